This design comes from an exercise in tuning for small area and a short achievable clock period on the open sky130 flow, not from production work. In this exercise RTL edits were held to simulation tests only and were not proved equivalent to the original. Order is by start time. A run may have started before the one above it ended, and the first run may already hold edits. Some runs may be left out. An edit can pass the tests and still lose a function that they never use.

--- flow/config.mk ---
export PLATFORM = sky130hd
export DESIGN_NAME = top_module
export DESIGN_NICKNAME = top_module
export VERILOG_FILES = /design/flow/design.v
export SDC_FILE = /design/flow/constraint.sdc
export NUM_CORES = 4
export LEC_CHECK = 0
export CAP_MARGIN = 20
export CORE_MARGIN = 2
export CORE_UTILIZATION = 40
export SLEW_MARGIN = 20
--- flow/constraint.sdc ---
create_clock -name core_clock -period 110.0 [get_ports {clk}]
set_input_delay 22.0000 -clock core_clock [delete_from_list [all_inputs] [get_ports {clk}]]
set_output_delay 22.0000 -clock core_clock [all_outputs]
set_load 0.01 [all_outputs]
--- flow/design.v ---
module fpadder3(a, b, sub, agtb, altb, r);
  input  [31:0] a, b;
  input  sub;           
  input  agtb, altb;    
  output [31:0] r;
  wire [30:0] big = altb ? b[30:0] : a[30:0];
  wire [30:0] sml = altb ? a[30:0] : b[30:0];
  wire [7:0] eb = big[30:23];
  wire [7:0] d = eb - sml[30:23];
  wire [23:0] s5 = {1'b1, big[22:0]};
  wire [23:0] s3 = {1'b1, sml[22:0]} - {23'b0, sub};
  wire [23:0] sh = (d > 8'd23) ? 24'b0 : (s3 >> d[4:0]);
  wire [24:0] sum = {1'b0, s5} + {1'b0, sh ^ {24{sub}}};
  wire [7:0] ea_add = eb + {7'b0, sum[24]};
  wire [22:0] ma_add = sum[24] ? sum[23:1] : sum[22:0];
  wire eqe = (a[30:23] == b[30:23]);
  wire dec = ~sum[23] & ~(eqe & altb);
  wire [7:0] es = eb - {7'b0, dec};
  wire [22:0] ms = sum[23] ? sum[22:0] : {sum[21:0], 1'b0};
  wire ss = agtb ? a[31] : b[31];
  assign r = sub ? {ss, es, ms} : {a[31], ea_add, ma_add};
endmodule
module fpmultiplier(a, b, mul_out);
  input  [31:0] a, b;
  output [31:0] mul_out;
  wire [47:0] f = {1'b1, a[22:0]} * {1'b1, b[22:0]};
  wire [7:0] e = a[30:23] + b[30:23] - 8'd127;
  wire [7:0] e1 = f[47] ? e + 8'd1 : e;
  wire [22:0] m = f[47] ? f[46:24] : f[45:23];
  assign mul_out = {a[31] ^ b[31], e1, m};
endmodule
module srt_row(ws, wc, d, ws_o, wc_o, qp, qn);
  input  [25:0] ws, wc;
  input  [23:0] d;
  output [25:0] ws_o, wc_o;
  output qp, qn;
  wire [3:0] v = ws[25:22] + wc[25:22];
  assign qp = ~v[3];
  assign qn = v[3] & ~(&v[2:0]);
  wire [25:0] a = {ws[24:0], 1'b0};
  wire [25:0] b = {wc[24:0], 1'b0};
  wire [25:0] dd = {2'b00, d};
  wire [25:0] c = ({26{qp}} & ~dd) | ({26{qn}} & dd);
  assign ws_o = a ^ b ^ c;
  assign wc_o = {((a[24:0] & b[24:0]) | (a[24:0] & c[24:0]) | (b[24:0] & c[24:0])), qp};
endmodule
module srt_front #(parameter K = 1) (xm, bm, ws, wc, qp, qn);
  input  [22:0] xm, bm;
  output [25:0] ws, wc;
  output [K-1:0] qp, qn;    
  wire [23:0] d = {1'b1, bm};
  wire [25:0] x = {3'b001, xm};
  wire [25:0] dn = ~{2'b00, d};
  wire [25:0] s1 = x ^ dn;
  wire [25:0] c1 = {x[24:0] & dn[24:0], 1'b1};
  wire [25:0] ws_r [0:K];
  wire [25:0] wc_r [0:K];
  assign ws_r[0] = s1;
  assign wc_r[0] = c1;
  genvar i;
  generate for (i = 0; i < K; i = i + 1) begin : row
    srt_row r(ws_r[i], wc_r[i], d, ws_r[i+1], wc_r[i+1], qp[K-1-i], qn[K-1-i]);
  end endgenerate
  assign ws = ws_r[K];
  assign wc = wc_r[K];
endmodule
module srt_mid #(parameter K = 1) (ws_i, wc_i, bm, ws, wc, qp, qn);
  input  [25:0] ws_i, wc_i;
  input  [22:0] bm;
  output [25:0] ws, wc;
  output [K-1:0] qp, qn;
  wire [23:0] d = {1'b1, bm};
  wire [25:0] ws_r [0:K];
  wire [25:0] wc_r [0:K];
  assign ws_r[0] = ws_i;
  assign wc_r[0] = wc_i;
  genvar i;
  generate for (i = 0; i < K; i = i + 1) begin : row
    srt_row r(ws_r[i], wc_r[i], d, ws_r[i+1], wc_r[i+1], qp[K-1-i], qn[K-1-i]);
  end endgenerate
  assign ws = ws_r[K];
  assign wc = wc_r[K];
endmodule
module srt_final #(parameter K = 1) (ws_i, wc_i, bm, qp_i, qn_i, e, s, z);
  input  [25:0] ws_i, wc_i;
  input  [22:0] bm;
  input  [24-K:0] qp_i, qn_i;
  input  [7:0] e;       
  input  s;
  output [31:0] z;
  wire [25:0] ws, wc;
  wire [K-1:0] qp3, qn3;
  srt_mid #(K) u_rows(ws_i, wc_i, bm, ws, wc, qp3, qn3);
  wire [24:0] qp = {qp_i, qp3};
  wire [24:0] qn = {qn_i, qn3};
  wire [25:0] w = ws + wc;
  wire neg = w[25];
  wire [25:0] q = {1'b1, qp} + {1'b1, ~qn} + {25'b0, ~neg};
  wire [22:0] m;
  genvar i;
  generate for (i = 0; i < 23; i = i + 1) begin : mb
    assign m[i] = q[0] ? q[23-i] : q[24-i];
  end endgenerate
  assign z = {s, e - {7'b0, q[0]}, m};
endmodule
module top_module(final_out,clk,reset,load,select,qnan,snan,negzero,poszero,neginfinity,posinfinity,overflow,underflow,a,b);
  input [31:0] a,b;
  output [31:0] final_out;
  input clk,reset,load;
  input [1:0] select;
  output qnan,snan,negzero,poszero,neginfinity,posinfinity,overflow,underflow;
  localparam K1 = 6;            
  localparam K3 = 3;            
  localparam K2 = 25 - K1 - K3;  
  wire [25:0] ws1, wc1, ws1z, wc1z;
  wire [K1-1:0] qp1, qn1, qp1z, qn1z;
  srt_front #(K1) f1(a[22:0], b[22:0], ws1, wc1, qp1, qn1);
  srt_front #(K1) f0(23'b0, 23'b0, ws1z, wc1z, qp1z, qn1z);    
  reg [31:0] ra, rb;
  reg [1:0] rsel;
  reg [25:0] rws, rwc;
  reg [K1-1:0] rqp, rqn;
  always @(posedge clk)
    if (reset) begin
      ra <= 0; rb <= 0; rsel <= 0;
      rws <= ws1z; rwc <= wc1z; rqp <= qp1z; rqn <= qn1z;
    end else if (load) begin
      ra <= a; rb <= b; rsel <= select;
      rws <= ws1; rwc <= wc1; rqp <= qp1; rqn <= qn1;
    end
  wire agtb = ra[30:0] > rb[30:0];
  wire altb = ra[30:0] < rb[30:0];
  wire [31:0] addsub, mul_out;
  fpadder3 u_as(ra, rb, rsel[0], agtb, altb, addsub);
  fpmultiplier u_mul(ra, rb, mul_out);
  wire [31:0] other = rsel[1] ? (rsel[0] ? {9'b0, rb[22:0]} : mul_out) : addsub;
  wire [25:0] ws2, wc2;
  wire [K2-1:0] qp2, qn2;
  srt_mid #(K2) m2(rws, rwc, rb[22:0], ws2, wc2, qp2, qn2);
  wire [7:0] ed = ra[30:23] - rb[30:23] + 8'd127;
  wire za = ra[22:0] == 23'b0, zb = rb[22:0] == 23'b0;
  wire e0a = ra[30:23] == 8'd0, e0b = rb[30:23] == 8'd0;
  wire e1a = ra[30:23] == 8'd1, e1b = rb[30:23] == 8'd1;
  wire o_pz = (za & ~ra[31]) | (zb & ~rb[31]);
  wire o_sn = (e1a & ~ra[22]) | (e1b & ~rb[22]);
  wire o_qn = (e1a & ra[22]) | (e1b & rb[22]);
  wire o_nz = (za & e0a & ra[31]) | (zb & e0b & rb[31]);
  wire o_ni = (ra[31] & e1a & za) | (rb[31] & e1b & zb);
  reg [31:0] r_other;
  reg r_div, r_v;
  reg [25:0] r_ws, r_wc;
  reg [24-K3:0] r_qp, r_qn;
  reg [7:0] r_ed;
  reg r_sd;
  reg [4:0] r_of;
  always @(posedge clk)
    if (reset) begin
      r_other <= 0; r_div <= 0; r_v <= 0; r_ws <= 0; r_wc <= 0; r_qp <= 0; r_qn <= 0;
      r_ed <= 0; r_sd <= 0; r_of <= 0;
    end else begin
      r_other <= other; r_div <= &rsel; r_v <= 1'b1; r_ws <= ws2; r_wc <= wc2;
      r_qp <= {rqp, qp2}; r_qn <= {rqn, qn2};
      r_ed <= ed; r_sd <= ra[31] ^ rb[31];
      r_of <= {o_pz, o_sn, o_qn, o_nz, o_ni};
    end
  wire [31:0] z;
  srt_final #(K3) u_fin(r_ws, r_wc, r_other[22:0], r_qp, r_qn, r_ed, r_sd, z);
  wire [31:0] result = r_div ? z : r_other;
  wire [22:0] fm = result[22:0];
  wire [7:0] fe = result[30:23];
  wire fs = result[31];
  wire mz = fm == 23'b0;
  wire e0 = fe == 8'd0, e1 = fe == 8'd1;
  assign final_out = result;
  assign poszero     = r_v & (r_of[4] | (mz & e0 & ~fs));
  assign posinfinity = r_v & (~fs & e1 & mz);
  assign snan        = r_v & (r_of[3] | (e1 & mz));
  assign qnan        = r_v & (r_of[2] | (e1 & (fm == 23'd1)));
  assign negzero     = r_v & (r_of[1] | (mz & e0 & fs));
  assign neginfinity = r_v & r_of[0];
  assign overflow    = r_v & (fe == 8'h80);
  assign underflow   = r_v & (fe == 8'h82);
endmodule
--- flow/run.sh ---
#!/bin/bash
# synth_recipe.tcl (not shown) runs the flow's synth.tcl, then flattens the netlist and writes it again
# the make line also repeats each setting of config.mk as NAME=value (left out here)
make -C /OpenROAD-flow-scripts/flow DESIGN_CONFIG=/design/flow/config.mk WORK_HOME=/design/flow/orfs CLKGATE_MAP_FILE= SYNTH_SCRIPT=/design/flow/synth_recipe.tcl finish
==> impl_metrics.csv, run 1 <==
group,metric,value,unit
worst_setup_path,critPathKind,"reg2reg",
floorplanning,die_y,386,µm
logic_synthesis,synth_edf_count,0,
worst_setup_path,endpoint_kind,"flop",
worst_setup_path,critPathMaxFanout,28,
floorplanning,die_area,149000,µm²
sta,fin_tns_setup,0,ns
logic_synthesis,avgSynthCellArea,8.27,µm²
sta,fin_skew,0.0596,ns
logic_synthesis,yosys-top-cells-area,"fa_1 (36%), ha_1 (9.5%), dfxtp_1 (9.3%)",
global_route,antenna_found_initial,8,
worst_setup_path,critPathMaxStageDelay,0.91,ns
clocking,cts_tree,"yes",
worst_setup_path,worst-r2r-setup-slack,63.53,ns
logic_synthesis,yosys_register_bits,270,
clocking,clkLatencyLatePin,0.60,ns
logic_synthesis,postSynthCellCount,7056,
global_route,grt-ovfl-total,0,
worst_setup_path,cpMostUsedCell,"inv_1",
clocking,cts_buffers,34,
place,place_congestion,0.930,
clocking,clockBufferDepth,3,
clocking,clkTransAtPathRegs,0.07,ns
route,drtAntennaViolNets,0,
floorplanning,ios,109,
floorplanning,dieWidth,386,µm
worst_setup_path,crit_cells,159,
sta,period_needed,46.47,ns
clocking,clock-sinks,270,
clocking,postCtsSetupBuffers,0,
sta,max_freq,21.5,MHz
clocking,cts-root-buf,"clkbuf_16",
final_layout,n_fill_cell,14400,
sta,finalCritPeriodShare,42.2,%
hold_path,hp-class,"reg2reg",
hold_path,holdPathStages,1,
logic_synthesis,syn-num-nets,8621,
logic_synthesis,synthArstFlopShare,0,%
sta,relSlewSlack,29.6,%
logic_synthesis,yosys_warnings,4,
logic_synthesis,syn_area,58400,µm²
logic_synthesis,synth_cell_types,87,
final_layout,drive_gt1_share,3.94,%
floorplanning,initial_core_util,40.2,%
clocking,ctsHoldBuffers,0,
floorplanning,design.core.area,145000,µm²
route,via_per_inst,5.40,
sta,setup_viol,0,
sta,tightest_slew,1.05,ns
sta,finalMaxSlewViolations,0,
hold_path,whs_endpoint,"r_qp[17]$_SDFF_PP0_",
route,drtIter0Drc,4624,
worst_setup_path,path_buf_inv,30,
worst_setup_path,crit-reg2reg-launch,"rws[24]$_SDFFE_PP1P_",
logic_synthesis,synth_commonest_cells,"inv_1 (1109), fa_1 (1051), nand2_1 (883)",
worst_setup_path,r2r_cells,159,
place,dp_hpwl,145,mm
worst_setup_path,worstPathArrival,46.87,ns
final_layout,syn_to_final_growth,6.60,%
worst_setup_path,critPathRequiredTime,110.41,ns
place,numPortBuffers,108,
route,routedWlPerCell,21.7,µm
worst_setup_path,cp-start-kind,"flop",
logic_synthesis,synth_ff_type,"dfxtp_1",
worst_setup_path,crit_path_top_delay_cell,"and2_0",
logic_synthesis,ys_seq_area_share,9.26,%
sta,holdWs,0.464,ns
clocking,htree_levels,2,
run,max-cap-violations,0,
hold_path,hold_path.startpoint,"rqp[1]$_SDFFE_PP0P_",
sta,rsz0062_at_grt,"no",
final_layout,final_nets,8418,
logic_synthesis,yosysTopAreaCell,"fa_1",
floorplanning,rows,140,
clocking,post_cts_resized,0,
route,drc,0,
logic_synthesis,synth_top_area_share,36.0,%
sta,hold_violations,0,
global_route,grt_max_degree,89,
run_status,outcome,"timing/DRC/antenna clean",
logic_synthesis,post-synth-top-count-cell,"inv_1",
route,drtPass1Iterations,8,
worst_setup_path,reg2reg_to,"r_ws[4]$_SDFF_PP0_",
global_route,grt_pass1_vias,48400,
worst_setup_path,critical_path.top_delay_family,"simple AND/OR/NAND/NOR gates",
route,num_vias,47500,
global_route,grtUsageTotal,25.8,%
global_route,grt_pass1_wl,294,mm
route,drt_wl_total,191,mm
-- kinds of logic after synthesis --
group	count (synthesis)	share of synthesized area (%)
AND/OR/NAND/NOR	2030	15.6
buffers and inverters	1590	10.3
adder cells (fa/ha/maj)	1496	45.6
AO/OA/AOI/OAI	1202	11.7
flip-flops	270	9.26
XOR/XNOR	259	3.92
multiplexers	209	3.62
-- worst max path at each step --
stage / end / from / slack (ns)
after detailed placement: r_ws[4]$_SDFF_PP0_ / rws[24]$_SDFFE_PP1P_ / 63.97
final: r_ws[4]$_SDFF_PP0_ / rws[24]$_SDFFE_PP1P_ / 63.53
after CTS: r_ws[4]$_SDFF_PP0_ / rws[24]$_SDFFE_PP1P_ / 63.81
after floorplan: r_ws[13]$_SDFF_PP0_ / rws[24]$_SDFFE_PP1P_ / 71.42
after global placement: r_ws[4]$_SDFF_PP0_ / rws[24]$_SDFFE_PP1P_ / 65.12
after global routing: r_ws[4]$_SDFF_PP0_ / rws[24]$_SDFFE_PP1P_ / 59.42
-- area by class of cell --
class / count / area [µm²] / share of cell area [%]
inverters: 1128 / 4230 / 6.80
clock buffers: 43 / 966 / 1.55
flip-flops and latches: 270 / 5440 / 8.74
clock inverters: 18 / 150 / 0.241
multi-input cells: 5196 / 47100 / 75.7
repair buffers: 223 / 1950 / 3.13
diodes: 2 / 5.00 / 0.00804
well taps: 1917 / 2400 / 3.85
-- cells in the final DEF, fill, tap and decap left out, types with 21 or more instances in the layout --
cell type / Yosys / final
or3_1: 21 / 21
nand2_1: 883 / 882
buf_4: 3 / 115
nand3_1: 60 / 60
nor4_1: 25 / 24
nand2b_1: 32 / 32
ha_1: 445 / 444
mux2i_1: 194 / 194
xor2_1: 90 / 84
nand4_1: 24 / 24
a211oi_1: 21 / 21
nor2_1: 544 / 544
fa_1: 1051 / 1051
nor3_1: 56 / 56
a21o_1: 73 / 73
o21a_1: 25 / 25
o21ai_1: 23 / 23
a21oi_1: 385 / 385
clkbuf_16: 0 / 35
and2_1: 200 / 200
dfxtp_2: 0 / 25
dfxtp_1: 270 / 245
xnor2_1: 167 / 159
clkdlybuf4s50_1: 0 / 106
nor2b_1: 84 / 84
and3_1: 25 / 25
inv_1: 1109 / 1109
o21ai_0: 503 / 503
a31oi_1: 24 / 24
-- routing by layer --
| layer | share of wire, % | track usage [%] | routed length, µm | up-vias |
|---|---|---|---|---|
| met5 | 0.016 | 0 | 30 | - |
| li1 | - | - | - | 21700 |
| met1 | 43 | 35.3 | 81400 | 23500 |
| met3 | 8.1 | 3.68 | 15500 | 347 |
| met4 | 3.7 | 8.25 | 7160 | 4 |
| met2 | 46 | 42.2 | 87000 | 2004 |
-- sequential cells by signal, summed over array words and instances (netlist names), 6 cells and up --
signal,cells
r_ed,8
r_other,32
r_qn,22
r_qp,22
r_wc,24
r_ws,26
ra,32
rb,32
rqn,6
rqp,6
rwc,24
rws,26
-- metrics by stage --
step | utilization, % | cell area (µm²) | worst slack (ns) | cells
final | 42.8 | 62200 | 63.53 | 8797
after global routing | 42.8 | 62200 | 59.42 | 8797
after CTS | 42.8 | 62200 | 63.81 | 8795
after detailed placement | 42.1 | 61100 | 63.97 | 8734
after global placement | 42.1 | 61100 | 65.12 | 8734
after floorplan | - | 58400 | 71.42 | 7056
Power of run 1 is left out: the tool's default activity adds up to more than one toggle a clock period on the data nets, which glitch-free logic cannot reach.
==> run 2, diff against run 1 <==
==> flow/design.v (replaced) <==
module fpadder3(a, b, sub, agtb, altb, r);
  input  [31:0] a, b;
  input  sub;           
  input  agtb, altb;    
  output [31:0] r;
  wire [30:0] big = altb ? b[30:0] : a[30:0];
  wire [30:0] sml = altb ? a[30:0] : b[30:0];
  wire [7:0] eb = big[30:23];
  wire [7:0] d = eb - sml[30:23];
  wire [23:0] s5 = {1'b1, big[22:0]};
  wire [23:0] s3 = {1'b1, sml[22:0]} - {23'b0, sub};
  wire [23:0] sh = (d > 8'd23) ? 24'b0 : (s3 >> d[4:0]);
  wire [24:0] sum = {1'b0, s5} + {1'b0, sh ^ {24{sub}}};
  wire [7:0] ea_add = eb + {7'b0, sum[24]};
  wire [22:0] ma_add = sum[24] ? sum[23:1] : sum[22:0];
  wire eqe = (a[30:23] == b[30:23]);
  wire dec = ~sum[23] & ~(eqe & altb);
  wire [7:0] es = eb - {7'b0, dec};
  wire [22:0] ms = sum[23] ? sum[22:0] : {sum[21:0], 1'b0};
  wire ss = agtb ? a[31] : b[31];
  assign r = sub ? {ss, es, ms} : {a[31], ea_add, ma_add};
endmodule
module fpmultiplier(a, b, mul_out);
  input  [31:0] a, b;
  output [31:0] mul_out;
  wire [23:0] x = {1'b1, a[22:0]};
  wire [23:0] y = {1'b1, b[22:0]};
  wire [23:0] s [0:23];
  wire [23:0] c [0:23];
  assign s[0] = x & {24{y[0]}};
  assign c[0] = 24'b0;
  genvar i, j;
  generate for (i = 1; i < 24; i = i + 1) begin : row
    wire [23:0] pp = x & {24{y[i]}};
    wire [23:0] sin = {1'b0, s[i-1][23:1]};
    assign s[i] = pp ^ sin ^ c[i-1];
    assign c[i] = (pp & sin) | (pp & c[i-1]) | (sin & c[i-1]);
  end endgenerate
  wire [23:0] hs = {1'b0, s[23][23:1]};
  wire [24:0] hc;
  wire [23:0] hi;
  assign hc[0] = 1'b0;
  generate for (j = 0; j < 24; j = j + 1) begin : cpa
    assign hi[j] = hs[j] ^ c[23][j] ^ hc[j];
    assign hc[j+1] = (hs[j] & c[23][j]) | (hs[j] & hc[j]) | (c[23][j] & hc[j]);
  end endgenerate
  wire [47:0] f;
  assign f[47:24] = hi[23:0];
  assign f[23] = s[23][0];
  assign f[22:0] = 23'b0;    
  wire [7:0] e = a[30:23] + b[30:23] - 8'd127;
  wire [7:0] e1 = f[47] ? e + 8'd1 : e;
  wire [22:0] m = f[47] ? f[46:24] : f[45:23];
  assign mul_out = {a[31] ^ b[31], e1, m};
endmodule
module srt4_sel(y, k, p2, p1, n2, n1);
  input  [6:0] y;
  input  [2:0] k;
  output p2, p1, n2, n1;
  reg [5:0] m2, m1;
  always @* case (k)
    3'd0: begin m2 = 6'd12; m1 = 6'd4; end
    3'd1: begin m2 = 6'd14; m1 = 6'd4; end
    3'd2: begin m2 = 6'd15; m1 = 6'd5; end
    3'd3: begin m2 = 6'd17; m1 = 6'd5; end
    3'd4: begin m2 = 6'd18; m1 = 6'd6; end
    3'd5: begin m2 = 6'd20; m1 = 6'd6; end
    3'd6: begin m2 = 6'd21; m1 = 6'd7; end
    default: begin m2 = 6'd23; m1 = 6'd7; end
  endcase
  wire s = y[6];
  wire [5:0] m = y[5:0] ^ {6{s}};
  wire ge2 = s ? (m > m2) : (m >= m2);
  wire ge1 = s ? (m > m1) : (m >= m1);
  assign p2 = ~s & ge2;
  assign p1 = ~s & ge1 & ~ge2;
  assign n2 = s & ge2;
  assign n1 = s & ge1 & ~ge2;
endmodule
module srt4_row(ws, wc, d, ws_o, wc_o, p2, p1, n2, n1);
  input  [24:0] ws, wc;
  input  [23:0] d;
  output [24:0] ws_o, wc_o;
  output p2, p1, n2, n1;
  wire [6:0] y = ws[24:18] + wc[24:18];
  srt4_sel sel(y, d[22:20], p2, p1, n2, n1);
  wire [24:0] a = {ws[22:0], 2'b00};
  wire [24:0] b = {wc[22:0], 2'b00};
  wire [24:0] d1 = {1'b0, d};
  wire [24:0] d2 = {d, 1'b0};
  wire [24:0] c = ({25{p1}} & ~d1) | ({25{p2}} & ~d2) | ({25{n1}} & d1) | ({25{n2}} & d2);
  assign ws_o = a ^ b ^ c;
  assign wc_o = {((a[23:0] & b[23:0]) | (a[23:0] & c[23:0]) | (b[23:0] & c[23:0])), p1 | p2};
endmodule
module srt4_front #(parameter K = 1) (xm, bm, ws, wc, p, n);
  input  [22:0] xm, bm;
  output [24:0] ws, wc;
  output [2*K-1:0] p, n;
  wire [23:0] d = {1'b1, bm};
  wire [24:0] x = {2'b01, xm};
  wire p2, p1, n2, n1;
  srt4_sel sel({3'b000, x[23:20]}, d[22:20], p2, p1, n2, n1);
  wire [24:0] d1 = {1'b0, d};
  wire [24:0] d2 = {d, 1'b0};
  wire [24:0] c = ({25{p1}} & ~d1) | ({25{p2}} & ~d2) | ({25{n1}} & d1) | ({25{n2}} & d2);
  wire [24:0] ws_r [0:K];
  wire [24:0] wc_r [0:K];
  wire [2*K+1:0] pp, nn;
  assign ws_r[1] = x ^ c;
  assign wc_r[1] = {x[23:0] & c[23:0], p1 | p2};
  assign pp[2*K+1:2*K] = {p2, p1};
  assign nn[2*K+1:2*K] = {n2, n1};
  genvar i;
  generate for (i = 1; i < K; i = i + 1) begin : row
    srt4_row r(ws_r[i], wc_r[i], d, ws_r[i+1], wc_r[i+1],
               pp[2*K+1-2*i], pp[2*K-2*i], nn[2*K+1-2*i], nn[2*K-2*i]);
  end endgenerate
  assign ws = ws_r[K];
  assign wc = wc_r[K];
  assign p = pp[2*K+1:2];
  assign n = nn[2*K+1:2];
endmodule
module srt4_mid #(parameter K = 1) (ws_i, wc_i, bm, ws, wc, p, n);
  input  [24:0] ws_i, wc_i;
  input  [22:0] bm;
  output [24:0] ws, wc;
  output [2*K-1:0] p, n;
  wire [23:0] d = {1'b1, bm};
  wire [24:0] ws_r [0:K];
  wire [24:0] wc_r [0:K];
  assign ws_r[0] = ws_i;
  assign wc_r[0] = wc_i;
  genvar i;
  generate for (i = 0; i < K; i = i + 1) begin : row
    srt4_row r(ws_r[i], wc_r[i], d, ws_r[i+1], wc_r[i+1],
               p[2*K-1-2*i], p[2*K-2-2*i], n[2*K-1-2*i], n[2*K-2-2*i]);
  end endgenerate
  assign ws = ws_r[K];
  assign wc = wc_r[K];
endmodule
module srt4_final #(parameter K = 1) (ws_i, wc_i, bm, p_i, n_i, e, s, z);
  input  [24:0] ws_i, wc_i;
  input  [22:0] bm;
  input  [25-2*K:0] p_i, n_i;
  input  [7:0] e;       
  input  s;
  output [31:0] z;
  wire [23:0] d = {1'b1, bm};
  wire [24:0] ws, wc;
  wire [2*K-1:0] p3, n3;
  srt4_mid #(K) u_rows(ws_i, wc_i, bm, ws, wc, p3, n3);
  wire [3:0] v = ws[24:21] + wc[24:21];
  wire qp = ~v[3];
  wire qn = v[3] & (v[2:0] <= 3'd5);
  wire [24:0] a = {ws[23:0], 1'b0};
  wire [24:0] b = {wc[23:0], 1'b0};
  wire [24:0] d1 = {1'b0, d};
  wire [24:0] c = ({25{qp}} & ~d1) | ({25{qn}} & d1);
  wire [24:0] ws2 = a ^ b ^ c;
  wire [24:0] wc2 = {((a[23:0] & b[23:0]) | (a[23:0] & c[23:0]) | (b[23:0] & c[23:0])), qp};
  wire [24:0] w = ws2 + wc2;
  wire neg = w[24];
  wire [26:0] P = {p_i, p3, qp};
  wire [26:0] N = {n_i, n3, qn};
  wire [25:0] q = P[25:0] + ~N[25:0] + {25'b0, ~neg};
  wire [22:0] m;
  genvar i;
  generate for (i = 0; i < 23; i = i + 1) begin : mb
    assign m[i] = q[0] ? q[23-i] : q[24-i];
  end endgenerate
  assign z = {s, e - {7'b0, q[0]}, m};
endmodule
module top_module(final_out,clk,reset,load,select,qnan,snan,negzero,poszero,neginfinity,posinfinity,overflow,underflow,a,b);
  input [31:0] a,b;
  output [31:0] final_out;
  input clk,reset,load;
  input [1:0] select;
  output qnan,snan,negzero,poszero,neginfinity,posinfinity,overflow,underflow;
  localparam K1 = 4;             
  localparam K3 = 1;             
  localparam K2 = 13 - K1 - K3;  
  wire [24:0] ws1, wc1, ws1z, wc1z;
  wire [2*K1-1:0] qp1, qn1, qp1z, qn1z;
  srt4_front #(K1) f1(a[22:0], b[22:0], ws1, wc1, qp1, qn1);
  srt4_front #(K1) f0(23'b0, 23'b0, ws1z, wc1z, qp1z, qn1z);    
  reg [31:0] ra, rb;
  reg [1:0] rsel;
  reg [24:0] rws, rwc;
  reg [2*K1-1:0] rqp, rqn;
  always @(posedge clk)
    if (reset) begin
      ra <= 0; rb <= 0; rsel <= 0;
      rws <= ws1z; rwc <= wc1z; rqp <= qp1z; rqn <= qn1z;
    end else if (load) begin
      ra <= a; rb <= b; rsel <= select;
      rws <= ws1; rwc <= wc1; rqp <= qp1; rqn <= qn1;
    end
  wire agtb = ra[30:0] > rb[30:0];
  wire altb = ra[30:0] < rb[30:0];
  wire [31:0] addsub, mul_out;
  fpadder3 u_as(ra, rb, rsel[0], agtb, altb, addsub);
  fpmultiplier u_mul(ra, rb, mul_out);
  wire [31:0] other = rsel[1] ? (rsel[0] ? {9'b0, rb[22:0]} : mul_out) : addsub;
  wire [24:0] ws2, wc2;
  wire [2*K2-1:0] qp2, qn2;
  srt4_mid #(K2) m2(rws, rwc, rb[22:0], ws2, wc2, qp2, qn2);
  wire [7:0] ed = ra[30:23] - rb[30:23] + 8'd127;
  wire za = ra[22:0] == 23'b0, zb = rb[22:0] == 23'b0;
  wire e0a = ra[30:23] == 8'd0, e0b = rb[30:23] == 8'd0;
  wire e1a = ra[30:23] == 8'd1, e1b = rb[30:23] == 8'd1;
  wire o_pz = (za & ~ra[31]) | (zb & ~rb[31]);
  wire o_sn = (e1a & ~ra[22]) | (e1b & ~rb[22]);
  wire o_qn = (e1a & ra[22]) | (e1b & rb[22]);
  wire o_nz = (za & e0a & ra[31]) | (zb & e0b & rb[31]);
  wire o_ni = (ra[31] & e1a & za) | (rb[31] & e1b & zb);
  reg [31:0] r_other;
  reg r_div, r_v;
  reg [24:0] r_ws, r_wc;
  reg [25-2*K3:0] r_qp, r_qn;
  reg [7:0] r_ed;
  reg r_sd;
  reg [4:0] r_of;
  always @(posedge clk)
    if (reset) begin
      r_other <= 0; r_div <= 0; r_v <= 0; r_ws <= 0; r_wc <= 0; r_qp <= 0; r_qn <= 0;
      r_ed <= 0; r_sd <= 0; r_of <= 0;
    end else begin
      r_other <= other; r_div <= &rsel; r_v <= 1'b1; r_ws <= ws2; r_wc <= wc2;
      r_qp <= {rqp, qp2}; r_qn <= {rqn, qn2};
      r_ed <= ed; r_sd <= ra[31] ^ rb[31];
      r_of <= {o_pz, o_sn, o_qn, o_nz, o_ni};
    end
  wire [31:0] z;
  srt4_final #(K3) u_fin(r_ws, r_wc, r_other[22:0], r_qp, r_qn, r_ed, r_sd, z);
  wire [31:0] result = r_div ? z : r_other;
  wire [22:0] fm = result[22:0];
  wire [7:0] fe = result[30:23];
  wire fs = result[31];
  wire mz = fm == 23'b0;
  wire e0 = fe == 8'd0, e1 = fe == 8'd1;
  assign final_out = result;
  assign poszero     = r_v & (r_of[4] | (mz & e0 & ~fs));
  assign posinfinity = r_v & (~fs & e1 & mz);
  assign snan        = r_v & (r_of[3] | (e1 & mz));
  assign qnan        = r_v & (r_of[2] | (e1 & (fm == 23'd1)));
  assign negzero     = r_v & (r_of[1] | (mz & e0 & fs));
  assign neginfinity = r_v & r_of[0];
  assign overflow    = r_v & (fe == 8'h80);
  assign underflow   = r_v & (fe == 8'h82);
endmodule
--- a/flow/config.mk
+++ b/flow/config.mk
@@ -5,6 +5,7 @@
 export SDC_FILE = /design/flow/constraint.sdc
 export NUM_CORES = 4
 export LEC_CHECK = 0
+export ABC_AREA = 1
 export CAP_MARGIN = 20
 export CORE_MARGIN = 2
 export CORE_UTILIZATION = 40
==> run 2 against run 1 <==
Effect of this change:
- design area down 9.4%
- sequential share of layout area rose by 0.77 points
- critical endpoint is now rws[18]$_SDFFE_PP1P_
- still clean on timing, DRC and antenna
- first-iteration DRC count is 5.1% lower
- largest cell class unchanged
- synthesized cell count up 0.41%
- via count down 1.6%
- routed wire length fell by 7.6%
==> impl_metrics.csv, run 2 <==
group,metric,value,unit
worst_setup_path,r2r_cells,192,
hold_path,hold_path.startpoint,"rqp[0]$_SDFFE_PP0P_",
global_route,grt_pass1_vias,46700,
place,place_inst,8610,
floorplanning,rows,134,
clocking,cts-root-buf,"clkbuf_16",
logic_synthesis,yosysTopAreaCell,"fa_1",
worst_setup_path,critPathRequiredTime,110.41,ns
route,num_vias,46800,
final_layout,final_util,42.4,%
final_layout,layout_commonest_cell,"inv_1",
logic_synthesis,postSynthCellCount,7085,
hold_path,whs_endpoint,"r_qp[16]$_SDFF_PP0_",
worst_setup_path,critPathMaxFanout,44,
worst_setup_path,endpoint_kind,"flop",
clocking,htree_levels,2,
clocking,clkLatencyLatePin,0.57,ns
sta,rsz0062_at_grt,"no",
sta,relSlewSlack,23.0,%
route,via_per_inst,5.40,
clocking,clkTransAtPathRegs,0.06,ns
sta,fin_tns_setup,0,ns
worst_setup_path,worst-r2r-setup-slack,71.74,ns
logic_synthesis,syn-num-nets,8315,
final_layout,final_nets,8108,
sta,hold_violations,0,
floorplanning,initial_core_util,40.2,%
logic_synthesis,synth_edf_count,0,
hold_path,hp-class,"reg2reg",
sta,fin_skew,0.0339,ns
place,place_congestion,0.956,
clocking,ctsHoldBuffers,0,
final_layout,most-common-layout-cells,"inv_1 (1377), nand2_1 (1247), fa_1 (790), o21ai_0 (462), a21oi_1 (426)",
route,drtPass1Iterations,6,
clocking,post_cts_resized,0,
global_route,antenna_found_initial,8,
clocking,cts_buffers,34,
logic_synthesis,yosys-top-cells-area,"fa_1 (30%), dfxtp_1 (10%), inv_1 (9.7%)",
place,dp_hpwl,138,mm
logic_synthesis,avgSynthCellArea,7.54,µm²
logic_synthesis,post-synth-top-count-cell,"inv_1",
logic_synthesis,synth_commonest_cells,"inv_1 (1379), nand2_1 (1248), fa_1 (790)",
floorplanning,dieWidth,370,µm
floorplanning,ios,109,
global_route,grt-ovfl-total,0,
sta,tightest_slew,1.15,ns
run,max-cap-violations,0,
floorplanning,die_area,137000,µm²
logic_synthesis,ys_seq_area_share,9.97,%
worst_setup_path,crit-reg2reg-launch,"rb[21]$_SDFFE_PP0P_",
global_route,grt_pass1_wl,276,mm
sta,setup_viol,0,
run_status,outcome,"timing/DRC/antenna clean",
sta,finalCritPeriodShare,36.8,%
worst_setup_path,critPathKind,"in2reg",
final_layout,syn_to_final_growth,5.50,%
sta,period_needed,40.53,ns
global_route,grt_max_degree,78,
floorplanning,die_y,370,µm
logic_synthesis,yosys_register_bits,266,
route,routedWlPerCell,20.4,µm
sta,max_freq,24.7,MHz
worst_setup_path,cp-start-kind,"input pin",
logic_synthesis,yosys_warnings,6,
worst_setup_path,crit_start,"b[21]",
sta,final.setup.worst_slack,69.47,ns
final_layout,drive_gt1_share,5.72,%
final_layout,layout_top_registers,"r_other: 32 flops, ra: 32 flops, rb: 32 flops",
worst_setup_path,cpMostUsedCell,"nand2_1",
worst_setup_path,crit_path_top_delay_cell,"a21oi_1",
worst_setup_path,reg2reg_to,"r_ws[6]$_SDFF_PP0_",
final_layout,final_cells,8672,
logic_synthesis,syn_area,53400,µm²
floorplanning,design.core.area,133000,µm²
clocking,cts_tree,"yes",
sta,finalMaxSlewViolations,0,
clocking,clock-sinks,266,
clocking,clockBufferDepth,3,
hold_path,holdPathStages,2,
logic_synthesis,synthArstFlopShare,0,%
global_route,grtUsageTotal,25.9,%
logic_synthesis,synth_ff_type,"dfxtp_1",
logic_synthesis,synth_cell_types,73,
route,drtIter0Drc,4390,
clocking,postCtsSetupBuffers,0,
logic_synthesis,synth_top_area_share,29.6,%
worst_setup_path,worstPathArrival,40.94,ns
route,drt_wl_total,177,mm
route,drc,0,
place,dp_slack,68.89,ns
place,numPortBuffers,108,
route,drtAntennaViolNets,0,
worst_setup_path,critPathMaxStageDelay,0.73,ns
## run 2: changes by cell type in the layout (fill, tap and decap cells not counted), moves of 73 or more
cell	change
a221oi_1	+89
and2_1	-187
fa_1	-261
ha_1	-73
inv_1	+268
mux2i_1	-174
nand2_1	+365
nand2_2	+74
nand3_1	+144
nor2_1	-133
nor2b_1	-84
o22ai_1	+113
xnor2_1	-88
## run 2: cell families after synthesis
family / share of synthesized area [%]
DFF: 9.97
buffers and inverters: 14.4
and+or+nand+nor: 17.6
AOI/OAI and AO/OA: 15.7
adders and majority gates: 38.3
muxes: 0.375
xor gates and xnor gates: 3.74
## run 2: area by class of cell
class / count / area [µm²]
Tap cell: 1768 / 2210
Clock buffer: 46 / 967
Multi-Input combinational cell: 4949 / 40400
Clock inverter: 14 / 220
Sequential cell: 266 / 5360
Antenna cell: 2 / 5.00
Inverter: 1416 / 5330
Timing Repair Buffer: 211 / 1850
Fill cell: 13600 / 76600
## run 2: critical path, delay by kind of cell
family / cells / cell delay, ns
adders and majority gates: 14 / 4.88
and+or+nand+nor: 20 / 3.75
AOI/OAI and AO/OA: 31 / 5.71
xor gates and xnor gates: 5 / 1.09
buffers and inverters: 16 / 3.45
## run 2: routing by layer
metal / wire length (µm) / global-route usage, % / up-vias
met5: 77 / 0 / -
met4: 6840 / 8.74 / 10
met3: 13600 / 4.12 / 316
met2: 78100 / 41.3 / 1711
met1: 77800 / 35.7 / 22800
li1: - / - / 21900
## run 2: how the worst max path moves through the flow
stage | endpoint | slack [ns] | cells past startpoint
2_1_floorplan | rws[21]$_SDFFE_PP1P_ | 72.93 | 88
3_3_place_gp | rws[21]$_SDFFE_PP1P_ | 69.05 | 84
3_5_place_dp | rws[18]$_SDFFE_PP1P_ | 68.89 | 86
4_1_cts | rws[18]$_SDFFE_PP1P_ | 69.40 | 86
5_1_grt | rws[17]$_SDFFE_PP1P_ | 67.78 | 85
6_report | rws[18]$_SDFFE_PP1P_ | 69.47 | 86
## run 2: per-stage QoR
stage          instance area (µm²)  hold WS, ns
2_1_floorplan                53400        0.399
6_report                     56400        0.429
3_3_place_gp                 55200        0.416
3_5_place_dp                 55200        0.419
4_1_cts                      56400        0.428
5_1_grt                      56400        0.448
Power of run 2 is left out for the same reason.
==> run 3, diff against run 2 <==
==> flow/design.v (replaced) <==
module fpadder3(a, b, sub, agtb, altb, r);
  input  [31:0] a, b;
  input  sub;           
  input  agtb, altb;    
  output [31:0] r;
  wire [30:0] big = altb ? b[30:0] : a[30:0];
  wire [30:0] sml = altb ? a[30:0] : b[30:0];
  wire [7:0] eb = big[30:23];
  wire [7:0] d = eb - sml[30:23];
  wire [23:0] s5 = {1'b1, big[22:0]};
  wire [23:0] s3 = {1'b1, sml[22:0]} - {23'b0, sub};
  wire [23:0] sh = (d > 8'd23) ? 24'b0 : (s3 >> d[4:0]);
  wire [24:0] sum = {1'b0, s5} + {1'b0, sh ^ {24{sub}}};
  wire [7:0] ea_add = eb + {7'b0, sum[24]};
  wire [22:0] ma_add = sum[24] ? sum[23:1] : sum[22:0];
  wire eqe = (a[30:23] == b[30:23]);
  wire dec = ~sum[23] & ~(eqe & altb);
  wire [7:0] es = eb - {7'b0, dec};
  wire [22:0] ms = sum[23] ? sum[22:0] : {sum[21:0], 1'b0};
  wire ss = agtb ? a[31] : b[31];
  assign r = sub ? {ss, es, ms} : {a[31], ea_add, ma_add};
endmodule
module fpmultiplier(a, b, mul_out);
  input  [31:0] a, b;
  output [31:0] mul_out;
  wire [23:0] x = {1'b1, a[22:0]};
  wire [23:0] y = {1'b1, b[22:0]};
  wire neg0 = y[1];
  wire one0 = y[0] ^ 1'b0;
  wire two0 = (y[1] & ~y[0] & ~1'b0) | (~y[1] & y[0] & 1'b0);
  wire pp0_0 = ((one0 & x[0]) | (two0 & 1'b0)) ^ neg0;
  wire pp0_1 = ((one0 & x[1]) | (two0 & x[0])) ^ neg0;
  wire pp0_2 = ((one0 & x[2]) | (two0 & x[1])) ^ neg0;
  wire pp0_3 = ((one0 & x[3]) | (two0 & x[2])) ^ neg0;
  wire pp0_4 = ((one0 & x[4]) | (two0 & x[3])) ^ neg0;
  wire pp0_5 = ((one0 & x[5]) | (two0 & x[4])) ^ neg0;
  wire pp0_6 = ((one0 & x[6]) | (two0 & x[5])) ^ neg0;
  wire pp0_7 = ((one0 & x[7]) | (two0 & x[6])) ^ neg0;
  wire pp0_8 = ((one0 & x[8]) | (two0 & x[7])) ^ neg0;
  wire pp0_9 = ((one0 & x[9]) | (two0 & x[8])) ^ neg0;
  wire pp0_10 = ((one0 & x[10]) | (two0 & x[9])) ^ neg0;
  wire pp0_11 = ((one0 & x[11]) | (two0 & x[10])) ^ neg0;
  wire pp0_12 = ((one0 & x[12]) | (two0 & x[11])) ^ neg0;
  wire pp0_13 = ((one0 & x[13]) | (two0 & x[12])) ^ neg0;
  wire pp0_14 = ((one0 & x[14]) | (two0 & x[13])) ^ neg0;
  wire pp0_15 = ((one0 & x[15]) | (two0 & x[14])) ^ neg0;
  wire pp0_16 = ((one0 & x[16]) | (two0 & x[15])) ^ neg0;
  wire pp0_17 = ((one0 & x[17]) | (two0 & x[16])) ^ neg0;
  wire pp0_18 = ((one0 & x[18]) | (two0 & x[17])) ^ neg0;
  wire pp0_19 = ((one0 & x[19]) | (two0 & x[18])) ^ neg0;
  wire pp0_20 = ((one0 & x[20]) | (two0 & x[19])) ^ neg0;
  wire pp0_21 = ((one0 & x[21]) | (two0 & x[20])) ^ neg0;
  wire pp0_22 = ((one0 & x[22]) | (two0 & x[21])) ^ neg0;
  wire pp0_23 = ((one0 & x[23]) | (two0 & x[22])) ^ neg0;
  wire pp0_24 = ((one0 & 1'b0) | (two0 & x[23])) ^ neg0;
  wire nneg0 = ~neg0;
  wire neg1 = y[3];
  wire one1 = y[2] ^ y[1];
  wire two1 = (y[3] & ~y[2] & ~y[1]) | (~y[3] & y[2] & y[1]);
  wire pp1_0 = ((one1 & x[0]) | (two1 & 1'b0)) ^ neg1;
  wire pp1_1 = ((one1 & x[1]) | (two1 & x[0])) ^ neg1;
  wire pp1_2 = ((one1 & x[2]) | (two1 & x[1])) ^ neg1;
  wire pp1_3 = ((one1 & x[3]) | (two1 & x[2])) ^ neg1;
  wire pp1_4 = ((one1 & x[4]) | (two1 & x[3])) ^ neg1;
  wire pp1_5 = ((one1 & x[5]) | (two1 & x[4])) ^ neg1;
  wire pp1_6 = ((one1 & x[6]) | (two1 & x[5])) ^ neg1;
  wire pp1_7 = ((one1 & x[7]) | (two1 & x[6])) ^ neg1;
  wire pp1_8 = ((one1 & x[8]) | (two1 & x[7])) ^ neg1;
  wire pp1_9 = ((one1 & x[9]) | (two1 & x[8])) ^ neg1;
  wire pp1_10 = ((one1 & x[10]) | (two1 & x[9])) ^ neg1;
  wire pp1_11 = ((one1 & x[11]) | (two1 & x[10])) ^ neg1;
  wire pp1_12 = ((one1 & x[12]) | (two1 & x[11])) ^ neg1;
  wire pp1_13 = ((one1 & x[13]) | (two1 & x[12])) ^ neg1;
  wire pp1_14 = ((one1 & x[14]) | (two1 & x[13])) ^ neg1;
  wire pp1_15 = ((one1 & x[15]) | (two1 & x[14])) ^ neg1;
  wire pp1_16 = ((one1 & x[16]) | (two1 & x[15])) ^ neg1;
  wire pp1_17 = ((one1 & x[17]) | (two1 & x[16])) ^ neg1;
  wire pp1_18 = ((one1 & x[18]) | (two1 & x[17])) ^ neg1;
  wire pp1_19 = ((one1 & x[19]) | (two1 & x[18])) ^ neg1;
  wire pp1_20 = ((one1 & x[20]) | (two1 & x[19])) ^ neg1;
  wire pp1_21 = ((one1 & x[21]) | (two1 & x[20])) ^ neg1;
  wire pp1_22 = ((one1 & x[22]) | (two1 & x[21])) ^ neg1;
  wire pp1_23 = ((one1 & x[23]) | (two1 & x[22])) ^ neg1;
  wire pp1_24 = ((one1 & 1'b0) | (two1 & x[23])) ^ neg1;
  wire nneg1 = ~neg1;
  wire neg2 = y[5];
  wire one2 = y[4] ^ y[3];
  wire two2 = (y[5] & ~y[4] & ~y[3]) | (~y[5] & y[4] & y[3]);
  wire pp2_0 = ((one2 & x[0]) | (two2 & 1'b0)) ^ neg2;
  wire pp2_1 = ((one2 & x[1]) | (two2 & x[0])) ^ neg2;
  wire pp2_2 = ((one2 & x[2]) | (two2 & x[1])) ^ neg2;
  wire pp2_3 = ((one2 & x[3]) | (two2 & x[2])) ^ neg2;
  wire pp2_4 = ((one2 & x[4]) | (two2 & x[3])) ^ neg2;
  wire pp2_5 = ((one2 & x[5]) | (two2 & x[4])) ^ neg2;
  wire pp2_6 = ((one2 & x[6]) | (two2 & x[5])) ^ neg2;
  wire pp2_7 = ((one2 & x[7]) | (two2 & x[6])) ^ neg2;
  wire pp2_8 = ((one2 & x[8]) | (two2 & x[7])) ^ neg2;
  wire pp2_9 = ((one2 & x[9]) | (two2 & x[8])) ^ neg2;
  wire pp2_10 = ((one2 & x[10]) | (two2 & x[9])) ^ neg2;
  wire pp2_11 = ((one2 & x[11]) | (two2 & x[10])) ^ neg2;
  wire pp2_12 = ((one2 & x[12]) | (two2 & x[11])) ^ neg2;
  wire pp2_13 = ((one2 & x[13]) | (two2 & x[12])) ^ neg2;
  wire pp2_14 = ((one2 & x[14]) | (two2 & x[13])) ^ neg2;
  wire pp2_15 = ((one2 & x[15]) | (two2 & x[14])) ^ neg2;
  wire pp2_16 = ((one2 & x[16]) | (two2 & x[15])) ^ neg2;
  wire pp2_17 = ((one2 & x[17]) | (two2 & x[16])) ^ neg2;
  wire pp2_18 = ((one2 & x[18]) | (two2 & x[17])) ^ neg2;
  wire pp2_19 = ((one2 & x[19]) | (two2 & x[18])) ^ neg2;
  wire pp2_20 = ((one2 & x[20]) | (two2 & x[19])) ^ neg2;
  wire pp2_21 = ((one2 & x[21]) | (two2 & x[20])) ^ neg2;
  wire pp2_22 = ((one2 & x[22]) | (two2 & x[21])) ^ neg2;
  wire pp2_23 = ((one2 & x[23]) | (two2 & x[22])) ^ neg2;
  wire pp2_24 = ((one2 & 1'b0) | (two2 & x[23])) ^ neg2;
  wire nneg2 = ~neg2;
  wire neg3 = y[7];
  wire one3 = y[6] ^ y[5];
  wire two3 = (y[7] & ~y[6] & ~y[5]) | (~y[7] & y[6] & y[5]);
  wire pp3_0 = ((one3 & x[0]) | (two3 & 1'b0)) ^ neg3;
  wire pp3_1 = ((one3 & x[1]) | (two3 & x[0])) ^ neg3;
  wire pp3_2 = ((one3 & x[2]) | (two3 & x[1])) ^ neg3;
  wire pp3_3 = ((one3 & x[3]) | (two3 & x[2])) ^ neg3;
  wire pp3_4 = ((one3 & x[4]) | (two3 & x[3])) ^ neg3;
  wire pp3_5 = ((one3 & x[5]) | (two3 & x[4])) ^ neg3;
  wire pp3_6 = ((one3 & x[6]) | (two3 & x[5])) ^ neg3;
  wire pp3_7 = ((one3 & x[7]) | (two3 & x[6])) ^ neg3;
  wire pp3_8 = ((one3 & x[8]) | (two3 & x[7])) ^ neg3;
  wire pp3_9 = ((one3 & x[9]) | (two3 & x[8])) ^ neg3;
  wire pp3_10 = ((one3 & x[10]) | (two3 & x[9])) ^ neg3;
  wire pp3_11 = ((one3 & x[11]) | (two3 & x[10])) ^ neg3;
  wire pp3_12 = ((one3 & x[12]) | (two3 & x[11])) ^ neg3;
  wire pp3_13 = ((one3 & x[13]) | (two3 & x[12])) ^ neg3;
  wire pp3_14 = ((one3 & x[14]) | (two3 & x[13])) ^ neg3;
  wire pp3_15 = ((one3 & x[15]) | (two3 & x[14])) ^ neg3;
  wire pp3_16 = ((one3 & x[16]) | (two3 & x[15])) ^ neg3;
  wire pp3_17 = ((one3 & x[17]) | (two3 & x[16])) ^ neg3;
  wire pp3_18 = ((one3 & x[18]) | (two3 & x[17])) ^ neg3;
  wire pp3_19 = ((one3 & x[19]) | (two3 & x[18])) ^ neg3;
  wire pp3_20 = ((one3 & x[20]) | (two3 & x[19])) ^ neg3;
  wire pp3_21 = ((one3 & x[21]) | (two3 & x[20])) ^ neg3;
  wire pp3_22 = ((one3 & x[22]) | (two3 & x[21])) ^ neg3;
  wire pp3_23 = ((one3 & x[23]) | (two3 & x[22])) ^ neg3;
  wire pp3_24 = ((one3 & 1'b0) | (two3 & x[23])) ^ neg3;
  wire nneg3 = ~neg3;
  wire neg4 = y[9];
  wire one4 = y[8] ^ y[7];
  wire two4 = (y[9] & ~y[8] & ~y[7]) | (~y[9] & y[8] & y[7]);
  wire pp4_0 = ((one4 & x[0]) | (two4 & 1'b0)) ^ neg4;
  wire pp4_1 = ((one4 & x[1]) | (two4 & x[0])) ^ neg4;
  wire pp4_2 = ((one4 & x[2]) | (two4 & x[1])) ^ neg4;
  wire pp4_3 = ((one4 & x[3]) | (two4 & x[2])) ^ neg4;
  wire pp4_4 = ((one4 & x[4]) | (two4 & x[3])) ^ neg4;
  wire pp4_5 = ((one4 & x[5]) | (two4 & x[4])) ^ neg4;
  wire pp4_6 = ((one4 & x[6]) | (two4 & x[5])) ^ neg4;
  wire pp4_7 = ((one4 & x[7]) | (two4 & x[6])) ^ neg4;
  wire pp4_8 = ((one4 & x[8]) | (two4 & x[7])) ^ neg4;
  wire pp4_9 = ((one4 & x[9]) | (two4 & x[8])) ^ neg4;
  wire pp4_10 = ((one4 & x[10]) | (two4 & x[9])) ^ neg4;
  wire pp4_11 = ((one4 & x[11]) | (two4 & x[10])) ^ neg4;
  wire pp4_12 = ((one4 & x[12]) | (two4 & x[11])) ^ neg4;
  wire pp4_13 = ((one4 & x[13]) | (two4 & x[12])) ^ neg4;
  wire pp4_14 = ((one4 & x[14]) | (two4 & x[13])) ^ neg4;
  wire pp4_15 = ((one4 & x[15]) | (two4 & x[14])) ^ neg4;
  wire pp4_16 = ((one4 & x[16]) | (two4 & x[15])) ^ neg4;
  wire pp4_17 = ((one4 & x[17]) | (two4 & x[16])) ^ neg4;
  wire pp4_18 = ((one4 & x[18]) | (two4 & x[17])) ^ neg4;
  wire pp4_19 = ((one4 & x[19]) | (two4 & x[18])) ^ neg4;
  wire pp4_20 = ((one4 & x[20]) | (two4 & x[19])) ^ neg4;
  wire pp4_21 = ((one4 & x[21]) | (two4 & x[20])) ^ neg4;
  wire pp4_22 = ((one4 & x[22]) | (two4 & x[21])) ^ neg4;
  wire pp4_23 = ((one4 & x[23]) | (two4 & x[22])) ^ neg4;
  wire pp4_24 = ((one4 & 1'b0) | (two4 & x[23])) ^ neg4;
  wire nneg4 = ~neg4;
  wire neg5 = y[11];
  wire one5 = y[10] ^ y[9];
  wire two5 = (y[11] & ~y[10] & ~y[9]) | (~y[11] & y[10] & y[9]);
  wire pp5_0 = ((one5 & x[0]) | (two5 & 1'b0)) ^ neg5;
  wire pp5_1 = ((one5 & x[1]) | (two5 & x[0])) ^ neg5;
  wire pp5_2 = ((one5 & x[2]) | (two5 & x[1])) ^ neg5;
  wire pp5_3 = ((one5 & x[3]) | (two5 & x[2])) ^ neg5;
  wire pp5_4 = ((one5 & x[4]) | (two5 & x[3])) ^ neg5;
  wire pp5_5 = ((one5 & x[5]) | (two5 & x[4])) ^ neg5;
  wire pp5_6 = ((one5 & x[6]) | (two5 & x[5])) ^ neg5;
  wire pp5_7 = ((one5 & x[7]) | (two5 & x[6])) ^ neg5;
  wire pp5_8 = ((one5 & x[8]) | (two5 & x[7])) ^ neg5;
  wire pp5_9 = ((one5 & x[9]) | (two5 & x[8])) ^ neg5;
  wire pp5_10 = ((one5 & x[10]) | (two5 & x[9])) ^ neg5;
  wire pp5_11 = ((one5 & x[11]) | (two5 & x[10])) ^ neg5;
  wire pp5_12 = ((one5 & x[12]) | (two5 & x[11])) ^ neg5;
  wire pp5_13 = ((one5 & x[13]) | (two5 & x[12])) ^ neg5;
  wire pp5_14 = ((one5 & x[14]) | (two5 & x[13])) ^ neg5;
  wire pp5_15 = ((one5 & x[15]) | (two5 & x[14])) ^ neg5;
  wire pp5_16 = ((one5 & x[16]) | (two5 & x[15])) ^ neg5;
  wire pp5_17 = ((one5 & x[17]) | (two5 & x[16])) ^ neg5;
  wire pp5_18 = ((one5 & x[18]) | (two5 & x[17])) ^ neg5;
  wire pp5_19 = ((one5 & x[19]) | (two5 & x[18])) ^ neg5;
  wire pp5_20 = ((one5 & x[20]) | (two5 & x[19])) ^ neg5;
  wire pp5_21 = ((one5 & x[21]) | (two5 & x[20])) ^ neg5;
  wire pp5_22 = ((one5 & x[22]) | (two5 & x[21])) ^ neg5;
  wire pp5_23 = ((one5 & x[23]) | (two5 & x[22])) ^ neg5;
  wire pp5_24 = ((one5 & 1'b0) | (two5 & x[23])) ^ neg5;
  wire nneg5 = ~neg5;
  wire neg6 = y[13];
  wire one6 = y[12] ^ y[11];
  wire two6 = (y[13] & ~y[12] & ~y[11]) | (~y[13] & y[12] & y[11]);
  wire pp6_0 = ((one6 & x[0]) | (two6 & 1'b0)) ^ neg6;
  wire pp6_1 = ((one6 & x[1]) | (two6 & x[0])) ^ neg6;
  wire pp6_2 = ((one6 & x[2]) | (two6 & x[1])) ^ neg6;
  wire pp6_3 = ((one6 & x[3]) | (two6 & x[2])) ^ neg6;
  wire pp6_4 = ((one6 & x[4]) | (two6 & x[3])) ^ neg6;
  wire pp6_5 = ((one6 & x[5]) | (two6 & x[4])) ^ neg6;
  wire pp6_6 = ((one6 & x[6]) | (two6 & x[5])) ^ neg6;
  wire pp6_7 = ((one6 & x[7]) | (two6 & x[6])) ^ neg6;
  wire pp6_8 = ((one6 & x[8]) | (two6 & x[7])) ^ neg6;
  wire pp6_9 = ((one6 & x[9]) | (two6 & x[8])) ^ neg6;
  wire pp6_10 = ((one6 & x[10]) | (two6 & x[9])) ^ neg6;
  wire pp6_11 = ((one6 & x[11]) | (two6 & x[10])) ^ neg6;
  wire pp6_12 = ((one6 & x[12]) | (two6 & x[11])) ^ neg6;
  wire pp6_13 = ((one6 & x[13]) | (two6 & x[12])) ^ neg6;
  wire pp6_14 = ((one6 & x[14]) | (two6 & x[13])) ^ neg6;
  wire pp6_15 = ((one6 & x[15]) | (two6 & x[14])) ^ neg6;
  wire pp6_16 = ((one6 & x[16]) | (two6 & x[15])) ^ neg6;
  wire pp6_17 = ((one6 & x[17]) | (two6 & x[16])) ^ neg6;
  wire pp6_18 = ((one6 & x[18]) | (two6 & x[17])) ^ neg6;
  wire pp6_19 = ((one6 & x[19]) | (two6 & x[18])) ^ neg6;
  wire pp6_20 = ((one6 & x[20]) | (two6 & x[19])) ^ neg6;
  wire pp6_21 = ((one6 & x[21]) | (two6 & x[20])) ^ neg6;
  wire pp6_22 = ((one6 & x[22]) | (two6 & x[21])) ^ neg6;
  wire pp6_23 = ((one6 & x[23]) | (two6 & x[22])) ^ neg6;
  wire pp6_24 = ((one6 & 1'b0) | (two6 & x[23])) ^ neg6;
  wire nneg6 = ~neg6;
  wire neg7 = y[15];
  wire one7 = y[14] ^ y[13];
  wire two7 = (y[15] & ~y[14] & ~y[13]) | (~y[15] & y[14] & y[13]);
  wire pp7_0 = ((one7 & x[0]) | (two7 & 1'b0)) ^ neg7;
  wire pp7_1 = ((one7 & x[1]) | (two7 & x[0])) ^ neg7;
  wire pp7_2 = ((one7 & x[2]) | (two7 & x[1])) ^ neg7;
  wire pp7_3 = ((one7 & x[3]) | (two7 & x[2])) ^ neg7;
  wire pp7_4 = ((one7 & x[4]) | (two7 & x[3])) ^ neg7;
  wire pp7_5 = ((one7 & x[5]) | (two7 & x[4])) ^ neg7;
  wire pp7_6 = ((one7 & x[6]) | (two7 & x[5])) ^ neg7;
  wire pp7_7 = ((one7 & x[7]) | (two7 & x[6])) ^ neg7;
  wire pp7_8 = ((one7 & x[8]) | (two7 & x[7])) ^ neg7;
  wire pp7_9 = ((one7 & x[9]) | (two7 & x[8])) ^ neg7;
  wire pp7_10 = ((one7 & x[10]) | (two7 & x[9])) ^ neg7;
  wire pp7_11 = ((one7 & x[11]) | (two7 & x[10])) ^ neg7;
  wire pp7_12 = ((one7 & x[12]) | (two7 & x[11])) ^ neg7;
  wire pp7_13 = ((one7 & x[13]) | (two7 & x[12])) ^ neg7;
  wire pp7_14 = ((one7 & x[14]) | (two7 & x[13])) ^ neg7;
  wire pp7_15 = ((one7 & x[15]) | (two7 & x[14])) ^ neg7;
  wire pp7_16 = ((one7 & x[16]) | (two7 & x[15])) ^ neg7;
  wire pp7_17 = ((one7 & x[17]) | (two7 & x[16])) ^ neg7;
  wire pp7_18 = ((one7 & x[18]) | (two7 & x[17])) ^ neg7;
  wire pp7_19 = ((one7 & x[19]) | (two7 & x[18])) ^ neg7;
  wire pp7_20 = ((one7 & x[20]) | (two7 & x[19])) ^ neg7;
  wire pp7_21 = ((one7 & x[21]) | (two7 & x[20])) ^ neg7;
  wire pp7_22 = ((one7 & x[22]) | (two7 & x[21])) ^ neg7;
  wire pp7_23 = ((one7 & x[23]) | (two7 & x[22])) ^ neg7;
  wire pp7_24 = ((one7 & 1'b0) | (two7 & x[23])) ^ neg7;
  wire nneg7 = ~neg7;
  wire neg8 = y[17];
  wire one8 = y[16] ^ y[15];
  wire two8 = (y[17] & ~y[16] & ~y[15]) | (~y[17] & y[16] & y[15]);
  wire pp8_0 = ((one8 & x[0]) | (two8 & 1'b0)) ^ neg8;
  wire pp8_1 = ((one8 & x[1]) | (two8 & x[0])) ^ neg8;
  wire pp8_2 = ((one8 & x[2]) | (two8 & x[1])) ^ neg8;
  wire pp8_3 = ((one8 & x[3]) | (two8 & x[2])) ^ neg8;
  wire pp8_4 = ((one8 & x[4]) | (two8 & x[3])) ^ neg8;
  wire pp8_5 = ((one8 & x[5]) | (two8 & x[4])) ^ neg8;
  wire pp8_6 = ((one8 & x[6]) | (two8 & x[5])) ^ neg8;
  wire pp8_7 = ((one8 & x[7]) | (two8 & x[6])) ^ neg8;
  wire pp8_8 = ((one8 & x[8]) | (two8 & x[7])) ^ neg8;
  wire pp8_9 = ((one8 & x[9]) | (two8 & x[8])) ^ neg8;
  wire pp8_10 = ((one8 & x[10]) | (two8 & x[9])) ^ neg8;
  wire pp8_11 = ((one8 & x[11]) | (two8 & x[10])) ^ neg8;
  wire pp8_12 = ((one8 & x[12]) | (two8 & x[11])) ^ neg8;
  wire pp8_13 = ((one8 & x[13]) | (two8 & x[12])) ^ neg8;
  wire pp8_14 = ((one8 & x[14]) | (two8 & x[13])) ^ neg8;
  wire pp8_15 = ((one8 & x[15]) | (two8 & x[14])) ^ neg8;
  wire pp8_16 = ((one8 & x[16]) | (two8 & x[15])) ^ neg8;
  wire pp8_17 = ((one8 & x[17]) | (two8 & x[16])) ^ neg8;
  wire pp8_18 = ((one8 & x[18]) | (two8 & x[17])) ^ neg8;
  wire pp8_19 = ((one8 & x[19]) | (two8 & x[18])) ^ neg8;
  wire pp8_20 = ((one8 & x[20]) | (two8 & x[19])) ^ neg8;
  wire pp8_21 = ((one8 & x[21]) | (two8 & x[20])) ^ neg8;
  wire pp8_22 = ((one8 & x[22]) | (two8 & x[21])) ^ neg8;
  wire pp8_23 = ((one8 & x[23]) | (two8 & x[22])) ^ neg8;
  wire pp8_24 = ((one8 & 1'b0) | (two8 & x[23])) ^ neg8;
  wire nneg8 = ~neg8;
  wire neg9 = y[19];
  wire one9 = y[18] ^ y[17];
  wire two9 = (y[19] & ~y[18] & ~y[17]) | (~y[19] & y[18] & y[17]);
  wire pp9_0 = ((one9 & x[0]) | (two9 & 1'b0)) ^ neg9;
  wire pp9_1 = ((one9 & x[1]) | (two9 & x[0])) ^ neg9;
  wire pp9_2 = ((one9 & x[2]) | (two9 & x[1])) ^ neg9;
  wire pp9_3 = ((one9 & x[3]) | (two9 & x[2])) ^ neg9;
  wire pp9_4 = ((one9 & x[4]) | (two9 & x[3])) ^ neg9;
  wire pp9_5 = ((one9 & x[5]) | (two9 & x[4])) ^ neg9;
  wire pp9_6 = ((one9 & x[6]) | (two9 & x[5])) ^ neg9;
  wire pp9_7 = ((one9 & x[7]) | (two9 & x[6])) ^ neg9;
  wire pp9_8 = ((one9 & x[8]) | (two9 & x[7])) ^ neg9;
  wire pp9_9 = ((one9 & x[9]) | (two9 & x[8])) ^ neg9;
  wire pp9_10 = ((one9 & x[10]) | (two9 & x[9])) ^ neg9;
  wire pp9_11 = ((one9 & x[11]) | (two9 & x[10])) ^ neg9;
  wire pp9_12 = ((one9 & x[12]) | (two9 & x[11])) ^ neg9;
  wire pp9_13 = ((one9 & x[13]) | (two9 & x[12])) ^ neg9;
  wire pp9_14 = ((one9 & x[14]) | (two9 & x[13])) ^ neg9;
  wire pp9_15 = ((one9 & x[15]) | (two9 & x[14])) ^ neg9;
  wire pp9_16 = ((one9 & x[16]) | (two9 & x[15])) ^ neg9;
  wire pp9_17 = ((one9 & x[17]) | (two9 & x[16])) ^ neg9;
  wire pp9_18 = ((one9 & x[18]) | (two9 & x[17])) ^ neg9;
  wire pp9_19 = ((one9 & x[19]) | (two9 & x[18])) ^ neg9;
  wire pp9_20 = ((one9 & x[20]) | (two9 & x[19])) ^ neg9;
  wire pp9_21 = ((one9 & x[21]) | (two9 & x[20])) ^ neg9;
  wire pp9_22 = ((one9 & x[22]) | (two9 & x[21])) ^ neg9;
  wire pp9_23 = ((one9 & x[23]) | (two9 & x[22])) ^ neg9;
  wire pp9_24 = ((one9 & 1'b0) | (two9 & x[23])) ^ neg9;
  wire nneg9 = ~neg9;
  wire neg10 = y[21];
  wire one10 = y[20] ^ y[19];
  wire two10 = (y[21] & ~y[20] & ~y[19]) | (~y[21] & y[20] & y[19]);
  wire pp10_0 = ((one10 & x[0]) | (two10 & 1'b0)) ^ neg10;
  wire pp10_1 = ((one10 & x[1]) | (two10 & x[0])) ^ neg10;
  wire pp10_2 = ((one10 & x[2]) | (two10 & x[1])) ^ neg10;
  wire pp10_3 = ((one10 & x[3]) | (two10 & x[2])) ^ neg10;
  wire pp10_4 = ((one10 & x[4]) | (two10 & x[3])) ^ neg10;
  wire pp10_5 = ((one10 & x[5]) | (two10 & x[4])) ^ neg10;
  wire pp10_6 = ((one10 & x[6]) | (two10 & x[5])) ^ neg10;
  wire pp10_7 = ((one10 & x[7]) | (two10 & x[6])) ^ neg10;
  wire pp10_8 = ((one10 & x[8]) | (two10 & x[7])) ^ neg10;
  wire pp10_9 = ((one10 & x[9]) | (two10 & x[8])) ^ neg10;
  wire pp10_10 = ((one10 & x[10]) | (two10 & x[9])) ^ neg10;
  wire pp10_11 = ((one10 & x[11]) | (two10 & x[10])) ^ neg10;
  wire pp10_12 = ((one10 & x[12]) | (two10 & x[11])) ^ neg10;
  wire pp10_13 = ((one10 & x[13]) | (two10 & x[12])) ^ neg10;
  wire pp10_14 = ((one10 & x[14]) | (two10 & x[13])) ^ neg10;
  wire pp10_15 = ((one10 & x[15]) | (two10 & x[14])) ^ neg10;
  wire pp10_16 = ((one10 & x[16]) | (two10 & x[15])) ^ neg10;
  wire pp10_17 = ((one10 & x[17]) | (two10 & x[16])) ^ neg10;
  wire pp10_18 = ((one10 & x[18]) | (two10 & x[17])) ^ neg10;
  wire pp10_19 = ((one10 & x[19]) | (two10 & x[18])) ^ neg10;
  wire pp10_20 = ((one10 & x[20]) | (two10 & x[19])) ^ neg10;
  wire pp10_21 = ((one10 & x[21]) | (two10 & x[20])) ^ neg10;
  wire pp10_22 = ((one10 & x[22]) | (two10 & x[21])) ^ neg10;
  wire pp10_23 = ((one10 & x[23]) | (two10 & x[22])) ^ neg10;
  wire pp10_24 = ((one10 & 1'b0) | (two10 & x[23])) ^ neg10;
  wire nneg10 = ~neg10;
  wire neg11 = y[23];
  wire one11 = y[22] ^ y[21];
  wire two11 = (y[23] & ~y[22] & ~y[21]) | (~y[23] & y[22] & y[21]);
  wire pp11_0 = ((one11 & x[0]) | (two11 & 1'b0)) ^ neg11;
  wire pp11_1 = ((one11 & x[1]) | (two11 & x[0])) ^ neg11;
  wire pp11_2 = ((one11 & x[2]) | (two11 & x[1])) ^ neg11;
  wire pp11_3 = ((one11 & x[3]) | (two11 & x[2])) ^ neg11;
  wire pp11_4 = ((one11 & x[4]) | (two11 & x[3])) ^ neg11;
  wire pp11_5 = ((one11 & x[5]) | (two11 & x[4])) ^ neg11;
  wire pp11_6 = ((one11 & x[6]) | (two11 & x[5])) ^ neg11;
  wire pp11_7 = ((one11 & x[7]) | (two11 & x[6])) ^ neg11;
  wire pp11_8 = ((one11 & x[8]) | (two11 & x[7])) ^ neg11;
  wire pp11_9 = ((one11 & x[9]) | (two11 & x[8])) ^ neg11;
  wire pp11_10 = ((one11 & x[10]) | (two11 & x[9])) ^ neg11;
  wire pp11_11 = ((one11 & x[11]) | (two11 & x[10])) ^ neg11;
  wire pp11_12 = ((one11 & x[12]) | (two11 & x[11])) ^ neg11;
  wire pp11_13 = ((one11 & x[13]) | (two11 & x[12])) ^ neg11;
  wire pp11_14 = ((one11 & x[14]) | (two11 & x[13])) ^ neg11;
  wire pp11_15 = ((one11 & x[15]) | (two11 & x[14])) ^ neg11;
  wire pp11_16 = ((one11 & x[16]) | (two11 & x[15])) ^ neg11;
  wire pp11_17 = ((one11 & x[17]) | (two11 & x[16])) ^ neg11;
  wire pp11_18 = ((one11 & x[18]) | (two11 & x[17])) ^ neg11;
  wire pp11_19 = ((one11 & x[19]) | (two11 & x[18])) ^ neg11;
  wire pp11_20 = ((one11 & x[20]) | (two11 & x[19])) ^ neg11;
  wire pp11_21 = ((one11 & x[21]) | (two11 & x[20])) ^ neg11;
  wire pp11_22 = ((one11 & x[22]) | (two11 & x[21])) ^ neg11;
  wire pp11_23 = ((one11 & x[23]) | (two11 & x[22])) ^ neg11;
  wire pp11_24 = ((one11 & 1'b0) | (two11 & x[23])) ^ neg11;
  wire nneg11 = ~neg11;
  wire s1 = pp0_2 ^ pp1_0 ^ neg1;
  wire c2 = (pp0_2 & pp1_0) | (pp0_2 & neg1) | (pp1_0 & neg1);
  wire s3 = pp0_4 ^ pp1_2 ^ pp2_0;
  wire c4 = (pp0_4 & pp1_2) | (pp0_4 & pp2_0) | (pp1_2 & pp2_0);
  wire s5 = pp0_5 ^ pp1_3 ^ pp2_1;
  wire c6 = (pp0_5 & pp1_3) | (pp0_5 & pp2_1) | (pp1_3 & pp2_1);
  wire s7 = pp0_6 ^ pp1_4 ^ pp2_2;
  wire c8 = (pp0_6 & pp1_4) | (pp0_6 & pp2_2) | (pp1_4 & pp2_2);
  wire s9 = pp0_7 ^ pp1_5 ^ pp2_3;
  wire c10 = (pp0_7 & pp1_5) | (pp0_7 & pp2_3) | (pp1_5 & pp2_3);
  wire s11 = pp0_8 ^ pp1_6 ^ pp2_4;
  wire c12 = (pp0_8 & pp1_6) | (pp0_8 & pp2_4) | (pp1_6 & pp2_4);
  wire s13 = pp3_2 ^ pp4_0 ^ neg4;
  wire c14 = (pp3_2 & pp4_0) | (pp3_2 & neg4) | (pp4_0 & neg4);
  wire s15 = pp0_9 ^ pp1_7 ^ pp2_5;
  wire c16 = (pp0_9 & pp1_7) | (pp0_9 & pp2_5) | (pp1_7 & pp2_5);
  wire s17 = pp0_10 ^ pp1_8 ^ pp2_6;
  wire c18 = (pp0_10 & pp1_8) | (pp0_10 & pp2_6) | (pp1_8 & pp2_6);
  wire s19 = pp3_4 ^ pp4_2 ^ pp5_0;
  wire c20 = (pp3_4 & pp4_2) | (pp3_4 & pp5_0) | (pp4_2 & pp5_0);
  wire s21 = pp0_11 ^ pp1_9 ^ pp2_7;
  wire c22 = (pp0_11 & pp1_9) | (pp0_11 & pp2_7) | (pp1_9 & pp2_7);
  wire s23 = pp3_5 ^ pp4_3 ^ pp5_1;
  wire c24 = (pp3_5 & pp4_3) | (pp3_5 & pp5_1) | (pp4_3 & pp5_1);
  wire s25 = pp0_12 ^ pp1_10 ^ pp2_8;
  wire c26 = (pp0_12 & pp1_10) | (pp0_12 & pp2_8) | (pp1_10 & pp2_8);
  wire s27 = pp3_6 ^ pp4_4 ^ pp5_2;
  wire c28 = (pp3_6 & pp4_4) | (pp3_6 & pp5_2) | (pp4_4 & pp5_2);
  wire s29 = pp0_13 ^ pp1_11 ^ pp2_9;
  wire c30 = (pp0_13 & pp1_11) | (pp0_13 & pp2_9) | (pp1_11 & pp2_9);
  wire s31 = pp3_7 ^ pp4_5 ^ pp5_3;
  wire c32 = (pp3_7 & pp4_5) | (pp3_7 & pp5_3) | (pp4_5 & pp5_3);
  wire s33 = pp0_14 ^ pp1_12 ^ pp2_10;
  wire c34 = (pp0_14 & pp1_12) | (pp0_14 & pp2_10) | (pp1_12 & pp2_10);
  wire s35 = pp3_8 ^ pp4_6 ^ pp5_4;
  wire c36 = (pp3_8 & pp4_6) | (pp3_8 & pp5_4) | (pp4_6 & pp5_4);
  wire s37 = pp6_2 ^ pp7_0 ^ neg7;
  wire c38 = (pp6_2 & pp7_0) | (pp6_2 & neg7) | (pp7_0 & neg7);
  wire s39 = pp0_15 ^ pp1_13 ^ pp2_11;
  wire c40 = (pp0_15 & pp1_13) | (pp0_15 & pp2_11) | (pp1_13 & pp2_11);
  wire s41 = pp3_9 ^ pp4_7 ^ pp5_5;
  wire c42 = (pp3_9 & pp4_7) | (pp3_9 & pp5_5) | (pp4_7 & pp5_5);
  wire s43 = pp0_16 ^ pp1_14 ^ pp2_12;
  wire c44 = (pp0_16 & pp1_14) | (pp0_16 & pp2_12) | (pp1_14 & pp2_12);
  wire s45 = pp3_10 ^ pp4_8 ^ pp5_6;
  wire c46 = (pp3_10 & pp4_8) | (pp3_10 & pp5_6) | (pp4_8 & pp5_6);
  wire s47 = pp6_4 ^ pp7_2 ^ pp8_0;
  wire c48 = (pp6_4 & pp7_2) | (pp6_4 & pp8_0) | (pp7_2 & pp8_0);
  wire s49 = pp0_17 ^ pp1_15 ^ pp2_13;
  wire c50 = (pp0_17 & pp1_15) | (pp0_17 & pp2_13) | (pp1_15 & pp2_13);
  wire s51 = pp3_11 ^ pp4_9 ^ pp5_7;
  wire c52 = (pp3_11 & pp4_9) | (pp3_11 & pp5_7) | (pp4_9 & pp5_7);
  wire s53 = pp6_5 ^ pp7_3 ^ pp8_1;
  wire c54 = (pp6_5 & pp7_3) | (pp6_5 & pp8_1) | (pp7_3 & pp8_1);
  wire s55 = pp0_18 ^ pp1_16 ^ pp2_14;
  wire c56 = (pp0_18 & pp1_16) | (pp0_18 & pp2_14) | (pp1_16 & pp2_14);
  wire s57 = pp3_12 ^ pp4_10 ^ pp5_8;
  wire c58 = (pp3_12 & pp4_10) | (pp3_12 & pp5_8) | (pp4_10 & pp5_8);
  wire s59 = pp6_6 ^ pp7_4 ^ pp8_2;
  wire c60 = (pp6_6 & pp7_4) | (pp6_6 & pp8_2) | (pp7_4 & pp8_2);
  wire s61 = pp0_19 ^ pp1_17 ^ pp2_15;
  wire c62 = (pp0_19 & pp1_17) | (pp0_19 & pp2_15) | (pp1_17 & pp2_15);
  wire s63 = pp3_13 ^ pp4_11 ^ pp5_9;
  wire c64 = (pp3_13 & pp4_11) | (pp3_13 & pp5_9) | (pp4_11 & pp5_9);
  wire s65 = pp6_7 ^ pp7_5 ^ pp8_3;
  wire c66 = (pp6_7 & pp7_5) | (pp6_7 & pp8_3) | (pp7_5 & pp8_3);
  wire s67 = pp0_20 ^ pp1_18 ^ pp2_16;
  wire c68 = (pp0_20 & pp1_18) | (pp0_20 & pp2_16) | (pp1_18 & pp2_16);
  wire s69 = pp3_14 ^ pp4_12 ^ pp5_10;
  wire c70 = (pp3_14 & pp4_12) | (pp3_14 & pp5_10) | (pp4_12 & pp5_10);
  wire s71 = pp6_8 ^ pp7_6 ^ pp8_4;
  wire c72 = (pp6_8 & pp7_6) | (pp6_8 & pp8_4) | (pp7_6 & pp8_4);
  wire s73 = pp9_2 ^ pp10_0 ^ neg10;
  wire c74 = (pp9_2 & pp10_0) | (pp9_2 & neg10) | (pp10_0 & neg10);
  wire s75 = pp0_21 ^ pp1_19 ^ pp2_17;
  wire c76 = (pp0_21 & pp1_19) | (pp0_21 & pp2_17) | (pp1_19 & pp2_17);
  wire s77 = pp3_15 ^ pp4_13 ^ pp5_11;
  wire c78 = (pp3_15 & pp4_13) | (pp3_15 & pp5_11) | (pp4_13 & pp5_11);
  wire s79 = pp6_9 ^ pp7_7 ^ pp8_5;
  wire c80 = (pp6_9 & pp7_7) | (pp6_9 & pp8_5) | (pp7_7 & pp8_5);
  wire s81 = pp0_22 ^ pp1_20 ^ pp2_18;
  wire c82 = (pp0_22 & pp1_20) | (pp0_22 & pp2_18) | (pp1_20 & pp2_18);
  wire s83 = pp3_16 ^ pp4_14 ^ pp5_12;
  wire c84 = (pp3_16 & pp4_14) | (pp3_16 & pp5_12) | (pp4_14 & pp5_12);
  wire s85 = pp6_10 ^ pp7_8 ^ pp8_6;
  wire c86 = (pp6_10 & pp7_8) | (pp6_10 & pp8_6) | (pp7_8 & pp8_6);
  wire s87 = pp9_4 ^ pp10_2 ^ pp11_0;
  wire c88 = (pp9_4 & pp10_2) | (pp9_4 & pp11_0) | (pp10_2 & pp11_0);
  wire s89 = pp0_23 ^ pp1_21 ^ pp2_19;
  wire c90 = (pp0_23 & pp1_21) | (pp0_23 & pp2_19) | (pp1_21 & pp2_19);
  wire s91 = pp3_17 ^ pp4_15 ^ pp5_13;
  wire c92 = (pp3_17 & pp4_15) | (pp3_17 & pp5_13) | (pp4_15 & pp5_13);
  wire s93 = pp6_11 ^ pp7_9 ^ pp8_7;
  wire c94 = (pp6_11 & pp7_9) | (pp6_11 & pp8_7) | (pp7_9 & pp8_7);
  wire s95 = pp9_5 ^ pp10_3 ^ pp11_1;
  wire c96 = (pp9_5 & pp10_3) | (pp9_5 & pp11_1) | (pp10_3 & pp11_1);
  wire s97 = pp0_24 ^ pp1_22 ^ pp2_20;
  wire c98 = (pp0_24 & pp1_22) | (pp0_24 & pp2_20) | (pp1_22 & pp2_20);
  wire s99 = pp3_18 ^ pp4_16 ^ pp5_14;
  wire c100 = (pp3_18 & pp4_16) | (pp3_18 & pp5_14) | (pp4_16 & pp5_14);
  wire s101 = pp6_12 ^ pp7_10 ^ pp8_8;
  wire c102 = (pp6_12 & pp7_10) | (pp6_12 & pp8_8) | (pp7_10 & pp8_8);
  wire s103 = pp9_6 ^ pp10_4 ^ pp11_2;
  wire c104 = (pp9_6 & pp10_4) | (pp9_6 & pp11_2) | (pp10_4 & pp11_2);
  wire s105 = nneg0 ^ pp1_23 ^ pp2_21;
  wire c106 = (nneg0 & pp1_23) | (nneg0 & pp2_21) | (pp1_23 & pp2_21);
  wire s107 = pp3_19 ^ pp4_17 ^ pp5_15;
  wire c108 = (pp3_19 & pp4_17) | (pp3_19 & pp5_15) | (pp4_17 & pp5_15);
  wire s109 = pp6_13 ^ pp7_11 ^ pp8_9;
  wire c110 = (pp6_13 & pp7_11) | (pp6_13 & pp8_9) | (pp7_11 & pp8_9);
  wire s111 = pp9_7 ^ pp10_5 ^ pp11_3;
  wire c112 = (pp9_7 & pp10_5) | (pp9_7 & pp11_3) | (pp10_5 & pp11_3);
  wire s113 = pp1_24 ^ pp2_22 ^ pp3_20;
  wire c114 = (pp1_24 & pp2_22) | (pp1_24 & pp3_20) | (pp2_22 & pp3_20);
  wire s115 = pp4_18 ^ pp5_16 ^ pp6_14;
  wire c116 = (pp4_18 & pp5_16) | (pp4_18 & pp6_14) | (pp5_16 & pp6_14);
  wire s117 = pp7_12 ^ pp8_10 ^ pp9_8;
  wire c118 = (pp7_12 & pp8_10) | (pp7_12 & pp9_8) | (pp8_10 & pp9_8);
  wire s119 = pp10_6 ^ pp11_4 ^ x[2];
  wire c120 = (pp10_6 & pp11_4) | (pp10_6 & x[2]) | (pp11_4 & x[2]);
  wire s121 = nneg1 ^ pp2_23 ^ pp3_21;
  wire c122 = (nneg1 & pp2_23) | (nneg1 & pp3_21) | (pp2_23 & pp3_21);
  wire s123 = pp4_19 ^ pp5_17 ^ pp6_15;
  wire c124 = (pp4_19 & pp5_17) | (pp4_19 & pp6_15) | (pp5_17 & pp6_15);
  wire s125 = pp7_13 ^ pp8_11 ^ pp9_9;
  wire c126 = (pp7_13 & pp8_11) | (pp7_13 & pp9_9) | (pp8_11 & pp9_9);
  wire s127 = pp10_7 ^ pp11_5 ^ x[3];
  wire c128 = (pp10_7 & pp11_5) | (pp10_7 & x[3]) | (pp11_5 & x[3]);
  wire s129 = pp2_24 ^ pp3_22 ^ pp4_20;
  wire c130 = (pp2_24 & pp3_22) | (pp2_24 & pp4_20) | (pp3_22 & pp4_20);
  wire s131 = pp5_18 ^ pp6_16 ^ pp7_14;
  wire c132 = (pp5_18 & pp6_16) | (pp5_18 & pp7_14) | (pp6_16 & pp7_14);
  wire s133 = pp8_12 ^ pp9_10 ^ pp10_8;
  wire c134 = (pp8_12 & pp9_10) | (pp8_12 & pp10_8) | (pp9_10 & pp10_8);
  wire s135 = pp11_6 ^ x[4] ^ 1'b1;
  wire c136 = (pp11_6 & x[4]) | (pp11_6 & 1'b1) | (x[4] & 1'b1);
  wire s137 = nneg2 ^ pp3_23 ^ pp4_21;
  wire c138 = (nneg2 & pp3_23) | (nneg2 & pp4_21) | (pp3_23 & pp4_21);
  wire s139 = pp5_19 ^ pp6_17 ^ pp7_15;
  wire c140 = (pp5_19 & pp6_17) | (pp5_19 & pp7_15) | (pp6_17 & pp7_15);
  wire s141 = pp8_13 ^ pp9_11 ^ pp10_9;
  wire c142 = (pp8_13 & pp9_11) | (pp8_13 & pp10_9) | (pp9_11 & pp10_9);
  wire s143 = pp3_24 ^ pp4_22 ^ pp5_20;
  wire c144 = (pp3_24 & pp4_22) | (pp3_24 & pp5_20) | (pp4_22 & pp5_20);
  wire s145 = pp6_18 ^ pp7_16 ^ pp8_14;
  wire c146 = (pp6_18 & pp7_16) | (pp6_18 & pp8_14) | (pp7_16 & pp8_14);
  wire s147 = pp9_12 ^ pp10_10 ^ pp11_8;
  wire c148 = (pp9_12 & pp10_10) | (pp9_12 & pp11_8) | (pp10_10 & pp11_8);
  wire s149 = nneg3 ^ pp4_23 ^ pp5_21;
  wire c150 = (nneg3 & pp4_23) | (nneg3 & pp5_21) | (pp4_23 & pp5_21);
  wire s151 = pp6_19 ^ pp7_17 ^ pp8_15;
  wire c152 = (pp6_19 & pp7_17) | (pp6_19 & pp8_15) | (pp7_17 & pp8_15);
  wire s153 = pp9_13 ^ pp10_11 ^ pp11_9;
  wire c154 = (pp9_13 & pp10_11) | (pp9_13 & pp11_9) | (pp10_11 & pp11_9);
  wire s155 = pp4_24 ^ pp5_22 ^ pp6_20;
  wire c156 = (pp4_24 & pp5_22) | (pp4_24 & pp6_20) | (pp5_22 & pp6_20);
  wire s157 = pp7_18 ^ pp8_16 ^ pp9_14;
  wire c158 = (pp7_18 & pp8_16) | (pp7_18 & pp9_14) | (pp8_16 & pp9_14);
  wire s159 = pp10_12 ^ pp11_10 ^ x[8];
  wire c160 = (pp10_12 & pp11_10) | (pp10_12 & x[8]) | (pp11_10 & x[8]);
  wire s161 = nneg4 ^ pp5_23 ^ pp6_21;
  wire c162 = (nneg4 & pp5_23) | (nneg4 & pp6_21) | (pp5_23 & pp6_21);
  wire s163 = pp7_19 ^ pp8_17 ^ pp9_15;
  wire c164 = (pp7_19 & pp8_17) | (pp7_19 & pp9_15) | (pp8_17 & pp9_15);
  wire s165 = pp10_13 ^ pp11_11 ^ x[9];
  wire c166 = (pp10_13 & pp11_11) | (pp10_13 & x[9]) | (pp11_11 & x[9]);
  wire s167 = pp5_24 ^ pp6_22 ^ pp7_20;
  wire c168 = (pp5_24 & pp6_22) | (pp5_24 & pp7_20) | (pp6_22 & pp7_20);
  wire s169 = pp8_18 ^ pp9_16 ^ pp10_14;
  wire c170 = (pp8_18 & pp9_16) | (pp8_18 & pp10_14) | (pp9_16 & pp10_14);
  wire s171 = pp11_12 ^ x[10] ^ 1'b1;
  wire c172 = (pp11_12 & x[10]) | (pp11_12 & 1'b1) | (x[10] & 1'b1);
  wire s173 = nneg5 ^ pp6_23 ^ pp7_21;
  wire c174 = (nneg5 & pp6_23) | (nneg5 & pp7_21) | (pp6_23 & pp7_21);
  wire s175 = pp8_19 ^ pp9_17 ^ pp10_15;
  wire c176 = (pp8_19 & pp9_17) | (pp8_19 & pp10_15) | (pp9_17 & pp10_15);
  wire s177 = pp6_24 ^ pp7_22 ^ pp8_20;
  wire c178 = (pp6_24 & pp7_22) | (pp6_24 & pp8_20) | (pp7_22 & pp8_20);
  wire s179 = pp9_18 ^ pp10_16 ^ pp11_14;
  wire c180 = (pp9_18 & pp10_16) | (pp9_18 & pp11_14) | (pp10_16 & pp11_14);
  wire s181 = nneg6 ^ pp7_23 ^ pp8_21;
  wire c182 = (nneg6 & pp7_23) | (nneg6 & pp8_21) | (pp7_23 & pp8_21);
  wire s183 = pp9_19 ^ pp10_17 ^ pp11_15;
  wire c184 = (pp9_19 & pp10_17) | (pp9_19 & pp11_15) | (pp10_17 & pp11_15);
  wire s185 = pp7_24 ^ pp8_22 ^ pp9_20;
  wire c186 = (pp7_24 & pp8_22) | (pp7_24 & pp9_20) | (pp8_22 & pp9_20);
  wire s187 = pp10_18 ^ pp11_16 ^ x[14];
  wire c188 = (pp10_18 & pp11_16) | (pp10_18 & x[14]) | (pp11_16 & x[14]);
  wire s189 = nneg7 ^ pp8_23 ^ pp9_21;
  wire c190 = (nneg7 & pp8_23) | (nneg7 & pp9_21) | (pp8_23 & pp9_21);
  wire s191 = pp10_19 ^ pp11_17 ^ x[15];
  wire c192 = (pp10_19 & pp11_17) | (pp10_19 & x[15]) | (pp11_17 & x[15]);
  wire s193 = pp8_24 ^ pp9_22 ^ pp10_20;
  wire c194 = (pp8_24 & pp9_22) | (pp8_24 & pp10_20) | (pp9_22 & pp10_20);
  wire s195 = pp11_18 ^ x[16] ^ 1'b1;
  wire c196 = (pp11_18 & x[16]) | (pp11_18 & 1'b1) | (x[16] & 1'b1);
  wire s197 = nneg8 ^ pp9_23 ^ pp10_21;
  wire c198 = (nneg8 & pp9_23) | (nneg8 & pp10_21) | (pp9_23 & pp10_21);
  wire s199 = pp9_24 ^ pp10_22 ^ pp11_20;
  wire c200 = (pp9_24 & pp10_22) | (pp9_24 & pp11_20) | (pp10_22 & pp11_20);
  wire s201 = nneg9 ^ pp10_23 ^ pp11_21;
  wire c202 = (nneg9 & pp10_23) | (nneg9 & pp11_21) | (pp10_23 & pp11_21);
  wire s203 = pp10_24 ^ pp11_22 ^ x[20];
  wire c204 = (pp10_24 & pp11_22) | (pp10_24 & x[20]) | (pp11_22 & x[20]);
  wire s205 = nneg10 ^ pp11_23 ^ x[21];
  wire c206 = (nneg10 & pp11_23) | (nneg10 & x[21]) | (pp11_23 & x[21]);
  wire s207 = pp11_24 ^ x[22] ^ 1'b1;
  wire c208 = (pp11_24 & x[22]) | (pp11_24 & 1'b1) | (x[22] & 1'b1);
  wire s209 = c2 ^ pp0_3 ^ pp1_1;
  wire c210 = (c2 & pp0_3) | (c2 & pp1_1) | (pp0_3 & pp1_1);
  wire s211 = c6 ^ s7 ^ pp3_0;
  wire c212 = (c6 & s7) | (c6 & pp3_0) | (s7 & pp3_0);
  wire s213 = c8 ^ s9 ^ pp3_1;
  wire c214 = (c8 & s9) | (c8 & pp3_1) | (s9 & pp3_1);
  wire s215 = c10 ^ s11 ^ s13;
  wire c216 = (c10 & s11) | (c10 & s13) | (s11 & s13);
  wire s217 = c12 ^ c14 ^ s15;
  wire c218 = (c12 & c14) | (c12 & s15) | (c14 & s15);
  wire s219 = c16 ^ s17 ^ s19;
  wire c220 = (c16 & s17) | (c16 & s19) | (s17 & s19);
  wire s221 = c18 ^ c20 ^ s21;
  wire c222 = (c18 & c20) | (c18 & s21) | (c20 & s21);
  wire s223 = c22 ^ c24 ^ s25;
  wire c224 = (c22 & c24) | (c22 & s25) | (c24 & s25);
  wire s225 = s27 ^ pp6_0 ^ neg6;
  wire c226 = (s27 & pp6_0) | (s27 & neg6) | (pp6_0 & neg6);
  wire s227 = c26 ^ c28 ^ s29;
  wire c228 = (c26 & c28) | (c26 & s29) | (c28 & s29);
  wire s229 = c30 ^ c32 ^ s33;
  wire c230 = (c30 & c32) | (c30 & s33) | (c32 & s33);
  wire s231 = c34 ^ c36 ^ c38;
  wire c232 = (c34 & c36) | (c34 & c38) | (c36 & c38);
  wire s233 = s39 ^ s41 ^ pp6_3;
  wire c234 = (s39 & s41) | (s39 & pp6_3) | (s41 & pp6_3);
  wire s235 = c40 ^ c42 ^ s43;
  wire c236 = (c40 & c42) | (c40 & s43) | (c42 & s43);
  wire s237 = s45 ^ s47 ^ neg8;
  wire c238 = (s45 & s47) | (s45 & neg8) | (s47 & neg8);
  wire s239 = c44 ^ c46 ^ c48;
  wire c240 = (c44 & c46) | (c44 & c48) | (c46 & c48);
  wire s241 = s49 ^ s51 ^ s53;
  wire c242 = (s49 & s51) | (s49 & s53) | (s51 & s53);
  wire s243 = c50 ^ c52 ^ c54;
  wire c244 = (c50 & c52) | (c50 & c54) | (c52 & c54);
  wire s245 = s55 ^ s57 ^ s59;
  wire c246 = (s55 & s57) | (s55 & s59) | (s57 & s59);
  wire s247 = c56 ^ c58 ^ c60;
  wire c248 = (c56 & c58) | (c56 & c60) | (c58 & c60);
  wire s249 = s61 ^ s63 ^ s65;
  wire c250 = (s61 & s63) | (s61 & s65) | (s63 & s65);
  wire s251 = c62 ^ c64 ^ c66;
  wire c252 = (c62 & c64) | (c62 & c66) | (c64 & c66);
  wire s253 = s67 ^ s69 ^ s71;
  wire c254 = (s67 & s69) | (s67 & s71) | (s69 & s71);
  wire s255 = c68 ^ c70 ^ c72;
  wire c256 = (c68 & c70) | (c68 & c72) | (c70 & c72);
  wire s257 = c74 ^ s75 ^ s77;
  wire c258 = (c74 & s75) | (c74 & s77) | (s75 & s77);
  wire s259 = s79 ^ pp9_3 ^ pp10_1;
  wire c260 = (s79 & pp9_3) | (s79 & pp10_1) | (pp9_3 & pp10_1);
  wire s261 = c76 ^ c78 ^ c80;
  wire c262 = (c76 & c78) | (c76 & c80) | (c78 & c80);
  wire s263 = s81 ^ s83 ^ s85;
  wire c264 = (s81 & s83) | (s81 & s85) | (s83 & s85);
  wire s265 = c82 ^ c84 ^ c86;
  wire c266 = (c82 & c84) | (c82 & c86) | (c84 & c86);
  wire s267 = c88 ^ s89 ^ s91;
  wire c268 = (c88 & s89) | (c88 & s91) | (s89 & s91);
  wire s269 = c90 ^ c92 ^ c94;
  wire c270 = (c90 & c92) | (c90 & c94) | (c92 & c94);
  wire s271 = c96 ^ s97 ^ s99;
  wire c272 = (c96 & s97) | (c96 & s99) | (s97 & s99);
  wire s273 = s101 ^ s103 ^ x[0];
  wire c274 = (s101 & s103) | (s101 & x[0]) | (s103 & x[0]);
  wire s275 = c98 ^ c100 ^ c102;
  wire c276 = (c98 & c100) | (c98 & c102) | (c100 & c102);
  wire s277 = c104 ^ s105 ^ s107;
  wire c278 = (c104 & s105) | (c104 & s107) | (s105 & s107);
  wire s279 = s109 ^ s111 ^ x[1];
  wire c280 = (s109 & s111) | (s109 & x[1]) | (s111 & x[1]);
  wire s281 = c106 ^ c108 ^ c110;
  wire c282 = (c106 & c108) | (c106 & c110) | (c108 & c110);
  wire s283 = c112 ^ s113 ^ s115;
  wire c284 = (c112 & s113) | (c112 & s115) | (s113 & s115);
  wire s285 = s117 ^ s119 ^ 1'b1;
  wire c286 = (s117 & s119) | (s117 & 1'b1) | (s119 & 1'b1);
  wire s287 = c114 ^ c116 ^ c118;
  wire c288 = (c114 & c116) | (c114 & c118) | (c116 & c118);
  wire s289 = c120 ^ s121 ^ s123;
  wire c290 = (c120 & s121) | (c120 & s123) | (s121 & s123);
  wire s291 = c122 ^ c124 ^ c126;
  wire c292 = (c122 & c124) | (c122 & c126) | (c124 & c126);
  wire s293 = c128 ^ s129 ^ s131;
  wire c294 = (c128 & s129) | (c128 & s131) | (s129 & s131);
  wire s295 = c130 ^ c132 ^ c134;
  wire c296 = (c130 & c132) | (c130 & c134) | (c132 & c134);
  wire s297 = c136 ^ s137 ^ s139;
  wire c298 = (c136 & s137) | (c136 & s139) | (s137 & s139);
  wire s299 = s141 ^ pp11_7 ^ x[5];
  wire c300 = (s141 & pp11_7) | (s141 & x[5]) | (pp11_7 & x[5]);
  wire s301 = c138 ^ c140 ^ c142;
  wire c302 = (c138 & c140) | (c138 & c142) | (c140 & c142);
  wire s303 = s143 ^ s145 ^ s147;
  wire c304 = (s143 & s145) | (s143 & s147) | (s145 & s147);
  wire s305 = c144 ^ c146 ^ c148;
  wire c306 = (c144 & c146) | (c144 & c148) | (c146 & c148);
  wire s307 = s149 ^ s151 ^ s153;
  wire c308 = (s149 & s151) | (s149 & s153) | (s151 & s153);
  wire s309 = c150 ^ c152 ^ c154;
  wire c310 = (c150 & c152) | (c150 & c154) | (c152 & c154);
  wire s311 = s155 ^ s157 ^ s159;
  wire c312 = (s155 & s157) | (s155 & s159) | (s157 & s159);
  wire s313 = c156 ^ c158 ^ c160;
  wire c314 = (c156 & c158) | (c156 & c160) | (c158 & c160);
  wire s315 = s161 ^ s163 ^ s165;
  wire c316 = (s161 & s163) | (s161 & s165) | (s163 & s165);
  wire s317 = c162 ^ c164 ^ c166;
  wire c318 = (c162 & c164) | (c162 & c166) | (c164 & c166);
  wire s319 = s167 ^ s169 ^ s171;
  wire c320 = (s167 & s169) | (s167 & s171) | (s169 & s171);
  wire s321 = c168 ^ c170 ^ c172;
  wire c322 = (c168 & c170) | (c168 & c172) | (c170 & c172);
  wire s323 = s173 ^ s175 ^ pp11_13;
  wire c324 = (s173 & s175) | (s173 & pp11_13) | (s175 & pp11_13);
  wire s325 = c174 ^ c176 ^ s177;
  wire c326 = (c174 & c176) | (c174 & s177) | (c176 & s177);
  wire s327 = s179 ^ x[12] ^ 1'b1;
  wire c328 = (s179 & x[12]) | (s179 & 1'b1) | (x[12] & 1'b1);
  wire s329 = c178 ^ c180 ^ s181;
  wire c330 = (c178 & c180) | (c178 & s181) | (c180 & s181);
  wire s331 = c182 ^ c184 ^ s185;
  wire c332 = (c182 & c184) | (c182 & s185) | (c184 & s185);
  wire s333 = c186 ^ c188 ^ s189;
  wire c334 = (c186 & c188) | (c186 & s189) | (c188 & s189);
  wire s335 = c190 ^ c192 ^ s193;
  wire c336 = (c190 & c192) | (c190 & s193) | (c192 & s193);
  wire s337 = c194 ^ c196 ^ s197;
  wire c338 = (c194 & c196) | (c194 & s197) | (c196 & s197);
  wire s339 = c198 ^ s199 ^ x[18];
  wire c340 = (c198 & s199) | (c198 & x[18]) | (s199 & x[18]);
  wire s341 = c200 ^ s201 ^ x[19];
  wire c342 = (c200 & s201) | (c200 & x[19]) | (s201 & x[19]);
  wire s343 = c202 ^ s203 ^ 1'b1;
  wire c344 = (c202 & s203) | (c202 & 1'b1) | (s203 & 1'b1);
  wire s345 = c208 ^ nneg11 ^ x[23];
  wire c346 = (c208 & nneg11) | (c208 & x[23]) | (nneg11 & x[23]);
  wire s347 = c210 ^ s3 ^ neg2;
  wire c348 = (c210 & s3) | (c210 & neg2) | (s3 & neg2);
  wire s349 = c216 ^ s217 ^ pp3_3;
  wire c350 = (c216 & s217) | (c216 & pp3_3) | (s217 & pp3_3);
  wire s351 = c218 ^ s219 ^ neg5;
  wire c352 = (c218 & s219) | (c218 & neg5) | (s219 & neg5);
  wire s353 = c220 ^ s221 ^ s23;
  wire c354 = (c220 & s221) | (c220 & s23) | (s221 & s23);
  wire s355 = c222 ^ s223 ^ s225;
  wire c356 = (c222 & s223) | (c222 & s225) | (s223 & s225);
  wire s357 = c224 ^ c226 ^ s227;
  wire c358 = (c224 & c226) | (c224 & s227) | (c226 & s227);
  wire s359 = c228 ^ s229 ^ s35;
  wire c360 = (c228 & s229) | (c228 & s35) | (s229 & s35);
  wire s361 = c230 ^ s231 ^ s233;
  wire c362 = (c230 & s231) | (c230 & s233) | (s231 & s233);
  wire s363 = c232 ^ c234 ^ s235;
  wire c364 = (c232 & c234) | (c232 & s235) | (c234 & s235);
  wire s365 = c236 ^ c238 ^ s239;
  wire c366 = (c236 & c238) | (c236 & s239) | (c238 & s239);
  wire s367 = c240 ^ c242 ^ s243;
  wire c368 = (c240 & c242) | (c240 & s243) | (c242 & s243);
  wire s369 = s245 ^ pp9_0 ^ neg9;
  wire c370 = (s245 & pp9_0) | (s245 & neg9) | (pp9_0 & neg9);
  wire s371 = c244 ^ c246 ^ s247;
  wire c372 = (c244 & c246) | (c244 & s247) | (c246 & s247);
  wire s373 = c248 ^ c250 ^ s251;
  wire c374 = (c248 & c250) | (c248 & s251) | (c250 & s251);
  wire s375 = c252 ^ c254 ^ s255;
  wire c376 = (c252 & c254) | (c252 & s255) | (c254 & s255);
  wire s377 = c256 ^ c258 ^ c260;
  wire c378 = (c256 & c258) | (c256 & c260) | (c258 & c260);
  wire s379 = s261 ^ s263 ^ s87;
  wire c380 = (s261 & s263) | (s261 & s87) | (s263 & s87);
  wire s381 = c262 ^ c264 ^ s265;
  wire c382 = (c262 & c264) | (c262 & s265) | (c264 & s265);
  wire s383 = s267 ^ s93 ^ s95;
  wire c384 = (s267 & s93) | (s267 & s95) | (s93 & s95);
  wire s385 = c266 ^ c268 ^ s269;
  wire c386 = (c266 & c268) | (c266 & s269) | (c268 & s269);
  wire s387 = c270 ^ c272 ^ c274;
  wire c388 = (c270 & c272) | (c270 & c274) | (c272 & c274);
  wire s389 = s275 ^ s277 ^ s279;
  wire c390 = (s275 & s277) | (s275 & s279) | (s277 & s279);
  wire s391 = c276 ^ c278 ^ c280;
  wire c392 = (c276 & c278) | (c276 & c280) | (c278 & c280);
  wire s393 = s281 ^ s283 ^ s285;
  wire c394 = (s281 & s283) | (s281 & s285) | (s283 & s285);
  wire s395 = c282 ^ c284 ^ c286;
  wire c396 = (c282 & c284) | (c282 & c286) | (c284 & c286);
  wire s397 = s287 ^ s289 ^ s125;
  wire c398 = (s287 & s289) | (s287 & s125) | (s289 & s125);
  wire s399 = c288 ^ c290 ^ s291;
  wire c400 = (c288 & c290) | (c288 & s291) | (c290 & s291);
  wire s401 = s293 ^ s133 ^ s135;
  wire c402 = (s293 & s133) | (s293 & s135) | (s133 & s135);
  wire s403 = c292 ^ c294 ^ s295;
  wire c404 = (c292 & c294) | (c292 & s295) | (c294 & s295);
  wire s405 = c296 ^ c298 ^ c300;
  wire c406 = (c296 & c298) | (c296 & c300) | (c298 & c300);
  wire s407 = s301 ^ s303 ^ x[6];
  wire c408 = (s301 & s303) | (s301 & x[6]) | (s303 & x[6]);
  wire s409 = c302 ^ c304 ^ s305;
  wire c410 = (c302 & c304) | (c302 & s305) | (c304 & s305);
  wire s411 = c306 ^ c308 ^ s309;
  wire c412 = (c306 & c308) | (c306 & s309) | (c308 & s309);
  wire s413 = c310 ^ c312 ^ s313;
  wire c414 = (c310 & c312) | (c310 & s313) | (c312 & s313);
  wire s415 = c314 ^ c316 ^ s317;
  wire c416 = (c314 & c316) | (c314 & s317) | (c316 & s317);
  wire s417 = c318 ^ c320 ^ s321;
  wire c418 = (c318 & c320) | (c318 & s321) | (c320 & s321);
  wire s419 = c322 ^ c324 ^ s325;
  wire c420 = (c322 & c324) | (c322 & s325) | (c324 & s325);
  wire s421 = c326 ^ c328 ^ s329;
  wire c422 = (c326 & c328) | (c326 & s329) | (c328 & s329);
  wire s423 = c330 ^ s331 ^ s187;
  wire c424 = (c330 & s331) | (c330 & s187) | (s331 & s187);
  wire s425 = c332 ^ s333 ^ s191;
  wire c426 = (c332 & s333) | (c332 & s191) | (s333 & s191);
  wire s427 = c334 ^ s335 ^ s195;
  wire c428 = (c334 & s335) | (c334 & s195) | (s335 & s195);
  wire s429 = c336 ^ s337 ^ pp11_19;
  wire c430 = (c336 & s337) | (c336 & pp11_19) | (s337 & pp11_19);
  wire s431 = c338 ^ s339 ^ 1'b1;
  wire c432 = (c338 & s339) | (c338 & 1'b1) | (s339 & 1'b1);
  wire s433 = c344 ^ c204 ^ s205;
  wire c434 = (c344 & c204) | (c344 & s205) | (c204 & s205);
  wire s435 = c348 ^ c4 ^ s5;
  wire c436 = (c348 & c4) | (c348 & s5) | (c4 & s5);
  wire s437 = c356 ^ s357 ^ s31;
  wire c438 = (c356 & s357) | (c356 & s31) | (s357 & s31);
  wire s439 = c358 ^ s359 ^ s37;
  wire c440 = (c358 & s359) | (c358 & s37) | (s359 & s37);
  wire s441 = c360 ^ s361 ^ pp7_1;
  wire c442 = (c360 & s361) | (c360 & pp7_1) | (s361 & pp7_1);
  wire s443 = c362 ^ s363 ^ s237;
  wire c444 = (c362 & s363) | (c362 & s237) | (s363 & s237);
  wire s445 = c364 ^ s365 ^ s241;
  wire c446 = (c364 & s365) | (c364 & s241) | (s365 & s241);
  wire s447 = c366 ^ s367 ^ s369;
  wire c448 = (c366 & s367) | (c366 & s369) | (s367 & s369);
  wire s449 = c368 ^ c370 ^ s371;
  wire c450 = (c368 & c370) | (c368 & s371) | (c370 & s371);
  wire s451 = c372 ^ s373 ^ s253;
  wire c452 = (c372 & s373) | (c372 & s253) | (s373 & s253);
  wire s453 = c374 ^ s375 ^ s257;
  wire c454 = (c374 & s375) | (c374 & s257) | (s375 & s257);
  wire s455 = c376 ^ s377 ^ s379;
  wire c456 = (c376 & s377) | (c376 & s379) | (s377 & s379);
  wire s457 = c378 ^ c380 ^ s381;
  wire c458 = (c378 & c380) | (c378 & s381) | (c380 & s381);
  wire s459 = c382 ^ c384 ^ s385;
  wire c460 = (c382 & c384) | (c382 & s385) | (c384 & s385);
  wire s461 = c386 ^ s387 ^ s389;
  wire c462 = (c386 & s387) | (c386 & s389) | (s387 & s389);
  wire s463 = c388 ^ c390 ^ s391;
  wire c464 = (c388 & c390) | (c388 & s391) | (c390 & s391);
  wire s465 = c392 ^ c394 ^ s395;
  wire c466 = (c392 & c394) | (c392 & s395) | (c394 & s395);
  wire s467 = c396 ^ c398 ^ s399;
  wire c468 = (c396 & c398) | (c396 & s399) | (c398 & s399);
  wire s469 = c400 ^ c402 ^ s403;
  wire c470 = (c400 & c402) | (c400 & s403) | (c402 & s403);
  wire s471 = c404 ^ s405 ^ s407;
  wire c472 = (c404 & s405) | (c404 & s407) | (s405 & s407);
  wire s473 = c406 ^ c408 ^ s409;
  wire c474 = (c406 & c408) | (c406 & s409) | (c408 & s409);
  wire s475 = c410 ^ s411 ^ s311;
  wire c476 = (c410 & s411) | (c410 & s311) | (s411 & s311);
  wire s477 = c412 ^ s413 ^ s315;
  wire c478 = (c412 & s413) | (c412 & s315) | (s413 & s315);
  wire s479 = c414 ^ s415 ^ s319;
  wire c480 = (c414 & s415) | (c414 & s319) | (s415 & s319);
  wire s481 = c416 ^ s417 ^ s323;
  wire c482 = (c416 & s417) | (c416 & s323) | (s417 & s323);
  wire s483 = c418 ^ s419 ^ s327;
  wire c484 = (c418 & s419) | (c418 & s327) | (s419 & s327);
  wire s485 = c420 ^ s421 ^ s183;
  wire c486 = (c420 & s421) | (c420 & s183) | (s421 & s183);
  wire s487 = c422 ^ s423 ^ 1'b1;
  wire c488 = (c422 & s423) | (c422 & 1'b1) | (s423 & 1'b1);
  wire s489 = c428 ^ s429 ^ x[17];
  wire c490 = (c428 & s429) | (c428 & x[17]) | (s429 & x[17]);
  wire s491 = c432 ^ c340 ^ s341;
  wire c492 = (c432 & c340) | (c432 & s341) | (c340 & s341);
  wire s493 = c434 ^ c206 ^ s207;
  wire c494 = (c434 & c206) | (c434 & s207) | (c206 & s207);
  wire s495 = c436 ^ s211 ^ neg3;
  wire c496 = (c436 & s211) | (c436 & neg3) | (s211 & neg3);
  wire s497 = c448 ^ s449 ^ s249;
  wire c498 = (c448 & s449) | (c448 & s249) | (s449 & s249);
  wire s499 = c450 ^ s451 ^ s73;
  wire c500 = (c450 & s451) | (c450 & s73) | (s451 & s73);
  wire s501 = c452 ^ s453 ^ s259;
  wire c502 = (c452 & s453) | (c452 & s259) | (s453 & s259);
  wire s503 = c454 ^ s455 ^ neg11;
  wire c504 = (c454 & s455) | (c454 & neg11) | (s455 & neg11);
  wire s505 = c456 ^ s457 ^ s383;
  wire c506 = (c456 & s457) | (c456 & s383) | (s457 & s383);
  wire s507 = c458 ^ s459 ^ s271;
  wire c508 = (c458 & s459) | (c458 & s271) | (s459 & s271);
  wire s509 = c460 ^ s461 ^ 1'b1;
  wire c510 = (c460 & s461) | (c460 & 1'b1) | (s461 & 1'b1);
  wire s511 = c462 ^ s463 ^ s393;
  wire c512 = (c462 & s463) | (c462 & s393) | (s463 & s393);
  wire s513 = c464 ^ s465 ^ s397;
  wire c514 = (c464 & s465) | (c464 & s397) | (s465 & s397);
  wire s515 = c466 ^ s467 ^ s401;
  wire c516 = (c466 & s467) | (c466 & s401) | (s467 & s401);
  wire s517 = c468 ^ s469 ^ s297;
  wire c518 = (c468 & s469) | (c468 & s297) | (s469 & s297);
  wire s519 = c470 ^ s471 ^ 1'b1;
  wire c520 = (c470 & s471) | (c470 & 1'b1) | (s471 & 1'b1);
  wire s521 = c472 ^ s473 ^ s307;
  wire c522 = (c472 & s473) | (c472 & s307) | (s473 & s307);
  wire s523 = c474 ^ s475 ^ 1'b1;
  wire c524 = (c474 & s475) | (c474 & 1'b1) | (s475 & 1'b1);
  wire s525 = c480 ^ s481 ^ x[11];
  wire c526 = (c480 & s481) | (c480 & x[11]) | (s481 & x[11]);
  wire s527 = c484 ^ s485 ^ x[13];
  wire c528 = (c484 & s485) | (c484 & x[13]) | (s485 & x[13]);
  wire s529 = c488 ^ c424 ^ s425;
  wire c530 = (c488 & c424) | (c488 & s425) | (c424 & s425);
  wire s531 = c490 ^ c430 ^ s431;
  wire c532 = (c490 & c430) | (c490 & s431) | (c430 & s431);
  wire s533 = c492 ^ c342 ^ s343;
  wire c534 = (c492 & c342) | (c492 & s343) | (c342 & s343);
  wire s535 = c496 ^ c212 ^ s213;
  wire c536 = (c496 & c212) | (c496 & s213) | (c212 & s213);
  wire s537 = c506 ^ s507 ^ s273;
  wire c538 = (c506 & s507) | (c506 & s273) | (s507 & s273);
  wire s539 = c512 ^ s513 ^ s127;
  wire c540 = (c512 & s513) | (c512 & s127) | (s513 & s127);
  wire s541 = c516 ^ s517 ^ s299;
  wire c542 = (c516 & s517) | (c516 & s299) | (s517 & s299);
  wire s543 = c520 ^ s521 ^ x[7];
  wire c544 = (c520 & s521) | (c520 & x[7]) | (s521 & x[7]);
  wire s545 = c524 ^ c476 ^ s477;
  wire c546 = (c524 & c476) | (c524 & s477) | (c476 & s477);
  wire s547 = c526 ^ c482 ^ s483;
  wire c548 = (c526 & c482) | (c526 & s483) | (c482 & s483);
  wire s549 = c528 ^ c486 ^ s487;
  wire c550 = (c528 & c486) | (c528 & s487) | (c486 & s487);
  wire s551 = c530 ^ c426 ^ s427;
  wire c552 = (c530 & c426) | (c530 & s427) | (c426 & s427);
  wire s553 = c536 ^ c214 ^ s215;
  wire c554 = (c536 & c214) | (c536 & s215) | (c214 & s215);
  wire s555 = c538 ^ c508 ^ s509;
  wire c556 = (c538 & c508) | (c538 & s509) | (c508 & s509);
  wire s557 = c540 ^ c514 ^ s515;
  wire c558 = (c540 & c514) | (c540 & s515) | (c514 & s515);
  wire s559 = c542 ^ c518 ^ s519;
  wire c560 = (c542 & c518) | (c542 & s519) | (c518 & s519);
  wire s561 = c544 ^ c522 ^ s523;
  wire c562 = (c544 & c522) | (c544 & s523) | (c522 & s523);
  wire s563 = c546 ^ c478 ^ s479;
  wire c564 = (c546 & c478) | (c546 & s479) | (c478 & s479);
  wire s565 = c554 ^ s349 ^ pp4_1;
  wire c566 = (c554 & s349) | (c554 & pp4_1) | (s349 & pp4_1);
  wire s567 = c556 ^ c510 ^ s511;
  wire c568 = (c556 & c510) | (c556 & s511) | (c510 & s511);
  wire s569 = c566 ^ c350 ^ s351;
  wire c570 = (c566 & c350) | (c566 & s351) | (c350 & s351);
  wire s571 = c570 ^ c352 ^ s353;
  wire c572 = (c570 & c352) | (c570 & s353) | (c352 & s353);
  wire s573 = c572 ^ c354 ^ s355;
  wire c574 = (c572 & c354) | (c572 & s355) | (c354 & s355);
  wire s575 = c574 ^ s437 ^ pp6_1;
  wire c576 = (c574 & s437) | (c574 & pp6_1) | (s437 & pp6_1);
  wire s577 = c576 ^ c438 ^ s439;
  wire c578 = (c576 & c438) | (c576 & s439) | (c438 & s439);
  wire s579 = c578 ^ c440 ^ s441;
  wire c580 = (c578 & c440) | (c578 & s441) | (c440 & s441);
  wire s581 = c580 ^ c442 ^ s443;
  wire c582 = (c580 & c442) | (c580 & s443) | (c442 & s443);
  wire s583 = c582 ^ c444 ^ s445;
  wire c584 = (c582 & c444) | (c582 & s445) | (c444 & s445);
  wire s585 = c584 ^ c446 ^ s447;
  wire c586 = (c584 & c446) | (c584 & s447) | (c446 & s447);
  wire s587 = c586 ^ s497 ^ pp9_1;
  wire c588 = (c586 & s497) | (c586 & pp9_1) | (s497 & pp9_1);
  wire s589 = c588 ^ c498 ^ s499;
  wire c590 = (c588 & c498) | (c588 & s499) | (c498 & s499);
  wire s591 = c590 ^ c500 ^ s501;
  wire c592 = (c590 & c500) | (c590 & s501) | (c500 & s501);
  wire s593 = c592 ^ c502 ^ s503;
  wire c594 = (c592 & c502) | (c592 & s503) | (c502 & s503);
  wire s595 = c594 ^ c504 ^ s505;
  wire c596 = (c594 & c504) | (c594 & s505) | (c504 & s505);
  wire [48:0] rc;
  wire [47:0] f;
  assign rc[0] = 1'b0;
  assign f[0] = pp0_0 ^ neg0 ^ rc[0];
  assign rc[1] = (pp0_0 & neg0) | (pp0_0 & rc[0]) | (neg0 & rc[0]);
  assign f[1] = pp0_1 ^ 1'b0 ^ rc[1];
  assign rc[2] = (pp0_1 & 1'b0) | (pp0_1 & rc[1]) | (1'b0 & rc[1]);
  assign f[2] = s1 ^ 1'b0 ^ rc[2];
  assign rc[3] = (s1 & 1'b0) | (s1 & rc[2]) | (1'b0 & rc[2]);
  assign f[3] = s209 ^ 1'b0 ^ rc[3];
  assign rc[4] = (s209 & 1'b0) | (s209 & rc[3]) | (1'b0 & rc[3]);
  assign f[4] = s347 ^ 1'b0 ^ rc[4];
  assign rc[5] = (s347 & 1'b0) | (s347 & rc[4]) | (1'b0 & rc[4]);
  assign f[5] = s435 ^ 1'b0 ^ rc[5];
  assign rc[6] = (s435 & 1'b0) | (s435 & rc[5]) | (1'b0 & rc[5]);
  assign f[6] = s495 ^ 1'b0 ^ rc[6];
  assign rc[7] = (s495 & 1'b0) | (s495 & rc[6]) | (1'b0 & rc[6]);
  assign f[7] = s535 ^ 1'b0 ^ rc[7];
  assign rc[8] = (s535 & 1'b0) | (s535 & rc[7]) | (1'b0 & rc[7]);
  assign f[8] = s553 ^ 1'b0 ^ rc[8];
  assign rc[9] = (s553 & 1'b0) | (s553 & rc[8]) | (1'b0 & rc[8]);
  assign f[9] = s565 ^ 1'b0 ^ rc[9];
  assign rc[10] = (s565 & 1'b0) | (s565 & rc[9]) | (1'b0 & rc[9]);
  assign f[10] = s569 ^ 1'b0 ^ rc[10];
  assign rc[11] = (s569 & 1'b0) | (s569 & rc[10]) | (1'b0 & rc[10]);
  assign f[11] = s571 ^ 1'b0 ^ rc[11];
  assign rc[12] = (s571 & 1'b0) | (s571 & rc[11]) | (1'b0 & rc[11]);
  assign f[12] = s573 ^ 1'b0 ^ rc[12];
  assign rc[13] = (s573 & 1'b0) | (s573 & rc[12]) | (1'b0 & rc[12]);
  assign f[13] = s575 ^ 1'b0 ^ rc[13];
  assign rc[14] = (s575 & 1'b0) | (s575 & rc[13]) | (1'b0 & rc[13]);
  assign f[14] = s577 ^ 1'b0 ^ rc[14];
  assign rc[15] = (s577 & 1'b0) | (s577 & rc[14]) | (1'b0 & rc[14]);
  assign f[15] = s579 ^ 1'b0 ^ rc[15];
  assign rc[16] = (s579 & 1'b0) | (s579 & rc[15]) | (1'b0 & rc[15]);
  assign f[16] = s581 ^ 1'b0 ^ rc[16];
  assign rc[17] = (s581 & 1'b0) | (s581 & rc[16]) | (1'b0 & rc[16]);
  assign f[17] = s583 ^ 1'b0 ^ rc[17];
  assign rc[18] = (s583 & 1'b0) | (s583 & rc[17]) | (1'b0 & rc[17]);
  assign f[18] = s585 ^ 1'b0 ^ rc[18];
  assign rc[19] = (s585 & 1'b0) | (s585 & rc[18]) | (1'b0 & rc[18]);
  assign f[19] = s587 ^ 1'b0 ^ rc[19];
  assign rc[20] = (s587 & 1'b0) | (s587 & rc[19]) | (1'b0 & rc[19]);
  assign f[20] = s589 ^ 1'b0 ^ rc[20];
  assign rc[21] = (s589 & 1'b0) | (s589 & rc[20]) | (1'b0 & rc[20]);
  assign f[21] = s591 ^ 1'b0 ^ rc[21];
  assign rc[22] = (s591 & 1'b0) | (s591 & rc[21]) | (1'b0 & rc[21]);
  assign f[22] = s593 ^ 1'b0 ^ rc[22];
  assign rc[23] = (s593 & 1'b0) | (s593 & rc[22]) | (1'b0 & rc[22]);
  assign f[23] = s595 ^ 1'b0 ^ rc[23];
  assign rc[24] = (s595 & 1'b0) | (s595 & rc[23]) | (1'b0 & rc[23]);
  assign f[24] = c596 ^ s537 ^ rc[24];
  assign rc[25] = (c596 & s537) | (c596 & rc[24]) | (s537 & rc[24]);
  assign f[25] = s555 ^ 1'b0 ^ rc[25];
  assign rc[26] = (s555 & 1'b0) | (s555 & rc[25]) | (1'b0 & rc[25]);
  assign f[26] = s567 ^ 1'b0 ^ rc[26];
  assign rc[27] = (s567 & 1'b0) | (s567 & rc[26]) | (1'b0 & rc[26]);
  assign f[27] = c568 ^ s539 ^ rc[27];
  assign rc[28] = (c568 & s539) | (c568 & rc[27]) | (s539 & rc[27]);
  assign f[28] = s557 ^ 1'b0 ^ rc[28];
  assign rc[29] = (s557 & 1'b0) | (s557 & rc[28]) | (1'b0 & rc[28]);
  assign f[29] = c558 ^ s541 ^ rc[29];
  assign rc[30] = (c558 & s541) | (c558 & rc[29]) | (s541 & rc[29]);
  assign f[30] = s559 ^ 1'b0 ^ rc[30];
  assign rc[31] = (s559 & 1'b0) | (s559 & rc[30]) | (1'b0 & rc[30]);
  assign f[31] = c560 ^ s543 ^ rc[31];
  assign rc[32] = (c560 & s543) | (c560 & rc[31]) | (s543 & rc[31]);
  assign f[32] = s561 ^ 1'b0 ^ rc[32];
  assign rc[33] = (s561 & 1'b0) | (s561 & rc[32]) | (1'b0 & rc[32]);
  assign f[33] = c562 ^ s545 ^ rc[33];
  assign rc[34] = (c562 & s545) | (c562 & rc[33]) | (s545 & rc[33]);
  assign f[34] = s563 ^ 1'b0 ^ rc[34];
  assign rc[35] = (s563 & 1'b0) | (s563 & rc[34]) | (1'b0 & rc[34]);
  assign f[35] = c564 ^ s525 ^ rc[35];
  assign rc[36] = (c564 & s525) | (c564 & rc[35]) | (s525 & rc[35]);
  assign f[36] = s547 ^ 1'b0 ^ rc[36];
  assign rc[37] = (s547 & 1'b0) | (s547 & rc[36]) | (1'b0 & rc[36]);
  assign f[37] = c548 ^ s527 ^ rc[37];
  assign rc[38] = (c548 & s527) | (c548 & rc[37]) | (s527 & rc[37]);
  assign f[38] = s549 ^ 1'b0 ^ rc[38];
  assign rc[39] = (s549 & 1'b0) | (s549 & rc[38]) | (1'b0 & rc[38]);
  assign f[39] = c550 ^ s529 ^ rc[39];
  assign rc[40] = (c550 & s529) | (c550 & rc[39]) | (s529 & rc[39]);
  assign f[40] = s551 ^ 1'b0 ^ rc[40];
  assign rc[41] = (s551 & 1'b0) | (s551 & rc[40]) | (1'b0 & rc[40]);
  assign f[41] = c552 ^ s489 ^ rc[41];
  assign rc[42] = (c552 & s489) | (c552 & rc[41]) | (s489 & rc[41]);
  assign f[42] = s531 ^ 1'b0 ^ rc[42];
  assign rc[43] = (s531 & 1'b0) | (s531 & rc[42]) | (1'b0 & rc[42]);
  assign f[43] = c532 ^ s491 ^ rc[43];
  assign rc[44] = (c532 & s491) | (c532 & rc[43]) | (s491 & rc[43]);
  assign f[44] = s533 ^ 1'b0 ^ rc[44];
  assign rc[45] = (s533 & 1'b0) | (s533 & rc[44]) | (1'b0 & rc[44]);
  assign f[45] = c534 ^ s433 ^ rc[45];
  assign rc[46] = (c534 & s433) | (c534 & rc[45]) | (s433 & rc[45]);
  assign f[46] = s493 ^ 1'b0 ^ rc[46];
  assign rc[47] = (s493 & 1'b0) | (s493 & rc[46]) | (1'b0 & rc[46]);
  assign f[47] = c494 ^ s345 ^ rc[47];
  assign rc[48] = (c494 & s345) | (c494 & rc[47]) | (s345 & rc[47]);
  wire [7:0] e = a[30:23] + b[30:23] - 8'd127;
  wire [7:0] e1 = f[47] ? e + 8'd1 : e;
  wire [22:0] m = f[47] ? f[46:24] : f[45:23];
  assign mul_out = {a[31] ^ b[31], e1, m};
endmodule
module srt4_sel(y, k, p2, p1, n2, n1);
  input  [6:0] y;
  input  [2:0] k;
  output p2, p1, n2, n1;
  reg [5:0] m2, m1;
  always @* case (k)
    3'd0: begin m2 = 6'd12; m1 = 6'd4; end
    3'd1: begin m2 = 6'd14; m1 = 6'd4; end
    3'd2: begin m2 = 6'd15; m1 = 6'd5; end
    3'd3: begin m2 = 6'd17; m1 = 6'd5; end
    3'd4: begin m2 = 6'd18; m1 = 6'd6; end
    3'd5: begin m2 = 6'd20; m1 = 6'd6; end
    3'd6: begin m2 = 6'd21; m1 = 6'd7; end
    default: begin m2 = 6'd23; m1 = 6'd7; end
  endcase
  wire s = y[6];
  wire [5:0] m = y[5:0] ^ {6{s}};
  wire ge2 = s ? (m > m2) : (m >= m2);
  wire ge1 = s ? (m > m1) : (m >= m1);
  assign p2 = ~s & ge2;
  assign p1 = ~s & ge1 & ~ge2;
  assign n2 = s & ge2;
  assign n1 = s & ge1 & ~ge2;
endmodule
module srt4_csa(ws, wc, d, p2, p1, n2, n1, ws_o, wc_o);
  input  [24:0] ws, wc;
  input  [23:0] d;
  input  p2, p1, n2, n1;
  output [24:0] ws_o, wc_o;
  wire [24:0] a = {ws[22:0], 2'b00};
  wire [24:0] b = {wc[22:0], 2'b00};
  wire [24:0] d1 = {1'b0, d};
  wire [24:0] d2 = {d, 1'b0};
  wire [24:0] c = ({25{p1}} & ~d1) | ({25{p2}} & ~d2) | ({25{n1}} & d1) | ({25{n2}} & d2);
  assign ws_o = a ^ b ^ c;
  assign wc_o = {((a[23:0] & b[23:0]) | (a[23:0] & c[23:0]) | (b[23:0] & c[23:0])), p1 | p2};
endmodule
module srt4_next(ws, wc, d, p2, p1, n2, n1);
  input  [24:0] ws, wc;
  input  [23:0] d;
  output p2, p1, n2, n1;
  wire [6:0] y = ws[24:18] + wc[24:18];
  srt4_sel sel(y, d[22:20], p2, p1, n2, n1);
endmodule
module srt4_mid #(parameter K = 1) (ws_i, wc_i, q_i, bm, ws, wc, q_o, p, n);
  input  [24:0] ws_i, wc_i;
  input  [3:0] q_i;             
  input  [22:0] bm;
  output [24:0] ws, wc;
  output [3:0] q_o;
  output [2*K-1:0] p, n;
  wire [23:0] d = {1'b1, bm};
  wire [24:0] ws_r [0:K];
  wire [24:0] wc_r [0:K];
  wire [3:0] q_r [0:K];
  assign ws_r[0] = ws_i;
  assign wc_r[0] = wc_i;
  assign q_r[0] = q_i;
  genvar i;
  generate for (i = 0; i < K; i = i + 1) begin : row
    srt4_csa c(ws_r[i], wc_r[i], d, q_r[i][3], q_r[i][2], q_r[i][1], q_r[i][0], ws_r[i+1], wc_r[i+1]);
    srt4_next s(ws_r[i+1], wc_r[i+1], d, q_r[i+1][3], q_r[i+1][2], q_r[i+1][1], q_r[i+1][0]);
    assign p[2*K-1-2*i] = q_r[i+1][3];
    assign p[2*K-2-2*i] = q_r[i+1][2];
    assign n[2*K-1-2*i] = q_r[i+1][1];
    assign n[2*K-2-2*i] = q_r[i+1][0];
  end endgenerate
  assign ws = ws_r[K];
  assign wc = wc_r[K];
  assign q_o = q_r[K];
endmodule
module srt4_front #(parameter K = 1) (xm, bm, ws, wc, q_o, p, n);
  input  [22:0] xm, bm;
  output [24:0] ws, wc;
  output [3:0] q_o;
  output [2*K+1:0] p, n;
  wire [23:0] d = {1'b1, bm};
  wire [24:0] x = {2'b01, xm};
  wire p2, p1, n2, n1;
  srt4_sel sel({3'b000, x[23:20]}, d[22:20], p2, p1, n2, n1);
  wire [24:0] c = ({25{p1}} & ~{1'b0, d}) | ({25{p2}} & ~{d, 1'b0}) | ({25{n1}} & {1'b0, d}) | ({25{n2}} & {d, 1'b0});
  wire [24:0] ws1 = x ^ c;
  wire [24:0] wc1 = {x[23:0] & c[23:0], p1 | p2};
  wire [3:0] q2;
  srt4_next s2(ws1, wc1, d, q2[3], q2[2], q2[1], q2[0]);
  generate if (K > 1) begin : more
    wire [2*K-3:0] pm, nm;
    srt4_mid #(K-1) m(ws1, wc1, q2, bm, ws, wc, q_o, pm, nm);
    assign p = {p2, p1, q2[3], q2[2], pm};
    assign n = {n2, n1, q2[1], q2[0], nm};
  end else begin : one
    assign ws = ws1;
    assign wc = wc1;
    assign q_o = q2;
    assign p = {p2, p1, q2[3], q2[2]};
    assign n = {n2, n1, q2[1], q2[0]};
  end endgenerate
endmodule
module srt4_final #(parameter K = 1) (ws_i, wc_i, q_i, bm, p_i, n_i, e, s, z);
  input  [24:0] ws_i, wc_i;
  input  [3:0] q_i;
  input  [22:0] bm;
  input  [25-2*K:0] p_i, n_i;
  input  [7:0] e;       
  input  s;
  output [31:0] z;
  wire [23:0] d = {1'b1, bm};
  wire [24:0] ws, wc;
  wire [26:0] P, N;
  assign P[26:2*K-1] = {p_i, q_i[3], q_i[2]};
  assign N[26:2*K-1] = {n_i, q_i[1], q_i[0]};
  generate if (K > 1) begin : more
    wire [24:0] ws_m, wc_m;
    wire [3:0] q_m;
    srt4_mid #(K-1) m(ws_i, wc_i, q_i, bm, ws_m, wc_m, q_m, P[2*K-2:1], N[2*K-2:1]);
    srt4_csa c(ws_m, wc_m, d, q_m[3], q_m[2], q_m[1], q_m[0], ws, wc);
  end else begin : one
    srt4_csa c(ws_i, wc_i, d, q_i[3], q_i[2], q_i[1], q_i[0], ws, wc);
  end endgenerate
  wire [3:0] v = ws[24:21] + wc[24:21];
  wire qp = ~v[3];
  wire qn = v[3] & (v[2:0] <= 3'd5);
  wire [24:0] a = {ws[23:0], 1'b0};
  wire [24:0] b = {wc[23:0], 1'b0};
  wire [24:0] d1 = {1'b0, d};
  wire [24:0] c2 = ({25{qp}} & ~d1) | ({25{qn}} & d1);
  wire [24:0] ws2 = a ^ b ^ c2;
  wire [24:0] wc2 = {((a[23:0] & b[23:0]) | (a[23:0] & c2[23:0]) | (b[23:0] & c2[23:0])), qp};
  wire [24:0] w = ws2 + wc2;
  wire neg = w[24];
  assign P[0] = qp;
  assign N[0] = qn;
  wire [25:0] q = P[25:0] + ~N[25:0] + {25'b0, ~neg};
  wire [22:0] m;
  genvar i;
  generate for (i = 0; i < 23; i = i + 1) begin : mb
    assign m[i] = q[0] ? q[23-i] : q[24-i];
  end endgenerate
  assign z = {s, e - {7'b0, q[0]}, m};
endmodule
module top_module(final_out,clk,reset,load,select,qnan,snan,negzero,poszero,neginfinity,posinfinity,overflow,underflow,a,b);
  input [31:0] a,b;
  output [31:0] final_out;
  input clk,reset,load;
  input [1:0] select;
  output qnan,snan,negzero,poszero,neginfinity,posinfinity,overflow,underflow;
  localparam K1 = 3;             
  localparam K3 = 2;             
  localparam K2 = 13 - K1 - K3;  
  wire [24:0] ws1, wc1, ws1z, wc1z;
  wire [3:0] q1, q1z;
  wire [2*K1+1:0] qp1, qn1, qp1z, qn1z;
  srt4_front #(K1) f1(a[22:0], b[22:0], ws1, wc1, q1, qp1, qn1);
  srt4_front #(K1) f0(23'b0, 23'b0, ws1z, wc1z, q1z, qp1z, qn1z);    
  reg [31:0] ra, rb;
  reg [1:0] rsel;
  reg [24:0] rws, rwc;
  reg [2*K1+1:0] rqp, rqn;
  always @(posedge clk)
    if (reset) begin
      ra <= 0; rb <= 0; rsel <= 0;
      rws <= ws1z; rwc <= wc1z; rqp <= qp1z; rqn <= qn1z;
    end else if (load) begin
      ra <= a; rb <= b; rsel <= select;
      rws <= ws1; rwc <= wc1; rqp <= qp1; rqn <= qn1;
    end
  wire agtb = ra[30:0] > rb[30:0];
  wire altb = ra[30:0] < rb[30:0];
  wire [31:0] addsub, mul_out;
  fpadder3 u_as(ra, rb, rsel[0], agtb, altb, addsub);
  fpmultiplier u_mul(ra, rb, mul_out);
  wire [7:0] ed = ra[30:23] - rb[30:23] + 8'd127;
  wire [31:0] other = rsel[1] ? (rsel[0] ? {ra[31] ^ rb[31], ed, rb[22:0]} : mul_out) : addsub;
  wire [24:0] ws2, wc2;
  wire [3:0] q2;
  wire [2*K2-1:0] qp2, qn2;
  srt4_mid #(K2) m2(rws, rwc, {rqp[1:0], rqn[1:0]}, rb[22:0], ws2, wc2, q2, qp2, qn2);
  wire za = ra[22:0] == 23'b0, zb = rb[22:0] == 23'b0;
  wire e0a = ra[30:23] == 8'd0, e0b = rb[30:23] == 8'd0;
  wire e1a = ra[30:23] == 8'd1, e1b = rb[30:23] == 8'd1;
  wire o_pz = (za & ~ra[31]) | (zb & ~rb[31]);
  wire o_sn = (e1a & ~ra[22]) | (e1b & ~rb[22]);
  wire o_qn = (e1a & ra[22]) | (e1b & rb[22]);
  wire o_nz = (za & e0a & ra[31]) | (zb & e0b & rb[31]);
  wire o_ni = (ra[31] & e1a & za) | (rb[31] & e1b & zb);
  reg [31:0] r_other;
  reg r_div, r_v;
  reg [24:0] r_ws, r_wc;
  reg [27-2*K3:0] r_qp, r_qn;
  reg [4:0] r_of;
  always @(posedge clk)
    if (reset) begin
      r_other <= 0; r_div <= 0; r_v <= 0;
    end else begin
      r_other <= other; r_div <= &rsel; r_v <= 1'b1;
    end
  always @(posedge clk) begin
    r_ws <= ws2; r_wc <= wc2; r_qp <= {rqp, qp2}; r_qn <= {rqn, qn2};
    r_of <= {o_pz, o_sn, o_qn, o_nz, o_ni};
  end
  wire [31:0] z;
  srt4_final #(K3) u_fin(r_ws, r_wc, {r_qp[1:0], r_qn[1:0]}, r_other[22:0], r_qp[27-2*K3:2], r_qn[27-2*K3:2], r_other[30:23], r_other[31], z);
  wire [31:0] result = r_div ? z : r_other;
  wire [22:0] fm = result[22:0];
  wire [7:0] fe = result[30:23];
  wire fs = result[31];
  wire mz = fm == 23'b0;
  wire e0 = fe == 8'd0, e1 = fe == 8'd1;
  assign final_out = result;
  assign poszero     = r_v & (r_of[4] | (mz & e0 & ~fs));
  assign posinfinity = r_v & (~fs & e1 & mz);
  assign snan        = r_v & (r_of[3] | (e1 & mz));
  assign qnan        = r_v & (r_of[2] | (e1 & (fm == 23'd1)));
  assign negzero     = r_v & (r_of[1] | (mz & e0 & fs));
  assign neginfinity = r_v & r_of[0];
  assign overflow    = r_v & (fe == 8'h80);
  assign underflow   = r_v & (fe == 8'h82);
endmodule
==> run 3 against run 2 <==
Effect of this change:
- still clean on timing, DRC and antenna
- non-clock buffer count rose by 16
- first-iteration DRC count rose by 15%
- area after synthesis fell by 9.7%
- critical path depth fell by 1
- utilization rose by 0.56 points
- via count fell by 1.6%
- synthesized cell count fell by 8.3%
- die area fell by 9.6%
- register-to-register slack improved by 0.49 ns
- design area fell by 8.7%
- fmax rose by 3.3%
- flip-flop and latch count fell by 17
==> impl_metrics.csv, run 3 <==
group,metric,value,unit
run_status,outcome,"timing/DRC/antenna clean",
worst_setup_path,crit_path_top_delay_cell,"clkinv_1",
run,max-cap-violations,0,
sta,fin_skew,0.0448,ns
route,num_vias,46100,
sta,period_needed,39.22,ns
logic_synthesis,synthAdderAreaFrac,33.0,%
route,drc,0,
final_layout,drive_gt1_share,4.75,%
logic_synthesis,synth_edf_count,0,
floorplanning,rows,127,
worst_setup_path,critPathKind,"reg2out",
global_route,grtUsageTotal,28.6,%
logic_synthesis,yosysTopAreaCell,"fa_1",
logic_synthesis,post-synth-top-count-cell,"inv_1",
sta,setup_viol,0,
floorplanning,die_y,351,µm
global_route,grt_max_degree,93,
floorplanning,die_area,123000,µm²
worst_setup_path,critPathRequiredTime,88.00,ns
clocking,cts_tree,"yes",
final_layout,layout_commonest_cell,"inv_1",
clocking,clock-sinks,249,
logic_synthesis,synth-xor-area-share,8.75,%
hold_path,hp-class,"reg2reg",
logic_synthesis,synth_ff_type,"dfxtp_1",
worst_setup_path,cpMostUsedCell,"a21oi_1",
logic_synthesis,yosys_register_bits,249,
worst_setup_path,critPathMaxStageDelay,0.63,ns
sta,tightest_slew,1.24,ns
sta,relSlewSlack,17.1,%
worst_setup_path,endpoint_kind,"primary output",
final_layout,layout_top_registers,"r_other: 32 flops, ra: 32 flops, rb: 32 flops",
global_route,grt-ovfl-total,0,
global_route,antenna_found_initial,14,
place,dp_hpwl,136,mm
clocking,cts-root-buf,"clkbuf_16",
clocking,post_cts_resized,0,
clocking,clockBufferDepth,3,
route,drtAntennaViolNets,0,
global_route,grt_pass1_vias,44600,
logic_synthesis,synth-compound-area-share,21.8,%
final_layout,most-common-layout-cells,"inv_1 (1080), nand2_1 (799), fa_1 (572), o21ai_0 (512), o22ai_1 (476)",
final_layout,syn_to_final_growth,6.72,%
clocking,clkLatencyLatePin,0.61,ns
logic_synthesis,syn-num-nets,7494,
sta,fin_tns_setup,0,ns
clocking,postCtsSetupBuffers,0,
route,drtPass1Iterations,8,
floorplanning,ios,109,
place,place_congestion,0.953,
floorplanning,design.core.area,120000,µm²
logic_synthesis,avgSynthCellArea,7.43,µm²
logic_synthesis,yosys-top-cells-area,"fa_1 (24%), dfxtp_1 (10%), ha_1 (9.3%)",
sta,rsz0062_at_grt,"no",
sta,hold_violations,0,
place,numPortBuffers,108,
floorplanning,initial_core_util,40.3,%
logic_synthesis,postSynthCellCount,6496,
route,via_per_inst,5.80,
worst_setup_path,critPathMaxFanout,26,
logic_synthesis,yosys_warnings,5,
logic_synthesis,syn_area,48200,µm²
worst_setup_path,worstPathArrival,17.22,ns
sta,finalMaxSlewViolations,0,
sta,holdWs,0.351,ns
logic_synthesis,synth_top_family_by_area,"adder cells",
logic_synthesis,synth_top_area_share,23.7,%
logic_synthesis,synth_cell_types,62,
sta,max_freq,25.5,MHz
final_layout,n_fill_cell,12400,
route,routedWlPerCell,22.5,µm
floorplanning,dieWidth,351,µm
logic_synthesis,ys_seq_area_share,10.3,%
clocking,htree_levels,1,
logic_synthesis,synthArstFlopShare,0,%
global_route,grt_pass1_wl,271,mm
sta,finalCritPeriodShare,35.7,%
final_layout,final_nets,7299,
logic_synthesis,synth_commonest_cells,"inv_1 (1084), nand2_1 (799), fa_1 (572)",
clocking,cts_buffers,29,
logic_synthesis,synth-simple-area-share,13.3,%
logic_synthesis,synth.area.mux_share,0.213,%
clocking,clkTransAtPathRegs,0.07,ns
route,drt_wl_total,178,mm
clocking,ctsHoldBuffers,0,
worst_setup_path,cp-start-kind,"flop",
route,drtIter0Drc,5054,
==> run 3: changes by cell type after synthesis, moves of 50 or more <==
cell,delta
a221oi_1,+64
clkbuf_1,+56
fa_1,-218
inv_1,-295
nand2_1,-449
nor2_1,-118
o21ai_0,+50
o22ai_1,+343
xor2_1,+288
==> run 3: per-layer routing <==
metal	part of all wire, %	global-route usage [%]	routed length [µm]	vias up
met5	0.0090	0	16	-
met4	5.0	12.7	8960	2
met3	9.7	5.12	17400	407
met2	43	44.0	77300	2393
met1	42	39.1	74800	22100
li1	-	-	-	21200
==> run 3: worst paths after layout <==
kind                             from                to  slack (ns)  cells after the start
setup / recovery      r_qp[1]$_DFF_P_           negzero       70.78                     85
hold / removal    rqp[5]$_SDFFE_PP0P_  r_qp[21]$_DFF_P_        0.35                      0
setup reg to reg  rqp[1]$_SDFFE_PP0P_   r_qn[0]$_DFF_P_       72.23                    202
hold reg to reg   rqp[5]$_SDFFE_PP0P_  r_qp[21]$_DFF_P_        0.35                      0
==> run 3: worst max-delay path, delay by kind of cell (launching register included) <==
| kind | cells | cell delay [ns] |
|---|---|---|
| flops | 1 | 0.34 |
| simple gates | 28 | 4.01 |
| fa+ha+maj | 10 | 3.55 |
| buf+inv | 9 | 2.12 |
| xor+xnor | 4 | 0.75 |
| compound gates | 34 | 5.83 |
==> run 3: layout make-up <==
cell class	count	area (µm²)	area share [%]
multi-input combinational	4651	37200	72.3
antenna	9	22.5	0.0438
inverter	1143	4290	8.34
tap	1612	2020	3.92
timing repair buffer	227	1970	3.82
sequential	249	5000	9.71
clock inverter	14	149	0.289
clock buffer	38	830	1.61
==> run 3: cell families (layout without fill, tap and decap cells) <==
| group | count (synthesis) | after routing |
|---|---|---|
| other cells | 0 | 9 |
| flops | 249 | 249 |
| buf+inv | 1596 | 1422 |
| fa+ha+maj | 929 | 929 |
| compound gates | 1748 | 1748 |
| xor+xnor | 482 | 482 |
| mux | 10 | 10 |
| simple gates | 1482 | 1482 |
==> run 3: metrics by stage <==
stage | cells | cell area [µm²] | worst slack, ns | util (%)
2_1_floorplan | 6496 | 48200 | 74.61 | -
3_3_place_gp | 7882 | 50500 | 70.88 | 42.1
3_5_place_dp | 7882 | 50500 | 70.77 | 42.1
4_1_cts | 7934 | 51400 | 70.85 | 42.9
5_1_grt | 7941 | 51500 | 68.73 | 43.0
6_report | 7943 | 51500 | 70.78 | 43.0
Power of run 3 is left out for the same reason.
==> run 4, diff against run 3 <==
==> flow/design.v (replaced) <==
module comparator(a, b, gt, lt);
  input  [30:0] a, b;
  output gt, lt;
  wire [31:0] g0 = {1'b0, a & ~b};
  wire [31:0] l0 = {1'b0, ~a & b};
  wire [15:0] g1, l1;
  wire [7:0] g2, l2;
  wire [3:0] g3, l3;
  wire [1:0] g4, l4;
  genvar i;
  generate
    for (i = 0; i < 16; i = i + 1) begin : s1
      assign g1[i] = g0[2*i+1] | (~l0[2*i+1] & g0[2*i]);
      assign l1[i] = l0[2*i+1] | (~g0[2*i+1] & l0[2*i]);
    end
    for (i = 0; i < 8; i = i + 1) begin : s2
      assign g2[i] = g1[2*i+1] | (~l1[2*i+1] & g1[2*i]);
      assign l2[i] = l1[2*i+1] | (~g1[2*i+1] & l1[2*i]);
    end
    for (i = 0; i < 4; i = i + 1) begin : s3
      assign g3[i] = g2[2*i+1] | (~l2[2*i+1] & g2[2*i]);
      assign l3[i] = l2[2*i+1] | (~g2[2*i+1] & l2[2*i]);
    end
    for (i = 0; i < 2; i = i + 1) begin : s4
      assign g4[i] = g3[2*i+1] | (~l3[2*i+1] & g3[2*i]);
      assign l4[i] = l3[2*i+1] | (~g3[2*i+1] & l3[2*i]);
    end
  endgenerate
  assign gt = g4[1] | (~l4[1] & g4[0]);
  assign lt = l4[1] | (~g4[1] & l4[0]);
endmodule
module fpadder3(a, b, sub, agtb, altb, r);
  input  [31:0] a, b;
  input  sub;           
  input  agtb, altb;    
  output [31:0] r;
  wire [30:0] big = altb ? b[30:0] : a[30:0];
  wire [30:0] sml = altb ? a[30:0] : b[30:0];
  wire [7:0] eb = big[30:23];
  wire [7:0] d = eb - sml[30:23];
  wire [23:0] s5 = {1'b1, big[22:0]};
  wire [23:0] s3 = {1'b1, sml[22:0]} - {23'b0, sub};
  wire [23:0] sh = (d > 8'd23) ? 24'b0 : (s3 >> d[4:0]);
  wire [23:0] t = sh ^ {24{sub}};
  wire [24:0] cy;
  wire [24:0] sum;
  assign cy[0] = 1'b0;
  genvar i;
  generate for (i = 0; i < 24; i = i + 1) begin : rca
    assign sum[i] = s5[i] ^ t[i] ^ cy[i];
    assign cy[i+1] = (s5[i] & t[i]) | (s5[i] & cy[i]) | (t[i] & cy[i]);
  end endgenerate
  assign sum[24] = cy[24];
  wire eqe = (a[30:23] == b[30:23]);
  wire shr = ~sub & sum[24];
  wire shl = sub & ~sum[23];
  wire dec = shl & ~(eqe & altb);
  wire [7:0] e = eb + {{7{dec}}, dec | shr};
  wire [22:0] m = shr ? sum[23:1] : (shl ? {sum[21:0], 1'b0} : sum[22:0]);
  wire s = sub ? (agtb ? a[31] : b[31]) : a[31];
  assign r = {s, e, m};
endmodule
module srt4_sel(y, k, p2, p1, n2, n1);
  input  [6:0] y;
  input  [2:0] k;
  output p2, p1, n2, n1;
  reg [5:0] m2;
  always @* case (k)
    3'd0: m2 = 6'd12;
    3'd1: m2 = 6'd14;
    3'd2: m2 = 6'd15;
    3'd3: m2 = 6'd16;
    3'd4: m2 = 6'd18;
    3'd5: m2 = 6'd20;
    3'd6: m2 = 6'd20;
    default: m2 = 6'd24;
  endcase
  wire [5:0] m1 = k[2] ? 6'd6 : 6'd4;
  wire s = y[6];
  wire [5:0] m = y[5:0] ^ {6{s}};
  wire ge2 = s ? (m > m2) : (m >= m2);
  wire ge1 = s ? (m > m1) : (m >= m1);
  assign p2 = ~s & ge2;
  assign p1 = ~s & ge1 & ~ge2;
  assign n2 = s & ge2;
  assign n1 = s & ge1 & ~ge2;
endmodule
module md_next(s, m, hot, k, q);
  input  [26:0] s, m;
  input  hot;
  input  [2:0] k;
  output [3:0] q;             
  wire [6:0] y = s[24:18] + m[23:17];
  srt4_sel sel(y, k, q[3], q[2], q[1], q[0]);
endmodule
module booth_dig(y2, y1, y0, q);
  input  y2, y1, y0;
  output [3:0] q;
  assign q[3] = y2 & ~y1 & ~y0;             
  assign q[2] = y2 & (y1 ^ y0);             
  assign q[1] = ~y2 & y1 & y0;              
  assign q[0] = ~y2 & (y1 ^ y0);            
endmodule
module md_ops(isdiv, xm, bm, o1, o2);
  input  isdiv;
  input  [22:0] xm, bm;       
  output [26:0] o1, o2;
  wire [23:0] d = {1'b1, bm};
  wire [23:0] x = {1'b1, xm};
  genvar p;
  generate for (p = 0; p < 27; p = p + 1) begin : col
    wire d1 = (p <= 23) ? d[(p <= 23) ? p : 0] : 1'b0;
    wire d2 = (p >= 1 && p <= 24) ? d[(p >= 1 && p <= 24) ? p - 1 : 0] : 1'b0;
    wire x1 = (p >= 3) ? x[(p >= 3) ? 26 - p : 0] : 1'b0;
    wire x2 = (p >= 2 && p <= 25) ? x[(p >= 2 && p <= 25) ? 25 - p : 0] : 1'b0;
    assign o1[p] = isdiv ? d1 : x1;
    assign o2[p] = isdiv ? d2 : x2;
  end endgenerate
endmodule
module md_row #(parameter FIRST = 0, parameter CONST26 = 0)
  (s, m, hot, x, isdiv, o1, o2, q, s_o, m_o, hot_o);
  input  [26:0] s, m;
  input  hot;
  input  [24:0] x;            
  input  isdiv;
  input  [26:0] o1, o2;
  input  [3:0] q;             
  output [26:0] s_o, m_o;
  output hot_o;
  wire [26:0] a, b, c;
  genvar p;
  generate for (p = 0; p < 27; p = p + 1) begin : col
    wire sel = (q[2] & ~o1[p]) | (q[3] & ~o2[p]) | (q[0] & o1[p]) | (q[1] & o2[p]);
    if (FIRST) begin : f
      assign a[p] = (p <= 24) ? (isdiv & x[(p <= 24) ? p : 0]) : 1'b0;
      assign b[p] = (p == 1) ? ~isdiv : 1'b0;
    end else begin : r
      assign a[p] = (p >= 2) ? s[(p >= 2) ? p - 2 : 0] : 1'b0;
      if (p == 2)
        assign b[p] = isdiv ? hot : m[1];
      else if (p >= 3)
        assign b[p] = isdiv ? m[(p >= 3) ? p - 3 : 0] : m[(p >= 3) ? p - 1 : 0];
      else
        assign b[p] = 1'b0;
    end
    if (p == 0)
      assign c[p] = isdiv ? sel : (CONST26 != 0);
    else if (p == 1)
      assign c[p] = isdiv ? sel : ~(q[3] | q[2]);
    else
      assign c[p] = sel;
  end endgenerate
  assign s_o = a ^ b ^ c;
  assign m_o = (a & b) | (a & c) | (b & c);
  assign hot_o = q[3] | q[2];
endmodule
module md_rows #(parameter J0 = 0, parameter K = 1)
  (s_i, m_i, hot_i, x, q_i, isdiv, o1, o2, k, y, s_o, m_o, hot_o, q_o, p, n, ls, lc);
  input  [26:0] s_i, m_i;
  input  hot_i;
  input  [24:0] x;
  input  [3:0] q_i;
  input  isdiv;
  input  [26:0] o1, o2;
  input  [2:0] k;
  input  [25:0] y;
  output [26:0] s_o, m_o;
  output hot_o;
  output [3:0] q_o;
  output [2*K-1:0] p, n, ls, lc;
  wire [26:0] s_r [0:K];
  wire [26:0] m_r [0:K];
  wire [K:0] h_r;
  wire [3:0] qd [0:K];
  assign s_r[0] = s_i;
  assign m_r[0] = m_i;
  assign h_r[0] = hot_i;
  assign qd[0] = q_i;
  genvar i;
  generate for (i = 0; i < K; i = i + 1) begin : row
    localparam J = J0 + i;
    wire [3:0] qb;
    booth_dig bd(y[2*J+1], y[2*J], (J == 0) ? 1'b0 : y[(J == 0) ? 0 : 2*J-1], qb);
    wire [3:0] q = isdiv ? qd[i] : qb;
    md_row #(.FIRST(J == 0), .CONST26(J <= 10)) r(s_r[i], m_r[i], h_r[i], x, isdiv, o1, o2, q,
      s_r[i+1], m_r[i+1], h_r[i+1]);
    md_next nx(s_r[i+1], m_r[i+1], h_r[i+1], k, qd[i+1]);
    assign p[2*K-1-2*i] = qd[i+1][3];
    assign p[2*K-2-2*i] = qd[i+1][2];
    assign n[2*K-1-2*i] = qd[i+1][1];
    assign n[2*K-2-2*i] = qd[i+1][0];
    assign ls[2*i]   = s_r[i+1][26];
    assign ls[2*i+1] = s_r[i+1][25];
    assign lc[2*i]   = h_r[i+1];
    assign lc[2*i+1] = m_r[i+1][26];
  end endgenerate
  assign s_o = s_r[K];
  assign m_o = m_r[K];
  assign hot_o = h_r[K];
  assign q_o = qd[K];
endmodule
module md_first(xm, k, q);
  input  [22:0] xm;
  input  [2:0] k;
  output [3:0] q;
  srt4_sel sel({4'b0001, xm[22:20]}, k, q[3], q[2], q[1], q[0]);
endmodule
module div_final(s, m, hot, bm, P, N, e, sg, z);
  input  [26:0] s, m;
  input  hot;
  input  [22:0] bm;
  input  [26:1] P, N;
  input  [7:0] e;       
  input  sg;
  output [31:0] z;
  wire [23:0] d = {1'b1, bm};
  wire [24:0] ws = s[24:0];
  wire [24:0] wc = {m[23:0], hot};
  wire [3:0] v = ws[24:21] + wc[24:21];
  wire qp = ~v[3];
  wire qn = v[3] & (v[2:0] <= 3'd5);
  wire [24:0] a = {ws[23:0], 1'b0};
  wire [24:0] b = {wc[23:0], 1'b0};
  wire [24:0] d1 = {1'b0, d};
  wire [24:0] c2 = ({25{qp}} & ~d1) | ({25{qn}} & d1);
  wire [24:0] ws2 = a ^ b ^ c2;
  wire [24:0] wc2 = {((a[23:0] & b[23:0]) | (a[23:0] & c2[23:0]) | (b[23:0] & c2[23:0])), qp};
  wire [24:0] w = ws2 + wc2;
  wire neg = w[24];
  wire [25:0] q = {P[25:1], qp} + ~{N[25:1], qn} + {25'b0, ~neg};
  wire [22:0] mt;
  genvar i;
  generate for (i = 0; i < 23; i = i + 1) begin : mb
    assign mt[i] = q[0] ? q[23-i] : q[24-i];
  end endgenerate
  assign z = {sg, e - {7'b0, q[0]}, mt};
endmodule
module mul_final #(parameter K = 2) (s, m, ls, lc, c, e, sg, r);
  input  [26:0] s, m;
  input  [2*K-1:0] ls, lc;
  input  c;
  input  [7:0] e;       
  input  sg;
  output [31:0] r;
  wire [21:0] hs, hc;
  genvar k;
  generate for (k = 2; k < 24; k = k + 1) begin : acc
    assign hs[k-2] = s[26-k];
    assign hc[k-2] = m[27-k];
  end endgenerate
  wire [21+2*K:0] f = {hs, ls} + {hc, lc} + {{(21+2*K){1'b0}}, c};
  wire top = f[21+2*K];
  wire [7:0] e1 = top ? e + 8'd1 : e;
  wire [22:0] mt = top ? f[20+2*K:2*K-2] : f[19+2*K:2*K-3];
  assign r = {sg, e1, mt};
endmodule
module top_module(final_out,clk,reset,load,select,qnan,snan,negzero,poszero,neginfinity,posinfinity,overflow,underflow,a,b);
  input [31:0] a,b;
  output [31:0] final_out;
  input clk,reset,load;
  input [1:0] select;
  output qnan,snan,negzero,poszero,neginfinity,posinfinity,overflow,underflow;
  localparam K1 = 3;             
  localparam K3 = 2;             
  localparam K2 = 13 - K1 - K3;  
  wire isdiv1 = &select;
  wire [26:0] o1a, o2a;
  md_ops ops1(isdiv1, a[22:0], b[22:0], o1a, o2a);
  wire [3:0] qf;
  md_first mf(a[22:0], b[22:20], qf);
  wire [26:0] s1, m1;
  wire h1;
  wire [3:0] q1;
  wire [2*K1-1:0] p1, n1, ls1, lc1;
  md_rows #(0, K1) rows1(27'b0, 27'b0, 1'b0, {2'b01, a[22:0]}, qf, isdiv1, o1a, o2a, b[22:20],
    {3'b001, b[22:0]}, s1, m1, h1, q1, p1, n1, ls1, lc1);
  wire [2*K1+1:0] pn1_p = isdiv1 ? {qf[3:2], p1} : {ls1, 2'b00};
  wire [2*K1+1:0] pn1_n = isdiv1 ? {qf[1:0], n1} : {lc1, 2'b00};
  reg [31:0] ra, rb;
  reg [1:0] rsel;
  always @(posedge clk)
    if (reset) begin
      ra <= 0; rb <= 0; rsel <= 0;
    end else if (load) begin
      ra <= a; rb <= b; rsel <= select;
    end
  reg [26:0] rs, rm;
  reg rh;
  reg [2*K1+1:0] rP, rN;
  always @(posedge clk)
    if (load) begin
      rs <= s1; rm <= m1; rh <= h1; rP <= pn1_p; rN <= pn1_n;
    end
  wire agtb, altb;
  comparator u_cmp(ra[30:0], rb[30:0], agtb, altb);
  wire [31:0] addsub;
  fpadder3 u_as(ra, rb, rsel[0], agtb, altb, addsub);
  wire isdiv2 = &rsel;
  wire [26:0] o1b, o2b;
  md_ops ops2(isdiv2, ra[22:0], rb[22:0], o1b, o2b);
  wire [26:0] s2, m2;
  wire h2;
  wire [3:0] q2;
  wire [2*K2-1:0] p2, n2, ls2, lc2;
  md_rows #(K1, K2) rows2(rs, rm, rh, 25'b0, {rP[1:0], rN[1:0]}, isdiv2, o1b, o2b, rb[22:20],
    {3'b001, rb[22:0]}, s2, m2, h2, q2, p2, n2, ls2, lc2);
  wire [2*(K1+K2)-1:0] lsv = {ls2, rP[2*K1+1:2]};
  wire [2*(K1+K2)-1:0] lcv = {lc2, rN[2*K1+1:2]};
  wire [2*(K1+K2):0] lcy;
  assign lcy[0] = 1'b0;
  genvar i;
  generate for (i = 0; i < 2*(K1+K2); i = i + 1) begin : lowc
    assign lcy[i+1] = (lsv[i] & lcv[i]) | (lsv[i] & lcy[i]) | (lcv[i] & lcy[i]);
  end endgenerate
  wire [2*(13-K3)-1:0] pn2_p = isdiv2 ? {rP, p2} : {{(2*(13-K3)-3){1'b0}}, rb[22:21], lcy[2*(K1+K2)]};
  wire [2*(13-K3)-1:0] pn2_n = {rN, n2};
  wire [7:0] ed = ra[30:23] - rb[30:23] + 8'd127;
  wire [7:0] em = ra[30:23] + rb[30:23] - 8'd127;
  wire [31:0] other = rsel[1] ? (rsel[0] ? {ra[31] ^ rb[31], ed, rb[22:0]} : {ra[31] ^ rb[31], em, ra[22:0]}) : addsub;
  wire za = ra[22:0] == 23'b0, zb = rb[22:0] == 23'b0;
  wire e0a = ra[30:23] == 8'd0, e0b = rb[30:23] == 8'd0;
  wire e1a = ra[30:23] == 8'd1, e1b = rb[30:23] == 8'd1;
  wire o_pz = (za & ~ra[31]) | (zb & ~rb[31]);
  wire o_sn = (e1a & ~ra[22]) | (e1b & ~rb[22]);
  wire o_qn = (e1a & ra[22]) | (e1b & rb[22]);
  wire o_nz = (za & e0a & ra[31]) | (zb & e0b & rb[31]);
  wire o_ni = (ra[31] & e1a & za) | (rb[31] & e1b & zb);
  reg [31:0] r_other;
  reg r_div, r_mul, r_v;
  reg [26:0] r_s, r_m;
  reg r_h;
  reg [2*(13-K3)-1:0] r_P, r_N;
  reg [4:0] r_of;
  always @(posedge clk)
    if (reset) begin
      r_other <= 0; r_div <= 0; r_mul <= 0; r_v <= 0;
    end else begin
      r_other <= other; r_div <= &rsel; r_mul <= rsel[1] & ~rsel[0]; r_v <= 1'b1;
    end
  always @(posedge clk) begin
    r_s <= s2; r_m <= m2; r_h <= h2; r_P <= pn2_p; r_N <= pn2_n;
    r_of <= {o_pz, o_sn, o_qn, o_nz, o_ni};
  end
  wire [26:0] o1c, o2c;
  md_ops ops3(r_div, r_other[22:0], r_other[22:0], o1c, o2c);
  wire [26:0] s3, m3;
  wire h3;
  wire [3:0] q3;
  wire [2*K3-1:0] p3, n3, ls3, lc3;
  md_rows #(13-K3, K3) rows3(r_s, r_m, r_h, 25'b0, {r_P[1:0], r_N[1:0]}, r_div, o1c, o2c, r_other[22:20],
    {3'b001, r_P[2:1], 21'b0}, s3, m3, h3, q3, p3, n3, ls3, lc3);
  wire [31:0] z, zm;
  div_final u_dfin(s3, m3, h3, r_other[22:0], {r_P, p3[2*K3-1:2*K3-2]}, {r_N, n3[2*K3-1:2*K3-2]},
    r_other[30:23], r_other[31], z);
  mul_final #(K3) u_mfin(s3, m3, ls3, lc3, r_P[0], r_other[30:23], r_other[31], zm);
  wire [31:0] result = r_div ? z : (r_mul ? zm : r_other);
  wire [22:0] fm = result[22:0];
  wire [7:0] fe = result[30:23];
  wire fs = result[31];
  wire mz = fm == 23'b0;
  wire e0 = fe == 8'd0, e1 = fe == 8'd1;
  assign final_out = result;
  assign poszero     = r_v & (r_of[4] | (mz & e0 & ~fs));
  assign posinfinity = r_v & (~fs & e1 & mz);
  assign snan        = r_v & (r_of[3] | (e1 & mz));
  assign qnan        = r_v & (r_of[2] | (e1 & (fm == 23'd1)));
  assign negzero     = r_v & (r_of[1] | (mz & e0 & fs));
  assign neginfinity = r_v & r_of[0];
  assign overflow    = r_v & (fe == 8'h80);
  assign underflow   = r_v & (fe == 8'h82);
endmodule
==> run 4 against run 3 <==
Effect of this change:
- die area shrank 8.3%
- clock-buffer cell count grew 8
- first-iteration DRC count grew 16%
- clock skew shrank 0.010 ns
- cell count shrank 0.82%
- routed wire length grew 13%
- via count grew 2.6%
- non-clock buffer count shrank 28
- largest cell class unchanged
- utilization grew 0.66 points
- critical path depth grew 126
- sequential share of layout area grew 2.9 points
- area after synthesis shrank 8.4%
==> impl_metrics.csv, run 4 <==
group,metric,value,unit
run_status,outcome,"timing/DRC/antenna clean",
clocking,clkTransAtPathRegs,0.07,ns
logic_synthesis,yosys-top-cells-area,"fa_1 (16%), nand2_1 (12%), dfxtp_1 (9.1%)",
worst_setup_path,worstPathArrival,43.73,ns
worst_setup_path,cpMostUsedCell,"nand2_1",
sta,period_needed,43.24,ns
clocking,clkLatencyLatePin,0.59,ns
floorplanning,die_area,113000,µm²
final_layout,drive_gt1_share,4.30,%
worst_setup_path,endpoint_kind,"flop",
floorplanning,rows,121,
sta,fin_tns_setup,0,ns
floorplanning,initial_core_util,40.5,%
final_layout,final_nets,7099,
logic_synthesis,synth_cell_types,74,
final_layout,n_fill_cell,11500,
route,drc,0,
logic_synthesis,yosys_warnings,7,
logic_synthesis,synth_top_area_share,16.5,%
hold_path,hp-class,"reg2reg",
sta,hold_violations,0,
route,via_per_inst,6.00,
sta,relSlewSlack,20.6,%
clocking,cts-root-buf,"clkbuf_16",
logic_synthesis,avgSynthCellArea,6.81,µm²
clocking,cts_tree,"yes",
place,numPortBuffers,108,
clocking,htree_levels,2,
clocking,cts_buffers,35,
final_layout,final_cells,7878,
logic_synthesis,synth_ff_type,"dfxtp_1",
clocking,post_cts_resized,0,
clocking,postCtsSetupBuffers,0,
final_layout,most-common-layout-cells,"nand2_1 (1368), inv_1 (954), o21ai_0 (626), a21oi_1 (390), nor2_1 (371)",
logic_synthesis,yosys_register_bits,266,
route,drtAntennaViolNets,0,
final_layout,fin_area,47600,µm²
floorplanning,dieWidth,336,µm
logic_synthesis,synthArstFlopShare,0,%
route,routedWlPerCell,25.5,µm
logic_synthesis,ys_seq_area_share,13.5,%
global_route,antenna_found_initial,6,
sta,fin_skew,0.0346,ns
worst_setup_path,critPathKind,"reg2reg",
run,max-cap-violations,0,
place,place_inst,7811,
logic_synthesis,synth_edf_count,66,
logic_synthesis,syn_area,44200,µm²
route,drtIter0Drc,5881,
sta,finalCritPeriodShare,39.3,%
place,dp_hpwl,158,mm
clocking,ctsHoldBuffers,0,
logic_synthesis,post-synth-top-count-cell,"nand2_1",
floorplanning,ios,109,
final_layout,layout_top_registers,"r_other: 32 flops, ra: 32 flops, rb: 32 flops",
sta,setup_viol,0,
sta,max_freq,23.1,MHz
logic_synthesis,syn-num-nets,7218,
global_route,grt_pass1_wl,290,mm
sta,rsz0062_at_grt,"no",
worst_setup_path,r2r_cells,211,
worst_setup_path,critPathMaxStageDelay,0.75,ns
logic_synthesis,yosysTopAreaCell,"fa_1",
route,drt_wl_total,201,mm
route,drtPass1Iterations,9,
global_route,grtUsageTotal,34.4,%
logic_synthesis,postSynthCellCount,6491,
final_layout,layout_commonest_cell,"nand2_1",
worst_setup_path,crit_path_top_delay_cell,"a221oi_1",
clocking,clockBufferDepth,3,
final_layout,syn_to_final_growth,7.75,%
clocking,clock-sinks,266,
floorplanning,die_y,336,µm
global_route,grt_pass1_vias,44500,
worst_setup_path,critPathMaxFanout,37,
route,num_vias,47300,
logic_synthesis,synth_commonest_cells,"nand2_1 (1370), inv_1 (956), o21ai_0 (628)",
worst_setup_path,critPathRequiredTime,110.49,ns
sta,finalMaxSlewViolations,0,
sta,tightest_slew,1.19,ns
global_route,grt_max_degree,162,
worst_setup_path,cp-start-kind,"flop",
global_route,grt-ovfl-total,0,
sta,holdWs,0.376,ns
floorplanning,design.core.area,109000,µm²
hold_path,holdPathStages,0,
place,place_congestion,1.03,
place,postPlaceCellArea,46400,µm²
## run 4: changes by cell type after synthesis, sizes merged, moves of 49 or more
cell and change:
nand2 +523, xor2 -287, o22ai -265, fa -208, o21ai +178, inv -129, nor2 +92, clkbuf -79
edfxtp +66, ha -63, dfxtp -49
## run 4: cell families after synthesis
| group | after synthesis | synth area share, % |
|---|---|---|
| AND/OR/NAND/NOR | 2202 | 20.6 |
| AO/OA/AOI/OAI | 1790 | 24.7 |
| buffers and inverters | 1342 | 11.7 |
| adder cells (fa/ha/maj) | 658 | 24.8 |
| flip-flops | 266 | 13.5 |
| XOR/XNOR | 214 | 4.27 |
| multiplexers | 19 | 0.430 |
## run 4: final timing paths
path                                      startpoint         endpoint  slack [ns]
worst max register to register  rsel[1]$_SDFFE_PP0P_   r_P[0]$_DFF_P_       66.76
worst min-delay path                 rN[2]$_DFFE_PP_  r_N[18]$_DFF_P_        0.38
worst min register to register       rN[2]$_DFFE_PP_  r_N[18]$_DFF_P_        0.38
worst max-delay path            rsel[1]$_SDFFE_PP0P_   r_P[0]$_DFF_P_       66.76
## run 4: critical path: cells and delay by family (launching register included)
kind	cells	cell delay, ns
simple gates	75	11.43
xor+xnor	4	1.01
fa+ha+maj	32	11.30
flops	1	0.73
compound gates	60	11.27
buf+inv	40	7.31
## run 4: area by class of cell
type	count	area, µm²	area share [%]
well taps	1476	1850	3.88
inverters	987	3710	7.80
repair buffers	199	1770	3.73
diodes	3	7.51	0.0158
multi-input cells	4883	33100	69.6
flip-flops and latches	266	5990	12.6
clock buffers	46	958	2.01
clock inverters	18	201	0.423
## run 4: metal layers
metal / wire, µm / vias to the layer above / GRT usage [%]
li1: - / 21600 / -
met1: 78500 / 22300 / 43.3
met2: 89200 / 2716 / 55.1
met3: 18900 / 652 / 6.23
met4: 14100 / 6 / 20.5
met5: 83 / - / 0
## run 4: through the flow
step	setup WS [ns]	util, %
2_1_floorplan	73.95	-
3_3_place_gp	67.94	42.5
3_5_place_dp	67.68	42.5
4_1_cts	67.65	43.6
5_1_grt	63.21	43.6
6_report	66.76	43.6
Power of run 4 is left out for the same reason.
==> run 5, diff against run 4 <==
--- a/flow/design.v
+++ b/flow/design.v
@@ -29,6 +29,147 @@
   assign gt = g4[1] | (~l4[1] & g4[0]);
   assign lt = l4[1] | (~g4[1] & l4[0]);
 endmodule
+module bk26(a, b, ci, s);
+  input  [25:0] a, b;
+  input  ci;
+  output [25:0] s;
+  wire [25:0] p = a ^ b;
+  wire [25:0] g0 = a & b;
+  wire gi0 = g0[0] | (p[0] & ci);
+  wire G1 = g0[1] | (p[1] & gi0);
+  wire G2 = g0[3] | (p[3] & g0[2]);
+  wire P2 = p[3] & p[2];
+  wire G3 = g0[5] | (p[5] & g0[4]);
+  wire P3 = p[5] & p[4];
+  wire G4 = g0[7] | (p[7] & g0[6]);
+  wire P4 = p[7] & p[6];
+  wire G5 = g0[9] | (p[9] & g0[8]);
+  wire P5 = p[9] & p[8];
+  wire G6 = g0[11] | (p[11] & g0[10]);
+  wire P6 = p[11] & p[10];
+  wire G7 = g0[13] | (p[13] & g0[12]);
+  wire P7 = p[13] & p[12];
+  wire G8 = g0[15] | (p[15] & g0[14]);
+  wire P8 = p[15] & p[14];
+  wire G9 = g0[17] | (p[17] & g0[16]);
+  wire P9 = p[17] & p[16];
+  wire G10 = g0[19] | (p[19] & g0[18]);
+  wire P10 = p[19] & p[18];
+  wire G11 = g0[21] | (p[21] & g0[20]);
+  wire P11 = p[21] & p[20];
+  wire G12 = g0[23] | (p[23] & g0[22]);
+  wire P12 = p[23] & p[22];
+  wire G13 = g0[25] | (p[25] & g0[24]);
+  wire P13 = p[25] & p[24];
+  wire G14 = G2 | (P2 & G1);
+  wire G15 = G4 | (P4 & G3);
+  wire P15 = P4 & P3;
+  wire G16 = G6 | (P6 & G5);
+  wire P16 = P6 & P5;
+  wire G17 = G8 | (P8 & G7);
+  wire P17 = P8 & P7;
+  wire G18 = G10 | (P10 & G9);
+  wire P18 = P10 & P9;
+  wire G19 = G12 | (P12 & G11);
+  wire P19 = P12 & P11;
+  wire G20 = G15 | (P15 & G14);
+  wire G21 = G17 | (P17 & G16);
+  wire P21 = P17 & P16;
+  wire G22 = G19 | (P19 & G18);
+  wire P22 = P19 & P18;
+  wire G23 = G21 | (P21 & G20);
+  wire G24 = G22 | (P22 & G23);
+  wire G25 = G16 | (P16 & G20);
+  wire G26 = G18 | (P18 & G23);
+  wire G27 = G3 | (P3 & G14);
+  wire G28 = G5 | (P5 & G20);
+  wire G29 = G7 | (P7 & G25);
+  wire G30 = G9 | (P9 & G23);
+  wire G31 = G11 | (P11 & G26);
+  wire G32 = G13 | (P13 & G24);
+  wire G33 = g0[2] | (p[2] & G1);
+  wire G34 = g0[4] | (p[4] & G14);
+  wire G35 = g0[6] | (p[6] & G27);
+  wire G36 = g0[8] | (p[8] & G20);
+  wire G37 = g0[10] | (p[10] & G28);
+  wire G38 = g0[12] | (p[12] & G25);
+  wire G39 = g0[14] | (p[14] & G29);
+  wire G40 = g0[16] | (p[16] & G23);
+  wire G41 = g0[18] | (p[18] & G30);
+  wire G42 = g0[20] | (p[20] & G26);
+  wire G43 = g0[22] | (p[22] & G31);
+  wire G44 = g0[24] | (p[24] & G24);
+  assign s = p ^ {G44, G24, G43, G31, G42, G26, G41, G30, G40, G23, G39, G29, G38, G25, G37, G28, G36, G20, G35, G27, G34, G14, G33, G1, gi0, ci};
+endmodule
+module bk25(a, b, ci, s);
+  input  [24:0] a, b;
+  input  ci;
+  output [24:0] s;
+  wire [24:0] p = a ^ b;
+  wire [24:0] g0 = a & b;
+  wire gi0 = g0[0] | (p[0] & ci);
+  wire G1 = g0[1] | (p[1] & gi0);
+  wire G2 = g0[3] | (p[3] & g0[2]);
+  wire P2 = p[3] & p[2];
+  wire G3 = g0[5] | (p[5] & g0[4]);
+  wire P3 = p[5] & p[4];
+  wire G4 = g0[7] | (p[7] & g0[6]);
+  wire P4 = p[7] & p[6];
+  wire G5 = g0[9] | (p[9] & g0[8]);
+  wire P5 = p[9] & p[8];
+  wire G6 = g0[11] | (p[11] & g0[10]);
+  wire P6 = p[11] & p[10];
+  wire G7 = g0[13] | (p[13] & g0[12]);
+  wire P7 = p[13] & p[12];
+  wire G8 = g0[15] | (p[15] & g0[14]);
+  wire P8 = p[15] & p[14];
+  wire G9 = g0[17] | (p[17] & g0[16]);
+  wire P9 = p[17] & p[16];
+  wire G10 = g0[19] | (p[19] & g0[18]);
+  wire P10 = p[19] & p[18];
+  wire G11 = g0[21] | (p[21] & g0[20]);
+  wire P11 = p[21] & p[20];
+  wire G12 = g0[23] | (p[23] & g0[22]);
+  wire P12 = p[23] & p[22];
+  wire G13 = G2 | (P2 & G1);
+  wire G14 = G4 | (P4 & G3);
+  wire P14 = P4 & P3;
+  wire G15 = G6 | (P6 & G5);
+  wire P15 = P6 & P5;
+  wire G16 = G8 | (P8 & G7);
+  wire P16 = P8 & P7;
+  wire G17 = G10 | (P10 & G9);
+  wire P17 = P10 & P9;
+  wire G18 = G12 | (P12 & G11);
+  wire P18 = P12 & P11;
+  wire G19 = G14 | (P14 & G13);
+  wire G20 = G16 | (P16 & G15);
+  wire P20 = P16 & P15;
+  wire G21 = G18 | (P18 & G17);
+  wire P21 = P18 & P17;
+  wire G22 = G20 | (P20 & G19);
+  wire G23 = G21 | (P21 & G22);
+  wire G24 = G15 | (P15 & G19);
+  wire G25 = G17 | (P17 & G22);
+  wire G26 = G3 | (P3 & G13);
+  wire G27 = G5 | (P5 & G19);
+  wire G28 = G7 | (P7 & G24);
+  wire G29 = G9 | (P9 & G22);
+  wire G30 = G11 | (P11 & G25);
+  wire G31 = g0[2] | (p[2] & G1);
+  wire G32 = g0[4] | (p[4] & G13);
+  wire G33 = g0[6] | (p[6] & G26);
+  wire G34 = g0[8] | (p[8] & G19);
+  wire G35 = g0[10] | (p[10] & G27);
+  wire G36 = g0[12] | (p[12] & G24);
+  wire G37 = g0[14] | (p[14] & G28);
+  wire G38 = g0[16] | (p[16] & G22);
+  wire G39 = g0[18] | (p[18] & G29);
+  wire G40 = g0[20] | (p[20] & G25);
+  wire G41 = g0[22] | (p[22] & G30);
+  wire G42 = g0[24] | (p[24] & G23);
+  assign s = p ^ {G23, G41, G30, G40, G25, G39, G29, G38, G22, G37, G28, G36, G24, G35, G27, G34, G19, G33, G26, G32, G13, G31, G1, gi0, ci};
+endmodule
 module fpadder3(a, b, sub, agtb, altb, r);
   input  [31:0] a, b;
   input  sub;           
@@ -225,9 +366,11 @@
   wire [24:0] c2 = ({25{qp}} & ~d1) | ({25{qn}} & d1);
   wire [24:0] ws2 = a ^ b ^ c2;
   wire [24:0] wc2 = {((a[23:0] & b[23:0]) | (a[23:0] & c2[23:0]) | (b[23:0] & c2[23:0])), qp};
-  wire [24:0] w = ws2 + wc2;
+  wire [24:0] w;
+  bk25 u_w(ws2, wc2, 1'b0, w);
   wire neg = w[24];
-  wire [25:0] q = {P[25:1], qp} + ~{N[25:1], qn} + {25'b0, ~neg};
+  wire [25:0] q;
+  bk26 u_q({P[25:1], qp}, ~{N[25:1], qn}, ~neg, q);
   wire [22:0] mt;
   genvar i;
   generate for (i = 0; i < 23; i = i + 1) begin : mb
@@ -248,7 +391,8 @@
     assign hs[k-2] = s[26-k];
     assign hc[k-2] = m[27-k];
   end endgenerate
-  wire [21+2*K:0] f = {hs, ls} + {hc, lc} + {{(21+2*K){1'b0}}, c};
+  wire [21+2*K:0] f;
+  bk26 u_f({hs, ls}, {hc, lc}, c, f);    
   wire top = f[21+2*K];
   wire [7:0] e1 = top ? e + 8'd1 : e;
   wire [22:0] mt = top ? f[20+2*K:2*K-2] : f[19+2*K:2*K-3];
==> run 5 against run 4 <==
Effect of this change:
- still clean on timing, DRC and antenna
- worst hold slack better by 0.0061 ns
- cell count down 3.0%
- sequential share of layout area rose by 0.13 points
- routed wire length is 2.4% lower
==> impl_metrics.csv, run 5 <==
group,metric,value,unit
route,via_per_inst,5.99,
worst_setup_path,cp-start-kind,"flop",
logic_synthesis,synth_ff_type,"dfxtp_1",
final_layout,n_fill_cell,11300,
place,place_congestion,1.05,
route,drc,0,
worst_setup_path,worst-r2r-setup-slack,67.63,ns
logic_synthesis,synth_edf_count,66,
floorplanning,design.core.area,109000,µm²
global_route,antenna_found_initial,5,
logic_synthesis,yosys_warnings,7,
sta,fin_skew,0.0474,ns
worst_setup_path,critPathKind,"reg2reg",
worst_setup_path,critPathMaxStageDelay,0.74,ns
clocking,clkLatencyLatePin,0.60,ns
global_route,grtUsageTotal,34.2,%
worst_setup_path,critPathRequiredTime,110.48,ns
sta,finalMaxSlewViolations,0,
global_route,grt_pass1_wl,286,mm
final_layout,drive_gt1_share,4.90,%
sta,relSlewSlack,19.9,%
worst_setup_path,critPathMaxFanout,75,
hold_path,holdPathStages,0,
worst_setup_path,crit-reg2reg-launch,"rsel[1]$_SDFFE_PP0P_",
run,max-cap-violations,0,
final_layout,syn_to_final_growth,7.97,%
floorplanning,rows,121,
global_route,grt-ovfl-total,0,
place,dp_hpwl,153,mm
run_status,outcome,"timing/DRC/antenna clean",
final_layout,layout_top_registers,"r_other: 32 flops, ra: 32 flops, rb: 32 flops",
logic_synthesis,yosys_register_bits,266,
sta,max_freq,23.6,MHz
route,drtAntennaViolNets,0,
final_layout,final_nets,6949,
clocking,ctsHoldBuffers,0,
clocking,postCtsSetupBuffers,0,
route,drtPass1Iterations,10,
logic_synthesis,ys_seq_area_share,13.7,%
logic_synthesis,yosysTopAreaCell,"fa_1",
clocking,clockBufferDepth,3,
logic_synthesis,postSynthCellCount,6310,
route,routedWlPerCell,25.6,µm
clocking,cts_buffers,36,
logic_synthesis,synth_top_area_share,17.7,%
final_layout,most-common-layout-cells,"nand2_1 (1237), inv_1 (970), o21ai_0 (631)",
clocking,cts-root-buf,"clkbuf_16",
logic_synthesis,yosys-top-cells-area,"fa_1 (18%), nand2_1 (11%), dfxtp_1 (9.2%)",
floorplanning,die_y,334,µm
worst_setup_path,worstPathArrival,42.85,ns
route,num_vias,45800,
final_layout,layout_commonest_cell,"nand2_1",
sta,hold_violations,0,
sta,rsz0062_at_grt,"no",
sta,setup_viol,0,
sta,fin_tns_setup,0,ns
worst_setup_path,crit_path_top_delay_cell,"a21oi_1",
logic_synthesis,syn-num-nets,7056,
sta,period_needed,42.37,ns
logic_synthesis,synthArstFlopShare,0,%
place,numPortBuffers,108,
floorplanning,dieWidth,334,µm
sta,tightest_slew,1.20,ns
logic_synthesis,synth_cell_types,78,
logic_synthesis,post-synth-top-count-cell,"nand2_1",
clocking,clock-sinks,266,
hold_path,hp-class,"reg2reg",
route,drt_wl_total,196,mm
clocking,clkTransAtPathRegs,0.06,ns
global_route,grt_pass1_vias,44000,
logic_synthesis,syn_area,43700,µm²
hold_path,hold_path.startpoint,"rN[2]$_DFFE_PP_",
route,drtIter0Drc,5889,
clocking,post_cts_resized,0,
floorplanning,die_area,112000,µm²
worst_setup_path,cpMostUsedCell,"inv_1",
global_route,grt_max_degree,89,
sta,finalCritPeriodShare,38.5,%
worst_setup_path,r2r_cells,214,
logic_synthesis,synth_commonest_cells,"nand2_1 (1239), inv_1 (972), o21ai_0 (635)",
clocking,htree_levels,2,
clocking,cts_tree,"yes",
floorplanning,ios,109,
logic_synthesis,avgSynthCellArea,6.92,µm²
hold_path,whs_endpoint,"r_N[18]$_DFF_P_",
floorplanning,initial_core_util,40.2,%
worst_setup_path,endpoint_kind,"flop",
worst_setup_path,reg2reg_to,"r_P[0]$_DFF_P_",
==> run 5: changes by cell type after synthesis, moves of 12 or more <==
cell,before,now
o2111ai_1,30,15
nand2_1,1370,1239
fa_1,364,386
nand3_1,240,149
inv_1,956,972
xor2_1,141,129
a22oi_1,52,34
nor2_1,376,389
==> run 5: worst max path at each step <==
stage | start | to | depth (start not counted)
2_1_floorplan | b[21] | rN[0]$_SDFFCE_PN0P_ | 90
3_3_place_gp | rsel[1]$_SDFFE_PP0P_ | r_P[0]$_DFF_P_ | 217
3_5_place_dp | rsel[1]$_SDFFE_PP0P_ | r_P[0]$_DFF_P_ | 215
4_1_cts | rsel[1]$_SDFFE_PP0P_ | r_P[0]$_DFF_P_ | 215
5_1_grt | rsel[1]$_SDFFE_PP0P_ | r_P[0]$_DFF_P_ | 213
6_report | rsel[1]$_SDFFE_PP0P_ | r_P[0]$_DFF_P_ | 214
==> run 5: worst max-delay path: cells and delay by family (launching register included) <==
kind	cells	cell delay (ns)
buffers and inverters	46	7.84
AO/OA/AOI/OAI	60	11.81
flip-flops	1	0.65
XOR/XNOR	5	1.25
AND/OR/NAND/NOR	72	9.84
adder cells (fa/ha/maj)	31	10.83
==> run 5: layer usage <==
metal | vias up | global-route usage, % | share of wire (%)
met2 | 2551 | 54.6 | 44
li1 | 21000 | - | -
met1 | 21600 | 43.0 | 39
met5 | - | 0 | 0.013
met4 | 4 | 21.1 | 7.5
met3 | 662 | 5.90 | 9.1
==> run 5: layout make-up <==
cell class                      instances  area, µm²  share of cell area [%]
Clock buffer                           48       1040                    2.21
Tap cell                             1414       1770                    3.75
Multi-Input combinational cell       4679      32500                    69.0
Inverter                             1014       3810                    8.09
Timing Repair Buffer                  206       1810                    3.84
Clock inverter                         17        200                   0.425
Sequential cell                       266       5990                    12.7
Antenna cell                            1       2.50                 0.00531
==> run 5: logic make-up (layout without fill, tap and decap cells) <==
| logic type | count (synthesis) | after routing | synth area share, % |
|---|---|---|---|
| AO/OA/AOI/OAI | 1784 | 1784 | 24.9 |
| XOR/XNOR | 199 | 199 | 4.01 |
| adder cells (fa/ha/maj) | 677 | 677 | 26.0 |
| buffers and inverters | 1365 | 1285 | 12.0 |
| flip-flops | 266 | 266 | 13.7 |
| multiplexers | 21 | 21 | 0.481 |
| other | 0 | 1 | 0 |
| AND/OR/NAND/NOR | 1998 | 1998 | 18.9 |
==> run 5: stage by stage <==
step	hold slack, ns	cells	setup WS [ns]	utilization [%]	instance area, µm²
after CTS	0.386	7642	68.48	43.4	47100
after detailed placement	0.366	7577	68.54	42.3	45900
after global placement	0.383	7577	69.44	42.2	45900
after global routing	0.405	7645	64.00	43.4	47100
after floorplan	0.348	6310	74.12	-	43700
final	0.382	7645	67.63	43.4	47100
Power of run 5 is left out for the same reason.
==> run 6, diff against run 5 <==
--- a/flow/config.mk
+++ b/flow/config.mk
@@ -6,7 +6,7 @@
 export NUM_CORES = 4
 export LEC_CHECK = 0
 export ABC_AREA = 1
-export CAP_MARGIN = 20
+export CAP_MARGIN = 50
 export CORE_MARGIN = 2
 export CORE_UTILIZATION = 40
-export SLEW_MARGIN = 20
+export SLEW_MARGIN = 75
==> run 6 against run 5 <==
Effect of this change:
- non-clock buffer count grew 114
- utilization grew 2.9 points
- first-iteration DRC count shrank 5.7%
- worst setup slack gained 3.2 ns
- routed wire length grew 0.50%
- area after synthesis is the same
- fmax grew 8.3%
- via count grew 1.3%
- clock-buffer cell count shrank 4
- global-route usage grew 0.18 points
- critical path type unchanged
- critical endpoint unchanged
- largest cell class unchanged
- highest routed layer unchanged
==> impl_metrics.csv, run 6 <==
group,metric,value,unit
clocking,cts-root-buf,"clkbuf_16",
clocking,cts_buffers,36,
global_route,grt_pass1_wl,287,mm
sta,setup_viol,0,
final_layout,drive_gt1_share,10.9,%
route,drt_wl_total,197,mm
logic_synthesis,syn-num-nets,7056,
sta,relSlewSlack,70.3,%
sta,fin_skew,0.0295,ns
run_status,outcome,"timing/DRC/antenna clean",
clocking,clock-sinks,266,
clocking,post_cts_resized,0,
place,place_congestion,1.05,
place,numPortBuffers,108,
route,routedWlPerCell,25.4,µm
logic_synthesis,synth_commonest_cells,"nand2_1 (1239), inv_1 (972), o21ai_0 (635)",
worst_setup_path,critPathRequiredTime,110.47,ns
logic_synthesis,synth_cell_types,78,
logic_synthesis,postSynthCellCount,6310,
sta,max_freq,25.6,MHz
final_layout,layout_commonest_cell,"nand2_1",
logic_synthesis,yosysTopAreaCell,"fa_1",
route,drtPass1Iterations,7,
sta,rsz0062_at_grt,"no",
sta,finalMaxSlewViolations,0,
final_layout,layout_top_registers,"r_other: 32 flops, ra: 32 flops, rb: 32 flops",
logic_synthesis,synth_ff_type,"dfxtp_1",
floorplanning,ios,109,
clocking,clkTransAtPathRegs,0.06,ns
logic_synthesis,yosys-top-cells-area,"fa_1 (18%), nand2_1 (11%), dfxtp_1 (9.2%)",
logic_synthesis,yosys_warnings,7,
worst_setup_path,critPathMaxStageDelay,0.56,ns
worst_setup_path,worstPathArrival,39.59,ns
route,num_vias,46400,
route,top_layer_used,"met5",
route,m1WireLength,75.8,mm
sta,finalCritPeriodShare,35.6,%
route,via_per_inst,5.98,
logic_synthesis,yosys_register_bits,266,
place,place_inst,7664,
logic_synthesis,post-synth-top-count-cell,"nand2_1",
worst_setup_path,crit_path_top_delay_cell,"fa_1",
floorplanning,die_y,334,µm
sta,hold_violations,0,
hold_path,hp-class,"reg2reg",
worst_setup_path,critPathMaxFanout,75,
clocking,htree_levels,2,
global_route,grtUsageTotal,34.4,%
global_route,grt_pass1_vias,44700,
logic_synthesis,syn_area,43700,µm²
place,postPlaceCellArea,48400,µm²
worst_setup_path,endpoint_kind,"flop",
clocking,clockBufferDepth,3,
floorplanning,rows,121,
final_layout,final_nets,7063,
worst_setup_path,cp-start-kind,"flop",
route,drtAntennaViolNets,0,
logic_synthesis,synth_top_area_share,17.7,%
global_route,antenna_found_initial,6,
floorplanning,design.core.area,109000,µm²
final_layout,n_fill_cell,11100,
route,route.met2.wl,87.6,mm
clocking,postCtsSetupBuffers,0,
sta,period_needed,39.13,ns
clocking,cts_tree,"yes",
final_layout,fin_area,50300,µm²
sta,tightest_slew,0.444,ns
route,drtIter0Drc,5552,
final_layout,most-common-layout-cells,"nand2_1 (1212), inv_1 (912), o21ai_0 (490), fa_1 (384), nor2_1 (366)",
global_route,grt-ovfl-total,0,
run,max-cap-violations,0,
worst_setup_path,cpMostUsedCell,"nand2_1",
floorplanning,die_area,112000,µm²
clocking,ctsHoldBuffers,0,
logic_synthesis,synth_edf_count,66,
floorplanning,initial_core_util,40.2,%
clocking,clkLatencyLatePin,0.58,ns
final_layout,final_cells,7761,
place,dp_hpwl,156,mm
route,drc,0,
floorplanning,dieWidth,334,µm
final_layout,syn_to_final_growth,15.1,%
worst_setup_path,critPathKind,"reg2reg",
logic_synthesis,synthArstFlopShare,0,%
global_route,grt_max_degree,76,
logic_synthesis,ys_seq_area_share,13.7,%
logic_synthesis,avgSynthCellArea,6.92,µm²
route,wl_met3,18.4,mm
sta,fin_tns_setup,0,ns
-- run 6: per-stage QoR --
step | setup WS, ns | util, % | hold WS (ns)
detailed placement | 71.20 | 44.6 | 0.372
global placement | 69.44 | 42.2 | 0.383
floorplan | 74.12 | - | 0.348
global route | 67.44 | 46.3 | 0.412
finish | 70.87 | 46.3 | 0.391
CTS | 71.16 | 45.7 | 0.390
-- run 6: layout make-up --
class | count | area [µm²] | area share (%)
Clock buffer | 44 | 1000 | 1.99
Antenna cell | 2 | 5.00 | 0.00996
Timing Repair Buffer | 320 | 3110 | 6.19
Multi-Input combinational cell | 4679 | 34200 | 68.0
Clock inverter | 22 | 238 | 0.473
Sequential cell | 266 | 6030 | 12.0
Inverter | 1014 | 3950 | 7.86
Tap cell | 1414 | 1770 | 3.52
-- run 6: worst paths after layout --
path | startpoint | endpoint | slack [ns] | depth (start not counted)
setup / recovery | rsel[1]$_SDFFE_PP0P_ | r_P[0]$_DFF_P_ | 70.87 | 221
hold / removal | rN[2]$_DFFE_PP_ | r_N[18]$_DFF_P_ | 0.39 | 0
setup reg to reg | rsel[1]$_SDFFE_PP0P_ | r_P[0]$_DFF_P_ | 70.87 | 221
hold reg to reg | rN[2]$_DFFE_PP_ | r_N[18]$_DFF_P_ | 0.39 | 0
-- run 6: logic make-up (layout without fill, tap and decap cells) --
family | after synthesis | in the layout | synth area share, %
xor gates and xnor gates | 199 | 199 | 4.01
muxes | 21 | 21 | 0.481
adders and majority gates | 677 | 677 | 26.0
DFF | 266 | 266 | 13.7
AOI/OAI and AO/OA | 1784 | 1784 | 24.9
and+or+nand+nor | 1998 | 1998 | 18.9
other | 0 | 2 | 0
buffers and inverters | 1365 | 1400 | 12.0
-- run 6: layer usage --
layer / vias up / global-route usage (%)
met5: - / 0
met4: 8 / 22.1
met3: 665 / 6.16
met2: 2558 / 54.9
met1: 21900 / 42.7
li1: 21300 / -
-- run 6: worst max-delay path: cells and delay by family (launching register included) --
family / cells / cell delay [ns]
XOR/XNOR: 7 / 1.54
AO/OA/AOI/OAI: 61 / 9.16
AND/OR/NAND/NOR: 74 / 9.31
adder cells (fa/ha/maj): 28 / 9.87
flip-flops: 1 / 0.52
buffers and inverters: 51 / 8.48
Power of run 6 is left out for the same reason.
==> run 7, diff against run 6 <==
--- a/flow/design.v
+++ b/flow/design.v
@@ -258,10 +258,24 @@
     assign o2[p] = isdiv ? d2 : x2;
   end endgenerate
 endmodule
-module md_row #(parameter FIRST = 0, parameter CONST26 = 0)
-  (s, m, hot, x, isdiv, o1, o2, q, s_o, m_o, hot_o);
-  input  [26:0] s, m;
+module md_bvec(isdiv, m, hot, bv);
+  input  isdiv;
+  input  [26:0] m;
   input  hot;
+  output [26:0] bv;
+  genvar p;
+  generate for (p = 0; p < 27; p = p + 1) begin : col
+    if (p == 2)
+      assign bv[p] = isdiv ? hot : m[1];
+    else if (p >= 3)
+      assign bv[p] = isdiv ? m[(p >= 3) ? p - 3 : 0] : m[(p >= 3) ? p - 1 : 0];
+    else
+      assign bv[p] = 1'b0;
+  end endgenerate
+endmodule
+module md_row #(parameter FIRST = 0, parameter CONST26 = 0)
+  (s, bv, x, isdiv, o1, o2, q, s_o, m_o, hot_o);
+  input  [26:0] s, bv;
   input  [24:0] x;            
   input  isdiv;
   input  [26:0] o1, o2;
@@ -277,12 +291,7 @@
       assign b[p] = (p == 1) ? ~isdiv : 1'b0;
     end else begin : r
       assign a[p] = (p >= 2) ? s[(p >= 2) ? p - 2 : 0] : 1'b0;
-      if (p == 2)
-        assign b[p] = isdiv ? hot : m[1];
-      else if (p >= 3)
-        assign b[p] = isdiv ? m[(p >= 3) ? p - 3 : 0] : m[(p >= 3) ? p - 1 : 0];
-      else
-        assign b[p] = 1'b0;
+      assign b[p] = bv[p];
     end
     if (p == 0)
       assign c[p] = isdiv ? sel : (CONST26 != 0);
@@ -296,49 +305,50 @@
   assign hot_o = q[3] | q[2];
 endmodule
 module md_rows #(parameter J0 = 0, parameter K = 1)
-  (s_i, m_i, hot_i, x, q_i, isdiv, o1, o2, k, y, s_o, m_o, hot_o, q_o, p, n, ls, lc);
-  input  [26:0] s_i, m_i;
-  input  hot_i;
-  input  [24:0] x;
+  (s_i, bv_i, q_i, x, isdiv, o1, o2, k, y, s_o, bv_o, q_o, m_o, hot_o, p, n, ls, lc);
+  input  [26:0] s_i, bv_i;
   input  [3:0] q_i;
+  input  [24:0] x;
   input  isdiv;
   input  [26:0] o1, o2;
   input  [2:0] k;
   input  [25:0] y;
-  output [26:0] s_o, m_o;
-  output hot_o;
+  output [26:0] s_o, bv_o, m_o;
   output [3:0] q_o;
+  output hot_o;
   output [2*K-1:0] p, n, ls, lc;
   wire [26:0] s_r [0:K];
-  wire [26:0] m_r [0:K];
-  wire [K:0] h_r;
-  wire [3:0] qd [0:K];
+  wire [26:0] b_r [0:K];
+  wire [26:0] m_r [1:K];
+  wire [K:1] h_r;
+  wire [3:0] q_r [0:K];
   assign s_r[0] = s_i;
-  assign m_r[0] = m_i;
-  assign h_r[0] = hot_i;
-  assign qd[0] = q_i;
+  assign b_r[0] = bv_i;
+  assign q_r[0] = q_i;
   genvar i;
   generate for (i = 0; i < K; i = i + 1) begin : row
-    localparam J = J0 + i;
-    wire [3:0] qb;
-    booth_dig bd(y[2*J+1], y[2*J], (J == 0) ? 1'b0 : y[(J == 0) ? 0 : 2*J-1], qb);
-    wire [3:0] q = isdiv ? qd[i] : qb;
-    md_row #(.FIRST(J == 0), .CONST26(J <= 10)) r(s_r[i], m_r[i], h_r[i], x, isdiv, o1, o2, q,
+    localparam J = J0 + i + 1;      
+    md_row #(.FIRST(J0 + i == 0), .CONST26(J0 + i <= 10)) r(s_r[i], b_r[i], x, isdiv, o1, o2, q_r[i],
       s_r[i+1], m_r[i+1], h_r[i+1]);
-    md_next nx(s_r[i+1], m_r[i+1], h_r[i+1], k, qd[i+1]);
-    assign p[2*K-1-2*i] = qd[i+1][3];
-    assign p[2*K-2-2*i] = qd[i+1][2];
-    assign n[2*K-1-2*i] = qd[i+1][1];
-    assign n[2*K-2-2*i] = qd[i+1][0];
+    md_bvec bvn(isdiv, m_r[i+1], h_r[i+1], b_r[i+1]);
+    wire [3:0] qd, qb;
+    md_next nx(s_r[i+1], m_r[i+1], h_r[i+1], k, qd);
+    booth_dig bd(J > 12 ? 1'b0 : y[J > 12 ? 0 : 2*J+1], J > 12 ? 1'b0 : y[J > 12 ? 0 : 2*J], y[J > 12 ? 0 : 2*J-1], qb);
+    assign q_r[i+1] = isdiv ? qd : qb;
+    assign p[2*K-1-2*i] = qd[3];
+    assign p[2*K-2-2*i] = qd[2];
+    assign n[2*K-1-2*i] = qd[1];
+    assign n[2*K-2-2*i] = qd[0];
     assign ls[2*i]   = s_r[i+1][26];
     assign ls[2*i+1] = s_r[i+1][25];
     assign lc[2*i]   = h_r[i+1];
     assign lc[2*i+1] = m_r[i+1][26];
   end endgenerate
   assign s_o = s_r[K];
+  assign bv_o = b_r[K];
+  assign q_o = q_r[K];
   assign m_o = m_r[K];
   assign hot_o = h_r[K];
-  assign q_o = qd[K];
 endmodule
 module md_first(xm, k, q);
   input  [22:0] xm;
@@ -410,54 +420,56 @@
   wire isdiv1 = &select;
   wire [26:0] o1a, o2a;
   md_ops ops1(isdiv1, a[22:0], b[22:0], o1a, o2a);
-  wire [3:0] qf;
+  wire [3:0] qf, qb0;
   md_first mf(a[22:0], b[22:20], qf);
-  wire [26:0] s1, m1;
+  booth_dig bd0(b[1], b[0], 1'b0, qb0);
+  wire [26:0] s1, bv1, m1;
   wire h1;
   wire [3:0] q1;
   wire [2*K1-1:0] p1, n1, ls1, lc1;
-  md_rows #(0, K1) rows1(27'b0, 27'b0, 1'b0, {2'b01, a[22:0]}, qf, isdiv1, o1a, o2a, b[22:20],
-    {3'b001, b[22:0]}, s1, m1, h1, q1, p1, n1, ls1, lc1);
-  wire [2*K1+1:0] pn1_p = isdiv1 ? {qf[3:2], p1} : {ls1, 2'b00};
-  wire [2*K1+1:0] pn1_n = isdiv1 ? {qf[1:0], n1} : {lc1, 2'b00};
+  md_rows #(0, K1) rows1(27'b0, 27'b0, isdiv1 ? qf : qb0, {2'b01, a[22:0]}, isdiv1, o1a, o2a, b[22:20],
+    {3'b001, b[22:0]}, s1, bv1, q1, m1, h1, p1, n1, ls1, lc1);
+  wire [2*K1-1:0] pn1_p = isdiv1 ? {qf[3:2], p1[2*K1-1:2]} : ls1;
+  wire [2*K1-1:0] pn1_n = isdiv1 ? {qf[1:0], n1[2*K1-1:2]} : lc1;
   reg [31:0] ra, rb;
   reg [1:0] rsel;
+  reg rdiv;
   always @(posedge clk)
     if (reset) begin
-      ra <= 0; rb <= 0; rsel <= 0;
+      ra <= 0; rb <= 0; rsel <= 0; rdiv <= 0;
     end else if (load) begin
-      ra <= a; rb <= b; rsel <= select;
+      ra <= a; rb <= b; rsel <= select; rdiv <= isdiv1;
     end
-  reg [26:0] rs, rm;
-  reg rh;
-  reg [2*K1+1:0] rP, rN;
+  reg [26:0] rs, rbv;
+  reg [3:0] rq;
+  reg [2*K1-1:0] rP, rN;
   always @(posedge clk)
     if (load) begin
-      rs <= s1; rm <= m1; rh <= h1; rP <= pn1_p; rN <= pn1_n;
+      rs <= s1; rbv <= bv1; rq <= q1; rP <= pn1_p; rN <= pn1_n;
     end
   wire agtb, altb;
   comparator u_cmp(ra[30:0], rb[30:0], agtb, altb);
   wire [31:0] addsub;
   fpadder3 u_as(ra, rb, rsel[0], agtb, altb, addsub);
-  wire isdiv2 = &rsel;
+  wire isdiv2 = rdiv;
   wire [26:0] o1b, o2b;
   md_ops ops2(isdiv2, ra[22:0], rb[22:0], o1b, o2b);
-  wire [26:0] s2, m2;
+  wire [26:0] s2, bv2, m2;
   wire h2;
   wire [3:0] q2;
   wire [2*K2-1:0] p2, n2, ls2, lc2;
-  md_rows #(K1, K2) rows2(rs, rm, rh, 25'b0, {rP[1:0], rN[1:0]}, isdiv2, o1b, o2b, rb[22:20],
-    {3'b001, rb[22:0]}, s2, m2, h2, q2, p2, n2, ls2, lc2);
-  wire [2*(K1+K2)-1:0] lsv = {ls2, rP[2*K1+1:2]};
-  wire [2*(K1+K2)-1:0] lcv = {lc2, rN[2*K1+1:2]};
+  md_rows #(K1, K2) rows2(rs, rbv, rq, 25'b0, isdiv2, o1b, o2b, rb[22:20],
+    {3'b001, rb[22:0]}, s2, bv2, q2, m2, h2, p2, n2, ls2, lc2);
+  wire [2*(K1+K2)-1:0] lsv = {ls2, rP};
+  wire [2*(K1+K2)-1:0] lcv = {lc2, rN};
   wire [2*(K1+K2):0] lcy;
   assign lcy[0] = 1'b0;
   genvar i;
   generate for (i = 0; i < 2*(K1+K2); i = i + 1) begin : lowc
     assign lcy[i+1] = (lsv[i] & lcv[i]) | (lsv[i] & lcy[i]) | (lcv[i] & lcy[i]);
   end endgenerate
-  wire [2*(13-K3)-1:0] pn2_p = isdiv2 ? {rP, p2} : {{(2*(13-K3)-3){1'b0}}, rb[22:21], lcy[2*(K1+K2)]};
-  wire [2*(13-K3)-1:0] pn2_n = {rN, n2};
+  wire [2*(K1+K2)-1:0] pn2_p = isdiv2 ? {rP, rq[3:2], p2[2*K2-1:2]} : {{(2*(K1+K2)-1){1'b0}}, lcy[2*(K1+K2)]};
+  wire [2*(K1+K2)-1:0] pn2_n = {rN, rq[1:0], n2[2*K2-1:2]};
   wire [7:0] ed = ra[30:23] - rb[30:23] + 8'd127;
   wire [7:0] em = ra[30:23] + rb[30:23] - 8'd127;
   wire [31:0] other = rsel[1] ? (rsel[0] ? {ra[31] ^ rb[31], ed, rb[22:0]} : {ra[31] ^ rb[31], em, ra[22:0]}) : addsub;
@@ -471,9 +483,9 @@
   wire o_ni = (ra[31] & e1a & za) | (rb[31] & e1b & zb);
   reg [31:0] r_other;
   reg r_div, r_mul, r_v;
-  reg [26:0] r_s, r_m;
-  reg r_h;
-  reg [2*(13-K3)-1:0] r_P, r_N;
+  reg [26:0] r_s, r_bv;
+  reg [3:0] r_q;
+  reg [2*(K1+K2)-1:0] r_P, r_N;
   reg [4:0] r_of;
   always @(posedge clk)
     if (reset) begin
@@ -482,19 +494,19 @@
       r_other <= other; r_div <= &rsel; r_mul <= rsel[1] & ~rsel[0]; r_v <= 1'b1;
     end
   always @(posedge clk) begin
-    r_s <= s2; r_m <= m2; r_h <= h2; r_P <= pn2_p; r_N <= pn2_n;
+    r_s <= s2; r_bv <= bv2; r_q <= q2; r_P <= pn2_p; r_N <= pn2_n;
     r_of <= {o_pz, o_sn, o_qn, o_nz, o_ni};
   end
   wire [26:0] o1c, o2c;
   md_ops ops3(r_div, r_other[22:0], r_other[22:0], o1c, o2c);
-  wire [26:0] s3, m3;
+  wire [26:0] s3, bv3, m3;
   wire h3;
   wire [3:0] q3;
   wire [2*K3-1:0] p3, n3, ls3, lc3;
-  md_rows #(13-K3, K3) rows3(r_s, r_m, r_h, 25'b0, {r_P[1:0], r_N[1:0]}, r_div, o1c, o2c, r_other[22:20],
-    {3'b001, r_P[2:1], 21'b0}, s3, m3, h3, q3, p3, n3, ls3, lc3);
+  md_rows #(13-K3, K3) rows3(r_s, r_bv, r_q, 25'b0, r_div, o1c, o2c, r_other[22:20],
+    {3'b001, 23'b0}, s3, bv3, q3, m3, h3, p3, n3, ls3, lc3);
   wire [31:0] z, zm;
-  div_final u_dfin(s3, m3, h3, r_other[22:0], {r_P, p3[2*K3-1:2*K3-2]}, {r_N, n3[2*K3-1:2*K3-2]},
+  div_final u_dfin(s3, m3, h3, r_other[22:0], {r_P, r_q[3:2], p3[2*K3-1:2]}, {r_N, r_q[1:0], n3[2*K3-1:2]},
     r_other[30:23], r_other[31], z);
   mul_final #(K3) u_mfin(s3, m3, ls3, lc3, r_P[0], r_other[30:23], r_other[31], zm);
   wire [31:0] result = r_div ? z : (r_mul ? zm : r_other);
--- a/flow/config.mk
+++ b/flow/config.mk
@@ -6,7 +6,7 @@
 export NUM_CORES = 4
 export LEC_CHECK = 0
 export ABC_AREA = 1
-export CAP_MARGIN = 50
+export CAP_MARGIN = 70
 export CORE_MARGIN = 2
 export CORE_UTILIZATION = 40
-export SLEW_MARGIN = 75
+export SLEW_MARGIN = 85
==> run 7 against run 6 <==
Effect of this change:
- clock-buffer cell count rose by 3
- highest routed layer unchanged
- worst setup slack worse by 7.6 ns
- synthesized cell count shrank 1.5%
- critical path depth fell by 116
- critical endpoint is now posinfinity
==> impl_metrics.csv, run 7 <==
group,metric,value,unit
floorplanning,die_y,333,µm
worst_setup_path,worstPathArrival,24.77,ns
final_layout,most-common-layout-cells,"nand2_1 (1107), inv_1 (753), fa_1 (340), ha_1 (270), a21oi_1 (263)",
logic_synthesis,avgSynthCellArea,6.96,µm²
worst_setup_path,critPathMaxStageDelay,0.73,ns
sta,finalCritPeriodShare,42.5,%
clocking,ctsHoldBuffers,0,
floorplanning,design.core.area,107000,µm²
route,routedWlPerCell,26.2,µm
place,numPortBuffers,108,
sta,tightest_slew,0.284,ns
sta,max_freq,21.4,MHz
logic_synthesis,synth_commonest_cells,"nand2_1 (1227), inv_1 (915), o21ai_0 (689)",
route,via_per_inst,6.16,
worst_setup_path,endpoint_kind,"primary output",
global_route,grtUsageTotal,37.2,%
logic_synthesis,syn-num-nets,6965,
clocking,clock-sinks,267,
clocking,cts-root-buf,"clkbuf_16",
logic_synthesis,yosys-top-cells-area,"fa_1 (18%), nand2_1 (11%), dfxtp_1 (9.3%)",
global_route,antenna_found_initial,5,
worst_setup_path,cp-start-kind,"flop",
global_route,grt-ovfl-total,0,
clocking,cts_tree,"yes",
clocking,clkLatencyLatePin,0.59,ns
logic_synthesis,postSynthCellCount,6218,
route,drtPass1Iterations,7,
final_layout,syn_to_final_growth,53.2,%
sta,fin_skew,0.0537,ns
logic_synthesis,syn_area,43300,µm²
route,drt_wl_total,213,mm
worst_setup_path,critPathKind,"reg2out",
place,place_congestion,1.02,
worst_setup_path,cpMostUsedCell,"clkdlybuf4s50_1",
floorplanning,initial_core_util,40.4,%
run_status,outcome,"timing/DRC/antenna clean",
logic_synthesis,synth_ff_type,"dfxtp_1",
route,drtIter0Drc,5618,
place,dp_hpwl,172,mm
worst_setup_path,critPathMaxFanout,23,
global_route,grt_max_degree,34,
place,dp_slack,67.58,ns
route,drtAntennaViolNets,0,
logic_synthesis,ys_seq_area_share,13.9,%
final_layout,layout_top_registers,"r_other: 32 flops, ra: 32 flops, rb: 32 flops",
final_layout,ff_latch_area,6200,µm²
route,drc,0,
clocking,postCtsSetupBuffers,0,
floorplanning,dieWidth,333,µm
final_layout,multiInputGateArea,44400,µm²
sta,hold_violations,0,
worst_setup_path,crit_path_top_delay_cell,"fa_4",
sta,finalMaxSlewViolations,0,
logic_synthesis,post-synth-top-count-cell,"nand2_1",
sta,period_needed,46.77,ns
floorplanning,rows,120,
global_route,grt_pass1_vias,49000,
sta,setup_viol,0,
hold_path,hp-class,"reg2reg",
clocking,htree_levels,2,
clocking,clockBufferDepth,3,
sta,rsz0062_at_grt,"no",
clocking,post_cts_resized,0,
worst_setup_path,critPathRequiredTime,88.00,ns
global_route,grt_pass1_wl,313,mm
logic_synthesis,synthArstFlopShare,0,%
worst_setup_path,worst-r2r-setup-slack,63.85,ns
route,num_vias,50200,
clocking,cts_buffers,35,
final_layout,layout_commonest_cell,"nand2_1",
floorplanning,ios,109,
final_layout,final_nets,7465,
sta,relSlewSlack,81.0,%
final_layout,drive_gt1_share,34.2,%
logic_synthesis,yosys_register_bits,267,
logic_synthesis,synth_cell_types,75,
sta,fin_tns_setup,0,ns
run,max-cap-violations,0,
logic_synthesis,yosysTopAreaCell,"fa_1",
logic_synthesis,yosys_warnings,5,
sta,final.setup.worst_slack,63.23,ns
logic_synthesis,synth_top_area_share,17.9,%
floorplanning,die_area,111000,µm²
logic_synthesis,synth_edf_count,66,
clocking,clkTransAtPathRegs,0.06,ns
final_layout,n_fill_cell,8814,
## run 7: cells by family (layout without fill, tap and decap cells)
group           count (synthesis)  count (layout)  synth area share, %
compound gates               1807            1807                 25.3
xor+xnor                      207             207                 4.21
fa+ha+maj                     678             678                 26.3
buf+inv                      1309            1836                 11.6
flops                         267             267                 13.9
mux                            19              19                0.469
other cells                     0               1                    0
simple gates                 1931            1931                 18.2
## run 7: final timing paths
check,from,end,depth (start not counted)
setup reg to reg,rdiv$_SDFFE_PP0P_,r_q[2]$_DFF_P_,249
hold / removal,rN[0]$_DFFE_PP_,r_N[16]$_DFF_P_,0
hold reg to reg,rN[0]$_DFFE_PP_,r_N[16]$_DFF_P_,0
setup / recovery,r_div$_SDFF_PP0_,posinfinity,105
## run 7: metal layers
metal  part of all wire [%]  wire, µm  GRT usage, %
met2                     43     92100          56.5
met4                    8.3     17800          24.1
met1                     38     80300          47.0
met3                     11     23100          9.21
met5                  0.018        38             0
## run 7: cell type report
type / count / share of cell area, %
diodes: 1 / 0.00378
repair buffers: 825 / 13.0
inverters: 947 / 6.32
flip-flops and latches: 267 / 9.36
clock inverters: 17 / 0.247
well taps: 1403 / 2.65
clock buffers: 47 / 1.45
multi-input cells: 4642 / 67.0
## run 7: worst max-delay path, delay by kind of cell (launching register included)
| family | cells | cell delay (ns) |
|---|---|---|
| flops | 1 | 0.36 |
| simple gates | 30 | 3.97 |
| buf+inv | 40 | 12.16 |
| xor+xnor | 3 | 0.46 |
| fa+ha+maj | 10 | 4.11 |
| compound gates | 22 | 3.13 |
## run 7: metrics by stage
stage	hold WS [ns]	instance area (µm²)	std cells	util, %
floorplan	0.346	43300	6218	-
global placement	0.375	45400	7459	42.4
detailed placement	0.386	62400	8006	58.2
CTS	0.403	63500	8070	59.3
global route	0.435	66300	8149	61.8
finish	0.430	66300	8149	61.8
Power of run 7 is left out for the same reason.
==> run 8, diff against run 7 <==
--- a/flow/config.mk
+++ b/flow/config.mk
@@ -6,7 +6,7 @@
 export NUM_CORES = 4
 export LEC_CHECK = 0
 export ABC_AREA = 1
-export CAP_MARGIN = 70
+export CAP_MARGIN = 20
 export CORE_MARGIN = 2
 export CORE_UTILIZATION = 40
-export SLEW_MARGIN = 85
+export SLEW_MARGIN = 20
==> run 8 against run 7 <==
Effect of this change:
- area after synthesis unchanged
- worst setup slack improved by 4.7 ns
- cell count decreased by 7.6%
- largest cell class unchanged
- via count decreased by 9.4%
- utilization decreased by 18 points
- fmax increased by 11%
- register-to-register slack improved by 4.1 ns
- non-clock buffer count decreased by 625
- critical path depth increased by 104
- still clean on timing, DRC and antenna
- clock skew decreased by 0.00077 ns
- global-route usage decreased by 3.6 points
==> impl_metrics.csv, run 8 <==
group,metric,value,unit
run_status,outcome,"timing/DRC/antenna clean",
final_layout,drive_gt1_share,4.25,%
final_layout,syn_to_final_growth,7.98,%
logic_synthesis,yosys-top-cells-area,"fa_1 (18%), nand2_1 (11%), dfxtp_1 (9.3%)",
sta,period_needed,42.02,ns
sta,fin_tns_setup,0,ns
clocking,cts_tree,"yes",
final_layout,layout_top_registers,"r_other: 32 flops, ra: 32 flops, rb: 32 flops",
logic_synthesis,synthArstFlopShare,0,%
logic_synthesis,yosysTopAreaCell,"fa_1",
global_route,grt_max_degree,128,
clocking,clkTransAtPathRegs,0.06,ns
worst_setup_path,reg2reg_to,"r_q[2]$_DFF_P_",
global_route,grt_pass1_vias,42500,
final_layout,final_nets,6840,
worst_setup_path,critPathRequiredTime,110.43,ns
sta,hold_violations,0,
sta,setup_viol,0,
route,via_per_inst,6.04,
place,numPortBuffers,108,
worst_setup_path,worst-r2r-setup-slack,67.98,ns
floorplanning,die_y,333,µm
hold_path,hp-class,"reg2reg",
logic_synthesis,avgSynthCellArea,6.96,µm²
worst_setup_path,critPathKind,"reg2reg",
route,routedWlPerCell,25.6,µm
hold_path,holdPathStages,0,
final_layout,most-common-layout-cells,"nand2_1 (1226), inv_1 (912), o21ai_0 (686), fa_1 (386), a21oi_1 (365)",
route,drtAntennaViolNets,0,
sta,relSlewSlack,18.0,%
sta,finalMaxSlewViolations,0,
clocking,clkLatencyLatePin,0.58,ns
sta,finalCritPeriodShare,38.2,%
hold_path,hold_path.startpoint,"rN[0]$_DFFE_PP_",
route,drtIter0Drc,6063,
route,drt_wl_total,192,mm
logic_synthesis,yosys_warnings,5,
hold_path,whs_endpoint,"r_N[16]$_DFF_P_",
worst_setup_path,crit_path_top_delay_cell,"fa_1",
clocking,post_cts_resized,0,
worst_setup_path,critPathMaxStageDelay,0.67,ns
clocking,clock-sinks,267,
logic_synthesis,ys_seq_area_share,13.9,%
sta,tightest_slew,1.23,ns
logic_synthesis,yosys_register_bits,267,
logic_synthesis,post-synth-top-count-cell,"nand2_1",
floorplanning,design.core.area,107000,µm²
place,place_congestion,1.02,
final_layout,layout_commonest_cell,"nand2_1",
sta,fin_skew,0.0529,ns
floorplanning,dieWidth,333,µm
logic_synthesis,synth_cell_types,75,
clocking,htree_levels,2,
worst_setup_path,cpMostUsedCell,"inv_1",
place,dp_hpwl,150,mm
floorplanning,die_area,111000,µm²
clocking,ctsHoldBuffers,0,
logic_synthesis,synth_commonest_cells,"nand2_1 (1227), inv_1 (915), o21ai_0 (689)",
worst_setup_path,worstPathArrival,42.46,ns
floorplanning,ios,109,
logic_synthesis,postSynthCellCount,6218,
logic_synthesis,syn_area,43300,µm²
clocking,cts_buffers,35,
worst_setup_path,r2r_cells,209,
worst_setup_path,cp-start-kind,"flop",
worst_setup_path,endpoint_kind,"flop",
run,max-cap-violations,0,
global_route,grtUsageTotal,33.6,%
clocking,postCtsSetupBuffers,0,
clocking,cts-root-buf,"clkbuf_16",
global_route,antenna_found_initial,3,
logic_synthesis,synth_top_area_share,17.9,%
worst_setup_path,critPathMaxFanout,120,
floorplanning,initial_core_util,40.4,%
floorplanning,rows,120,
route,num_vias,45500,
route,drc,0,
route,drtPass1Iterations,7,
sta,holdWs,0.411,ns
logic_synthesis,synth_edf_count,66,
global_route,grt-ovfl-total,0,
clocking,clockBufferDepth,3,
logic_synthesis,syn-num-nets,6965,
final_layout,n_fill_cell,11300,
global_route,grt_pass1_wl,281,mm
sta,rsz0062_at_grt,"no",
worst_setup_path,crit-reg2reg-launch,"rdiv$_SDFFE_PP0P_",
logic_synthesis,synth_ff_type,"dfxtp_1",
sta,max_freq,23.8,MHz
## run 8: cell counts after synthesis
No cell type changed its count.
## run 8: critical path: cells and delay by family (launching register included)
kind            cells  cell delay (ns)
simple gates       69            10.60
flops               1             0.56
compound gates     61            10.16
xor+xnor            7             1.65
fa+ha+maj          30            11.23
buf+inv            42             7.48
## run 8: cells by family (layout without fill, tap and decap cells)
family | after synthesis | after routing | share of synthesized area [%]
AO/OA/AOI/OAI | 1807 | 1807 | 25.3
AND/OR/NAND/NOR | 1931 | 1931 | 18.2
XOR/XNOR | 207 | 207 | 4.21
flip-flops | 267 | 267 | 13.9
adder cells (fa/ha/maj) | 678 | 678 | 26.3
other | 0 | 5 | 0
multiplexers | 19 | 19 | 0.469
buffers and inverters | 1309 | 1211 | 11.6
## run 8: routing by layer
metal  part of all wire [%]  routed length (µm)  GRT usage (%)
met1                     41               78200           45.0
met2                     43               82600           51.5
met3                     10               19700           6.24
met4                    6.2               11800           17.4
met5                  0.010                  20              0
## run 8: stage by stage
stage                     util, %  instances  instance area (µm²)  setup WS [ns]
after global placement       42.4       7459                45400          69.47
after floorplan                 -       6218                43300          74.21
after global routing         43.6       7523                46700          64.36
after detailed placement     42.4       7459                45400          68.76
after CTS                    43.5       7523                46700          68.59
final                        43.6       7528                46700          67.98
## run 8: worst max-delay path by stage
stage | to | slack (ns) | cells after the start | startpoint
after CTS | r_q[2]$_DFF_P_ | 68.59 | 207 | rdiv$_SDFFE_PP0P_
after detailed placement | r_q[2]$_DFF_P_ | 68.76 | 207 | rdiv$_SDFFE_PP0P_
after global placement | r_q[2]$_DFF_P_ | 69.47 | 210 | rdiv$_SDFFE_PP0P_
after floorplan | rq[2]$_DFFE_PP_ | 74.21 | 90 | b[21]
final | r_q[2]$_DFF_P_ | 67.98 | 209 | rdiv$_SDFFE_PP0P_
after global routing | r_q[2]$_DFF_P_ | 64.36 | 207 | rdiv$_SDFFE_PP0P_
## run 8: area by class of cell
cell class / count / area [µm²] / area share, %
tap: 1403 / 1760 / 3.76
sequential: 267 / 6010 / 12.9
multi-input combinational: 4642 / 32300 / 69.2
clock buffer: 47 / 1000 / 2.15
inverter: 947 / 3560 / 7.63
timing repair buffer: 200 / 1790 / 3.84
antenna: 5 / 12.5 / 0.0268
clock inverter: 17 / 256 / 0.549
Power of run 8 is left out for the same reason.
==> run 9, diff against run 8 <==
--- a/flow/config.mk
+++ b/flow/config.mk
@@ -9,4 +9,4 @@
 export CAP_MARGIN = 20
 export CORE_MARGIN = 2
 export CORE_UTILIZATION = 40
-export SLEW_MARGIN = 20
+export SLEW_MARGIN = 60
==> run 9 against run 8 <==
Effect of this change:
- synthesized cell count stayed put
- critical path depth fell by 5
- utilization rose by 0.33 points
- worst hold slack worse by 0.015 ns
- still clean
- area after synthesis unchanged
- first-iteration DRC count shrank 1.2%
- worst setup slack better by 1.2 ns
- register-to-register slack improved by 1.2 ns
- clock-buffer cell count down 3
- cell count grew 0.17%
==> impl_metrics.csv, run 9 <==
group,metric,value,unit
run_status,outcome,"timing/DRC/antenna clean",
worst_setup_path,critPathKind,"reg2reg",
logic_synthesis,synthArstFlopShare,0,%
logic_synthesis,yosys-top-cells-area,"fa_1 (18%), nand2_1 (11%), dfxtp_1 (9.3%)",
worst_setup_path,critPathRequiredTime,110.44,ns
sta,fin_tns_setup,0,ns
logic_synthesis,yosysTopAreaCell,"fa_1",
final_layout,syn_to_final_growth,8.80,%
logic_synthesis,yosys_warnings,5,
route,drc,0,
clocking,cts_tree,"yes",
logic_synthesis,post-synth-top-count-cell,"nand2_1",
logic_synthesis,synth_edf_count,66,
logic_synthesis,synth_cell_types,75,
clocking,post_cts_resized,0,
place,numPortBuffers,108,
logic_synthesis,ys_seq_area_share,13.9,%
hold_path,hp-class,"reg2reg",
logic_synthesis,syn_area,43300,µm²
clocking,clockBufferDepth,3,
worst_setup_path,crit_path_top_delay_cell,"a221oi_1",
clocking,ctsHoldBuffers,0,
clocking,clkTransAtPathRegs,0.06,ns
place,dp_hpwl,151,mm
clocking,postCtsSetupBuffers,0,
logic_synthesis,synth_ff_type,"dfxtp_1",
place,place_congestion,1.02,
sta,hold_violations,0,
route,drtPass1Iterations,9,
logic_synthesis,syn-num-nets,6965,
final_layout,ff_latch_area,6030,µm²
logic_synthesis,synth_top_area_share,17.9,%
logic_synthesis,yosys_register_bits,267,
clocking,clock-sinks,267,
floorplanning,die_area,111000,µm²
final_layout,multiInputGateArea,32600,µm²
final_layout,final_nets,6857,
logic_synthesis,synth_commonest_cells,"nand2_1 (1227), inv_1 (915), o21ai_0 (689)",
route,routedWlPerCell,25.6,µm
worst_setup_path,critPathMaxStageDelay,0.66,ns
clocking,htree_levels,2,
global_route,grt_pass1_vias,42700,
final_layout,layout_commonest_cell,"nand2_1",
floorplanning,initial_core_util,40.4,%
sta,finalMaxSlewViolations,0,
floorplanning,dieWidth,333,µm
sta,setup_viol,0,
floorplanning,ios,109,
final_layout,n_fill_cell,11300,
run,max-cap-violations,0,
worst_setup_path,path_buf_inv,41,
global_route,antenna_found_initial,4,
worst_setup_path,cpMostUsedCell,"nand2_1",
worst_setup_path,worstPathArrival,41.25,ns
floorplanning,rows,120,
sta,fin_skew,0.0503,ns
worst_setup_path,critPathMaxFanout,120,
floorplanning,design.core.area,107000,µm²
logic_synthesis,avgSynthCellArea,6.96,µm²
global_route,grt_pass1_wl,281,mm
global_route,grt-ovfl-total,0,
sta,relSlewSlack,55.9,%
clocking,cts-root-buf,"clkbuf_16",
global_route,grt_max_degree,128,
sta,period_needed,40.81,ns
clocking,cts_buffers,35,
final_layout,layout_top_registers,"r_other: 32 flops, ra: 32 flops, rb: 32 flops",
logic_synthesis,postSynthCellCount,6218,
floorplanning,die_y,333,µm
route,drt_wl_total,193,mm
final_layout,drive_gt1_share,6.13,%
worst_setup_path,cp-start-kind,"flop",
sta,tightest_slew,0.662,ns
sta,finalCritPeriodShare,37.1,%
route,drtAntennaViolNets,0,
sta,max_freq,24.5,MHz
final_layout,most-common-layout-cells,"nand2_1 (1214), inv_1 (865), o21ai_0 (665), fa_1 (386), a21oi_1 (355)",
worst_setup_path,worst-r2r-setup-slack,69.19,ns
clocking,clkLatencyLatePin,0.57,ns
route,num_vias,45700,
worst_setup_path,endpoint_kind,"flop",
worst_setup_path,critical_path.top_delay_family,"compound AO/OA/AOI/OAI gates",
sta,rsz0062_at_grt,"no",
route,drtIter0Drc,5993,
global_route,grtUsageTotal,33.7,%
route,via_per_inst,6.06,
==> run 9: cell counts after synthesis <==
No cell type changed its count.
==> run 9: worst paths after layout <==
kind	to	from	depth (start not counted)
setup / recovery	r_q[2]$_DFF_P_	rdiv$_SDFFE_PP0P_	204
hold / removal	r_N[16]$_DFF_P_	rN[0]$_DFFE_PP_	0
setup reg to reg	r_q[2]$_DFF_P_	rdiv$_SDFFE_PP0P_	204
hold reg to reg	r_N[16]$_DFF_P_	rN[0]$_DFFE_PP_	0
==> run 9: layout make-up <==
cell class                      instances  share of cell area (%)
Inverter                              947                    7.59
Timing Repair Buffer                  217                    4.20
Clock buffer                           44                    2.02
Multi-Input combinational cell       4642                    69.2
Antenna cell                            1                 0.00532
Sequential cell                       267                    12.8
Clock inverter                         20                   0.494
Tap cell                             1403                    3.73
==> run 9: kinds of logic (layout without fill, tap and decap cells) <==
| kind of cell | Yosys count | count (layout) | synth area share, % |
|---|---|---|---|
| AO/OA/AOI/OAI | 1807 | 1807 | 25.3 |
| other | 0 | 1 | 0 |
| multiplexers | 19 | 19 | 0.469 |
| buffers and inverters | 1309 | 1228 | 11.6 |
| AND/OR/NAND/NOR | 1931 | 1931 | 18.2 |
| adder cells (fa/ha/maj) | 678 | 678 | 26.3 |
| XOR/XNOR | 207 | 207 | 4.21 |
| flip-flops | 267 | 267 | 13.9 |
==> run 9: metal layers <==
layer / part of all wire, % / routed length (µm) / GRT usage (%) / vias up
met1: 40 / 78000 / 44.8 / 21600
met5: 0.014 / 27 / 0 / -
met3: 10 / 20000 / 6.13 / 575
met2: 43 / 82700 / 51.9 / 2782
met4: 6.5 / 12500 / 17.9 / 4
li1: - / - / - / 20700
==> run 9: stage by stage <==
stage	cell area, µm²	utilization (%)	setup slack (ns)	hold WS, ns	instances
floorplan	43300	-	74.21	0.346	6218
global placement	45400	42.4	69.47	0.375	7459
detailed placement	45700	42.7	69.71	0.381	7473
CTS	46900	43.8	69.64	0.397	7537
global route	47100	43.9	65.70	0.404	7540
finish	47100	43.9	69.19	0.396	7541
Power of run 9 is left out for the same reason.
==> run 10, diff against run 9 <==
--- a/flow/config.mk
+++ b/flow/config.mk
@@ -6,7 +6,7 @@
 export NUM_CORES = 4
 export LEC_CHECK = 0
 export ABC_AREA = 1
-export CAP_MARGIN = 20
+export CAP_MARGIN = 50
 export CORE_MARGIN = 2
 export CORE_UTILIZATION = 40
-export SLEW_MARGIN = 60
+export SLEW_MARGIN = 75
==> run 10 against run 9 <==
Effect of this change:
- critical path depth is 11 higher
- worst setup slack gained 1.1 ns
- design area rose by 5.3%
- flip-flop and latch count unchanged
- clock skew fell by 0.018 ns
- cell count grew 1.3%
- routed wire length rose by 0.15%
- via count increased by 0.76%
- still clean on timing, DRC and antenna
- utilization grew 2.3 points
- synthesized cell count is the same
==> impl_metrics.csv, run 10 <==
group,metric,value,unit
run_status,outcome,"timing/DRC/antenna clean",
clocking,clock-sinks,267,
sta,relSlewSlack,71.5,%
logic_synthesis,synth_ff_type,"dfxtp_1",
route,drc,0,
sta,hold_violations,0,
final_layout,final_cells,7640,
final_layout,layout_top_registers,"r_other: 32 flops, ra: 32 flops, rb: 32 flops",
worst_setup_path,worstPathArrival,40.13,ns
worst_setup_path,critPathRequiredTime,110.44,ns
sta,period_needed,39.68,ns
global_route,antenna_found_initial,5,
worst_setup_path,path_buf_inv,49,
worst_setup_path,critPathMaxFanout,52,
sta,tightest_slew,0.428,ns
logic_synthesis,synthArstFlopShare,0,%
hold_path,hp-class,"reg2reg",
worst_setup_path,endpoint_kind,"flop",
clocking,cts-root-buf,"clkbuf_16",
global_route,grt-ovfl-total,0,
logic_synthesis,ys_seq_area_share,13.9,%
logic_synthesis,synth_top_area_share,17.9,%
logic_synthesis,synth_cell_types,75,
route,routedWlPerCell,25.3,µm
sta,setup_viol,0,
floorplanning,die_area,111000,µm²
clocking,clockBufferDepth,3,
logic_synthesis,syn_area,43300,µm²
worst_setup_path,crit_path_top_delay_cell,"clkdlybuf4s50_1",
floorplanning,initial_core_util,40.4,%
logic_synthesis,yosys-top-cells-area,"fa_1 (18%), nand2_1 (11%), dfxtp_1 (9.3%)",
logic_synthesis,syn-num-nets,6965,
final_layout,drive_gt1_share,10.5,%
place,dp_slack,70.24,ns
place,place_inst,7550,
logic_synthesis,yosys_register_bits,267,
clocking,cts_buffers,35,
logic_synthesis,post-synth-top-count-cell,"nand2_1",
place,numPortBuffers,108,
floorplanning,ios,109,
sta,max_freq,25.2,MHz
sta,rsz0062_at_grt,"no",
sta,fin_tns_setup,0,ns
floorplanning,rows,120,
worst_setup_path,cp-start-kind,"flop",
run,max-cap-violations,0,
final_layout,syn_to_final_growth,14.5,%
place,dp_hpwl,153,mm
route,num_vias,46000,
logic_synthesis,yosysTopAreaCell,"fa_1",
global_route,grtUsageTotal,33.9,%
worst_setup_path,critPathMaxStageDelay,0.58,ns
global_route,grt_pass1_vias,43200,
final_layout,final_nets,6954,
clocking,clkTransAtPathRegs,0.06,ns
place,place_congestion,1.02,
sta,finalMaxSlewViolations,0,
clocking,postCtsSetupBuffers,0,
logic_synthesis,yosys_warnings,5,
global_route,grt_max_degree,64,
floorplanning,design.core.area,107000,µm²
clocking,clkLatencyLatePin,0.58,ns
sta,final.setup.worst_slack,70.32,ns
route,drt_wl_total,193,mm
route,drtPass1Iterations,8,
worst_setup_path,critPathKind,"reg2reg",
floorplanning,die_y,333,µm
floorplanning,dieWidth,333,µm
worst_setup_path,cpMostUsedCell,"nand2_1",
sta,finalCritPeriodShare,36.1,%
clocking,ctsHoldBuffers,0,
logic_synthesis,postSynthCellCount,6218,
final_layout,layout_commonest_cell,"nand2_1",
logic_synthesis,synth_commonest_cells,"nand2_1 (1227), inv_1 (915), o21ai_0 (689)",
logic_synthesis,avgSynthCellArea,6.96,µm²
logic_synthesis,synth_edf_count,66,
route,via_per_inst,6.02,
global_route,grt_pass1_wl,283,mm
final_layout,most-common-layout-cells,"nand2_1 (1198), inv_1 (842), o21ai_0 (539), fa_1 (384), a21oi_1 (338)",
clocking,htree_levels,2,
clocking,post_cts_resized,0,
route,drtIter0Drc,5583,
clocking,cts_tree,"yes",
worst_setup_path,critical_path.top_delay_family,"adder cells",
sta,fin_skew,0.0327,ns
route,drtAntennaViolNets,0,
==> run 10: cell type report <==
cell class / count / area (µm²)
diodes: 3 / 7.51
clock inverters: 18 / 156
fillers: 11000 / 57700
clock buffers: 46 / 978
flip-flops and latches: 267 / 6070
inverters: 947 / 3710
well taps: 1403 / 1760
repair buffers: 314 / 3000
multi-input cells: 4642 / 33900
==> run 10: worst reg2reg max path: cells and delay by family (launching register included) <==
family	cells	cell delay, ns
compound gates	61	9.22
xor+xnor	7	1.59
fa+ha+maj	28	9.73
buf+inv	49	8.89
flops	1	0.50
simple gates	70	9.65
==> run 10: through the flow <==
stage	utilization (%)	instance area, µm²	hold slack [ns]
4_1_cts	45.7	49000	0.394
3_3_place_gp	42.4	45400	0.375
6_report	46.2	49500	0.400
5_1_grt	46.2	49500	0.406
3_5_place_dp	44.6	47800	0.383
2_1_floorplan	-	43300	0.346
==> run 10: worst paths after layout <==
| kind | from | cells past startpoint | end | slack (ns) |
|---|---|---|---|---|
| worst max-delay path | rdiv$_SDFFE_PP0P_ | 215 | r_q[2]$_DFF_P_ | 70.32 |
| worst min-delay path | rN[0]$_DFFE_PP_ | 0 | r_N[16]$_DFF_P_ | 0.40 |
| worst max register to register | rdiv$_SDFFE_PP0P_ | 215 | r_q[2]$_DFF_P_ | 70.32 |
| worst min register to register | rN[0]$_DFFE_PP_ | 0 | r_N[16]$_DFF_P_ | 0.40 |
==> run 10: kinds of logic after synthesis <==
family                   count (synthesis)  share of synthesized area, %
flip-flops                             267                          13.9
multiplexers                            19                         0.469
AO/OA/AOI/OAI                         1807                          25.3
buffers and inverters                 1309                          11.6
AND/OR/NAND/NOR                       1931                          18.2
XOR/XNOR                               207                          4.21
adder cells (fa/ha/maj)                678                          26.3
==> run 10: layer usage <==
layer | wire length [µm] | part of all wire [%] | vias up | global-route usage, %
li1 | - | - | 21000 | -
met4 | 13700 | 7.1 | 8 | 19.8
met1 | 78200 | 40 | 21800 | 44.7
met5 | 64 | 0.033 | - | 0
met2 | 82000 | 42 | 2638 | 51.2
met3 | 19500 | 10 | 620 | 6.88
Power of run 10 is left out for the same reason.
==> run 11, diff against run 10 <==
--- a/flow/design.v
+++ b/flow/design.v
@@ -414,7 +414,7 @@
   input clk,reset,load;
   input [1:0] select;
   output qnan,snan,negzero,poszero,neginfinity,posinfinity,overflow,underflow;
-  localparam K1 = 3;             
+  localparam K1 = 4;             
   localparam K3 = 2;             
   localparam K2 = 13 - K1 - K3;  
   wire isdiv1 = &select;
@@ -440,12 +440,12 @@
     end else if (load) begin
       ra <= a; rb <= b; rsel <= select; rdiv <= isdiv1;
     end
-  reg [26:0] rs, rbv;
-  reg [3:0] rq;
+  reg [26:0] rs, rm;
+  reg rh;
   reg [2*K1-1:0] rP, rN;
   always @(posedge clk)
     if (load) begin
-      rs <= s1; rbv <= bv1; rq <= q1; rP <= pn1_p; rN <= pn1_n;
+      rs <= s1; rm <= m1; rh <= h1; rP <= pn1_p; rN <= pn1_n;
     end
   wire agtb, altb;
   comparator u_cmp(ra[30:0], rb[30:0], agtb, altb);
@@ -458,6 +458,12 @@
   wire h2;
   wire [3:0] q2;
   wire [2*K2-1:0] p2, n2, ls2, lc2;
+  wire [3:0] rqd, rqb, rq;
+  wire [26:0] rbv;
+  md_next nx2(rs, rm, rh, rb[22:20], rqd);
+  booth_dig bd2(rb[2*K1+1], rb[2*K1], rb[2*K1-1], rqb);
+  assign rq = isdiv2 ? rqd : rqb;
+  md_bvec bvc2(isdiv2, rm, rh, rbv);
   md_rows #(K1, K2) rows2(rs, rbv, rq, 25'b0, isdiv2, o1b, o2b, rb[22:20],
     {3'b001, rb[22:0]}, s2, bv2, q2, m2, h2, p2, n2, ls2, lc2);
   wire [2*(K1+K2)-1:0] lsv = {ls2, rP};
@@ -468,8 +474,8 @@
   generate for (i = 0; i < 2*(K1+K2); i = i + 1) begin : lowc
     assign lcy[i+1] = (lsv[i] & lcv[i]) | (lsv[i] & lcy[i]) | (lcv[i] & lcy[i]);
   end endgenerate
-  wire [2*(K1+K2)-1:0] pn2_p = isdiv2 ? {rP, rq[3:2], p2[2*K2-1:2]} : {{(2*(K1+K2)-1){1'b0}}, lcy[2*(K1+K2)]};
-  wire [2*(K1+K2)-1:0] pn2_n = {rN, rq[1:0], n2[2*K2-1:2]};
+  wire [2*(K1+K2)-1:0] pn2_p = isdiv2 ? {rP, rqd[3:2], p2[2*K2-1:2]} : {{(2*(K1+K2)-1){1'b0}}, lcy[2*(K1+K2)]};
+  wire [2*(K1+K2)-1:0] pn2_n = {rN, rqd[1:0], n2[2*K2-1:2]};
   wire [7:0] ed = ra[30:23] - rb[30:23] + 8'd127;
   wire [7:0] em = ra[30:23] + rb[30:23] - 8'd127;
   wire [31:0] other = rsel[1] ? (rsel[0] ? {ra[31] ^ rb[31], ed, rb[22:0]} : {ra[31] ^ rb[31], em, ra[22:0]}) : addsub;
--- a/flow/config.mk
+++ b/flow/config.mk
@@ -6,7 +6,7 @@
 export NUM_CORES = 4
 export LEC_CHECK = 0
 export ABC_AREA = 1
-export CAP_MARGIN = 50
+export CAP_MARGIN = 20
 export CORE_MARGIN = 2
 export CORE_UTILIZATION = 40
-export SLEW_MARGIN = 75
+export SLEW_MARGIN = 45
==> run 11 against run 10 <==
Effect of this change:
- clock-buffer cell count fell by 1
- synthesized cell count rose by 0.79%
- clock skew rose by 0.021 ns
- flip-flop and latch count did not move
- critical path depth fell by 125
- area after synthesis rose by 0.69%
- design area fell by 5.1%
- fmax fell by 3.5%
- worst hold slack got worse by 0.027 ns
- utilization fell by 2.9 points
- non-clock buffer count fell by 119
- first-iteration DRC count fell by 6.2%
- largest cell class unchanged
- highest routed layer unchanged
==> impl_metrics.csv, run 11 <==
group,metric,value,unit
logic_synthesis,postSynthCellCount,6267,
logic_synthesis,yosysTopAreaCell,"fa_1",
sta,holdWs,0.373,ns
route,via_per_inst,6.01,
clocking,ctsHoldBuffers,0,
sta,hold_violations,0,
floorplanning,ios,109,
worst_setup_path,worst-r2r-setup-slack,69.40,ns
sta,tightest_slew,0.898,ns
final_layout,layout_commonest_cell,"nand2_1",
worst_setup_path,worstPathArrival,41.42,ns
global_route,antenna_found_initial,5,
place,place_congestion,1.03,
worst_setup_path,critPathMaxFanout,24,
logic_synthesis,avgSynthCellArea,6.95,µm²
run,max-cap-violations,0,
final_layout,syn_to_final_growth,7.89,%
worst_setup_path,critical_path.top_delay_family,"simple AND/OR/NAND/NOR gates",
place,numPortBuffers,108,
sta,max_freq,24.3,MHz
floorplanning,die_y,334,µm
sta,rsz0062_at_grt,"no",
route,drt_wl_total,186,mm
logic_synthesis,synth_commonest_cells,"nand2_1 (1221), inv_1 (956), o21ai_0 (675)",
floorplanning,die_area,112000,µm²
clocking,postCtsSetupBuffers,0,
global_route,grt_max_degree,93,
global_route,grtUsageTotal,32.5,%
run_status,outcome,"timing/DRC/antenna clean",
route,num_vias,45600,
logic_synthesis,synth_edf_count,66,
logic_synthesis,synth_ff_type,"dfxtp_1",
clocking,clkLatencyLatePin,0.60,ns
worst_setup_path,crit-reg2reg-launch,"rs[18]$_DFFE_PP_",
hold_path,hp-class,"reg2reg",
hold_path,whs_endpoint,"r_N[14]$_DFF_P_",
place,dp_hpwl,149,mm
clocking,clockBufferDepth,3,
final_layout,n_fill_cell,11300,
hold_path,hold_path.startpoint,"rN[0]$_DFFE_PP_",
sta,fin_tns_setup,0,ns
logic_synthesis,syn_area,43600,µm²
sta,finalMaxSlewViolations,0,
logic_synthesis,yosys_warnings,5,
route,routedWlPerCell,24.4,µm
logic_synthesis,yosys_register_bits,267,
final_layout,drive_gt1_share,4.58,%
logic_synthesis,yosys-top-cells-area,"fa_1 (18%), nand2_1 (11%), dfxtp_1 (9.2%)",
final_layout,final_nets,6903,
floorplanning,initial_core_util,40.2,%
logic_synthesis,synth_top_area_share,17.7,%
floorplanning,design.core.area,108000,µm²
worst_setup_path,path_buf_inv,15,
logic_synthesis,synthArstFlopShare,0,%
worst_setup_path,critPathMaxStageDelay,0.63,ns
clocking,cts-root-buf,"clkbuf_16",
floorplanning,rows,121,
clocking,clkTransAtPathRegs,0.06,ns
sta,period_needed,41.13,ns
floorplanning,dieWidth,334,µm
worst_setup_path,endpoint_kind,"flop",
clocking,cts_buffers,35,
sta,relSlewSlack,39.7,%
worst_setup_path,reg2reg_to,"r_q[2]$_DFF_P_",
route,drtIter0Drc,5238,
logic_synthesis,syn-num-nets,7014,
route,drtPass1Iterations,8,
global_route,grt_pass1_vias,43100,
sta,setup_viol,0,
logic_synthesis,ys_seq_area_share,13.8,%
worst_setup_path,cp-start-kind,"input pin",
sta,finalCritPeriodShare,37.4,%
sta,fin_skew,0.0534,ns
worst_setup_path,crit_path_top_delay_cell,"inv_1",
hold_path,holdPathStages,0,
global_route,grt-ovfl-total,0,
clocking,clock-sinks,267,
final_layout,num_antenna_cells,0,
worst_setup_path,cpMostUsedCell,"nand2_1",
route,drc,0,
logic_synthesis,synth_cell_types,79,
worst_setup_path,r2r_cells,202,
logic_synthesis,post-synth-top-count-cell,"nand2_1",
worst_setup_path,critPathRequiredTime,110.29,ns
clocking,post_cts_resized,0,
route,drtAntennaViolNets,0,
clocking,cts_tree,"yes",
final_layout,layout_top_registers,"r_other: 32 flops, ra: 32 flops, rb: 32 flops",
worst_setup_path,critPathKind,"in2reg",
final_layout,most-common-layout-cells,"nand2_1 (1213), inv_1 (946), o21ai_0 (667), fa_1 (386), nor2_1 (357)",
global_route,grt_pass1_wl,276,mm
clocking,htree_levels,2,
-- run 11: cell types whose count changed in the layout (fill, tap and decap cells not counted), moves of 30 or more --
cell / change
a221oi_1: +41
a221oi_2: -36
clkdlybuf4s50_1: -36
dfxtp_1: +32
inv_1: +104
inv_4: -37
o21ai_0: +128
o21ai_1: -83
o21ai_2: -30
o221ai_1: +41
o22ai_1: -31
-- run 11: metal layers --
| layer | share of wire (%) | track usage (%) | vias to the layer above |
|---|---|---|---|
| met4 | 6.5 | 17.7 | 6 |
| li1 | - | - | 20900 |
| met2 | 44 | 51.1 | 2478 |
| met1 | 40 | 42.5 | 21700 |
| met3 | 9.1 | 5.43 | 540 |
| met5 | 0.10 | 0.999 | - |
-- run 11: kinds of logic after synthesis --
kind of cell / after synthesis / synth area share [%]
buf+inv: 1339 / 11.8
mux: 20 / 0.460
fa+ha+maj: 678 / 26.1
flops: 267 / 13.8
compound gates: 1799 / 25.2
xor+xnor: 202 / 4.06
simple gates: 1962 / 18.6
-- run 11: final cells by class --
| cell class | instances | area (µm²) | share of cell area (%) |
|---|---|---|---|
| inverter | 996 | 3740 | 7.97 |
| timing repair buffer | 195 | 1740 | 3.71 |
| sequential | 267 | 6010 | 12.8 |
| clock inverter | 19 | 209 | 0.445 |
| tap | 1414 | 1770 | 3.76 |
| clock buffer | 45 | 1010 | 2.14 |
| multi-input combinational | 4661 | 32500 | 69.2 |
-- run 11: worst max-delay path by stage --
stage | slack [ns] | start | to | cells after the start
floorplan | 72.68 | b[21] | rP[7]$_DFFE_PP_ | 102
finish | 68.87 | b[22] | rs[10]$_DFFE_PP_ | 90
detailed placement | 68.25 | b[22] | rs[10]$_DFFE_PP_ | 90
global route | 66.27 | rs[18]$_DFFE_PP_ | r_q[2]$_DFF_P_ | 202
CTS | 68.77 | b[22] | rs[10]$_DFFE_PP_ | 90
global placement | 68.10 | b[22] | rs[10]$_DFFE_PP_ | 90
-- run 11: through the flow --
step | setup slack (ns) | instance area, µm² | util (%) | std cells
after detailed placement | 68.25 | 45800 | 42.2 | 7533
after floorplan | 72.68 | 43600 | - | 6267
final | 68.87 | 47000 | 43.4 | 7597
after CTS | 68.77 | 47000 | 43.3 | 7597
after global placement | 68.10 | 45700 | 42.2 | 7533
after global routing | 66.27 | 47000 | 43.4 | 7597
-- run 11: worst reg2reg max path, delay by kind of cell (launching register included) --
kind                       cells  cell delay, ns
and+or+nand+nor               78           11.89
adders and majority gates     29           10.63
AOI/OAI and AO/OA             57           10.56
buffers and inverters         35            6.06
xor gates and xnor gates       3            0.80
DFF                            1            0.53
Power of run 11 is left out for the same reason.
==> run 12, diff against run 11 <==
--- a/flow/config.mk
+++ b/flow/config.mk
@@ -9,4 +9,4 @@
 export CAP_MARGIN = 20
 export CORE_MARGIN = 2
 export CORE_UTILIZATION = 40
-export SLEW_MARGIN = 45
+export SLEW_MARGIN = 60
==> run 12 against run 11 <==
Effect of this change:
- fmax is 1.8% higher
- utilization is 0.24 points higher
- worst setup slack gained 0.71 ns
- critical path type unchanged
- clock skew decreased by 0.021 ns
- critical endpoint unchanged
- flip-flop and latch count did not move
- critical path depth up 3
==> impl_metrics.csv, run 12 <==
group,metric,value,unit
run_status,outcome,"timing/DRC/antenna clean",
logic_synthesis,postSynthCellCount,6267,
floorplanning,rows,121,
worst_setup_path,cp-start-kind,"input pin",
final_layout,num_antenna_cells,0,
worst_setup_path,worstPathArrival,40.69,ns
route,routedWlPerCell,24.4,µm
logic_synthesis,synth-compound-area-share,25.2,%
logic_synthesis,synth_top_area_share,17.7,%
global_route,grt_max_degree,93,
final_layout,n_fill_cell,11300,
logic_synthesis,yosysTopAreaCell,"fa_1",
worst_setup_path,crit-reg2reg-launch,"rs[18]$_DFFE_PP_",
route,drtIter0Drc,4906,
worst_setup_path,critPathMaxStageDelay,0.68,ns
worst_setup_path,critPathMaxFanout,24,
logic_synthesis,synth_ff_type,"dfxtp_1",
worst_setup_path,endpoint_kind,"flop",
sta,tightest_slew,0.639,ns
hold_path,hold_path.startpoint,"rN[0]$_DFFE_PP_",
global_route,grt-ovfl-total,0,
logic_synthesis,syn_area,43600,µm²
sta,max_freq,24.7,MHz
logic_synthesis,post-synth-top-count-cell,"nand2_1",
clocking,htree_levels,2,
global_route,grt_pass1_vias,43200,
logic_synthesis,synthArstFlopShare,0,%
route,drtAntennaViolNets,0,
place,dp_hpwl,149,mm
place,postPlaceCellArea,46000,µm²
place,numPortBuffers,108,
sta,relSlewSlack,57.2,%
logic_synthesis,synth_cell_types,79,
clocking,ctsHoldBuffers,0,
clocking,clock-sinks,267,
sta,fin_skew,0.0329,ns
floorplanning,initial_core_util,40.2,%
final_layout,drive_gt1_share,5.97,%
global_route,grt_pass1_wl,277,mm
final_layout,final_nets,6908,
final_layout,syn_to_final_growth,8.48,%
sta,period_needed,40.42,ns
clocking,clkTransAtPathRegs,0.07,ns
sta,hold_violations,0,
floorplanning,design.core.area,108000,µm²
place,dp_slack,68.97,ns
logic_synthesis,synth-simple-area-share,18.6,%
logic_synthesis,ys_seq_area_share,13.8,%
logic_synthesis,synthAdderAreaFrac,26.1,%
sta,setup_viol,0,
logic_synthesis,synth_edf_count,66,
worst_setup_path,critPathRequiredTime,110.27,ns
worst_setup_path,crit_start,"b[22]",
logic_synthesis,syn-num-nets,7014,
final_layout,layout_top_registers,"r_other: 32 flops, ra: 32 flops, rb: 32 flops",
final_layout,fin_area,47300,µm²
clocking,cts_tree,"yes",
route,drtPass1Iterations,9,
sta,finalMaxSlewViolations,0,
worst_setup_path,cpMostUsedCell,"nand2_1",
logic_synthesis,yosys_warnings,5,
logic_synthesis,avgSynthCellArea,6.95,µm²
route,drc,0,
worst_setup_path,critical_path.top_delay_family,"simple AND/OR/NAND/NOR gates",
clocking,clkLatencyLatePin,0.56,ns
global_route,antenna_found_initial,1,
sta,final.setup.worst_slack,69.58,ns
logic_synthesis,yosys_register_bits,267,
place,place_congestion,1.03,
clocking,cts_buffers,35,
sta,rsz0062_at_grt,"no",
logic_synthesis,yosys-top-cells-area,"fa_1 (18%), nand2_1 (11%), dfxtp_1 (9.2%)",
clocking,postCtsSetupBuffers,0,
worst_setup_path,path_buf_inv,16,
floorplanning,ios,109,
floorplanning,die_y,334,µm
clocking,clockBufferDepth,3,
final_layout,layout_commonest_cell,"nand2_1",
route,num_vias,45500,
logic_synthesis,synth.area.mux_share,0.460,%
worst_setup_path,crit_path_top_delay_cell,"clkdlybuf4s50_1",
global_route,grtUsageTotal,32.5,%
final_layout,most-common-layout-cells,"nand2_1 (1208), inv_1 (921), o21ai_0 (650), fa_1 (386), nor2_1 (347)",
floorplanning,die_area,112000,µm²
logic_synthesis,synth-xor-area-share,4.06,%
logic_synthesis,synth_top_family_by_area,"adder cells",
route,via_per_inst,5.98,
sta,fin_tns_setup,0,ns
logic_synthesis,synth_commonest_cells,"nand2_1 (1221), inv_1 (956), o21ai_0 (675)",
floorplanning,dieWidth,334,µm
run,max-cap-violations,0,
clocking,cts-root-buf,"clkbuf_16",
worst_setup_path,critPathKind,"in2reg",
sta,finalCritPeriodShare,36.7,%
clocking,post_cts_resized,0,
hold_path,hp-class,"reg2reg",
route,drt_wl_total,185,mm
==> run 12: cell types whose count changed in the layout (fill, tap and decap cells not counted), sizes merged <==
cell,before,now
clkinvlp,4,2
bufinv,3,0
clkinv,19,20
inv,989,992
clkbuf,45,46
buf,88,91
==> run 12: layout make-up <==
cell class	count	area (µm²)	share of cell area (%)
clock buffers	44	1020	2.17
clock inverters	18	120	0.254
inverters	996	3750	7.94
multi-input cells	4661	32700	69.3
flip-flops and latches	267	6020	12.7
well taps	1414	1770	3.74
repair buffers	200	1850	3.91
==> run 12: worst reg2reg max path: cells and delay by family (launching register included) <==
family / cells / cell delay [ns]
compound gates: 56 / 9.35
xor+xnor: 3 / 0.78
fa+ha+maj: 30 / 10.61
buf+inv: 36 / 5.44
flops: 1 / 0.53
simple gates: 79 / 12.07
==> run 12: per-stage QoR <==
stage	instances	utilization (%)	hold WS (ns)
6_report	7600	43.6	0.385
2_1_floorplan	6267	-	0.348
4_1_cts	7599	43.5	0.392
3_3_place_gp	7533	42.2	0.356
5_1_grt	7600	43.6	0.400
3_5_place_dp	7537	42.5	0.384
==> run 12: cell families (layout without fill, tap and decap cells) <==
kind of cell | Yosys count | count (layout)
buffers and inverters | 1339 | 1258
multiplexers | 20 | 20
XOR/XNOR | 202 | 202
AO/OA/AOI/OAI | 1799 | 1799
adder cells (fa/ha/maj) | 678 | 678
AND/OR/NAND/NOR | 1962 | 1962
flip-flops | 267 | 267
==> run 12: path summary, 6_finish.rpt <==
path	end	slack, ns	depth (start not counted)
setup / recovery	rs[10]$_DFFE_PP_	69.58	93
setup reg to reg	r_q[2]$_DFF_P_	71.08	204
hold / removal	r_N[14]$_DFF_P_	0.38	0
hold reg to reg	r_N[14]$_DFF_P_	0.38	0
==> run 12: routing by layer <==
metal / wire length (µm) / vias to the layer above / global-route usage [%]
li1: - / 20900 / -
met1: 74500 / 21500 / 42.1
met2: 80600 / 2449 / 51.0
met3: 17500 / 552 / 5.72
met4: 12800 / 2 / 18.5
met5: 10 / - / 0
Power of run 12 is left out for the same reason.
==> run 13, diff against run 12 <==
--- a/flow/config.mk
+++ b/flow/config.mk
@@ -8,5 +8,5 @@
 export ABC_AREA = 1
 export CAP_MARGIN = 20
 export CORE_MARGIN = 2
-export CORE_UTILIZATION = 40
+export CORE_UTILIZATION = 55
 export SLEW_MARGIN = 60
==> run 13 against run 12 <==
Effect of this change:
- utilization is 16 points higher
- non-clock buffer count fell by 8
- global-route usage up 10 points
- die area shrank 27%
- fmax grew 1.4%
- first-iteration DRC count grew 31%
- sequential share of layout area is 0.17 points higher
- synthesized cell count is the same
- flip-flop and latch count unchanged
==> impl_metrics.csv, run 13 <==
group,metric,value,unit
final_layout,final_nets,6896,
global_route,grt_pass1_vias,42400,
sta,setup_viol,0,
logic_synthesis,syn_area,43600,µm²
worst_setup_path,reg2reg_to,"r_q[0]$_SDFF_PN0_",
clocking,cts_buffers,31,
clocking,cts-root-buf,"clkbuf_16",
global_route,grt_pass1_wl,265,mm
route,drt_wl_total,179,mm
sta,rsz0062_at_grt,"no",
sta,tightest_slew,0.671,ns
worst_setup_path,worst-r2r-setup-slack,71.90,ns
route,via_per_inst,6.36,
floorplanning,rows,103,
final_layout,layout_top_registers,"r_other: 32 flops, ra: 32 flops, rb: 32 flops",
worst_setup_path,cpMostUsedCell,"nand2_1",
sta,finalMaxSlewViolations,0,
route,drtPass1Iterations,7,
final_layout,most-common-layout-cells,"nand2_1 (1201), inv_1 (925), o21ai_0 (646), fa_1 (386), nor2_1 (354)",
logic_synthesis,synth_cell_types,79,
final_layout,final_cells,7225,
logic_synthesis,yosysTopAreaCell,"fa_1",
floorplanning,dieWidth,285,µm
clocking,clockBufferDepth,3,
floorplanning,initial_core_util,55.3,%
route,routedWlPerCell,24.8,µm
logic_synthesis,post-synth-top-count-cell,"nand2_1",
floorplanning,die_y,285,µm
clocking,htree_levels,1,
clocking,clkLatencyLatePin,0.64,ns
worst_setup_path,endpoint_kind,"primary output",
worst_setup_path,critPathRequiredTime,88.00,ns
floorplanning,ios,109,
clocking,ctsHoldBuffers,0,
place,place_congestion,1.08,
sta,hold_violations,0,
logic_synthesis,synth_commonest_cells,"nand2_1 (1221), inv_1 (956), o21ai_0 (675)",
logic_synthesis,yosys-top-cells-area,"fa_1 (18%), nand2_1 (11%), dfxtp_1 (9.2%)",
worst_setup_path,critPathMaxFanout,46,
run_status,outcome,"timing/DRC/antenna clean",
place,numPortBuffers,108,
route,num_vias,45900,
clocking,cts_tree,"yes",
hold_path,whs_endpoint,"r_N[14]$_DFF_P_",
logic_synthesis,avgSynthCellArea,6.95,µm²
logic_synthesis,synth_edf_count,66,
sta,final.setup.worst_slack,70.12,ns
place,dp_hpwl,143,mm
logic_synthesis,syn-num-nets,7014,
global_route,grt_max_degree,142,
hold_path,hold_path.startpoint,"rN[0]$_DFFE_PP_",
clocking,postCtsSetupBuffers,0,
logic_synthesis,synthArstFlopShare,0,%
logic_synthesis,synth_top_area_share,17.7,%
sta,finalCritPeriodShare,36.3,%
global_route,grtUsageTotal,42.7,%
worst_setup_path,worstPathArrival,17.88,ns
sta,period_needed,39.88,ns
route,drtIter0Drc,6444,
clocking,clock-sinks,267,
worst_setup_path,crit_path_top_delay_cell,"fa_1",
worst_setup_path,r2r_cells,197,
sta,max_freq,25.1,MHz
route,drc,0,
logic_synthesis,yosys_register_bits,267,
worst_setup_path,cp-start-kind,"flop",
hold_path,hp-class,"reg2reg",
global_route,antenna_found_initial,4,
clocking,clkTransAtPathRegs,0.07,ns
global_route,grt-ovfl-total,0,
run,max-cap-violations,0,
place,dp_slack,69.76,ns
route,drtAntennaViolNets,0,
floorplanning,design.core.area,78700,µm²
final_layout,drive_gt1_share,5.86,%
floorplanning,die_area,81500,µm²
final_layout,syn_to_final_growth,7.19,%
logic_synthesis,yosys_warnings,5,
sta,fin_tns_setup,0,ns
logic_synthesis,ys_seq_area_share,13.8,%
place,place_inst,7163,
sta,fin_skew,0.0582,ns
worst_setup_path,critPathMaxStageDelay,0.64,ns
sta,relSlewSlack,55.0,%
clocking,post_cts_resized,0,
logic_synthesis,postSynthCellCount,6267,
worst_setup_path,critPathKind,"reg2out",
hold_path,holdPathStages,0,
final_layout,layout_commonest_cell,"nand2_1",
worst_setup_path,crit-reg2reg-launch,"rs[18]$_DFFE_PP_",
logic_synthesis,synth_ff_type,"dfxtp_1",
-- run 13: cell count changes in the layout (fill, tap and decap cells not counted), sizes merged --
cell           delta
inv               +2
clkinv            -2
clkdlybuf4s50     -1
dlymetal6s2s      +1
clkinvlp          -1
buf               -8
clkbuf            -3
diode             +1
-- run 13: final cells by class --
| cell class | count | area, µm² |
|---|---|---|
| diodes | 1 | 2.50 |
| clock buffers | 41 | 855 |
| clock inverters | 17 | 156 |
| fillers | 7678 | 32000 |
| inverters | 996 | 3750 |
| multi-input cells | 4661 | 32800 |
| flip-flops and latches | 267 | 6020 |
| well taps | 1050 | 1310 |
| repair buffers | 192 | 1790 |
-- run 13: metrics by stage --
stage | area [µm²] | util [%] | hold WS [ns]
floorplan | 43600 | - | 0.348
global placement | 45200 | 57.4 | 0.362
detailed placement | 45500 | 57.8 | 0.369
CTS | 46500 | 59.1 | 0.383
global route | 46700 | 59.3 | 0.383
finish | 46700 | 59.3 | 0.385
-- run 13: worst max-delay path by stage --
stage | to | start | slack [ns]
final | posinfinity | r_div$_SDFF_PP0_ | 70.12
after detailed placement | rP[6]$_DFFE_PP_ | b[22] | 69.76
after global routing | rP[7]$_DFFE_PP_ | b[22] | 68.89
after floorplan | rP[7]$_DFFE_PP_ | b[21] | 72.68
after global placement | rP[7]$_DFFE_PP_ | b[22] | 69.18
after CTS | rP[6]$_DFFE_PP_ | b[22] | 70.34
-- run 13: routing by layer --
layer / up-vias / routed length, µm / track usage, %
met5: - / 27 / 0
met4: 4 / 12700 / 24.4
met3: 633 / 21900 / 10.6
met2: 2986 / 74200 / 62.5
met1: 21400 / 70400 / 57.4
li1: 20900 / - / -
-- run 13: critical path, delay by kind of cell (launching register included) --
| kind | cells | cell delay, ns |
|---|---|---|
| and+or+nand+nor | 28 | 4.99 |
| DFF | 1 | 0.31 |
| xor gates and xnor gates | 3 | 0.48 |
| AOI/OAI and AO/OA | 22 | 4.60 |
| adders and majority gates | 10 | 3.88 |
| buffers and inverters | 14 | 2.92 |
-- run 13: cell families (layout without fill, tap and decap cells) --
group	count (synthesis)	in the layout	share of synthesized area, %
xor+xnor	202	202	4.06
fa+ha+maj	678	678	26.1
compound gates	1799	1799	25.2
other cells	0	1	0
mux	20	20	0.460
simple gates	1962	1962	18.6
flops	267	267	13.8
buf+inv	1339	1246	11.8
Power of run 13 is left out for the same reason.
==> run 14, diff against run 13 <==
--- a/flow/config.mk
+++ b/flow/config.mk
@@ -8,5 +8,6 @@
 export ABC_AREA = 1
 export CAP_MARGIN = 20
 export CORE_MARGIN = 2
-export CORE_UTILIZATION = 55
+export CORE_UTILIZATION = 40
+export CTS_BUF_LIST = sky130_fd_sc_hd__clkbuf_8
 export SLEW_MARGIN = 60
==> run 14 against run 13 <==
Effect of this change:
- flip-flop and latch count is the same
- synthesized cell count stayed put
- worst hold slack better by 0.012 ns
- die area up 37%
- critical path type is now in2reg
- fmax is 1.1% lower
- clock-buffer cell count grew 19
- clock skew rose by 0.043 ns
- design area up 1.4%
- sequential share of layout area down 0.20 points
- via count down 0.43%
- non-clock buffer count grew 8
==> impl_metrics.csv, run 14 <==
group,metric,value,unit
sta,period_needed,40.31,ns
final_layout,fin_area,47400,µm²
sta,max_freq,24.8,MHz
floorplanning,initial_core_util,40.2,%
hold_path,holdPathStages,0,
logic_synthesis,synth_commonest_cells,"nand2_1 (1221), inv_1 (956), o21ai_0 (675)",
final_layout,most-common-layout-cells,"nand2_1 (1208), inv_1 (931), o21ai_0 (650), fa_1 (386), nor2_1 (347)",
clocking,clock-sinks,267,
global_route,grt_pass1_vias,43300,
sta,fin_skew,0.101,ns
floorplanning,design.core.area,108000,µm²
worst_setup_path,worstPathArrival,40.70,ns
logic_synthesis,syn_area,43600,µm²
route,routedWlPerCell,24.4,µm
floorplanning,ios,109,
clocking,clkTransAtPathRegs,0.06,ns
route,drt_wl_total,186,mm
clocking,cts_buffers,51,
place,numPortBuffers,108,
clocking,postCtsSetupBuffers,0,
logic_synthesis,synthArstFlopShare,0,%
final_layout,n_fill_cell,11300,
global_route,grtUsageTotal,32.6,%
worst_setup_path,r2r_cells,204,
final_layout,drive_gt1_share,6.32,%
worst_setup_path,path_buf_inv,16,
route,drtPass1Iterations,8,
place,place_inst,7537,
sta,tightest_slew,0.638,ns
sta,hold_violations,0,
floorplanning,rows,121,
sta,rsz0062_at_grt,"no",
global_route,grt_max_degree,93,
logic_synthesis,yosysTopAreaCell,"fa_1",
final_layout,syn_to_final_growth,8.75,%
worst_setup_path,critPathMaxStageDelay,0.68,ns
route,drtAntennaViolNets,0,
run_status,outcome,"timing/DRC/antenna clean",
clocking,clkLatencyLatePin,0.71,ns
floorplanning,dieWidth,334,µm
logic_synthesis,synth_top_area_share,17.7,%
worst_setup_path,crit_path_top_delay_cell,"clkdlybuf4s50_1",
place,dp_hpwl,149,mm
run,max-cap-violations,0,
worst_setup_path,endpoint_kind,"flop",
sta,finalCritPeriodShare,36.6,%
route,drtIter0Drc,5507,
final_layout,final_cells,7638,
final_layout,layout_commonest_cell,"nand2_1",
global_route,antenna_found_initial,3,
clocking,post_cts_resized,0,
clocking,ctsHoldBuffers,0,
clocking,htree_levels,2,
floorplanning,die_y,334,µm
worst_setup_path,cpMostUsedCell,"nand2_1",
worst_setup_path,critPathMaxFanout,24,
worst_setup_path,critical_path.top_delay_family,"simple AND/OR/NAND/NOR gates",
worst_setup_path,crit_cells,93,
floorplanning,die_area,112000,µm²
clocking,cts_tree,"yes",
place,place_congestion,1.03,
logic_synthesis,post-synth-top-count-cell,"nand2_1",
final_layout,final_nets,6924,
clocking,clockBufferDepth,3,
sta,relSlewSlack,57.4,%
worst_setup_path,critPathRequiredTime,110.38,ns
logic_synthesis,yosys_register_bits,267,
logic_synthesis,syn-num-nets,7014,
logic_synthesis,ys_seq_area_share,13.8,%
global_route,grt_pass1_wl,277,mm
place,postPlaceCellArea,46000,µm²
worst_setup_path,cp-start-kind,"input pin",
logic_synthesis,yosys-top-cells-area,"fa_1 (18%), nand2_1 (11%), dfxtp_1 (9.2%)",
final_layout,layout_top_registers,"r_other: 32 flops, ra: 32 flops, rb: 32 flops",
sta,fin_tns_setup,0,ns
route,via_per_inst,5.99,
logic_synthesis,synth_cell_types,79,
sta,setup_viol,0,
hold_path,hp-class,"reg2reg",
route,num_vias,45700,
logic_synthesis,postSynthCellCount,6267,
logic_synthesis,avgSynthCellArea,6.95,µm²
logic_synthesis,synth_ff_type,"dfxtp_1",
route,drc,0,
worst_setup_path,critPathKind,"in2reg",
global_route,grt-ovfl-total,0,
clocking,cts-root-buf,"clkbuf_8",
sta,finalMaxSlewViolations,0,
logic_synthesis,synth_edf_count,66,
logic_synthesis,yosys_warnings,5,
==> run 14: cells by family (layout without fill, tap and decap cells) <==
kind of cell,count (synthesis),after routing,share of synthesized area (%)
other,0,5,0
and+or+nand+nor,1962,1962,18.6
adders and majority gates,678,678,26.1
xor gates and xnor gates,202,202,4.06
DFF,267,267,13.8
buffers and inverters,1339,1291,11.8
muxes,20,20,0.460
AOI/OAI and AO/OA,1799,1799,25.2
==> run 14: cell type report <==
type                    instances  area, µm²  area share, %
clock inverters                35        404          0.853
multi-input cells            4661      32700           69.1
repair buffers                200       1860           3.92
clock buffers                  60        826           1.74
well taps                    1414       1770           3.73
flip-flops and latches        267       6020           12.7
diodes                          5       12.5         0.0264
inverters                     996       3750           7.92
==> run 14: stage by stage <==
step,setup WS (ns),hold WS [ns],utilization [%]
4_1_cts,69.68,0.397,43.6
3_5_place_dp,68.97,0.384,42.5
3_3_place_gp,68.10,0.356,42.2
6_report,69.69,0.397,43.7
2_1_floorplan,72.68,0.348,-
5_1_grt,67.93,0.402,43.7
==> run 14: worst paths after layout <==
path | start | endpoint | slack [ns]
max reg2reg | rs[18]$_DFFE_PP_ | r_q[2]$_DFF_P_ | 70.96
min reg2reg | rN[0]$_DFFE_PP_ | r_N[14]$_DFF_P_ | 0.40
max | b[22] | rs[10]$_DFFE_PP_ | 69.69
min | rN[0]$_DFFE_PP_ | r_N[14]$_DFF_P_ | 0.40
==> run 14: layer usage <==
layer / up-vias / GRT usage (%) / share of wire [%]
li1: 21000 / - / -
met1: 21800 / 41.8 / 40
met2: 2420 / 51.1 / 44
met3: 513 / 6.38 / 9.2
met4: 2 / 18.4 / 6.5
met5: - / 0 / 0.0054
==> run 14: worst reg2reg max path, delay by kind of cell, from the launching register on <==
family	cells	cell delay [ns]
AND/OR/NAND/NOR	79	12.09
adder cells (fa/ha/maj)	30	10.61
XOR/XNOR	3	0.78
AO/OA/AOI/OAI	56	9.39
flip-flops	1	0.52
buffers and inverters	36	5.45
Power of run 14 is left out for the same reason.
==> run 15, diff against run 14 <==
--- a/flow/config.mk
+++ b/flow/config.mk
@@ -8,6 +8,5 @@
 export ABC_AREA = 1
 export CAP_MARGIN = 20
 export CORE_MARGIN = 2
-export CORE_UTILIZATION = 40
-export CTS_BUF_LIST = sky130_fd_sc_hd__clkbuf_8
+export CORE_UTILIZATION = 65
 export SLEW_MARGIN = 60
==> run 15 against run 14 <==
Effect of this change:
- clock skew fell by 0.069 ns
- clock-buffer cell count fell by 18
- critical path depth fell by 14
- flip-flop and latch count did not move
- die area fell by 38%
- design area fell by 1.7%
- critical path type is now reg2out
==> impl_metrics.csv, run 15 <==
group,metric,value,unit
sta,period_needed,40.38,ns
logic_synthesis,synth_cell_types,79,
global_route,grt_max_degree,102,
sta,setup_viol,0,
hold_path,whs_endpoint,"r_N[19]$_DFF_P_",
global_route,grtUsageTotal,49.7,%
floorplanning,design.core.area,66100,µm²
route,drtPass1Iterations,13,
route,routedWlPerCell,25.2,µm
global_route,grt_pass1_wl,265,mm
floorplanning,die_area,69100,µm²
worst_setup_path,worstPathArrival,18.38,ns
route,drtAntennaViolNets,0,
logic_synthesis,ys_seq_area_share,13.8,%
sta,finalMaxSlewViolations,0,
clocking,postCtsSetupBuffers,0,
sta,rsz0062_at_grt,"no",
route,drtIter0Drc,8474,
logic_synthesis,postSynthCellCount,6267,
clocking,clkLatencyLatePin,0.63,ns
sta,hold_violations,0,
worst_setup_path,crit_path_top_delay_cell,"buf_4",
clocking,clockBufferDepth,3,
hold_path,hp-class,"reg2reg",
final_layout,most-common-layout-cells,"nand2_1 (1200), inv_1 (923), o21ai_0 (635), fa_1 (386), nor2_1 (348)",
logic_synthesis,post-synth-top-count-cell,"nand2_1",
place,place_congestion,1.11,
logic_synthesis,synth_edf_count,66,
logic_synthesis,syn-num-nets,7014,
route,drc,0,
worst_setup_path,cp-start-kind,"flop",
clocking,clkTransAtPathRegs,0.06,ns
final_layout,layout_top_registers,"r_other: 32 flops, ra: 32 flops, rb: 32 flops",
floorplanning,rows,94,
worst_setup_path,critical_path.top_delay_family,"simple AND/OR/NAND/NOR gates",
clocking,post_cts_resized,0,
worst_setup_path,r2r_cells,201,
logic_synthesis,synth_top_area_share,17.7,%
clocking,ctsHoldBuffers,0,
worst_setup_path,endpoint_kind,"primary output",
clocking,cts_buffers,31,
worst_setup_path,critPathMaxFanout,76,
final_layout,syn_to_final_growth,6.90,%
sta,tightest_slew,0.671,ns
worst_setup_path,critPathRequiredTime,88.00,ns
logic_synthesis,syn_area,43600,µm²
floorplanning,dieWidth,263,µm
route,via_per_inst,6.78,
place,numPortBuffers,108,
global_route,grt-ovfl-total,0,
worst_setup_path,crit-reg2reg-launch,"rs[18]$_DFFE_PP_",
global_route,antenna_found_initial,6,
hold_path,hold_path.startpoint,"rN[5]$_DFFE_PP_",
worst_setup_path,cpMostUsedCell,"nand2_1",
sta,relSlewSlack,54.8,%
clocking,cts-root-buf,"clkbuf_16",
logic_synthesis,synth-simple-area-share,18.6,%
final_layout,final_nets,6892,
floorplanning,ios,109,
logic_synthesis,avgSynthCellArea,6.95,µm²
final_layout,fin_area,46600,µm²
run_status,outcome,"timing/DRC/antenna clean",
worst_setup_path,critPathMaxStageDelay,0.58,ns
logic_synthesis,yosys_warnings,5,
place,postPlaceCellArea,45200,µm²
worst_setup_path,path_buf_inv,13,
sta,max_freq,24.8,MHz
sta,fin_skew,0.0314,ns
clocking,htree_levels,1,
sta,fin_tns_setup,0,ns
logic_synthesis,synth_ff_type,"dfxtp_1",
route,num_vias,47700,
worst_setup_path,worst-r2r-setup-slack,70.34,ns
sta,finalCritPeriodShare,36.7,%
logic_synthesis,synth.area.mux_share,0.460,%
hold_path,holdPathStages,0,
run,max-cap-violations,0,
sta,holdWs,0.429,ns
clocking,cts_tree,"yes",
logic_synthesis,yosysTopAreaCell,"fa_1",
global_route,grt_pass1_vias,44200,
logic_synthesis,synth_top_family_by_area,"adder cells",
route,drt_wl_total,177,mm
worst_setup_path,reg2reg_to,"r_q[2]$_DFF_P_",
logic_synthesis,synth-xor-area-share,4.06,%
logic_synthesis,yosys-top-cells-area,"fa_1 (18%), nand2_1 (11%), dfxtp_1 (9.2%)",
logic_synthesis,yosys_register_bits,267,
clocking,clock-sinks,267,
logic_synthesis,synthArstFlopShare,0,%
floorplanning,die_y,263,µm
logic_synthesis,synth-compound-area-share,25.2,%
logic_synthesis,synthAdderAreaFrac,26.1,%
logic_synthesis,synth_commonest_cells,"nand2_1 (1221), inv_1 (956), o21ai_0 (675)",
worst_setup_path,critPathKind,"reg2out",
final_layout,layout_commonest_cell,"nand2_1",
final_layout,drive_gt1_share,6.09,%
floorplanning,initial_core_util,65.9,%
place,dp_hpwl,138,mm
[run 15: routing by layer]
metal / routed length, µm / global-route usage [%] / vias to the layer above
li1: - / - / 20900
met1: 63300 / 63.6 / 22000
met2: 71400 / 71.2 / 3868
met3: 26900 / 16.8 / 975
met4: 15600 / 33.1 / 8
met5: 173 / 0.762 / -
[run 15: through the flow]
step	setup WS (ns)	util (%)	cells
global placement	69.17	68.0	6969
detailed placement	69.51	68.5	6974
global route	67.79	70.4	7034
CTS	70.08	70.2	7032
finish	69.62	70.4	7036
floorplan	72.68	-	6267
[run 15: cell type report]
| cell class | instances | area, µm² |
|---|---|---|
| antenna | 2 | 5.00 |
| inverter | 996 | 3750 |
| sequential | 267 | 6020 |
| tap | 864 | 1080 |
| clock buffer | 42 | 905 |
| fill | 5566 | 19500 |
| clock inverter | 16 | 234 |
| multi-input combinational | 4661 | 32800 |
| timing repair buffer | 188 | 1750 |
[run 15: cells by family (layout without fill, tap and decap cells)]
kind of cell,Yosys count,in the layout
and+or+nand+nor,1962,1962
adders and majority gates,678,678
DFF,267,267
muxes,20,20
buffers and inverters,1339,1242
AOI/OAI and AO/OA,1799,1799
other,0,2
xor gates and xnor gates,202,202
[run 15: worst max-delay path by stage]
stage                      from  depth (start not counted)         endpoint
2_1_floorplan             b[21]                        102  rP[7]$_DFFE_PP_
3_3_place_gp              b[22]                         98  rP[7]$_DFFE_PP_
3_5_place_dp              b[22]                         93  rs[4]$_DFFE_PP_
4_1_cts                   b[22]                         93  rP[6]$_DFFE_PP_
5_1_grt        rs[18]$_DFFE_PP_                        198   r_q[2]$_DFF_P_
6_report       r_div$_SDFF_PP0_                         79      posinfinity
[run 15: worst reg2reg max path: cells and delay by family (launching register included)]
family	cells	cell delay, ns
buf+inv	31	4.86
fa+ha+maj	31	11.02
compound gates	54	8.55
xor+xnor	3	0.71
simple gates	82	13.83
flops	1	0.48
Power of run 15 is left out for the same reason.
==> run 16, diff against run 15 <==
--- a/flow/config.mk
+++ b/flow/config.mk
@@ -8,5 +8,5 @@
 export ABC_AREA = 1
 export CAP_MARGIN = 20
 export CORE_MARGIN = 2
-export CORE_UTILIZATION = 65
+export CORE_UTILIZATION = 60
 export SLEW_MARGIN = 60
==> run 16 against run 15 <==
Effect of this change:
- routed wire length down 0.79%
- area after synthesis unchanged
- non-clock buffer count down 8
- synthesized cell count unchanged
- design area about the same
- register-to-register slack better by 0.24 ns
- sequential share of layout area about the same
- utilization down 5.5 points
- cell count up 1.1%
- clock-buffer cell count down 3
==> impl_metrics.csv, run 16 <==
group,metric,value,unit
logic_synthesis,yosys_warnings,5,
worst_setup_path,critPathKind,"in2reg",
route,drtIter0Drc,7360,
worst_setup_path,r2r_cells,202,
place,dp_slack,69.65,ns
worst_setup_path,crit-reg2reg-launch,"rs[18]$_DFFE_PP_",
global_route,grt_max_degree,106,
worst_setup_path,reg2reg_to,"r_q[0]$_SDFF_PN0_",
worst_setup_path,critPathRequiredTime,110.36,ns
hold_path,holdPathStages,0,
global_route,grt_pass1_vias,42800,
final_layout,syn_to_final_growth,6.91,%
final_layout,drive_gt1_share,5.94,%
clocking,htree_levels,1,
worst_setup_path,endpoint_kind,"flop",
place,place_congestion,1.11,
clocking,clkLatencyLatePin,0.63,ns
route,num_vias,46500,
route,drt_wl_total,176,mm
run,max-cap-violations,0,
sta,setup_viol,0,
route,via_per_inst,6.54,
route,routedWlPerCell,24.7,µm
global_route,grtUsageTotal,45.6,%
floorplanning,rows,98,
clocking,clockBufferDepth,3,
worst_setup_path,worstPathArrival,40.48,ns
logic_synthesis,synth_commonest_cells,"nand2_1 (1221), inv_1 (956), o21ai_0 (675)",
route,drc,0,
clocking,post_cts_resized,0,
worst_setup_path,path_buf_inv,15,
global_route,antenna_found_initial,3,
logic_synthesis,synth_cell_types,79,
clocking,clkTransAtPathRegs,0.06,ns
final_layout,n_fill_cell,6583,
sta,tightest_slew,0.685,ns
logic_synthesis,yosys-top-cells-area,"fa_1 (18%), nand2_1 (11%), dfxtp_1 (9.2%)",
worst_setup_path,cpMostUsedCell,"nand2_1",
worst_setup_path,critPathMaxFanout,24,
final_layout,most-common-layout-cells,"nand2_1 (1202), inv_1 (920), o21ai_0 (641), fa_1 (386), nor2_1 (347)",
place,numPortBuffers,108,
hold_path,hp-class,"reg2reg",
clocking,cts_tree,"yes",
sta,finalCritPeriodShare,36.5,%
worst_setup_path,critPathMaxStageDelay,0.71,ns
hold_path,whs_endpoint,"r_N[16]$_DFF_P_",
sta,fin_skew,0.0589,ns
final_layout,layout_commonest_cell,"nand2_1",
logic_synthesis,synth_edf_count,66,
floorplanning,die_y,273,µm
clocking,ctsHoldBuffers,0,
sta,finalMaxSlewViolations,0,
worst_setup_path,crit_path_top_delay_cell,"clkdlybuf4s50_1",
hold_path,hold_path.startpoint,"rN[2]$_DFFE_PP_",
floorplanning,die_area,74800,µm²
floorplanning,ios,109,
logic_synthesis,postSynthCellCount,6267,
floorplanning,dieWidth,273,µm
logic_synthesis,syn_area,43600,µm²
logic_synthesis,yosys_register_bits,267,
sta,final.setup.worst_slack,69.87,ns
worst_setup_path,cp-start-kind,"input pin",
logic_synthesis,synth_top_area_share,17.7,%
logic_synthesis,ys_seq_area_share,13.8,%
logic_synthesis,synthArstFlopShare,0,%
final_layout,final_nets,6883,
sta,fin_tns_setup,0,ns
clocking,cts_buffers,30,
place,dp_hpwl,138,mm
clocking,postCtsSetupBuffers,0,
global_route,grt_pass1_wl,259,mm
logic_synthesis,yosysTopAreaCell,"fa_1",
final_layout,layout_top_registers,"r_other: 32 flops, ra: 32 flops, rb: 32 flops",
route,drtAntennaViolNets,0,
sta,period_needed,40.13,ns
sta,rsz0062_at_grt,"no",
logic_synthesis,synth_ff_type,"dfxtp_1",
global_route,grt-ovfl-total,0,
sta,holdWs,0.403,ns
route,drtPass1Iterations,8,
worst_setup_path,worst-r2r-setup-slack,70.58,ns
clocking,clock-sinks,267,
sta,relSlewSlack,54.1,%
logic_synthesis,avgSynthCellArea,6.95,µm²
logic_synthesis,post-synth-top-count-cell,"nand2_1",
sta,hold_violations,0,
worst_setup_path,critical_path.top_delay_family,"simple AND/OR/NAND/NOR gates",
floorplanning,initial_core_util,60.7,%
run_status,outcome,"timing/DRC/antenna clean",
floorplanning,design.core.area,71700,µm²
logic_synthesis,syn-num-nets,7014,
final_layout,final_util,64.9,%
sta,max_freq,24.9,MHz
clocking,cts-root-buf,"clkbuf_16",
-- run 16: cell counts after synthesis --
Identical to the previous run, type by type.
-- run 16: stage by stage --
stage | instances | instance area (µm²)
2_1_floorplan | 6267 | 43600
3_3_place_gp | 7049 | 45000
3_5_place_dp | 7049 | 45300
4_1_cts | 7105 | 46400
5_1_grt | 7110 | 46600
6_report | 7114 | 46600
-- run 16: how the worst max path moves through the flow --
stage,cells after the start,from,end
5_1_grt,201,rs[18]$_DFFE_PP_,r_q[0]$_SDFF_PN0_
2_1_floorplan,102,b[21],rP[7]$_DFFE_PP_
3_3_place_gp,96,b[22],rP[7]$_DFFE_PP_
6_report,93,b[22],rP[6]$_DFFE_PP_
3_5_place_dp,93,b[22],rP[6]$_DFFE_PP_
4_1_cts,93,b[22],rP[6]$_DFFE_PP_
-- run 16: kinds of logic (layout without fill, tap and decap cells) --
kind of cell	count (synthesis)	count (layout)	synth area share (%)
simple gates	1962	1962	18.6
compound gates	1799	1799	25.2
buf+inv	1339	1232	11.8
fa+ha+maj	678	678	26.1
flops	267	267	13.8
xor+xnor	202	202	4.06
mux	20	20	0.460
other cells	0	4	0
-- run 16: layout make-up --
| type | instances | area (µm²) | area share, % |
|---|---|---|---|
| Clock buffer | 39 | 846 | 1.82 |
| Clock inverter | 17 | 225 | 0.484 |
| Multi-Input combinational cell | 4661 | 32800 | 70.5 |
| Tap cell | 950 | 1190 | 2.55 |
| Timing Repair Buffer | 180 | 1710 | 3.67 |
| Inverter | 996 | 3750 | 8.05 |
| Sequential cell | 267 | 6020 | 12.9 |
| Antenna cell | 4 | 10.0 | 0.0215 |
-- run 16: routing by layer --
layer  global-route usage, %  vias up  wire (µm)
met5                       0        -          0
met4                    28.1        0      13500
met3                    13.8      736      24800
met1                    59.8    21500      66400
met2                    65.8     3356      71400
li1                        -    20900          -
Power of run 16 is left out for the same reason.

-- re-timing with driven ports --
The results above use ideal ports. As a check the final layouts listed here were re-extracted and re-timed, cells and wires unchanged. Step 1 assumes that a clkbuf_16 drives the clock port and a buf_2 every other input. Step 2 also shifts input and output timing later by t, the mid clock arrival at the registers, as if the neighbouring blocks saw the same clock. Slacks: ideal ports / drivers / drivers and shift; pairs: ideal ports / drivers.
run | shift t [ns] | slack for setup (ns) | worst hold slack (ns) | worst register clock-pin slew, ns | worst data-port slew with drivers (ns)
run 1 | 0.643 | 63.533 / 63.533 / 63.533 | 0.464 / 0.464 / 0.464 | 0.08 / 0.08 | 0.13
run 2 | 0.619 | 69.468 / 69.509 / 68.890 | 0.429 / 0.429 / 0.429 | 0.08 / 0.08 | 0.12
run 3 | 0.655 | 70.778 / 70.709 / 70.572 | 0.351 / 0.351 / 0.351 | 0.08 / 0.08 | 0.12
run 4 | 0.630 | 66.758 / 66.758 / 66.758 | 0.376 / 0.376 / 0.376 | 0.07 / 0.07 | 0.06
run 5 | 0.640 | 67.627 / 67.627 / 67.627 | 0.382 / 0.382 / 0.382 | 0.07 / 0.07 | 0.06
run 6 | 0.637 | 70.875 / 70.875 / 70.875 | 0.391 / 0.391 / 0.391 | 0.08 / 0.08 | 0.07
run 7 | 0.631 | 63.229 / 63.157 / 63.788 | 0.430 / 0.430 / 0.430 | 0.07 / 0.07 | 0.09
run 8 | 0.617 | 67.977 / 67.977 / 67.977 | 0.411 / 0.411 / 0.411 | 0.07 / 0.07 | 0.08
run 9 | 0.611 | 69.192 / 69.192 / 69.192 | 0.396 / 0.396 / 0.396 | 0.09 / 0.09 | 0.09
run 10 | 0.629 | 70.316 / 70.316 / 70.316 | 0.400 / 0.400 / 0.400 | 0.08 / 0.08 | 0.08
run 11 | 0.634 | 68.869 / 68.912 / 68.278 | 0.373 / 0.373 / 0.373 | 0.07 / 0.07 | 0.05
run 12 | 0.613 | 69.577 / 69.628 / 69.014 | 0.385 / 0.385 / 0.385 | 0.07 / 0.07 | 0.05
run 13 | 0.676 | 70.118 / 70.047 / 69.723 | 0.385 / 0.385 / 0.385 | 0.08 / 0.08 | 0.07
run 14 | 0.732 | 69.688 / 69.738 / 69.007 | 0.397 / 0.397 / 0.397 | 0.07 / 0.07 | 0.05
run 15 | 0.689 | 69.620 / 69.549 / 69.350 | 0.429 / 0.429 / 0.429 | 0.09 / 0.09 | 0.07
run 16 | 0.662 | 69.875 / 69.913 / 69.251 | 0.403 / 0.403 / 0.403 | 0.08 / 0.08 | 0.06
After both steps every run listed still meets setup and hold. For run 14, which loses most, drivers alone change the setup slack by +0.050 ns; drivers and shift together by -0.681 ns.
